Context: an optimization exercise on an open-source flow, tuned for small area. The choices shown serve that exercise and are no tape-out recipe.
RTL that was checked went through simulation tests only; none was proved equivalent to the original.
Order is by start time. A run may have started before the one above it ended, and the first run may already hold edits.
Some runs may be left out. An edit can pass the tests and still lose a function that they never use.
The RTL of run 2 was laid out without a check of its function.
Power and IR drop assume default switching activity.

[design.v]
module i2c_Slave (
    input scl,
    input clk,
    input rst,
    input sda_i,
    output sda_oe,
    output reg busy,
    output reg ack_err,
    output reg done
);
    reg [7:0] mem [0:127];
    reg [7:0] r_addr;
    reg [6:0] addr;
    reg [7:0] dout, din;
    reg r_mem, w_mem;
    reg sda_t;
    reg sda_en;
    reg [3:0] bitcnt;
    reg [3:0] state;
    localparam IDLE = 0, READ_ADDR = 1, SEND_ACK1 = 2, SEND_DATA = 3,
               MASTER_ACK = 4, READ_DATA = 5, SEND_ACK2 = 6,
               WAIT_P = 7, DETECT_STOP = 8;
    integer i;
    always @(posedge clk) begin
        if (rst) begin
            for (i = 0; i < 128; i = i + 1)
                mem[i] <= i;
            dout <= 0;
        end else begin
            if (r_mem)
                dout <= mem[addr];
            if (w_mem)
                mem[addr] <= din;
        end
    end
    reg sda_prev;
    reg scl_prev;
    always @(posedge clk) begin
        if (rst) begin
            sda_prev <= 1;
            scl_prev <= 1;
        end else begin
            sda_prev <= sda_i;
            scl_prev <= scl;
        end
    end
    wire start_condition = (sda_prev == 1 && sda_i == 0 && scl_prev && scl);
    wire stop_condition  = (sda_prev == 0 && sda_i == 1 && scl_prev && scl);
    wire scl_rise = !scl_prev && scl;
    wire scl_fall = scl_prev && !scl;
    always @(posedge clk) begin
        if (rst) begin
            bitcnt <= 0;
            state <= IDLE;
            r_addr <= 0;
            sda_en <= 0;
            sda_t <= 0;
            addr <= 0;
            r_mem <= 0;
            w_mem <= 0;
            din <= 0;
            ack_err <= 0;
            done <= 0;
            busy <= 0;
        end else begin
            r_mem <= 0;
            w_mem <= 0;
            done <= 0;
            if (start_condition) begin
                busy <= 1;
                state <= READ_ADDR;
                bitcnt <= 0;
                sda_en <= 0;
            end else if (stop_condition && state != IDLE) begin
                busy <= 0;
                done <= (state == DETECT_STOP);
                sda_en <= 0;
                state <= IDLE;
            end else begin
                case (state)
                    IDLE: begin
                        sda_en <= 0;
                    end
                    READ_ADDR: begin
                        if (bitcnt < 8) begin
                            if (scl_rise) begin
                                r_addr <= {r_addr[6:0], sda_i};
                                bitcnt <= bitcnt + 1;
                            end
                        end else if (scl_fall) begin
                            addr <= r_addr[7:1];
                            r_mem <= r_addr[0];
                            state <= SEND_ACK1;
                            sda_en <= 1;
                            sda_t <= 0;
                            bitcnt <= 0;
                        end
                    end
                    SEND_ACK1: begin
                        if (scl_fall) begin
                            if (r_addr[0]) begin
                                sda_en <= 1;
                                sda_t <= dout[7];
                                state <= SEND_DATA;
                            end else begin
                                sda_en <= 0;
                                state <= READ_DATA;
                            end
                        end
                    end
                    READ_DATA: begin
                        if (bitcnt < 8) begin
                            if (scl_rise) begin
                                din <= {din[6:0], sda_i};
                                bitcnt <= bitcnt + 1;
                            end
                        end else if (scl_fall) begin
                            w_mem <= 1;
                            state <= SEND_ACK2;
                            bitcnt <= 0;
                            sda_en <= 1;
                            sda_t <= 0;
                        end
                    end
                    SEND_ACK2: begin
                        if (scl_fall) begin
                            sda_en <= 0;
                            state <= DETECT_STOP;
                        end
                    end
                    SEND_DATA: begin
                        if (scl_fall) begin
                            if (bitcnt == 7) begin
                                bitcnt <= 0;
                                sda_en <= 0;
                                state <= MASTER_ACK;
                            end else begin
                                sda_t <= dout[6 - bitcnt];
                                bitcnt <= bitcnt + 1;
                            end
                        end
                    end
                    MASTER_ACK: begin
                        if (scl_rise) begin
                            ack_err <= (sda_i == 0) ? 1 : 0;
                            state <= DETECT_STOP;
                        end
                    end
                    DETECT_STOP: begin
                    end
                    default: state <= IDLE;
                endcase
            end
        end
    end
    assign sda_oe = sda_en && sda_t == 0;
endmodule
[run.sh]
#!/bin/bash
# synth_recipe.tcl (not shown) runs the flow's synth.tcl, then flattens the netlist and writes it again
# the make line also repeats each setting of config.mk as NAME=value (left out here)
make -C /OpenROAD-flow-scripts/flow DESIGN_CONFIG=/design/flow/config.mk WORK_HOME=/design/flow/orfs CLKGATE_MAP_FILE= SYNTH_SCRIPT=/design/flow/synth_recipe.tcl finish
[config.mk]
export PLATFORM = sky130hd
export DESIGN_NAME = i2c_Slave
export DESIGN_NICKNAME = i2c_Slave
export VERILOG_FILES = /design/flow/design.v
export SDC_FILE = /design/flow/constraint.sdc
export NUM_CORES = 4
export LEC_CHECK = 0
export CAP_MARGIN = 20
export CORE_MARGIN = 2
export CORE_UTILIZATION = 40
export SLEW_MARGIN = 20
[constraint.sdc]
create_clock -name core_clock -period 10.0 [get_ports {clk}]
set_input_delay 2.0000 -clock core_clock [delete_from_list [all_inputs] [get_ports {clk}]]
set_output_delay 2.0000 -clock core_clock [all_outputs]
set_load 0.01 [all_outputs]
==> run summary, run 1 <==
status no timing/DRC/antenna violations; setup TNS 0 ns; number of failing setup endpoints in the final timing report 0; via count of the first global-routing pass 30900; Setup crit start kind input port; maximum count of clock buffers along a single path 3; net switching share of the total power 20.8%; final cell count without fillers 5270; HPWL after detailed placement 85400 um; path type of the worst min-delay path reg -> reg; layout cell share with drive strength beyond 1 16.1%; Vias/cell 5.94; leak pwr 17.4 nW; number of storage elements in the synthesis netlist 1072; multi-input logic area 16800 um^2; detailed-router iteration count before antenna repair 6; Max rail drop VDD 0.000140 V; nets 3542; power density of the placed cells 176 nW/um^2; CTS tree yes; area taken by flip-flops and latches 31800 um^2; internal power of the cells 7.66 mW; share of total power in the clock network 43.9%; unrepaired setup endpoints after global routing false; cell with the most instances after synthesis sky130_fd_sc_hd__edfxtp_1; horizontal die dimension 358 um; routed wire length 145000 um; area share of the largest cell type after synthesis 61.4%; number of distinct standard cells referenced by the synthesized netlist 72; I/O pin cnt 8; cts bufs inserted 111; growth of design area from synthesis to finish 9.81%; number of H-tree levels 3; count of cells resized by post-cts repair 0; root buf cell sky130_fd_sc_hd__clkbuf_16; Worst R2R End mem[1][2]$_SDFFCE_PN0P_; Arrival @ worst endpoint 4.86 ns; final routed wire length divided by cell count 27.6 um; Rows 129; CP startpoint rst; CP Capture Point mem[12][6]$_SDFFCE_PN0P_; maxcap violations 0; number of design-rule violations left by the first detailed-router iteration 3642; number of buffers inserted to repair setup after CTS 0; category of the critical setup timing path in -> reg; core box area 124000 um^2; Max Slew Vio Count 0; pin count of the biggest net entering global routing 109; number of antenna violations at the first check in global routing 9; Worst Clk Skew 0.0326 ns; placed instance count 5060; leading post-synthesis cells by instance count sky130_fd_sc_hd__edfxtp_1, sky130_fd_sc_hd__and2_1, sky130_fd_sc_hd__or3_1; clock latency at the later pin of the worst-skew pair 0.72 ns; worst-margin pin slew 1.12 ns; number of enable flip-flop cells after synthesis 1024; Die Outline Area 128000 um^2; number of fill cells 11000; Post-synth ARST share 0%; critical-path maximum fanout 62; largest area contributor in the netlist sky130_fd_sc_hd__edfxtp_1; Synth Area per Inst 13.4 um^2; relative contribution of sequential cells to total power 53.6%; dominant synthesized flop cell sky130_fd_sc_hd__edfxtp_1; Global Route Usage Sum 22.6%; Tmin final 4.47 ns; Post-route DRC 0; clk sinks 1072; worst-case reg-to-reg path depth 6; Post-CTS Hold Fix Bufs 0; routed via count 31300; share of the cycle needed by the critical path after routing 44.7%; final-report hold violation count 0; residual antenna-violating net count after detailed routing 0; Syn Inst Count 3736; required time at the endpoint of the critical path 10.40 ns; Cell Area, Synth 50100 um^2; final weighted congestion of routability-driven global placement 0.834; achievable frequency 224 MHz; global-route wire length before repair 213000 um; warnings from Yosys 1; Worst Setup End Kind flip-flop; reg2reg start addr[2]$_SDFFE_PP0P_; sequential share of the synthesized area 63.3%; global-route congestion overflow total 0; Area contributors post-synth sky130_fd_sc_hd__edfxtp_1, sky130_fd_sc_hd__and2_1, sky130_fd_sc_hd__mux4_2, sky130_fd_sc_hd__or3_1, sky130_fd_sc_hd__a221oi_1; Die Height 358 um; Initial Utilization 40.4%; Sw Pwr 2.01 mW; register clock-pin slew on the reported worst setup and hold paths 0.06 ns; net count after synthesis 3742; portion of total power attributed to combinational logic 2.4%; startpoint of the worst hold path r_addr[7]$_SDFFE_PP0P_; count of input and output buffers 7; reg-to-reg slack, setup 5.77 ns; relative slew slack 25.4%
## through the flow
stage	worst slack, ns	total power [mW]	cell area [um^2]	utilization [%]	hold slack (ns)
after global routing	5.41	9.92	55000	44.3	0.490
final	5.53	9.68	55000	44.3	0.459
after CTS	5.58	9.71	54900	44.3	0.460
after global placement	4.96	5.51	51200	41.3	0.444
after detailed placement	4.87	5.52	51200	41.3	0.451
after floorplan	6.39	5.41	50100	-	0.432
## cells by family after synthesis
| family | Yosys count | share of synthesized area, % |
|---|---|---|
| buffers and inverters | 394 | 3.32 |
| flip-flops | 1072 | 63.3 |
| AO/OA/AOI/OAI | 427 | 6.47 |
| AND/OR/NAND/NOR | 1614 | 18.5 |
| adder cells (fa/ha/maj) | 2 | 0.0500 |
| multiplexers | 227 | 8.30 |
## per-layer routing
layer / up-vias / global-route usage, % / routed length (um)
met4: 12 / 8.27 / 5050
met5: - / 0 / 74
met2: 1414 / 35.7 / 67500
met3: 270 / 3.89 / 12100
met1: 16000 / 31.5 / 60600
li1: 13700 / - / -
## critical path, stage by stage
cell and delay, ns:
sky130_fd_sc_hd__buf_6 0.23, sky130_fd_sc_hd__nor2b_2 0.70, sky130_fd_sc_hd__nand2_2 0.70, sky130_fd_sc_hd__buf_4 0.52, sky130_fd_sc_hd__nor2_1 0.33, sky130_fd_sc_hd__or2_2 0.30
## cell usage in the layout (no fill, tap or decap), types with 11 or more instances in the layout
cell type,netlist,layout
sky130_fd_sc_hd__or2_2,128,128
sky130_fd_sc_hd__dfxtp_1,48,36
sky130_fd_sc_hd__a21oi_1,60,60
sky130_fd_sc_hd__o21ai_0,46,46
sky130_fd_sc_hd__a221oi_1,129,129
sky130_fd_sc_hd__nor3_1,13,12
sky130_fd_sc_hd__clkinv_2,0,25
sky130_fd_sc_hd__a22oi_1,30,30
sky130_fd_sc_hd__mux4_2,146,146
sky130_fd_sc_hd__nor2_1,210,208
sky130_fd_sc_hd__dfxtp_4,0,11
sky130_fd_sc_hd__buf_4,18,60
sky130_fd_sc_hd__mux2_2,40,40
sky130_fd_sc_hd__a221o_1,21,21
sky130_fd_sc_hd__or3_1,430,430
sky130_fd_sc_hd__a22o_1,21,21
sky130_fd_sc_hd__mux2i_1,35,35
sky130_fd_sc_hd__bufinv_16,0,15
sky130_fd_sc_hd__a31oi_1,16,16
sky130_fd_sc_hd__clkbuf_16,0,112
sky130_fd_sc_hd__clkinv_1,1,23
sky130_fd_sc_hd__edfxtp_1,1024,1024
sky130_fd_sc_hd__and3_1,35,35
sky130_fd_sc_hd__nand2b_1,35,35
sky130_fd_sc_hd__and2_1,566,565
sky130_fd_sc_hd__nand2_1,129,123
sky130_fd_sc_hd__clkbuf_1,277,17
sky130_fd_sc_hd__nand3_1,20,17
## sequential cells by signal, summed over array words and instances, names as in the netlist, 4 cells and up
name,cells
mem,1024
din,8
r_addr,8
bitcnt,4
dout,8
state,4
addr,7
## power groups by stage
stage | combinational [mW] | sequential (mW) | clock, mW
2_1_floorplan | 0.169 | 5.24 | 0
3_3_place_gp | 0.234 | 5.28 | 0
3_5_place_dp | 0.237 | 5.28 | 0
4_1_cts | 0.238 | 5.19 | 4.28
5_1_grt | 0.253 | 5.21 | 4.46
6_report | 0.237 | 5.19 | 4.25
## worst min-delay path by stage
stage                                   endpoint  depth (start not counted)  slack (ns)
final                     r_addr[7]$_SDFFE_PP0P_                          2        0.46
after global routing      r_addr[7]$_SDFFE_PP0P_                          2        0.49
after CTS                 r_addr[7]$_SDFFE_PP0P_                          2        0.46
after detailed placement  r_addr[7]$_SDFFE_PP0P_                          2        0.45
after global placement    r_addr[7]$_SDFFE_PP0P_                          2        0.44
after floorplan           r_addr[7]$_SDFFE_PP0P_                          2        0.43
## cell type report
class | count | share of cell area, %
Clock buffer | 132 | 5.29
Antenna cell | 3 | 0.0137
Timing Repair Buffer | 71 | 1.09
Sequential cell | 1072 | 57.8
Clock inverter | 75 | 1.45
Tap cell | 1637 | 3.73
Inverter | 10 | 0.0683
Multi-Input combinational cell | 2270 | 30.6
==> inputs of run 2 (changes only) <==
--- a/design.v
+++ b/design.v
@@ -9,9 +9,11 @@
     output reg done
 );
-    reg [7:0] mem [0:127];
+    reg [1023:0] m;       
+    reg [3:0] c;          
+    reg fl;               
+    reg pw;               
     reg [7:0] r_addr;
     reg [6:0] addr;
-    reg [7:0] dout, din;
-    reg r_mem, w_mem;
+    reg [7:0] din;
     reg sda_t;
     reg sda_en;
@@ -21,17 +23,30 @@
                MASTER_ACK = 4, READ_DATA = 5, SEND_ACK2 = 6,
                WAIT_P = 7, DETECT_STOP = 8;
-    integer i;
+    wire hit = pw && (addr[3:0] == ~c);
+    integer r, p;
+    always @(posedge clk) begin
+        for (r = 0; r < 8; r = r + 1) begin
+            for (p = 15; p > 0; p = p - 1)
+                m[(r*16+p)*8 +: 8] <= m[(r*16+p-1)*8 +: 8];
+            if (fl)
+                m[(r*16)*8 +: 8] <= {1'b0, r[2:0], ~c};
+            else if (hit && addr[6:4] == r)
+                m[(r*16)*8 +: 8] <= din;
+            else
+                m[(r*16)*8 +: 8] <= m[(r*16+15)*8 +: 8];
+        end
+    end
     always @(posedge clk) begin
         if (rst) begin
-            for (i = 0; i < 128; i = i + 1)
-                mem[i] <= i;
-            dout <= 0;
+            c <= 0;
+            fl <= 1;
         end else begin
-            if (r_mem)
-                dout <= mem[addr];
-            if (w_mem)
-                mem[addr] <= din;
+            c <= c + 1;
+            if (c == 15)
+                fl <= 0;
         end
     end
+    wire [3:0] rpos = addr[3:0] + c;
+    wire [7:0] rbyte = m[{addr[6:4], rpos} * 8 +: 8];
     reg sda_prev;
     reg scl_prev;
@@ -57,6 +72,5 @@
             sda_t <= 0;
             addr <= 0;
-            r_mem <= 0;
-            w_mem <= 0;
+            pw <= 0;
             din <= 0;
             ack_err <= 0;
@@ -64,7 +78,7 @@
             busy <= 0;
         end else begin
-            r_mem <= 0;
-            w_mem <= 0;
             done <= 0;
+            if (hit)
+                pw <= 0;
             if (start_condition) begin
                 busy <= 1;
@@ -90,5 +104,4 @@
                         end else if (scl_fall) begin
                             addr <= r_addr[7:1];
-                            r_mem <= r_addr[0];
                             state <= SEND_ACK1;
                             sda_en <= 1;
@@ -101,5 +114,5 @@
                             if (r_addr[0]) begin
                                 sda_en <= 1;
-                                sda_t <= dout[7];
+                                sda_t <= rbyte[7];
                                 state <= SEND_DATA;
                             end else begin
@@ -116,5 +129,5 @@
                             end
                         end else if (scl_fall) begin
-                            w_mem <= 1;
+                            pw <= 1;
                             state <= SEND_ACK2;
                             bitcnt <= 0;
@@ -136,5 +149,5 @@
                                 state <= MASTER_ACK;
                             end else begin
-                                sda_t <= dout[6 - bitcnt];
+                                sda_t <= rbyte[6 - bitcnt];
                                 bitcnt <= bitcnt + 1;
                             end
==> run 2 against run 1 <==
Against the previous run:
- clock-buffer cell count is 21 higher
- final area is 33% lower
- synthesized cell count is 43% lower
- core utilization is 1.4 points higher
- clock skew is 0.014 ns lower
- flip-flop and latch count is 4 lower
- hold slack worse by 0.12 ns
- non-clock buffer count is 33 lower
- still clean
- area after synthesis is 35% lower
==> run summary, run 2 <==
count of input and output buffers 7 (unchanged); largest area contributor in the netlist sky130_fd_sc_hd__dfxtp_1 (was sky130_fd_sc_hd__edfxtp_1); nets 2171 (was 3542); path type of the worst min-delay path reg -> reg (unchanged); most common cell after layout, fill and taps aside sky130_fd_sc_hd__dfxtp_1 (was sky130_fd_sc_hd__edfxtp_1); dominant combinational cell family by area after synthesis multiplexers (was simple AND/OR/NAND/NOR gates); horizontal die dimension 288 um (was 358 um); sequential share of the synthesized area 66.1% (was 63.3%); area taken by flip-flops and latches 21400 um^2 (was 31800 um^2); I/O pin cnt 8 (unchanged); Synth Area per Inst 15.1 um^2 (was 13.4 um^2); Adder-Cell Fraction of Synth Area 0.294% (was 0.0500%); WHS 0.339 ns (was 0.459 ns); critical path's largest stage delay 0.81 ns (was 0.70 ns); compound-gate portion of the synthesized area 3.19% (was 6.47%); Setup crit start kind flip-flop (was input port); flip-flop count of the largest register after layout 1024 (unchanged); final weighted congestion of routability-driven global placement 0.790 (was 0.834); simple logic cell fraction of the synthesized area 5.27% (was 18.5%); Tmin final 4.89 ns (was 4.47 ns); Initial Utilization 40.3% (was 40.4%); Die Height 288 um (was 358 um); cts bufs inserted 101 (was 111); number of fill cells 6888 (was 11000); number of distinct standard cells referenced by the synthesized netlist 67 (was 72); Arrival @ worst endpoint 5.42 ns (was 4.86 ns); global-route wire length before repair 110000 um (was 213000 um); root buf cell sky130_fd_sc_hd__clkbuf_16 (unchanged); power density of the placed cells 234 nW/um^2 (was 176 nW/um^2); warnings from Yosys 1 (unchanged); routed wire length 70600 um (was 145000 um); slack of the critical path 5.11 ns (was 5.53 ns); via count of the first global-routing pass 18200 (was 30900); fraction of synthesized area in multiplexers 22.5% (was 8.30%); cell breakdown of the critical path ha_4, buf_4, buf_12, mux4_2, mux4_2, o2111a_1, nand3_1, o311ai_0, o311ai_0, o21ai_1 (was buf_6, nor2b_2, nand2_2, buf_4, nor2_1, or2_2); clock latency at the later pin of the worst-skew pair 0.67 ns (was 0.72 ns); number of buffers inserted to repair setup after CTS 0 (unchanged); relative slew slack 25.5% (was 25.4%); growth of design area from synthesis to finish 13.5% (was 9.81%); Post-CTS Hold Fix Bufs 0 (unchanged); setup TNS 0 ns (unchanged); global-route congestion overflow total 0 (unchanged); HPWL after detailed placement 41700 um (was 85400 um); final-report hold violation count 0 (unchanged); area share of the largest cell type after synthesis 66.1% (was 61.4%); Max rail drop VDD 0.000155 V (was 0.000140 V); clk sinks 1068 (was 1072); setup slack at placement 5.01 ns (was 4.87 ns); worst-margin pin slew 1.11 ns (was 1.12 ns); net count after synthesis 2153 (was 3742); top register by number of flip-flops m (was mem); number of antenna violations at the first check in global routing 1 (was 9); Rows 104 (was 129); unrepaired setup endpoints after global routing false (unchanged); number of H-tree levels 3 (unchanged); registers with the highest flip-flop counts m: 1024 flops, din: 8 flops, r_addr: 8 flops; status no timing/DRC/antenna violations (unchanged); antenna diode instance count 0 (was 3); dominant synthesized flop cell sky130_fd_sc_hd__dfxtp_1 (was sky130_fd_sc_hd__edfxtp_1); post-route total power 8.58 mW (was 9.68 mW); Post-synth ARST share 0% (unchanged); routed via count 17100 (was 31300); leading post-synthesis cells by instance count sky130_fd_sc_hd__dfxtp_1, sky130_fd_sc_hd__mux4_2, sky130_fd_sc_hd__nand2_1 (was sky130_fd_sc_hd__edfxtp_1, sky130_fd_sc_hd__and2_1, sky130_fd_sc_hd__or3_1); leak pwr 13.7 nW (was 17.4 nW); count of cells resized by post-cts repair 0 (unchanged); core box area 80300 um^2 (was 124000 um^2); Vias/cell 5.18 (was 5.94); Post-route DRC 0 (unchanged); Die Outline Area 83100 um^2 (was 128000 um^2); Worst Clk Skew 0.0185 ns (was 0.0326 ns); critical-path maximum fanout 114 (was 62); pin count of the biggest net entering global routing 128 (was 109); register clock-pin slew on the reported worst setup and hold paths 0.07 ns (was 0.06 ns); category of the critical setup timing path reg -> reg (was in -> reg); required time at the endpoint of the critical path 10.54 ns (was 10.40 ns); maxcap violations 0 (unchanged); number of failing setup endpoints in the final timing report 0 (unchanged); CTS tree yes (unchanged); cell with the most instances after synthesis sky130_fd_sc_hd__dfxtp_1 (was sky130_fd_sc_hd__edfxtp_1); number of storage elements in the synthesis netlist 1068 (was 1072); commonest non-fill, non-tap cells in the layout sky130_fd_sc_hd__dfxtp_1, sky130_fd_sc_hd__mux4_2, sky130_fd_sc_hd__nand2_1 (was sky130_fd_sc_hd__edfxtp_1, sky130_fd_sc_hd__and2_1, sky130_fd_sc_hd__or3_1); residual antenna-violating net count after detailed routing 0 (unchanged); Cell Area, Synth 32300 um^2 (was 50100 um^2); Global Route Usage Sum 17.3% (was 22.6%); Area contributors post-synth sky130_fd_sc_hd__dfxtp_1, sky130_fd_sc_hd__mux4_2, sky130_fd_sc_hd__mux2i_1, sky130_fd_sc_hd__nand2_1, sky130_fd_sc_hd__a21oi_1 (was sky130_fd_sc_hd__edfxtp_1, sky130_fd_sc_hd__and2_1, sky130_fd_sc_hd__mux4_2, sky130_fd_sc_hd__or3_1, sky130_fd_sc_hd__a221oi_1); Syn Inst Count 2142 (was 3736); layout cell share with drive strength beyond 1 21.2% (was 16.1%); final routed wire length divided by cell count 21.4 um (was 27.6 um); multi-input logic area 10300 um^2 (was 16800 um^2); Max Slew Vio Count 0 (unchanged); share of the cycle needed by the critical path after routing 48.9% (was 44.7%); detailed-router iteration count before antenna repair 7 (was 6); Post-Synth XOR/XNOR Area 0.186% (was 0%); number of enable flip-flop cells after synthesis 0 (was 1024); library cell contributing the largest single delay on the critical path sky130_fd_sc_hd__buf_4 (was sky130_fd_sc_hd__nor2b_2); number of design-rule violations left by the first detailed-router iteration 942 (was 3642); achievable frequency 205 MHz (was 224 MHz); maximum count of clock buffers along a single path 3 (unchanged); Worst Setup End Kind flip-flop (unchanged)
## run 2: critical path, delay by kind of cell (launching register included)
family / cells / cell delay (ns)
flops: 1 / 0.37
compound gates: 4 / 0.79
mux: 2 / 1.06
simple gates: 1 / 0.15
buf+inv: 2 / 1.46
fa+ha+maj: 1 / 0.64
## run 2: metrics by stage
step	utilization [%]	instances	instance area [um^2]
CTS	45.7	3302	36700
finish	45.7	3302	36700
detailed placement	41.6	3117	33400
global placement	41.6	3117	33400
floorplan	-	2142	32300
global route	45.7	3302	36700
## run 2: power by group
part           leakage (nW)  switching [mW]  internal, mW  total [mW]
logic                  3.38           0.177         0.171       0.348
clock network          1.64            1.62          2.16        3.77
registers              8.71          0.0653          4.39        4.46
total                  13.7            1.86          6.72        8.58
## run 2: metal layers
metal | share of wire (%) | global-route usage [%] | routed length [um] | up-vias
met3 | 5.6 | 4.08 | 3970 | 123
li1 | - | - | - | 7847
met5 | 0.018 | 0 | 13 | -
met2 | 46 | 27.4 | 32800 | 372
met4 | 3.0 | 6.00 | 2130 | 2
met1 | 45 | 23.4 | 31700 | 8746
## run 2: kinds of logic (layout without fill, tap and decap cells)
kind of cell | after synthesis | count (layout)
compound gates | 155 | 155
buf+inv | 135 | 235
xor+xnor | 6 | 6
mux | 396 | 396
flops | 1068 | 1068
fa+ha+maj | 7 | 7
simple gates | 375 | 375
## run 2: final timing paths
path,start,to,slack (ns),cells past startpoint
setup / recovery,c[0]$_SDFF_PP0_,sda_t$_SDFFE_PP0P_,5.11,10
hold / removal,m[202]$_DFF_P_,m[210]$_DFF_P_,0.34,0
setup reg to reg,c[0]$_SDFF_PP0_,sda_t$_SDFFE_PP0P_,5.11,10
hold reg to reg,m[202]$_DFF_P_,m[210]$_DFF_P_,0.34,0
## run 2: layout make-up
class	instances	share of cell area, %
clock inverters	32	1.08
flip-flops and latches	1068	58.2
well taps	1060	3.61
clock buffers	153	8.02
repair buffers	38	0.961
multi-input cells	939	28.0
inverters	12	0.123
==> inputs of run 3 (changes only) <==
--- a/design.v
+++ b/design.v
@@ -13,5 +13,7 @@
     reg fl;               
     reg pw;               
-    reg [7:0] r_addr;
+    reg [6:0] a7;         
+    reg rw;               
+    reg [7:0] cap;        
     reg [6:0] addr;
     reg [7:0] din;
@@ -47,6 +49,24 @@
         end
     end
-    wire [3:0] rpos = addr[3:0] + c;
-    wire [7:0] rbyte = m[{addr[6:4], rpos} * 8 +: 8];
+    wire [3:0] rpos = a7[3:0] + c;
+    wire [2:0] rr = a7[6:4];
+    reg [7:0] nxt;
+    always @(*) begin
+        nxt = cap;
+        if (rpos[1:0] == 0) nxt[7] = m[({rr, rpos[3:2], 2'b00}) * 8 + 7];
+        if (rpos == 0 || rpos == 6 || rpos == 11) nxt[6] = m[({rr, rpos}) * 8 + 6];
+        if (rpos[2:0] == 0) begin
+            nxt[5] = m[({rr, rpos[3], 3'b000}) * 8 + 5];
+            nxt[4] = m[({rr, rpos[3], 3'b000}) * 8 + 4];
+            nxt[3] = m[({rr, rpos[3], 3'b000}) * 8 + 3];
+            nxt[2] = m[({rr, rpos[3], 3'b000}) * 8 + 2];
+        end
+        if (rpos == 0) begin
+            nxt[1] = m[({rr, 4'b0000}) * 8 + 1];
+            nxt[0] = m[({rr, 4'b0000}) * 8 + 0];
+        end
+    end
+    always @(posedge clk)
+        cap <= nxt;
     reg sda_prev;
     reg scl_prev;
@@ -68,5 +88,6 @@
             bitcnt <= 0;
             state <= IDLE;
-            r_addr <= 0;
+            a7 <= 0;
+            rw <= 0;
             sda_en <= 0;
             sda_t <= 0;
@@ -99,9 +120,12 @@
                         if (bitcnt < 8) begin
                             if (scl_rise) begin
-                                r_addr <= {r_addr[6:0], sda_i};
+                                if (bitcnt[2:0] == 7)
+                                    rw <= sda_i;
+                                else
+                                    a7 <= {a7[5:0], sda_i};
                                 bitcnt <= bitcnt + 1;
                             end
                         end else if (scl_fall) begin
-                            addr <= r_addr[7:1];
+                            addr <= a7;
                             state <= SEND_ACK1;
                             sda_en <= 1;
@@ -112,7 +136,7 @@
                     SEND_ACK1: begin
                         if (scl_fall) begin
-                            if (r_addr[0]) begin
+                            if (rw) begin
                                 sda_en <= 1;
-                                sda_t <= rbyte[7];
+                                sda_t <= nxt[7];
                                 state <= SEND_DATA;
                             end else begin
@@ -149,5 +173,5 @@
                                 state <= MASTER_ACK;
                             end else begin
-                                sda_t <= rbyte[6 - bitcnt];
+                                sda_t <= nxt[6 - bitcnt];
                                 bitcnt <= bitcnt + 1;
                             end
==> run 3 against run 2 <==
Against the previous run:
- fmax is 25% higher
- non-clock buffer count down 19
- critical path depth increased by 2
- synthesized cell count decreased by 22%
- first-iteration DRC count shrank 27%
- largest power group unchanged
- clock power barely moved
- sequential share of layout area increased by 12 points
- clock skew rose by 0.0061 ns
- setup slack better by 0.98 ns
- largest cell class unchanged
==> run summary, run 3 <==
status no timing/DRC/antenna violations (unchanged); power density of the placed cells 273 nW/um^2 (was 234 nW/um^2); cts bufs inserted 95 (was 101); largest area contributor in the netlist sky130_fd_sc_hd__dfxtp_1 (unchanged); detailed-router iteration count before antenna repair 5 (was 7); number of failing setup endpoints in the final timing report 0 (unchanged); Placed Instance Area 27200 um^2 (was 33400 um^2); Global Route Usage Sum 13.6% (was 17.3%); CTS tree yes (unchanged); I/O pin cnt 8 (unchanged); final-report hold violation count 0 (unchanged); cell count of the worst hold path 0 (unchanged); number of buffers inserted to repair setup after CTS 0 (unchanged); clock latency at the later pin of the worst-skew pair 0.65 ns (was 0.67 ns); routed wire length 44800 um (was 70600 um); Synth Area per Inst 15.6 um^2 (was 15.1 um^2); reg-to-reg slack, setup 6.10 ns (was 5.11 ns); register clock-pin slew on the reported worst setup and hold paths 0.06 ns (was 0.07 ns); relative slew slack 31.4% (was 25.5%); number of distinct standard cells referenced by the synthesized netlist 67 (unchanged); pin count of the biggest net entering global routing 45 (was 128); layout cell share with drive strength beyond 1 13.8% (was 21.2%); Rows 93 (was 104); required time at the endpoint of the critical path 10.57 ns (was 10.54 ns); Syn Inst Count 1679 (was 2142); Initial Utilization 40.6% (was 40.3%); global-route wire length before repair 70800 um (was 110000 um); Tmin final 3.90 ns (was 4.89 ns); Post-route DRC 0 (unchanged); top register by number of flip-flops m (unchanged); critical-path maximum fanout 32 (was 114); Post-CTS Hold Fix Bufs 0 (unchanged); Die Outline Area 67700 um^2 (was 83100 um^2); cell with the most instances after synthesis sky130_fd_sc_hd__dfxtp_1 (unchanged); via count of the first global-routing pass 12200 (was 18200); clk sinks 1076 (was 1068); Max rail drop VDD 0.000120 V (was 0.000155 V); maxcap violations 0 (unchanged); unrepaired setup endpoints after global routing false (unchanged); final weighted congestion of routability-driven global placement 0.830 (was 0.790); setup slack at placement 5.92 ns (was 5.01 ns); Die Height 260 um (was 288 um); Setup crit start kind flip-flop (unchanged); core box area 64700 um^2 (was 80300 um^2); Max Slew Vio Count 0 (unchanged); global-route congestion overflow total 0 (unchanged); most common cell after layout, fill and taps aside sky130_fd_sc_hd__dfxtp_1 (unchanged); leading post-synthesis cells by instance count sky130_fd_sc_hd__dfxtp_1, sky130_fd_sc_hd__mux2i_1, sky130_fd_sc_hd__nor2_1 (was sky130_fd_sc_hd__dfxtp_1, sky130_fd_sc_hd__mux4_2, sky130_fd_sc_hd__nand2_1); Worst Setup End Kind flip-flop (unchanged); Cell Area, Synth 26200 um^2 (was 32300 um^2); Vias/cell 4.48 (was 5.18); sequential share of the synthesized area 82.1% (was 66.1%); HPWL after detailed placement 26400 um (was 41700 um); number of H-tree levels 3 (unchanged); worst-margin pin slew 1.03 ns (was 1.11 ns); slack of the critical path 6.10 ns (was 5.11 ns); antenna diode instance count 0 (unchanged); flip-flop count of the largest register after layout 1024 (unchanged); number of storage elements in the synthesis netlist 1076 (was 1068); maximum count of clock buffers along a single path 3 (unchanged); number of design-rule violations left by the first detailed-router iteration 684 (was 942); final routed wire length divided by cell count 16.8 um (was 21.4 um); count of cells resized by post-cts repair 0 (unchanged); net count after synthesis 1691 (was 2153); root buf cell sky130_fd_sc_hd__clkbuf_16 (unchanged); registers with the highest flip-flop counts m: 1024 flops, cap: 8 flops, din: 8 flops (was m: 1024 flops, din: 8 flops, r_addr: 8 flops); worst-case reg-to-reg path depth 12 (was 10); routed via count 11900 (was 17100); achievable frequency 256 MHz (was 205 MHz); leak pwr 12.3 nW (was 13.7 nW); residual antenna-violating net count after detailed routing 0 (unchanged); Post-synth ARST share 0% (unchanged); category of the critical setup timing path reg -> reg (unchanged); share of the cycle needed by the critical path after routing 39.0% (was 48.9%); number of enable flip-flop cells after synthesis 0 (unchanged); number of antenna violations at the first check in global routing 0 (was 1); Area contributors post-synth sky130_fd_sc_hd__dfxtp_1, sky130_fd_sc_hd__mux4_2, sky130_fd_sc_hd__mux2i_1, sky130_fd_sc_hd__nor2_1, sky130_fd_sc_hd__a21oi_1 (was sky130_fd_sc_hd__dfxtp_1, sky130_fd_sc_hd__mux4_2, sky130_fd_sc_hd__mux2i_1, sky130_fd_sc_hd__nand2_1, sky130_fd_sc_hd__a21oi_1); final design instance area without fill 30600 um^2 (was 36700 um^2); path type of the worst min-delay path reg -> reg (unchanged); Worst Clk Skew 0.0246 ns (was 0.0185 ns); growth of design area from synthesis to finish 16.4% (was 13.5%); horizontal die dimension 260 um (was 288 um); area share of the largest cell type after synthesis 82.1% (was 66.1%); nets 1745 (was 2171); Arrival @ worst endpoint 4.47 ns (was 5.42 ns); dominant synthesized flop cell sky130_fd_sc_hd__dfxtp_1 (unchanged); count of input and output buffers 7 (unchanged); commonest non-fill, non-tap cells in the layout sky130_fd_sc_hd__dfxtp_1, sky130_fd_sc_hd__mux2i_1, sky130_fd_sc_hd__clkbuf_16 (was sky130_fd_sc_hd__dfxtp_1, sky130_fd_sc_hd__mux4_2, sky130_fd_sc_hd__nand2_1); WHS 0.314 ns (was 0.339 ns); warnings from Yosys 1 (unchanged); setup TNS 0 ns (unchanged)
## run 3: cells by family (layout without fill, tap and decap cells)
kind of cell | Yosys count | count (layout) | share of synthesized area [%]
AOI/OAI and AO/OA | 133 | 133 | 3.30
adders and majority gates | 8 | 8 | 0.410
and+or+nand+nor | 230 | 230 | 4.35
muxes | 154 | 154 | 8.24
DFF | 1076 | 1076 | 82.1
buffers and inverters | 68 | 199 | 1.21
xor gates and xnor gates | 10 | 10 | 0.391
## run 3: metrics by stage
| step | util (%) | power (mW) | instances |
|---|---|---|---|
| after floorplan | - | 4.60 | 1679 |
| after global placement | 42.0 | 4.63 | 2491 |
| after detailed placement | 42.0 | 4.64 | 2491 |
| after CTS | 47.2 | 8.43 | 2665 |
| after global routing | 47.2 | 8.62 | 2665 |
| final | 47.2 | 8.35 | 2665 |
## run 3: power breakdown
part	total, mW	leakage [nW]	switching, mW	internal [mW]
sequential	4.47	8.78	0.0423	4.43
combinational	0.0779	1.84	0.0463	0.0316
clock	3.80	1.67	1.55	2.26
## run 3: layer usage
metal  vias up  share of wire (%)  GRT usage [%]
met2       257                 43           20.4
met1      5827                 49           19.1
met3        85                4.7           3.24
li1       5764                  -              -
met4         0                2.7           5.06
met5         -                  0              0
## run 3: final timing paths
check                  start                  to
min reg2reg   m[116]$_DFF_P_      m[124]$_DFF_P_
min           m[116]$_DFF_P_      m[124]$_DFF_P_
max reg2reg  c[0]$_SDFF_PP0_  sda_t$_SDFFE_PP0P_
max          c[0]$_SDFF_PP0_  sda_t$_SDFFE_PP0P_
## run 3: critical path: stages (launching register included)
cell and delay (ns):
sky130_fd_sc_hd__dfxtp_1 0.49, sky130_fd_sc_hd__ha_2 0.26, sky130_fd_sc_hd__fa_1 0.44, sky130_fd_sc_hd__buf_4 0.30, sky130_fd_sc_hd__nor2_2 0.28, sky130_fd_sc_hd__nand2_1 0.37, sky130_fd_sc_hd__or2_1 0.36, sky130_fd_sc_hd__a31oi_1 0.26
sky130_fd_sc_hd__a22oi_1 0.15, sky130_fd_sc_hd__o211ai_2 0.25, sky130_fd_sc_hd__nor3b_1 0.08, sky130_fd_sc_hd__o31a_1 0.34, sky130_fd_sc_hd__o31ai_1 0.22
## run 3: final cells by class
type / instances / area [um^2]
flip-flops and latches: 1076 / 21500
repair buffers: 19 / 160
multi-input cells: 535 / 4380
inverters: 6 / 22.5
fillers: 5518 / 34100
clock buffers: 126 / 2750
well taps: 855 / 1070
clock inverters: 48 / 627
==> inputs of run 4 (changes only) <==
--- a/config.mk
+++ b/config.mk
@@ -9,3 +9,6 @@
 export CORE_MARGIN = 2
 export CORE_UTILIZATION = 40
+export CTS_BUF_LIST = sky130_fd_sc_hd__clkbuf_8
+export CTS_CLUSTER_DIAMETER = 50
+export CTS_CLUSTER_SIZE = 18
 export SLEW_MARGIN = 20
==> run 4 against run 3 <==
Against the previous run:
- register-to-register slack worse by 0.03 ns
- critical path type unchanged
- sequential power about the same
- first-iteration DRC count up 2.8%
- still clean
- sequential share of layout area up 5.0 points
- flip-flop and latch count unchanged
- clock-buffer cell count down 46
- die area unchanged
- final area down 6.6%
- synthesized cell count unchanged
- highest routed layer unchanged
- cell count down 2.4%
==> run summary, run 4 <==
path type of the worst min-delay path reg -> reg (unchanged); area share of the largest cell type after synthesis 82.1% (unchanged); Vias/cell 4.48 (about the same); layout cell share with drive strength beyond 1 10.6% (was 13.8%); number of failing setup endpoints in the final timing report 0 (unchanged); routed wire length 43200 um (was 44800 um); detailed-router iteration count before antenna repair 7 (was 5); count of cells resized by post-cts repair 0 (unchanged); flip-flop count of the largest register after layout 1024 (unchanged); growth of design area from synthesis to finish 8.73% (was 16.4%); I/O pin cnt 8 (unchanged); final-report hold violation count 0 (unchanged); status no timing/DRC/antenna violations (unchanged); power density of the placed cells 232 nW/um^2 (was 273 nW/um^2); number of storage elements in the synthesis netlist 1076 (unchanged); met1 GRT Util 18.8% (was 19.1%); Post-route DRC 0 (unchanged); setup TNS 0 ns (unchanged); dominant synthesized flop cell sky130_fd_sc_hd__dfxtp_1 (unchanged); Die Outline Area 67700 um^2 (unchanged); Global Route Usage Sum 13.2% (was 13.6%); top register by number of flip-flops m (unchanged); count of input and output buffers 7 (unchanged); required time at the endpoint of the critical path 10.60 ns (was 10.57 ns); maxcap violations 0 (unchanged); nets 1725 (was 1745); Cell Area, Synth 26200 um^2 (unchanged); Syn Inst Count 1679 (unchanged); unrepaired setup endpoints after global routing false (unchanged); cell with the most instances after synthesis sky130_fd_sc_hd__dfxtp_1 (unchanged); Util after Layout 44.1% (was 47.2%); via count of the first global-routing pass 11800 (was 12200); busiest layer in global routing met2 (unchanged); Placed Instance Area 27200 um^2 (unchanged); core box area 64700 um^2 (unchanged); relative slew slack 32.2% (was 31.4%); leading post-synthesis cells by instance count sky130_fd_sc_hd__dfxtp_1, sky130_fd_sc_hd__mux2i_1, sky130_fd_sc_hd__nor2_1 (unchanged); number of design-rule violations left by the first detailed-router iteration 703 (was 684); met3 track demand over resource 3.07% (was 3.24%); Rows 93 (unchanged); cell breakdown of the critical path ha_2, fa_1, buf_4, nor2_2, nand2_1, or2_1, a31oi_1, a22oi_1, o211ai_2, nor3b_1, o31a_1, o31ai_1 (unchanged); library cell contributing the largest single delay on the critical path sky130_fd_sc_hd__dfxtp_1 (unchanged); Post-synth ARST share 0% (unchanged); share of the cycle needed by the critical path after routing 39.3% (was 39.0%); Setup crit start kind flip-flop (unchanged); sequential share of the synthesized area 82.1% (unchanged); clk sinks 1076 (unchanged); maximum count of clock buffers along a single path 3 (unchanged); Die Height 260 um (unchanged); Synth Area per Inst 15.6 um^2 (unchanged); global-route congestion overflow total 0 (unchanged); cts bufs inserted 75 (was 95); largest area contributor in the netlist sky130_fd_sc_hd__dfxtp_1 (unchanged); global-route wire length before repair 68600 um (was 70800 um); Initial Utilization 40.6% (unchanged); routed via count 11700 (was 11900); post-route total power 6.62 mW (was 8.35 mW); most common cell after layout, fill and taps aside sky130_fd_sc_hd__dfxtp_1 (unchanged); pin count of the biggest net entering global routing 45 (unchanged); Post-CTS Hold Fix Bufs 0 (unchanged); category of the critical setup timing path reg -> reg (unchanged); number of buffers inserted to repair setup after CTS 0 (unchanged); placed instance count 2491 (unchanged); grt met2 use 19.5% (was 20.4%); worst-margin pin slew 1.01 ns (was 1.03 ns); HPWL after detailed placement 26400 um (unchanged); root buf cell sky130_fd_sc_hd__clkbuf_8 (was sky130_fd_sc_hd__clkbuf_16); final cell count without fillers 2600 (was 2665); critical-path maximum fanout 32 (unchanged); horizontal die dimension 260 um (unchanged); number of H-tree levels 3 (unchanged); final weighted congestion of routability-driven global placement 0.830 (unchanged); number of distinct standard cells referenced by the synthesized netlist 67 (unchanged); Max Slew Vio Count 0 (unchanged); Area contributors post-synth sky130_fd_sc_hd__dfxtp_1, sky130_fd_sc_hd__mux4_2, sky130_fd_sc_hd__mux2i_1, sky130_fd_sc_hd__nor2_1, sky130_fd_sc_hd__a21oi_1 (unchanged); clock latency at the later pin of the worst-skew pair 0.68 ns (was 0.65 ns); final design instance area without fill 28500 um^2 (was 30600 um^2); leak pwr 11.3 nW (was 12.3 nW); register clock-pin slew on the reported worst setup and hold paths 0.10 ns (was 0.06 ns); Worst Clk Skew 0.0228 ns (was 0.0246 ns); commonest non-fill, non-tap cells in the layout sky130_fd_sc_hd__dfxtp_1, sky130_fd_sc_hd__mux2i_1, sky130_fd_sc_hd__clkbuf_8 (was sky130_fd_sc_hd__dfxtp_1, sky130_fd_sc_hd__mux2i_1, sky130_fd_sc_hd__clkbuf_16); number of antenna violations at the first check in global routing 1 (was 0); critical path's largest stage delay 0.51 ns (was 0.49 ns); final routed wire length divided by cell count 16.6 um (was 16.8 um); residual antenna-violating net count after detailed routing 0 (unchanged); achievable frequency 254 MHz (was 256 MHz); registers with the highest flip-flop counts m: 1024 flops, cap: 8 flops, din: 8 flops (unchanged); warnings from Yosys 1 (unchanged); net count after synthesis 1691 (unchanged); Max rail drop VDD 0.0000955 V (was 0.000120 V); CTS tree yes (unchanged); Tmin final 3.93 ns (was 3.90 ns); number of enable flip-flop cells after synthesis 0 (unchanged); Worst Setup End Kind flip-flop (unchanged); Arrival @ worst endpoint 4.53 ns (was 4.47 ns)
[run 4: cell types whose count changed in the layout (fill, tap and decap cells not counted), sizes merged]
| cell | delta |
|---|---|
| bufinv | -10 |
| clkbuf | -46 |
| clkinv | -22 |
| diode | +1 |
| inv | +12 |
[run 4: critical path: cells and delay by family (launching register included)]
family                     cells  cell delay, ns
and+or+nand+nor                4            1.11
DFF                            1            0.51
buffers and inverters          1            0.30
AOI/OAI and AO/OA              5            1.20
adders and majority gates      2            0.72
[run 4: report_power, final]
group / leakage, nW / total, mW / internal, mW / switching, mW
Combinational: 1.84 / 0.0780 / 0.0316 / 0.0464
Clock: 0.709 / 2.08 / 0.809 / 1.27
Sequential: 8.78 / 4.46 / 4.42 / 0.0399
Total: 11.3 / 6.62 / 5.26 / 1.36
[run 4: worst paths after layout]
check                                startpoint                 end  slack (ns)  depth (start not counted)
worst max register to register  c[0]$_SDFF_PP0_  sda_t$_SDFFE_PP0P_        6.07                         12
worst min register to register   m[693]$_DFF_P_      m[701]$_DFF_P_        0.32                          0
worst max-delay path            c[0]$_SDFF_PP0_  sda_t$_SDFFE_PP0P_        6.07                         12
worst min-delay path             m[693]$_DFF_P_      m[701]$_DFF_P_        0.32                          0
[run 4: layout make-up]
cell class                      count  area, um^2
Fill cell                        5749       36200
Sequential cell                  1076       21500
Multi-Input combinational cell    535        4380
Clock buffer                       80        1100
Tap cell                          855        1070
Clock inverter                     28         246
Timing Repair Buffer               19         160
Inverter                            6        22.5
Antenna cell                        1        2.50
[run 4: logic make-up (layout without fill, tap and decap cells)]
| family | Yosys count | in the layout | share of synthesized area, % |
|---|---|---|---|
| flip-flops | 1076 | 1076 | 82.1 |
| AND/OR/NAND/NOR | 230 | 230 | 4.35 |
| multiplexers | 154 | 154 | 8.24 |
| AO/OA/AOI/OAI | 133 | 133 | 3.30 |
| buffers and inverters | 68 | 133 | 1.21 |
| XOR/XNOR | 10 | 10 | 0.391 |
| adder cells (fa/ha/maj) | 8 | 8 | 0.410 |
| other | 0 | 1 | 0 |
[run 4: stage by stage]
stage	hold WS, ns	worst slack [ns]
6_report	0.316	6.07
5_1_grt	0.320	5.89
4_1_cts	0.319	6.06
3_5_place_dp	0.312	5.92
3_3_place_gp	0.310	5.89
2_1_floorplan	0.310	6.68
[run 4: routing by layer]
metal	vias to the layer above	share of wire, %
li1	5677	-
met1	5647	50
met2	240	42
met3	88	4.7
met4	0	2.8
met5	-	0
==> inputs of run 5 (changes only) <==
==> design.v (replaced) <==
module i2c_Slave (
    input scl,
    input clk,
    input rst,
    input sda_i,
    output sda_oe,
    output busy,
    output reg ack_err,
    output reg done
);
    reg [1023:0] m;       
    reg [4:0] c;          
    reg fl;               
    reg pw;               
    reg [6:0] a7;         
    reg rw;               
    reg [6:0] addr;       
    reg [7:0] din;        
    reg oe;               
    reg [3:0] bitcnt;
    reg [2:0] state;
    localparam IDLE = 0, READ_ADDR = 1, SEND_ACK1 = 2, SEND_DATA = 3,
               MASTER_ACK = 4, READ_DATA = 5, SEND_ACK2 = 6,
               DETECT_STOP = 7;
    assign busy = (state != IDLE);
    assign sda_oe = oe;
    wire hit = pw && (addr[3:0] == ~c[3:0]);
    reg [7:0] sel;
    reg [7:0] wdn [0:7];   
    integer r, p;
    always @(*) begin
        for (r = 0; r < 8; r = r + 1) begin
            sel[r] = fl || (hit && addr[6:4] == r);
            wdn[r] = (fl ? {1'b0, r[2:0], ~c[3:0]} : din) ^ {8{c[4]}};
        end
    end
    always @(posedge clk) begin
        for (r = 0; r < 8; r = r + 1) begin
            for (p = 15; p > 0; p = p - 1)
                m[(r*16+p)*8 +: 8] <= m[(r*16+p-1)*8 +: 8];
            m[(r*16)*8 +: 8] <= ~((m[(r*16+15)*8 +: 8] | {8{sel[r]}}) &
                                  (wdn[r] | {8{!sel[r]}}));
        end
    end
    always @(posedge clk) begin
        if (rst) begin
            c <= 0;
            fl <= 1;
        end else begin
            c <= c + 1;
            if (c[3:0] == 15)
                fl <= 0;
        end
    end
    wire [4:0] rsum = a7[3:0] + c;
    wire [3:0] rpos = rsum[3:0];
    wire rinv = rsum[4];
    wire [2:0] rr = a7[6:4];
    reg [7:0] tap, at;
    reg [7:0] nxt;
    always @(*) begin
        tap = 0;
        at = 0;
        at[7] = (rpos[1:0] == 0);
        tap[7] = m[({rr, rpos[3:2], 2'b00}) * 8 + 7];
        at[6] = (rpos == 0 || rpos == 6 || rpos == 11);
        tap[6] = m[({rr, rpos == 6 ? 4'd6 : rpos == 11 ? 4'd11 : 4'd0}) * 8 + 6];
        at[5:2] = {4{rpos[2:0] == 0}};
        tap[5] = m[({rr, rpos[3], 3'b000}) * 8 + 5];
        tap[4] = m[({rr, rpos[3], 3'b000}) * 8 + 4];
        tap[3] = m[({rr, rpos[3], 3'b000}) * 8 + 3];
        tap[2] = m[({rr, rpos[3], 3'b000}) * 8 + 2];
        at[1:0] = {2{rpos == 0}};
        tap[1] = m[({rr, 4'b0000}) * 8 + 1];
        tap[0] = m[({rr, 4'b0000}) * 8 + 0];
        for (p = 0; p < 8; p = p + 1)
            nxt[p] = at[p] ? tap[p] ^ rinv : din[p];
    end
    reg sda_prev;
    reg scl_prev;
    always @(posedge clk) begin
        if (rst) begin
            sda_prev <= 1;
            scl_prev <= 1;
        end else begin
            sda_prev <= sda_i;
            scl_prev <= scl;
        end
    end
    wire start_condition = (sda_prev == 1 && sda_i == 0 && scl_prev && scl);
    wire stop_condition  = (sda_prev == 0 && sda_i == 1 && scl_prev && scl);
    wire scl_rise = !scl_prev && scl;
    wire scl_fall = scl_prev && !scl;
    wire shift_din = !start_condition && !(stop_condition && state != IDLE) &&
                     state == READ_DATA && !bitcnt[3] && scl_rise;
    always @(posedge clk) begin
        if (shift_din)
            din <= {din[6:0], sda_i};
        else if (state != READ_DATA && !pw)
            din <= nxt;
    end
    always @(posedge clk) begin
        if (rst) begin
            bitcnt <= 0;
            state <= IDLE;
            oe <= 0;
            pw <= 0;
            ack_err <= 0;
            done <= 0;
        end else begin
            done <= 0;
            if (hit)
                pw <= 0;
            if (start_condition) begin
                state <= READ_ADDR;
                bitcnt <= 0;
                oe <= 0;
            end else if (stop_condition && state != IDLE) begin
                done <= (state == DETECT_STOP);
                oe <= 0;
                state <= IDLE;
            end else begin
                case (state)
                    READ_ADDR: begin
                        if (!bitcnt[3]) begin
                            if (scl_rise) begin
                                if (bitcnt[2:0] == 7)
                                    rw <= sda_i;
                                else
                                    a7 <= {a7[5:0], sda_i};
                                bitcnt <= bitcnt + 1;
                            end
                        end else if (scl_fall) begin
                            addr <= a7;
                            state <= SEND_ACK1;
                            oe <= 1;
                            bitcnt <= 0;
                        end
                    end
                    SEND_ACK1: begin
                        if (scl_fall) begin
                            if (rw) begin
                                oe <= !nxt[7];
                                state <= SEND_DATA;
                            end else begin
                                oe <= 0;
                                state <= READ_DATA;
                            end
                        end
                    end
                    READ_DATA: begin
                        if (!bitcnt[3]) begin
                            if (scl_rise)
                                bitcnt <= bitcnt + 1;
                        end else if (scl_fall) begin
                            pw <= 1;
                            state <= SEND_ACK2;
                            bitcnt <= 0;
                            oe <= 1;
                        end
                    end
                    SEND_ACK2: begin
                        if (scl_fall) begin
                            oe <= 0;
                            state <= DETECT_STOP;
                        end
                    end
                    SEND_DATA: begin
                        if (scl_fall) begin
                            if (bitcnt == 7) begin
                                bitcnt <= 0;
                                oe <= 0;
                                state <= MASTER_ACK;
                            end else begin
                                oe <= !nxt[6 - bitcnt];
                                bitcnt <= bitcnt + 1;
                            end
                        end
                    end
                    MASTER_ACK: begin
                        if (scl_rise) begin
                            ack_err <= (sda_i == 0) ? 1 : 0;
                            state <= DETECT_STOP;
                        end
                    end
                    default: begin
                    end
                endcase
            end
        end
    end
endmodule
--- a/config.mk
+++ b/config.mk
@@ -8,7 +8,7 @@
 export CAP_MARGIN = 20
 export CORE_MARGIN = 2
-export CORE_UTILIZATION = 40
-export CTS_BUF_LIST = sky130_fd_sc_hd__clkbuf_8
-export CTS_CLUSTER_DIAMETER = 50
-export CTS_CLUSTER_SIZE = 18
+export CORE_UTILIZATION = 70
+export CTS_BUF_LIST = sky130_fd_sc_hd__clkbuf_4
+export CTS_CLUSTER_DIAMETER = 40
+export CTS_CLUSTER_SIZE = 12
 export SLEW_MARGIN = 20
==> run 5 against run 4 <==
Against the previous run:
- still clean on timing, DRC and antenna
- register-to-register slack worse by 0.42 ns
- sequential share of layout area is 4.6 points higher
- die area fell by 44%
- clock-buffer cell count is 32 higher
- clock skew rose by 0.036 ns
- clock power decreased by 15%
- fmax decreased by 14%
- critical path type is now reg -> out
- largest cell class unchanged
- largest power group unchanged
- highest routed layer unchanged
==> run summary, run 5 <==
count of cells resized by post-cts repair 0 (unchanged); number of distinct standard cells referenced by the synthesized netlist 79 (was 67); layout cell share with drive strength beyond 1 11.2% (was 10.6%); sequential share of the synthesized area 85.2% (was 82.1%); number of antenna violations at the first check in global routing 2 (was 1); Buffers & Inverters on Critical Path 1 (unchanged); root buf cell sky130_fd_sc_hd__clkbuf_4 (was sky130_fd_sc_hd__clkbuf_8); Post-CTS Hold Fix Bufs 0 (unchanged); Arrival @ worst endpoint 2.58 ns (was 4.53 ns); cell count of the worst hold path 0 (unchanged); maximum count of clock buffers along a single path 3 (unchanged); category of the critical setup timing path reg -> out (was reg -> reg); largest area contributor in the netlist sky130_fd_sc_hd__dfxtp_1 (unchanged); horizontal die dimension 194 um (was 260 um); growth of design area from synthesis to finish 6.38% (was 8.73%); path type of the worst min-delay path reg -> reg (unchanged); critical path's largest stage delay 0.80 ns (was 0.51 ns); reg-to-reg slack, setup 5.65 ns (was 6.07 ns); final routed wire length divided by cell count 18.2 um (was 16.6 um); pin count of the biggest net entering global routing 34 (was 45); flip-flop count of the largest register after layout 1024 (unchanged); setup slack at placement 5.62 ns (was 5.92 ns); power density of the placed cells 240 nW/um^2 (was 232 nW/um^2); Max rail drop VDD 0.000181 V (was 0.0000955 V); critical-path maximum fanout 22 (was 32); Die Outline Area 37700 um^2 (was 67700 um^2); relative slew slack 24.5% (was 32.2%); clock latency at the later pin of the worst-skew pair 0.84 ns (was 0.68 ns); nets 1685 (was 1725); Worst R2R End din[6]$_DFFE_PP_ (was sda_t$_SDFFE_PP0P_); worst-case reg-to-reg path depth 12 (unchanged); Worst Clk Skew 0.0584 ns (was 0.0228 ns); Syn Inst Count 1573 (was 1679); number of enable flip-flop cells after synthesis 23 (was 0); worst-margin pin slew 1.12 ns (was 1.01 ns); leak pwr 10.6 nW (was 11.3 nW); core box area 35600 um^2 (was 64700 um^2); count of input and output buffers 7 (unchanged); cell with the most instances after synthesis sky130_fd_sc_hd__dfxtp_1 (unchanged); reg2reg start a7[0]$_DFFE_PP_ (was c[0]$_SDFF_PP0_); registers with the highest flip-flop counts m: 1024 flops, din: 8 flops (was m: 1024 flops, cap: 8 flops, din: 8 flops); I/O pin cnt 8 (unchanged); maxcap violations 0 (unchanged); cell class contributing the biggest share of worst-path delay flip-flops (was compound AO/OA/AOI/OAI gates); unrepaired setup endpoints after global routing false (unchanged); dominant synthesized flop cell sky130_fd_sc_hd__dfxtp_1 (unchanged); CP startpoint state[1]$_SDFFE_PP0P_ (was c[0]$_SDFF_PP0_); global-route congestion overflow total 0 (unchanged); Rows 69 (was 93); slack of the critical path 5.42 ns (was 6.07 ns); terminating pin of the worst hold path m[582]$_DFF_P_ (was m[701]$_DFF_P_); warnings from Yosys 2 (was 1); residual antenna-violating net count after detailed routing 0 (unchanged); via count of the first global-routing pass 11200 (was 11800); number of design-rule violations left by the first detailed-router iteration 447 (was 703); cts bufs inserted 103 (was 75); Worst Setup End Kind output pin (was flip-flop); final-report hold violation count 0 (unchanged); Synth Area per Inst 16.1 um^2 (was 15.6 um^2); net count after synthesis 1585 (was 1691); routed via count 11000 (was 11700); required time at the endpoint of the critical path 8.00 ns (was 10.60 ns); library cell contributing the largest single delay on the critical path sky130_fd_sc_hd__dfxtp_1 (unchanged); global-route wire length before repair 61200 um (was 68600 um); cell breakdown of the critical path nor2_1, nand2_1, clkdlybuf4s50_1 (was ha_2, fa_1, buf_4, nor2_2, nand2_1, or2_1, a31oi_1, a22oi_1, o211ai_2, nor3b_1, o31a_1, o31ai_1); number of failing setup endpoints in the final timing report 0 (unchanged); Setup crit start kind flip-flop (unchanged); most common cell after layout, fill and taps aside sky130_fd_sc_hd__dfxtp_1 (unchanged); area share of the largest cell type after synthesis 82.4% (was 82.1%); share of the cycle needed by the critical path after routing 45.8% (was 39.3%); final weighted congestion of routability-driven global placement 0.842 (was 0.830); Cell Area, Synth 25300 um^2 (was 26200 um^2); leading post-synthesis cells by instance count sky130_fd_sc_hd__dfxtp_1, sky130_fd_sc_hd__mux2i_1, sky130_fd_sc_hd__nand2_1 (was sky130_fd_sc_hd__dfxtp_1, sky130_fd_sc_hd__mux2i_1, sky130_fd_sc_hd__nor2_1); startpoint of the worst hold path m[574]$_DFF_P_ (was m[693]$_DFF_P_); status no timing/DRC/antenna violations (unchanged); Area contributors post-synth sky130_fd_sc_hd__dfxtp_1, sky130_fd_sc_hd__mux2i_1, sky130_fd_sc_hd__edfxtp_1, sky130_fd_sc_hd__mux4_2, sky130_fd_sc_hd__xnor2_1 (was sky130_fd_sc_hd__dfxtp_1, sky130_fd_sc_hd__mux4_2, sky130_fd_sc_hd__mux2i_1, sky130_fd_sc_hd__nor2_1, sky130_fd_sc_hd__a21oi_1); Die Height 194 um (was 260 um); Vias/cell 5.12 (was 4.48); number of buffers inserted to repair setup after CTS 0 (unchanged); commonest non-fill, non-tap cells in the layout sky130_fd_sc_hd__dfxtp_1, sky130_fd_sc_hd__clkbuf_4, sky130_fd_sc_hd__mux2i_1 (was sky130_fd_sc_hd__dfxtp_1, sky130_fd_sc_hd__mux2i_1, sky130_fd_sc_hd__clkbuf_8); CTS tree yes (unchanged); top register by number of flip-flops m (unchanged); achievable frequency 219 MHz (was 254 MHz); register clock-pin slew on the reported worst setup and hold paths 0.12 ns (was 0.10 ns); setup TNS 0 ns (unchanged); Initial Utilization 71.2% (was 40.6%); Post-route DRC 0 (unchanged); Tmin final 4.58 ns (was 3.93 ns); routed wire length 39200 um (was 43200 um); clk sinks 1066 (was 1076); HPWL after detailed placement 25000 um (was 26400 um); Post-synth ARST share 0% (unchanged); number of storage elements in the synthesis netlist 1066 (was 1076); number of H-tree levels 3 (unchanged); detailed-router iteration count before antenna repair 4 (was 7); Max Slew Vio Count 0 (unchanged); Global Route Usage Sum 21.4% (was 13.2%)
==> run 5: cell type report <==
class                      instances  area (um^2)
tap                              461          577
sequential                      1066        21600
timing repair buffer              24          198
inverter                          10         37.5
multi-input combinational        468         3570
clock inverter                    12          135
clock buffer                     112          841
antenna                            3         7.51
fill                            2183         8630
==> run 5: metal layers <==
metal | part of all wire [%] | track usage, %
met5 | 0 | 0
met4 | 2.3 | 7.63
met3 | 4.2 | 4.82
met2 | 44 | 32.1
met1 | 50 | 31.1
==> run 5: cells by family after synthesis <==
| logic type | count (synthesis) | share of synthesized area (%) |
|---|---|---|
| compound gates | 124 | 3.48 |
| xor+xnor | 30 | 1.07 |
| fa+ha+maj | 8 | 0.425 |
| buf+inv | 39 | 0.731 |
| flops | 1066 | 85.2 |
| mux | 113 | 5.27 |
| simple gates | 193 | 3.85 |
==> run 5: worst reg2reg max path, stage by stage (launching register included) <==
cell,delay (ns)
sky130_fd_sc_hd__edfxtp_1,0.43
sky130_fd_sc_hd__ha_1,0.25
sky130_fd_sc_hd__fa_1,0.47
sky130_fd_sc_hd__xor2_2,0.17
sky130_fd_sc_hd__buf_4,0.23
sky130_fd_sc_hd__a2111oi_2,0.63
sky130_fd_sc_hd__or2_1,0.38
sky130_fd_sc_hd__mux4_2,0.55
sky130_fd_sc_hd__a31o_1,0.26
sky130_fd_sc_hd__a31oi_1,0.21
sky130_fd_sc_hd__xnor2_1,0.15
sky130_fd_sc_hd__a21oi_1,0.11
sky130_fd_sc_hd__a31o_2,0.25
==> run 5: metrics by stage <==
stage / instances / utilization [%] / cell area, um^2 / hold WS (ns) / total power [mW]
floorplan: 1573 / - / 25300 / 0.310 / 4.71
global placement: 2029 / 73.0 / 26000 / 0.310 / 4.79
detailed placement: 2029 / 73.0 / 26000 / 0.312 / 4.79
CTS: 2153 / 75.7 / 26900 / 0.291 / 6.52
global route: 2156 / 75.7 / 26900 / 0.292 / 6.71
finish: 2156 / 75.7 / 26900 / 0.278 / 6.46
==> run 5: worst max-delay path by stage <==
stage	cells past startpoint	endpoint	slack, ns
global route	3	busy	5.29
detailed placement	4	a7[4]$_DFFE_PP_	5.62
CTS	3	busy	5.39
finish	3	busy	5.42
global placement	4	a7[4]$_DFFE_PP_	5.71
floorplan	12	din[6]$_DFFE_PP_	6.37
==> run 5: report_power, final <==
part	internal, mW	switching (mW)	total (mW)
Sequential	4.42	0.0767	4.50
Clock	0.582	1.17	1.76
Combinational	0.0883	0.115	0.204
Total	5.09	1.37	6.46
==> inputs of run 6 (changes only) <==
--- a/design.v
+++ b/design.v
@@ -25,5 +25,6 @@
     assign busy = (state != IDLE);
     assign sda_oe = oe;
-    wire hit = pw && (addr[3:0] == ~c[3:0]);
+    wire [4:0] cn = c + 1;
+    wire hit = pw && (addr[3:0] == cn[3:0]);
     reg [7:0] sel;
     reg [7:0] wdn [0:7];   
@@ -32,5 +33,5 @@
         for (r = 0; r < 8; r = r + 1) begin
             sel[r] = fl || (hit && addr[6:4] == r);
-            wdn[r] = (fl ? {1'b0, r[2:0], ~c[3:0]} : din) ^ {8{c[4]}};
+            wdn[r] = (fl ? {1'b0, r[2:0], cn[3:0]} : din) ^ {8{!cn[4]}};
         end
     end
@@ -48,32 +49,33 @@
             fl <= 1;
         end else begin
-            c <= c + 1;
+            c <= cn;
             if (c[3:0] == 15)
                 fl <= 0;
         end
     end
-    wire [4:0] rsum = a7[3:0] + c;
-    wire [3:0] rpos = rsum[3:0];
-    wire rinv = rsum[4];
     wire [2:0] rr = a7[6:4];
-    reg [7:0] tap, at;
+    wire [3:0] x = a7[3:0];
+    wire [3:0] cl = c[3:0];
+    wire [1:0] q4 = cl[3:2] - x[3:2];       
+    wire at4 = (cl[1:0] == x[1:0]);
+    wire inv4 = c[4] ^ (cl < {q4, 2'b00});
+    wire q8 = cl[3] ^ x[3];                 
+    wire at8 = (cl[2:0] == x[2:0]);
+    wire inv8 = c[4] ^ (q8 && !cl[3]);
+    wire at16 = (cl == x);
+    wire inv16 = c[4];
     reg [7:0] nxt;
     always @(*) begin
-        tap = 0;
-        at = 0;
-        at[7] = (rpos[1:0] == 0);
-        tap[7] = m[({rr, rpos[3:2], 2'b00}) * 8 + 7];
-        at[6] = (rpos == 0 || rpos == 6 || rpos == 11);
-        tap[6] = m[({rr, rpos == 6 ? 4'd6 : rpos == 11 ? 4'd11 : 4'd0}) * 8 + 6];
-        at[5:2] = {4{rpos[2:0] == 0}};
-        tap[5] = m[({rr, rpos[3], 3'b000}) * 8 + 5];
-        tap[4] = m[({rr, rpos[3], 3'b000}) * 8 + 4];
-        tap[3] = m[({rr, rpos[3], 3'b000}) * 8 + 3];
-        tap[2] = m[({rr, rpos[3], 3'b000}) * 8 + 2];
-        at[1:0] = {2{rpos == 0}};
-        tap[1] = m[({rr, 4'b0000}) * 8 + 1];
-        tap[0] = m[({rr, 4'b0000}) * 8 + 0];
-        for (p = 0; p < 8; p = p + 1)
-            nxt[p] = at[p] ? tap[p] ^ rinv : din[p];
+        nxt = din;
+        if (at4) begin
+            nxt[7] = m[({rr, q4, 2'b00}) * 8 + 7] ^ inv4;
+            nxt[6] = m[({rr, q4, 2'b00}) * 8 + 6] ^ inv4;
+        end
+        if (at8)
+            for (p = 2; p < 6; p = p + 1)
+                nxt[p] = m[({rr, q8, 3'b000}) * 8 + p] ^ inv8;
+        if (at16)
+            for (p = 0; p < 2; p = p + 1)
+                nxt[p] = m[({rr, 4'b0000}) * 8 + p] ^ inv16;
     end
     reg sda_prev;
@@ -141,5 +143,5 @@
                         if (scl_fall) begin
                             if (rw) begin
-                                oe <= !nxt[7];
+                                oe <= !din[7];
                                 state <= SEND_DATA;
                             end else begin
@@ -173,5 +175,5 @@
                                 state <= MASTER_ACK;
                             end else begin
-                                oe <= !nxt[6 - bitcnt];
+                                oe <= !din[6 - bitcnt];
                                 bitcnt <= bitcnt + 1;
                             end
==> run 6 against run 5 <==
Against the previous run:
- combinational power fell by 63%
- via count fell by 9.1%
- fmax rose by 4.0%
- clock power up 4%
- critical endpoint unchanged
- setup slack better by 0.18 ns
- sequential power barely moved
- still clean
- largest cell class unchanged
- non-clock buffer count down 4
- global-route usage decreased by 1.7 points
==> run summary, run 6 <==
Setup crit start kind flip-flop (unchanged); CTS tree yes (unchanged); dominant synthesized flop cell sky130_fd_sc_hd__dfxtp_1 (unchanged); growth of design area from synthesis to finish 6.84% (was 6.38%); share of the cycle needed by the critical path after routing 44.0% (was 45.8%); number of design-rule violations left by the first detailed-router iteration 345 (was 447); cell count of the worst hold path 0 (unchanged); clk sinks 1066 (unchanged); CP startpoint state[1]$_SDFFE_PP0P_ (unchanged); count of cells resized by post-cts repair 0 (unchanged); I/O pin cnt 8 (unchanged); terminating pin of the worst hold path m[625]$_DFF_P_ (was m[582]$_DFF_P_); number of failing setup endpoints in the final timing report 0 (unchanged); sequential share of the synthesized area 86.7% (was 85.2%); global-route wire length before repair 54400 um (was 61200 um); top register by number of flip-flops m (unchanged); number of enable flip-flop cells after synthesis 23 (unchanged); portion of total power attributed to combinational logic 1.2% (was 3.2%); Buffers & Inverters on Critical Path 2 (was 1); status no timing/DRC/antenna violations (unchanged); reg2reg start c[3]$_SDFF_PP0_ (was a7[0]$_DFFE_PP_); core box area 35300 um^2 (was 35600 um^2); cell with the most instances after synthesis sky130_fd_sc_hd__dfxtp_1 (unchanged); startpoint of the worst hold path m[617]$_DFF_P_ (was m[574]$_DFF_P_); area taken by flip-flops and latches 21600 um^2 (unchanged); count of input and output buffers 7 (unchanged); Arrival @ worst endpoint 2.40 ns (was 2.58 ns); Max Slew Vio Count 0 (unchanged); number of antenna violations at the first check in global routing 2 (unchanged); Syn Inst Count 1473 (was 1573); number of buffers inserted to repair setup after CTS 0 (unchanged); root buf cell sky130_fd_sc_hd__clkbuf_4 (unchanged); Global Route Usage Sum 19.8% (was 21.4%); Max rail drop VDD 0.000186 V (was 0.000181 V); Post-synth ARST share 0% (unchanged); number of H-tree levels 3 (unchanged); Worst Setup End Kind output pin (unchanged); registers with the highest flip-flop counts m: 1024 flops, din: 8 flops (unchanged); warnings from Yosys 2 (unchanged); Sw Pwr 1.29 mW (was 1.37 mW); global-route congestion overflow total 0 (unchanged); residual antenna-violating net count after detailed routing 0 (unchanged); Area contributors post-synth sky130_fd_sc_hd__dfxtp_1, sky130_fd_sc_hd__mux2i_1, sky130_fd_sc_hd__edfxtp_1, sky130_fd_sc_hd__mux4_2, sky130_fd_sc_hd__xnor2_1 (unchanged); detailed-router iteration count before antenna repair 4 (unchanged); Tmin final 4.40 ns (was 4.58 ns); power density of the placed cells 242 nW/um^2 (was 240 nW/um^2); achievable frequency 227 MHz (was 219 MHz); relative contribution of sequential cells to total power 70.4% (was 69.6%); Die Height 193 um (was 194 um); cell breakdown of the critical path nor3_1, inv_1, clkdlybuf4s50_1 (was nor2_1, nand2_1, clkdlybuf4s50_1); clock latency at the later pin of the worst-skew pair 0.83 ns (was 0.84 ns); maximum count of clock buffers along a single path 3 (unchanged); category of the critical setup timing path reg -> out (unchanged); internal power of the cells 5.15 mW (was 5.09 mW); final routed wire length divided by cell count 17.1 um (was 18.2 um); routed via count 10000 (was 11000); critical-path maximum fanout 22 (unchanged); path type of the worst min-delay path reg -> reg (unchanged); area share of the largest cell type after synthesis 83.9% (was 82.4%); reg-to-reg slack, setup 6.85 ns (was 5.65 ns); Rows 69 (unchanged); Initial Utilization 70.4% (was 71.2%); maxcap violations 0 (unchanged); final-report hold violation count 0 (unchanged); Cell Area, Synth 24900 um^2 (was 25300 um^2); routed wire length 35100 um (was 39200 um); HPWL after detailed placement 21100 um (was 25000 um); required time at the endpoint of the critical path 8.00 ns (about the same); most common cell after layout, fill and taps aside sky130_fd_sc_hd__dfxtp_1 (unchanged); worst-case reg-to-reg path depth 6 (was 12); flip-flop count of the largest register after layout 1024 (unchanged); layout cell share with drive strength beyond 1 11.2% (about the same); nets 1579 (was 1685); cts bufs inserted 102 (was 103); Worst R2R End din[3]$_DFFE_PP_ (was din[6]$_DFFE_PP_); net switching share of the total power 20.1% (was 21.2%); number of storage elements in the synthesis netlist 1066 (unchanged); Util after Layout 75.3% (was 75.7%); number of fill cells 2129 (was 2183); final weighted congestion of routability-driven global placement 0.817 (was 0.842); critical path's largest stage delay 0.82 ns (was 0.80 ns); largest area contributor in the netlist sky130_fd_sc_hd__dfxtp_1 (unchanged); Post-CTS Hold Fix Bufs 0 (unchanged); Synth Area per Inst 16.9 um^2 (was 16.1 um^2); setup TNS 0 ns (unchanged); net count after synthesis 1484 (was 1585); share of total power in the clock network 28.5% (was 27.2%); cell class contributing the biggest share of worst-path delay flip-flops (unchanged); commonest non-fill, non-tap cells in the layout sky130_fd_sc_hd__dfxtp_1, sky130_fd_sc_hd__clkbuf_4, sky130_fd_sc_hd__mux2i_1 (unchanged); register clock-pin slew on the reported worst setup and hold paths 0.12 ns (about the same); Vias/cell 4.88 (was 5.12); unrepaired setup endpoints after global routing false (unchanged); horizontal die dimension 193 um (was 194 um); pin count of the biggest net entering global routing 24 (was 34); number of distinct standard cells referenced by the synthesized netlist 44 (was 79); setup slack at placement 5.49 ns (was 5.62 ns); slack of the critical path 5.60 ns (was 5.42 ns); Post-route DRC 0 (unchanged); leak pwr 10.5 nW (was 10.6 nW); worst-margin pin slew 1.15 ns (was 1.12 ns); Die Outline Area 37100 um^2 (was 37700 um^2); relative slew slack 23.3% (was 24.5%); Worst Clk Skew 0.0311 ns (was 0.0584 ns); leading post-synthesis cells by instance count sky130_fd_sc_hd__dfxtp_1, sky130_fd_sc_hd__mux2i_1, sky130_fd_sc_hd__nand2_1 (unchanged); library cell contributing the largest single delay on the critical path sky130_fd_sc_hd__dfxtp_1 (unchanged); multi-input logic area 3180 um^2 (was 3570 um^2); via count of the first global-routing pass 10100 (was 11200)
-- run 6: cells by family after synthesis --
logic type	Yosys count	share of synthesized area, %
multiplexers	129	6.50
AND/OR/NAND/NOR	131	2.70
adder cells (fa/ha/maj)	7	0.382
AO/OA/AOI/OAI	72	1.99
buffers and inverters	37	0.583
flip-flops	1066	86.7
XOR/XNOR	31	1.12
-- run 6: layout make-up --
type,instances,share of cell area [%]
clock buffer,110,3.11
inverter,8,0.113
antenna,2,0.0188
tap,461,2.17
multi-input combinational,370,11.9
timing repair buffer,20,0.631
sequential,1066,81.2
clock inverter,18,0.847
-- run 6: worst register-to-register path: stages, from the launching register on --
cell and delay (ns):
sky130_fd_sc_hd__dfxtp_1 0.41, sky130_fd_sc_hd__inv_1 0.11, sky130_fd_sc_hd__ha_1 1.07, sky130_fd_sc_hd__mux4_2 0.49, sky130_fd_sc_hd__mux4_2 0.57, sky130_fd_sc_hd__xor2_1 0.17, sky130_fd_sc_hd__o21ai_0 0.08
-- run 6: metrics by stage --
step | total power [mW] | std cells | hold WS (ns) | cell area, um^2
after floorplan | 4.65 | 1473 | 0.310 | 24900
after global placement | 4.70 | 1925 | 0.310 | 25500
after detailed placement | 4.71 | 1925 | 0.312 | 25500
after CTS | 6.51 | 2053 | 0.321 | 26600
after global routing | 6.69 | 2055 | 0.329 | 26600
final | 6.44 | 2055 | 0.309 | 26600
-- run 6: power by group through the flow --
stage / clock network, mW / logic, mW / registers, mW
5_1_grt: 2.05 / 0.0832 / 4.56
3_3_place_gp: 0 / 0.0734 / 4.62
2_1_floorplan: 0 / 0.0593 / 4.60
6_report: 1.83 / 0.0756 / 4.53
4_1_cts: 1.90 / 0.0758 / 4.54
3_5_place_dp: 0 / 0.0751 / 4.63
-- run 6: how the worst max path moves through the flow --
stage,depth (start not counted),endpoint,slack (ns)
2_1_floorplan,3,a7[0]$_DFFE_PP_,6.61
3_3_place_gp,5,a7[2]$_DFFE_PP_,5.65
3_5_place_dp,5,a7[3]$_DFFE_PP_,5.49
4_1_cts,3,busy,5.52
5_1_grt,3,busy,5.41
6_report,3,busy,5.60
-- run 6: routing by layer --
layer	share of wire [%]	global-route usage, %	wire, um
met5	0	0	0
met4	2.7	8.13	959
met3	3.3	4.27	1170
met2	43	29.0	15100
met1	51	28.9	17900
==> inputs of run 7 (changes only) <==
--- a/config.mk
+++ b/config.mk
@@ -6,5 +6,5 @@
 export NUM_CORES = 4
 export LEC_CHECK = 0
-export CAP_MARGIN = 20
+export CAP_MARGIN = 0
 export CORE_MARGIN = 2
 export CORE_UTILIZATION = 70
@@ -12,3 +12,3 @@
 export CTS_CLUSTER_DIAMETER = 40
 export CTS_CLUSTER_SIZE = 12
-export SLEW_MARGIN = 20
+export SLEW_MARGIN = 0
==> run 7 against run 6 <==
Against the previous run:
- setup slack gained 0.0067 ns
- combinational power is essentially flat
- flip-flop and latch count is the same
==> run summary, run 7 <==
Worst Setup End Kind output pin (unchanged); Vias/cell 4.90 (was 4.88); power density of the placed cells 242 nW/um^2 (about the same); Arrival @ worst endpoint 2.39 ns (was 2.40 ns); achievable frequency 228 MHz (was 227 MHz); HPWL after detailed placement 21100 um (unchanged); share of the cycle needed by the critical path after routing 43.9% (was 44.0%); Syn Inst Count 1473 (unchanged); growth of design area from synthesis to finish 6.80% (was 6.84%); leak pwr 10.5 nW (about the same); commonest non-fill, non-tap cells in the layout sky130_fd_sc_hd__dfxtp_1, sky130_fd_sc_hd__clkbuf_4, sky130_fd_sc_hd__mux2i_1 (unchanged); I/O pin cnt 8 (unchanged); flip-flop count of the largest register after layout 1024 (unchanged); top register by number of flip-flops m (unchanged); number of storage elements in the synthesis netlist 1066 (unchanged); Cell Area, Synth 24900 um^2 (unchanged); horizontal die dimension 193 um (unchanged); startpoint of the worst hold path m[617]$_DFF_P_ (unchanged); routed via count 10100 (was 10000); Area contributors post-synth sky130_fd_sc_hd__dfxtp_1, sky130_fd_sc_hd__mux2i_1, sky130_fd_sc_hd__edfxtp_1, sky130_fd_sc_hd__mux4_2, sky130_fd_sc_hd__xnor2_1 (unchanged); cell breakdown of the critical path nor3_1, inv_1, clkdlybuf4s50_1 (unchanged); cts bufs inserted 102 (unchanged); area share of the largest cell type after synthesis 83.9% (unchanged); WHS 0.307 ns (was 0.309 ns); root buf cell sky130_fd_sc_hd__clkbuf_4 (unchanged); Initial Utilization 70.4% (unchanged); critical path's largest stage delay 0.82 ns (about the same); most common cell after layout, fill and taps aside sky130_fd_sc_hd__dfxtp_1 (unchanged); Worst Clk Skew 0.0325 ns (was 0.0311 ns); leading post-synthesis cells by instance count sky130_fd_sc_hd__dfxtp_1, sky130_fd_sc_hd__mux2i_1, sky130_fd_sc_hd__nand2_1 (unchanged); number of distinct standard cells referenced by the synthesized netlist 44 (unchanged); unrepaired setup endpoints after global routing false (unchanged); category of the critical setup timing path reg -> out (unchanged); critical-path maximum fanout 22 (unchanged); Post-route DRC 0 (unchanged); worst-margin pin slew 1.16 ns (was 1.15 ns); number of enable flip-flop cells after synthesis 23 (unchanged); Die Outline Area 37100 um^2 (unchanged); Post-CTS Hold Fix Bufs 0 (unchanged); number of antenna violations at the first check in global routing 2 (unchanged); core box area 35300 um^2 (unchanged); final routed wire length divided by cell count 17.0 um (was 17.1 um); count of cells resized by post-cts repair 0 (unchanged); Util after Layout 75.2% (was 75.3%); final cell count without fillers 2055 (unchanged); dominant synthesized flop cell sky130_fd_sc_hd__dfxtp_1 (unchanged); layout cell share with drive strength beyond 1 11.1% (was 11.2%); reg2reg start a7[2]$_DFFE_PP_ (was c[3]$_SDFF_PP0_); library cell contributing the largest single delay on the critical path sky130_fd_sc_hd__dfxtp_1 (unchanged); cell with the most instances after synthesis sky130_fd_sc_hd__dfxtp_1 (unchanged); warnings from Yosys 2 (unchanged); Tmin final 4.39 ns (was 4.40 ns); Max Slew Vio Count 0 (unchanged); number of design-rule violations left by the first detailed-router iteration 376 (was 345); Buffers & Inverters on Critical Path 2 (unchanged); routed wire length 35000 um (was 35100 um); registers with the highest flip-flop counts m: 1024 flops, din: 8 flops (unchanged); required time at the endpoint of the critical path 8.00 ns (about the same); via count of the first global-routing pass 10100 (unchanged); placed instance count 1925 (unchanged); status no timing/DRC/antenna violations (unchanged); clock latency at the later pin of the worst-skew pair 0.83 ns (about the same); sequential share of the synthesized area 86.7% (unchanged); number of fill cells 2131 (was 2129); Global Route Usage Sum 19.8% (unchanged); setup TNS 0 ns (unchanged); maxcap violations 0 (unchanged); number of H-tree levels 3 (unchanged); net count after synthesis 1484 (unchanged); final weighted congestion of routability-driven global placement 0.817 (unchanged); pin count of the biggest net entering global routing 24 (unchanged); CTS tree yes (unchanged); CP startpoint state[1]$_SDFFE_PP0P_ (unchanged); count of input and output buffers 7 (unchanged); global-route wire length before repair 54400 um (unchanged); Die Height 193 um (unchanged); Synth Area per Inst 16.9 um^2 (unchanged); final-report hold violation count 0 (unchanged); nets 1579 (unchanged); number of buffers inserted to repair setup after CTS 0 (unchanged); largest area contributor in the netlist sky130_fd_sc_hd__dfxtp_1 (unchanged); residual antenna-violating net count after detailed routing 0 (unchanged); Rows 69 (unchanged); relative slew slack 22.4% (was 23.3%); Post-synth ARST share 0% (unchanged); number of failing setup endpoints in the final timing report 0 (unchanged); path type of the worst min-delay path reg -> reg (unchanged); global-route congestion overflow total 0 (unchanged); clk sinks 1066 (unchanged); Setup crit start kind flip-flop (unchanged); detailed-router iteration count before antenna repair 4 (unchanged); register clock-pin slew on the reported worst setup and hold paths 0.12 ns (about the same); maximum count of clock buffers along a single path 3 (unchanged); Max rail drop VDD 0.000186 V (about the same); cell class contributing the biggest share of worst-path delay flip-flops (unchanged)
[run 7: cell counts after synthesis]
Identical to the previous run, type by type.
[run 7: layout make-up]
type / instances / area (um^2) / share of cell area [%]
sequential: 1066 / 21600 / 81.2
clock inverter: 18 / 225 / 0.848
tap: 461 / 577 / 2.17
inverter: 8 / 30.0 / 0.113
timing repair buffer: 20 / 168 / 0.631
multi-input combinational: 370 / 3170 / 11.9
antenna: 2 / 5.00 / 0.0188
clock buffer: 110 / 826 / 3.11
[run 7: final timing paths]
path                                         end  slack (ns)  cells past startpoint
worst max-delay path                        busy        5.61                      3
worst min-delay path              m[625]$_DFF_P_        0.31                      0
worst max register to register  din[6]$_DFFE_PP_        6.61                      9
worst min register to register    m[625]$_DFF_P_        0.31                      0
[run 7: cell families after synthesis]
logic type	share of synthesized area [%]
XOR/XNOR	1.12
multiplexers	6.50
buffers and inverters	0.583
AND/OR/NAND/NOR	2.70
flip-flops	86.7
AO/OA/AOI/OAI	1.99
adder cells (fa/ha/maj)	0.382
[run 7: worst register-to-register path, delay by kind of cell, from the launching register on]
kind	cells	cell delay [ns]
fa+ha+maj	2	1.43
flops	1	0.43
buf+inv	1	0.05
compound gates	3	0.44
simple gates	3	0.80
[run 7: where the power goes]
group	leakage, nW	switching (mW)	internal (mW)
Combinational	1.15	0.0410	0.0343
Clock	0.607	1.18	0.649
Sequential	8.73	0.0673	4.47
Total	10.5	1.29	5.15
[run 7: metrics by stage]
stage / cell area, um^2 / total power, mW / setup slack (ns)
finish: 26600 / 6.44 / 5.61
CTS: 26600 / 6.51 / 5.52
detailed placement: 25500 / 4.71 / 5.49
floorplan: 24900 / 4.65 / 6.61
global placement: 25500 / 4.70 / 5.65
global route: 26600 / 6.69 / 5.41
[run 7: routing by layer]
metal / track usage [%] / vias to the layer above / part of all wire, %
li1: - / 5042 / -
met1: 28.9 / 4786 / 51
met2: 29.0 / 164 / 43
met3: 4.27 / 73 / 3.3
met4: 8.13 / 0 / 2.8
met5: 0 / - / 0
==> inputs of run 8 (changes only) <==
==> flow/run.sh (new file) <==
#!/bin/bash
# Standard layout (standard.sh, unchanged synthesis and steps), with
# clock tree synthesis told not to add dummy load cells for skew balancing.
set -euo pipefail
export CTS_ARGS="-sink_clustering_enable -repair_clock_nets -sink_clustering_size 12 -sink_clustering_max_diameter 40 -buf_list sky130_fd_sc_hd__clkbuf_4 -dont_use_dummy_load"
bash standard.sh finish > standard.log 2>&1
==> standard.sh (new file) <==
#!/bin/bash
# synth_recipe.tcl (not shown) runs the flow's synth.tcl, then flattens the netlist and writes it again
# the make line also repeats each setting of config.mk as NAME=value (left out here)
make -C /OpenROAD-flow-scripts/flow DESIGN_CONFIG=/design/flow/config.mk WORK_HOME=/design/flow/orfs CLKGATE_MAP_FILE= SYNTH_SCRIPT=/design/flow/synth_recipe.tcl "${@:-finish}"
--- a/config.mk
+++ b/config.mk
@@ -6,5 +6,5 @@
 export NUM_CORES = 4
 export LEC_CHECK = 0
-export CAP_MARGIN = 0
+export CAP_MARGIN = 20
 export CORE_MARGIN = 2
 export CORE_UTILIZATION = 70
@@ -12,3 +12,3 @@
 export CTS_CLUSTER_DIAMETER = 40
 export CTS_CLUSTER_SIZE = 12
-export SLEW_MARGIN = 0
+export SLEW_MARGIN = 20
removed: run.sh
==> run 8 against run 7 <==
Against the previous run:
- still clean
- area after synthesis did not move
- register-to-register slack improved by 0.25 ns
- power decreased by 3.6%
==> run summary, run 8 <==
pin count of the biggest net entering global routing 24 (unchanged); compound-gate portion of the synthesized area 1.99% (unchanged); Tmin final 4.38 ns (was 4.39 ns); post-route total power 6.21 mW (was 6.44 mW); largest area contributor in the netlist sky130_fd_sc_hd__dfxtp_1 (unchanged); Util after Layout 74.5% (was 75.2%); Post-Synth XOR/XNOR Area 1.12% (unchanged); Buffers & Inverters on Critical Path 2 (unchanged); cell breakdown of the critical path nor3_1, inv_1, clkdlybuf4s50_1 (unchanged); Max Slew Vio Count 0 (unchanged); number of failing setup endpoints in the final timing report 0 (unchanged); Die Outline Area 37100 um^2 (unchanged); Synth Area per Inst 16.9 um^2 (unchanged); count of input and output buffers 7 (unchanged); Post-synth ARST share 0% (unchanged); number of enable flip-flop cells after synthesis 23 (unchanged); library cell contributing the largest single delay on the critical path sky130_fd_sc_hd__dfxtp_1 (unchanged); setup TNS 0 ns (unchanged); Vias/cell 4.92 (was 4.90); Die Height 193 um (unchanged); WHS 0.295 ns (was 0.307 ns); fraction of synthesized area in multiplexers 6.50% (unchanged); leak pwr 10.4 nW (was 10.5 nW); Placed Instance Area 25500 um^2 (unchanged); layout cell share with drive strength beyond 1 10.1% (was 11.1%); relative slew slack 21.5% (was 22.4%); Initial Utilization 70.4% (unchanged); sequential share of the synthesized area 86.7% (unchanged); Area contributors post-synth sky130_fd_sc_hd__dfxtp_1, sky130_fd_sc_hd__mux2i_1, sky130_fd_sc_hd__edfxtp_1, sky130_fd_sc_hd__mux4_2, sky130_fd_sc_hd__xnor2_1 (unchanged); number of H-tree levels 3 (unchanged); simple logic cell fraction of the synthesized area 2.70% (unchanged); Max rail drop VDD 0.000173 V (was 0.000186 V); nets 1579 (unchanged); Rows 69 (unchanged); cell class contributing the biggest share of worst-path delay flip-flops (unchanged); placed instance count 1925 (unchanged); final-report hold violation count 0 (unchanged); Worst Clk Skew 0.0788 ns (was 0.0325 ns); registers with the highest flip-flop counts m: 1024 flops, din: 8 flops (unchanged); number of buffers inserted to repair setup after CTS 0 (unchanged); HPWL after detailed placement 21100 um (unchanged); slack of the critical path 5.62 ns (was 5.61 ns); number of storage elements in the synthesis netlist 1066 (unchanged); Adder-Cell Fraction of Synth Area 0.382% (unchanged); final weighted congestion of routability-driven global placement 0.817 (unchanged); required time at the endpoint of the critical path 8.00 ns (about the same); core box area 35300 um^2 (unchanged); horizontal die dimension 193 um (unchanged); status no timing/DRC/antenna violations (unchanged); top register by number of flip-flops m (unchanged); global-route congestion overflow total 0 (unchanged); final design instance area without fill 26300 um^2 (was 26600 um^2); Post-CTS Hold Fix Bufs 0 (unchanged); terminating pin of the worst hold path m[157]$_DFF_P_ (was m[625]$_DFF_P_); number of design-rule violations left by the first detailed-router iteration 374 (was 376); root buf cell sky130_fd_sc_hd__clkbuf_4 (unchanged); maxcap violations 0 (unchanged); number of distinct standard cells referenced by the synthesized netlist 44 (unchanged); cts bufs inserted 102 (unchanged); net count after synthesis 1484 (unchanged); number of antenna violations at the first check in global routing 2 (unchanged); cell count of the worst hold path 0 (unchanged); routed via count 9980 (was 10100); dominant combinational cell family by area after synthesis multiplexers (unchanged); worst-margin pin slew 1.18 ns (was 1.16 ns); worst-case reg-to-reg path depth 6 (was 9); Global Route Usage Sum 19.5% (was 19.8%); I/O pin cnt 8 (unchanged); share of the cycle needed by the critical path after routing 43.8% (was 43.9%); setup slack at placement 5.49 ns (unchanged); critical path's largest stage delay 0.83 ns (was 0.82 ns); startpoint of the worst hold path m[149]$_DFF_P_ (was m[617]$_DFF_P_); count of cells resized by post-cts repair 0 (unchanged); CTS tree yes (unchanged); leading post-synthesis cells by instance count sky130_fd_sc_hd__dfxtp_1, sky130_fd_sc_hd__mux2i_1, sky130_fd_sc_hd__nand2_1 (unchanged); Setup crit start kind flip-flop (unchanged); cell with the most instances after synthesis sky130_fd_sc_hd__dfxtp_1 (unchanged); via count of the first global-routing pass 9993 (was 10100); growth of design area from synthesis to finish 5.69% (was 6.80%); power density of the placed cells 236 nW/um^2 (was 242 nW/um^2); Post-route DRC 0 (unchanged); Syn Inst Count 1473 (unchanged); routed wire length 34500 um (was 35000 um); commonest non-fill, non-tap cells in the layout sky130_fd_sc_hd__dfxtp_1, sky130_fd_sc_hd__mux2i_1, sky130_fd_sc_hd__clkbuf_4 (was sky130_fd_sc_hd__dfxtp_1, sky130_fd_sc_hd__clkbuf_4, sky130_fd_sc_hd__mux2i_1); achievable frequency 228 MHz (about the same); global-route wire length before repair 53900 um (was 54400 um); path type of the worst min-delay path reg -> reg (unchanged); Worst Setup End Kind output pin (unchanged); flip-flop count of the largest register after layout 1024 (unchanged); area share of the largest cell type after synthesis 83.9% (unchanged); critical-path maximum fanout 22 (unchanged); final routed wire length divided by cell count 17.0 um (about the same); clock latency at the later pin of the worst-skew pair 0.79 ns (was 0.83 ns); detailed-router iteration count before antenna repair 5 (was 4); unrepaired setup endpoints after global routing false (unchanged); category of the critical setup timing path reg -> out (unchanged); maximum count of clock buffers along a single path 3 (unchanged); final cell count without fillers 2029 (was 2055); most common cell after layout, fill and taps aside sky130_fd_sc_hd__dfxtp_1 (unchanged); warnings from Yosys 2 (unchanged); Cell Area, Synth 24900 um^2 (unchanged); Worst R2R End din[3]$_DFFE_PP_ (was din[6]$_DFFE_PP_); register clock-pin slew on the reported worst setup and hold paths 0.11 ns (was 0.12 ns); reg2reg start c[3]$_SDFF_PP0_ (was a7[2]$_DFFE_PP_); clk sinks 1066 (unchanged); dominant synthesized flop cell sky130_fd_sc_hd__dfxtp_1 (unchanged); Arrival @ worst endpoint 2.38 ns (was 2.39 ns); reg-to-reg slack, setup 6.86 ns (was 6.61 ns); residual antenna-violating net count after detailed routing 0 (unchanged)
## run 8: changes by cell type in the layout (fill, tap and decap cells not counted)
cell                         before  now
sky130_fd_sc_hd__inv_8            1    0
sky130_fd_sc_hd__clkinvlp_4       3    0
sky130_fd_sc_hd__inv_2            1    0
sky130_fd_sc_hd__fa_1             1    0
sky130_fd_sc_hd__clkinv_4         1    0
sky130_fd_sc_hd__xnor2_2          1    2
sky130_fd_sc_hd__bufinv_16        5    0
sky130_fd_sc_hd__xnor2_1         15   14
sky130_fd_sc_hd__clkinv_1         5    0
sky130_fd_sc_hd__clkinv_2         2    0
sky130_fd_sc_hd__fa_2             0    1
sky130_fd_sc_hd__clkbuf_4       110  102
## run 8: per-layer routing
layer	wire [um]	vias to the layer above	GRT usage, %	share of wire, %
met5	0	-	0	0
met4	720	0	7.11	2.1
met2	14800	152	28.6	43
met3	1150	56	4.31	3.3
met1	17800	4761	28.9	52
li1	-	5011	-	-
## run 8: worst max path at each step
stage                                      from         endpoint  slack, ns  cells past startpoint
final                     state[1]$_SDFFE_PP0P_             busy       5.62                      3
after global placement                      scl  a7[2]$_DFFE_PP_       5.65                      5
after floorplan                           sda_i  a7[0]$_DFFE_PP_       6.61                      3
after CTS                 state[1]$_SDFFE_PP0P_             busy       5.57                      3
after detailed placement                    scl  a7[3]$_DFFE_PP_       5.49                      5
after global routing      state[1]$_SDFFE_PP0P_             busy       5.45                      3
## run 8: kinds of logic after synthesis
group / after synthesis
buf+inv: 37
mux: 129
xor+xnor: 31
simple gates: 131
fa+ha+maj: 7
flops: 1066
compound gates: 72
## run 8: where the power goes
group          switching, mW  total, mW  internal, mW
combinational         0.0412     0.0756        0.0344
sequential            0.0667       4.53          4.47
clock                   1.13       1.60         0.471
## run 8: final cells by class
cell class	instances	area, um^2
multi-input combinational	370	3180
antenna	2	5.00
sequential	1066	21600
fill	2165	9020
clock buffer	102	766
timing repair buffer	20	168
inverter	8	30.0
tap	461	577
==> inputs of run 9 (changes only) <==
--- a/config.mk
+++ b/config.mk
@@ -12,3 +12,4 @@
 export CTS_CLUSTER_DIAMETER = 40
 export CTS_CLUSTER_SIZE = 12
+export GPL_TIMING_DRIVEN = 0
 export SLEW_MARGIN = 20
==> run 9 against run 8 <==
Against the previous run:
- highest routed layer unchanged
- routed wire length is 1.1% higher
- cell count up 0.99%
- flip-flop and latch count unchanged
- power is 0.11% lower
- largest cell class unchanged
- non-clock buffer count is 16 higher
==> run summary, run 9 <==
Initial Utilization 70.4% (unchanged); relative slew slack 23.0% (was 21.5%); power density of the placed cells 235 nW/um^2 (was 236 nW/um^2); routed via count 10200 (was 9980); count of cells resized by post-cts repair 0 (unchanged); cts bufs inserted 101 (was 102); share of the cycle needed by the critical path after routing 46.4% (was 43.8%); unrepaired setup endpoints after global routing false (unchanged); maxcap violations 0 (unchanged); required time at the endpoint of the critical path 8.00 ns (about the same); commonest non-fill, non-tap cells in the layout sky130_fd_sc_hd__dfxtp_1, sky130_fd_sc_hd__mux2i_1, sky130_fd_sc_hd__clkbuf_4 (unchanged); number of storage elements in the synthesis netlist 1066 (unchanged); final-report hold violation count 0 (unchanged); number of antenna violations at the first check in global routing 2 (unchanged); registers with the highest flip-flop counts m: 1024 flops, din: 8 flops (unchanged); cell count of the worst hold path 0 (unchanged); largest area contributor in the netlist sky130_fd_sc_hd__dfxtp_1 (unchanged); global-route wire length before repair 54400 um (was 53900 um); Syn Inst Count 1473 (unchanged); critical-path maximum fanout 10 (was 22); growth of design area from synthesis to finish 5.95% (was 5.69%); I/O pin cnt 8 (unchanged); routed wire length 34900 um (was 34500 um); residual antenna-violating net count after detailed routing 0 (unchanged); number of distinct standard cells referenced by the synthesized netlist 44 (unchanged); CP startpoint state[1]$_SDFFE_PP0P_ (unchanged); core box area 35300 um^2 (unchanged); achievable frequency 215 MHz (was 228 MHz); Util after Layout 74.6% (was 74.5%); dominant synthesized flop cell sky130_fd_sc_hd__dfxtp_1 (unchanged); Worst Setup End Kind output pin (unchanged); terminating pin of the worst hold path m[328]$_DFF_P_ (was m[157]$_DFF_P_); HPWL after detailed placement 21600 um (was 21100 um); final routed wire length divided by cell count 17.0 um (about the same); final weighted congestion of routability-driven global placement 0.870 (was 0.817); CTS tree yes (unchanged); Arrival @ worst endpoint 2.64 ns (was 2.38 ns); worst-case reg-to-reg path depth 8 (was 6); flip-flop count of the largest register after layout 1024 (unchanged); final design instance area without fill 26400 um^2 (was 26300 um^2); number of design-rule violations left by the first detailed-router iteration 438 (was 374); Placed Instance Area 25600 um^2 (was 25500 um^2); net count after synthesis 1484 (unchanged); register clock-pin slew on the reported worst setup and hold paths 0.12 ns (was 0.11 ns); leading post-synthesis cells by instance count sky130_fd_sc_hd__dfxtp_1, sky130_fd_sc_hd__mux2i_1, sky130_fd_sc_hd__nand2_1 (unchanged); horizontal die dimension 193 um (unchanged); Die Outline Area 37100 um^2 (unchanged); category of the critical setup timing path reg -> out (unchanged); final cell count without fillers 2049 (was 2029); status no timing/DRC/antenna violations (unchanged); Worst Clk Skew 0.0590 ns (was 0.0788 ns); Max rail drop VDD 0.000199 V (was 0.000173 V); top register by number of flip-flops m (unchanged); Synth Area per Inst 16.9 um^2 (unchanged); number of buffers inserted to repair setup after CTS 0 (unchanged); number of H-tree levels 3 (unchanged); number of failing setup endpoints in the final timing report 0 (unchanged); leak pwr 10.3 nW (was 10.4 nW); clock latency at the later pin of the worst-skew pair 0.82 ns (was 0.79 ns); nets 1594 (was 1579); clk sinks 1066 (unchanged); number of enable flip-flop cells after synthesis 23 (unchanged); placed instance count 1941 (was 1925); Post-CTS Hold Fix Bufs 0 (unchanged); Worst R2R End din[3]$_DFFE_PP_ (unchanged); Die Height 193 um (unchanged); setup TNS 0 ns (unchanged); Post-route DRC 0 (unchanged); root buf cell sky130_fd_sc_hd__clkbuf_4 (unchanged); slack of the critical path 5.36 ns (was 5.62 ns); maximum count of clock buffers along a single path 3 (unchanged); Post-synth ARST share 0% (unchanged); path type of the worst min-delay path reg -> reg (unchanged); pin count of the biggest net entering global routing 16 (was 24); Vias/cell 4.96 (was 4.92); setup slack at placement 5.46 ns (was 5.49 ns); Setup crit start kind flip-flop (unchanged); Area contributors post-synth sky130_fd_sc_hd__dfxtp_1, sky130_fd_sc_hd__mux2i_1, sky130_fd_sc_hd__edfxtp_1, sky130_fd_sc_hd__mux4_2, sky130_fd_sc_hd__xnor2_1 (unchanged); warnings from Yosys 2 (unchanged); area share of the largest cell type after synthesis 83.9% (unchanged); global-route congestion overflow total 0 (unchanged); Max Slew Vio Count 0 (unchanged); layout cell share with drive strength beyond 1 9.36% (was 10.1%); via count of the first global-routing pass 10000 (was 9993); detailed-router iteration count before antenna repair 4 (was 5); worst-margin pin slew 1.15 ns (was 1.18 ns); Rows 69 (unchanged); sequential share of the synthesized area 86.7% (unchanged); reg2reg start c[3]$_SDFF_PP0_ (unchanged); WHS 0.299 ns (was 0.295 ns); count of input and output buffers 7 (unchanged); post-route total power 6.20 mW (was 6.21 mW); reg-to-reg slack, setup 6.37 ns (was 6.86 ns); Global Route Usage Sum 19.8% (was 19.5%); startpoint of the worst hold path m[320]$_DFF_P_ (was m[149]$_DFF_P_); Tmin final 4.64 ns (was 4.38 ns); Cell Area, Synth 24900 um^2 (unchanged); most common cell after layout, fill and taps aside sky130_fd_sc_hd__dfxtp_1 (unchanged); cell with the most instances after synthesis sky130_fd_sc_hd__dfxtp_1 (unchanged)
run 9: cell counts after synthesis:
No cell type changed its count.
run 9: worst max-delay path by stage:
| stage | slack (ns) | to |
|---|---|---|
| 6_report | 5.36 | busy |
| 3_5_place_dp | 5.46 | a7[6]$_DFFE_PP_ |
| 5_1_grt | 5.11 | busy |
| 3_3_place_gp | 5.43 | din[6]$_DFFE_PP_ |
| 4_1_cts | 5.29 | busy |
| 2_1_floorplan | 6.61 | a7[0]$_DFFE_PP_ |
run 9: final cells by class:
type	instances	area, um^2
antenna	7	17.5
timing repair buffer	7	70.1
clock buffer	101	758
fill	2205	8950
buffer	29	115
inverter	8	30.0
tap	461	577
multi-input combinational	370	3220
sequential	1066	21600
run 9: cells by family (layout without fill, tap and decap cells):
kind of cell,after synthesis,count (layout),synth area share [%]
AOI/OAI and AO/OA,72,72,1.99
xor gates and xnor gates,31,31,1.12
adders and majority gates,7,7,0.382
buffers and inverters,37,145,0.583
DFF,1066,1066,86.7
muxes,129,129,6.50
other,0,7,0
and+or+nand+nor,131,131,2.70
run 9: where the power goes:
| group | leakage, nW | internal [mW] | switching (mW) |
|---|---|---|---|
| registers | 8.73 | 4.47 | 0.0623 |
| clock network | 0.465 | 0.466 | 1.12 |
| logic | 1.13 | 0.0353 | 0.0474 |
run 9: critical path: stages, from the launching register on:
cell,delay (ns)
sky130_fd_sc_hd__dfxtp_1,0.38
sky130_fd_sc_hd__buf_1,0.39
sky130_fd_sc_hd__clkbuf_1,0.37
sky130_fd_sc_hd__nor3_1,0.12
sky130_fd_sc_hd__inv_1,0.07
sky130_fd_sc_hd__clkdlybuf4s50_1,0.52
run 9: layer usage:
layer | part of all wire (%) | vias to the layer above | wire length [um] | track usage (%)
met5 | 0 | - | 0 | 0
met4 | 2.8 | 0 | 964 | 7.57
met3 | 4.2 | 76 | 1450 | 4.69
met2 | 42 | 170 | 14500 | 28.3
met1 | 51 | 4877 | 17900 | 29.7
li1 | - | 5033 | - | -
==> inputs of run 10 (changes only) <==
--- a/design.v
+++ b/design.v
@@ -104,5 +104,4 @@
     always @(posedge clk) begin
         if (rst) begin
-            bitcnt <= 0;
             state <= IDLE;
             oe <= 0;
==> flow/run.sh (replaced) <==
#!/bin/bash
# Standard layout (standard.sh, unchanged synthesis and steps), with
# clock tree synthesis told not to add dummy load cells for skew balancing.
set -euo pipefail
export CTS_ARGS="-sink_clustering_enable -repair_clock_nets -sink_clustering_size 13 -sink_clustering_max_diameter 32 -buf_list sky130_fd_sc_hd__clkbuf_4 -dont_use_dummy_load"
bash standard.sh finish > standard.log 2>&1
--- a/config.mk
+++ b/config.mk
@@ -10,6 +10,5 @@
 export CORE_UTILIZATION = 70
 export CTS_BUF_LIST = sky130_fd_sc_hd__clkbuf_4
-export CTS_CLUSTER_DIAMETER = 40
-export CTS_CLUSTER_SIZE = 12
-export GPL_TIMING_DRIVEN = 0
+export CTS_CLUSTER_DIAMETER = 32
+export CTS_CLUSTER_SIZE = 13
 export SLEW_MARGIN = 20
==> run 10 against run 9 <==
Against the previous run:
- sequential share of layout area is 0.074 points higher
- clock power is 6% higher
- largest power group unchanged
- die area hardly changed
- core utilization is 0.071 points higher
- final area hardly changed
- hold slack worse by 0.037 ns
- still clean
- area after synthesis hardly changed
- routed wire length is 1.1% lower
- global-route usage is 0.39 points lower
- combinational power is 64% higher
- via count is 1.3% lower
==> run summary, run 10 <==
number of storage elements in the synthesis netlist 1066 (unchanged); Max rail drop VDD 0.000181 V (was 0.000199 V); Worst Setup End Kind output pin (unchanged); number of distinct standard cells referenced by the synthesized netlist 52 (was 44); maximum count of clock buffers along a single path 3 (unchanged); area share of the largest cell type after synthesis 83.7% (was 83.9%); I/O pin cnt 8 (unchanged); warnings from Yosys 2 (unchanged); worst-margin pin slew 1.09 ns (was 1.15 ns); Worst R2R End m[384]$_DFF_P_ (was din[3]$_DFFE_PP_); number of antenna violations at the first check in global routing 1 (was 2); most common cell after layout, fill and taps aside sky130_fd_sc_hd__dfxtp_1 (unchanged); sequential share of the synthesized area 86.9% (was 86.7%); category of the critical setup timing path reg -> out (unchanged); status no timing/DRC/antenna violations (unchanged); horizontal die dimension 192 um (was 193 um); WHS 0.262 ns (was 0.299 ns); cts bufs inserted 120 (was 101); count of cells resized by post-cts repair 0 (unchanged); top register by number of flip-flops m (unchanged); clock latency at the later pin of the worst-skew pair 0.83 ns (was 0.82 ns); Post-route DRC 0 (unchanged); final routed wire length divided by cell count 17.0 um (about the same); Tmin final 4.36 ns (was 4.64 ns); worst-case reg-to-reg path depth 6 (was 8); count of input and output buffers 7 (unchanged); Max Slew Vio Count 0 (unchanged); CTS tree yes (unchanged); Arrival @ worst endpoint 2.36 ns (was 2.64 ns); growth of design area from synthesis to finish 6.13% (was 5.95%); HPWL after detailed placement 20700 um (was 21600 um); final-report hold violation count 0 (unchanged); Post-CTS Hold Fix Bufs 0 (unchanged); share of the cycle needed by the critical path after routing 43.6% (was 46.4%); residual antenna-violating net count after detailed routing 0 (unchanged); layout cell share with drive strength beyond 1 11.3% (was 9.36%); power density of the placed cells 242 nW/um^2 (was 235 nW/um^2); register clock-pin slew on the reported worst setup and hold paths 0.10 ns (was 0.12 ns); via count of the first global-routing pass 10100 (was 10000); global-route congestion overflow total 0 (unchanged); pin count of the biggest net entering global routing 41 (was 16); Cell Area, Synth 24900 um^2 (about the same); registers with the highest flip-flop counts m: 1024 flops, din: 8 flops (unchanged); Initial Utilization 70.4% (about the same); required time at the endpoint of the critical path 8.00 ns (about the same); Vias/cell 4.94 (was 4.96); Worst Clk Skew 0.0786 ns (was 0.0590 ns); setup TNS 0 ns (unchanged); flip-flop count of the largest register after layout 1024 (unchanged); commonest non-fill, non-tap cells in the layout sky130_fd_sc_hd__dfxtp_1, sky130_fd_sc_hd__clkbuf_4, sky130_fd_sc_hd__mux2i_1 (was sky130_fd_sc_hd__dfxtp_1, sky130_fd_sc_hd__mux2i_1, sky130_fd_sc_hd__clkbuf_4); final cell count without fillers 2028 (was 2049); number of buffers inserted to repair setup after CTS 0 (unchanged); routed via count 10000 (was 10200); Die Height 192 um (was 193 um); reg2reg start c[0]$_SDFF_PP0_ (was c[3]$_SDFF_PP0_); Setup crit start kind flip-flop (unchanged); root buf cell sky130_fd_sc_hd__clkbuf_4 (unchanged); clk sinks 1066 (unchanged); startpoint of the worst hold path m[353]$_DFF_P_ (was m[320]$_DFF_P_); Die Outline Area 37000 um^2 (was 37100 um^2); number of H-tree levels 3 (unchanged); largest area contributor in the netlist sky130_fd_sc_hd__dfxtp_1 (unchanged); nets 1579 (was 1594); unrepaired setup endpoints after global routing false (unchanged); leak pwr 10.4 nW (was 10.3 nW); Post-synth ARST share 0% (unchanged); cell count of the worst hold path 0 (unchanged); global-route wire length before repair 53600 um (was 54400 um); final weighted congestion of routability-driven global placement 0.818 (was 0.870); Util after Layout 74.7% (was 74.6%); number of enable flip-flop cells after synthesis 27 (was 23); Area contributors post-synth sky130_fd_sc_hd__dfxtp_1, sky130_fd_sc_hd__mux2i_1, sky130_fd_sc_hd__edfxtp_1, sky130_fd_sc_hd__mux4_2, sky130_fd_sc_hd__xnor2_1 (unchanged); number of failing setup endpoints in the final timing report 0 (unchanged); Syn Inst Count 1457 (was 1473); net count after synthesis 1468 (was 1484); reg-to-reg slack, setup 6.84 ns (was 6.37 ns); maxcap violations 0 (unchanged); critical-path maximum fanout 18 (was 10); leading post-synthesis cells by instance count sky130_fd_sc_hd__dfxtp_1, sky130_fd_sc_hd__mux2i_1, sky130_fd_sc_hd__mux4_2 (was sky130_fd_sc_hd__dfxtp_1, sky130_fd_sc_hd__mux2i_1, sky130_fd_sc_hd__nand2_1); relative slew slack 27.2% (was 23.0%); Global Route Usage Sum 19.4% (was 19.8%); path type of the worst min-delay path reg -> reg (unchanged); Synth Area per Inst 17.1 um^2 (was 16.9 um^2); core box area 35300 um^2 (unchanged); dominant synthesized flop cell sky130_fd_sc_hd__dfxtp_1 (unchanged); number of design-rule violations left by the first detailed-router iteration 364 (was 438); achievable frequency 229 MHz (was 215 MHz); routed wire length 34500 um (was 34900 um); cell with the most instances after synthesis sky130_fd_sc_hd__dfxtp_1 (unchanged); terminating pin of the worst hold path m[361]$_DFF_P_ (was m[328]$_DFF_P_); placed instance count 1907 (was 1941); detailed-router iteration count before antenna repair 5 (was 4); Rows 69 (unchanged)
## run 10: logic make-up (layout without fill, tap and decap cells)
group,count (synthesis),count (layout),share of synthesized area (%)
AND/OR/NAND/NOR,132,132,2.71
adder cells (fa/ha/maj),7,7,0.383
XOR/XNOR,30,30,1.09
buffers and inverters,37,146,0.584
other,0,1,0
AO/OA/AOI/OAI,68,68,2.02
flip-flops,1066,1066,86.9
multiplexers,117,117,6.28
## run 10: power by group
group	internal, mW	leakage [nW]	switching [mW]	total [mW]
combinational	0.0625	1.10	0.0733	0.136
sequential	4.48	8.74	0.0828	4.56
clock	0.549	0.552	1.15	1.69
total	5.09	10.4	1.30	6.39
## run 10: worst max path at each step
stage                                startpoint         endpoint  slack (ns)  depth (start not counted)
after floorplan                             scl  a7[0]$_DFFE_PP_        6.17                          7
final                     state[1]$_SDFFE_PP0P_             busy        5.64                          3
after CTS                 state[1]$_SDFFE_PP0P_             busy        5.63                          3
after detailed placement                  sda_i  a7[4]$_DFFE_PP_        5.33                          7
after global routing      state[1]$_SDFFE_PP0P_             busy        5.45                          3
after global placement                    sda_i  a7[5]$_DFFE_PP_        5.39                          7
## run 10: metal layers
metal  vias up  wire [um]  track usage (%)  part of all wire (%)
met5         -          0                0                     0
met4         0        882             8.72                   2.6
met3        63       1500             4.60                   4.3
met2       191      14700             28.1                    43
met1      4761      17400             28.2                    50
li1       5010          -                -                     -
## run 10: critical path: stages, from the launching register on
cell,delay (ns)
sky130_fd_sc_hd__dfxtp_1,0.71
sky130_fd_sc_hd__nor2_1,0.23
sky130_fd_sc_hd__nand2_1,0.12
sky130_fd_sc_hd__clkdlybuf4s50_1,0.53
## run 10: final cells by class
class	count	area (um^2)
Fill cell	2195	8930
Inverter	9	33.8
Sequential cell	1066	21600
Tap cell	461	577
Antenna cell	1	2.50
Timing Repair Buffer	17	145
Clock buffer	120	901
Multi-Input combinational cell	354	3110
## run 10: through the flow
step / power (mW) / worst slack (ns) / area (um^2)
after global routing: 6.66 / 5.45 / 26400
after CTS: 6.46 / 5.63 / 26400
after global placement: 4.78 / 5.39 / 25500
after floorplan: 4.72 / 6.17 / 24900
after detailed placement: 4.79 / 5.33 / 25500
final: 6.39 / 5.64 / 26400
==> inputs of run 11 (changes only) <==
==> flow/run.sh (replaced) <==
#!/bin/bash
# Standard layout (standard.sh, unchanged synthesis and steps), with
# clock tree synthesis told not to add dummy load cells for skew balancing.
set -euo pipefail
export CTS_ARGS="-sink_clustering_enable -repair_clock_nets -sink_clustering_size 12 -sink_clustering_max_diameter 40 -buf_list sky130_fd_sc_hd__clkbuf_4 -dont_use_dummy_load"
bash standard.sh finish > standard.log 2>&1
--- a/config.mk
+++ b/config.mk
@@ -10,5 +10,5 @@
 export CORE_UTILIZATION = 70
 export CTS_BUF_LIST = sky130_fd_sc_hd__clkbuf_4
-export CTS_CLUSTER_DIAMETER = 32
-export CTS_CLUSTER_SIZE = 13
+export CTS_CLUSTER_DIAMETER = 40
+export CTS_CLUSTER_SIZE = 12
 export SLEW_MARGIN = 20
==> run 11 against run 10 <==
Against the previous run:
- sequential share of layout area increased by 0.40 points
- still clean
- area after synthesis unchanged
- setup slack improved by 0.046 ns
- critical endpoint unchanged
- critical path type unchanged
==> run summary, run 11 <==
Initial Utilization 70.4% (unchanged); final-report hold violation count 0 (unchanged); most common cell after layout, fill and taps aside sky130_fd_sc_hd__dfxtp_1 (unchanged); largest area contributor in the netlist sky130_fd_sc_hd__dfxtp_1 (unchanged); final cell count without fillers 2011 (was 2028); CTS tree yes (unchanged); Setup crit start kind flip-flop (unchanged); setup TNS 0 ns (unchanged); flip-flop count of the largest register after layout 1024 (unchanged); number of antenna violations at the first check in global routing 1 (unchanged); Post-synth ARST share 0% (unchanged); number of storage elements in the synthesis netlist 1066 (unchanged); leak pwr 10.3 nW (was 10.4 nW); layout cell share with drive strength beyond 1 10.3% (was 11.3%); number of enable flip-flop cells after synthesis 27 (unchanged); nets 1562 (was 1579); core box area 35300 um^2 (unchanged); routed wire length 34200 um (was 34500 um); placed instance count 1907 (unchanged); top register by number of flip-flops m (unchanged); residual antenna-violating net count after detailed routing 0 (unchanged); Die Outline Area 37000 um^2 (unchanged); power density of the placed cells 240 nW/um^2 (was 242 nW/um^2); warnings from Yosys 2 (unchanged); via count of the first global-routing pass 9963 (was 10100); cell count of the worst hold path 0 (unchanged); horizontal die dimension 192 um (unchanged); net count after synthesis 1468 (unchanged); required time at the endpoint of the critical path 8.00 ns (about the same); clock latency at the later pin of the worst-skew pair 0.80 ns (was 0.83 ns); Max rail drop VDD 0.000169 V (was 0.000181 V); reg2reg start c[0]$_SDFF_PP0_ (unchanged); count of input and output buffers 7 (unchanged); Tmin final 4.31 ns (was 4.36 ns); category of the critical setup timing path reg -> out (unchanged); Post-route DRC 0 (unchanged); share of the cycle needed by the critical path after routing 43.1% (was 43.6%); Global Route Usage Sum 19.3% (was 19.4%); cts bufs inserted 103 (was 120); registers with the highest flip-flop counts m: 1024 flops, din: 8 flops (unchanged); sequential share of the synthesized area 86.9% (unchanged); cell with the most instances after synthesis sky130_fd_sc_hd__dfxtp_1 (unchanged); area share of the largest cell type after synthesis 83.7% (unchanged); number of failing setup endpoints in the final timing report 0 (unchanged); worst-margin pin slew 1.10 ns (was 1.09 ns); worst-case reg-to-reg path depth 7 (was 6); Worst R2R End m[519]$_DFF_P_ (was m[384]$_DFF_P_); detailed-router iteration count before antenna repair 4 (was 5); Syn Inst Count 1457 (unchanged); reg-to-reg slack, setup 6.90 ns (was 6.84 ns); startpoint of the worst hold path m[238]$_DFF_P_ (was m[353]$_DFF_P_); Die Height 192 um (unchanged); HPWL after detailed placement 20700 um (unchanged); critical-path maximum fanout 18 (unchanged); number of distinct standard cells referenced by the synthesized netlist 52 (unchanged); achievable frequency 232 MHz (was 229 MHz); global-route wire length before repair 53200 um (was 53600 um); status no timing/DRC/antenna violations (unchanged); Worst Setup End Kind output pin (unchanged); unrepaired setup endpoints after global routing false (unchanged); final weighted congestion of routability-driven global placement 0.818 (unchanged); commonest non-fill, non-tap cells in the layout sky130_fd_sc_hd__dfxtp_1, sky130_fd_sc_hd__clkbuf_4, sky130_fd_sc_hd__mux2i_1 (unchanged); maximum count of clock buffers along a single path 3 (unchanged); register clock-pin slew on the reported worst setup and hold paths 0.12 ns (was 0.10 ns); clk sinks 1066 (unchanged); Post-CTS Hold Fix Bufs 0 (unchanged); Vias/cell 4.95 (was 4.94); Rows 69 (unchanged); CP startpoint state[1]$_SDFFE_PP0P_ (unchanged); maxcap violations 0 (unchanged); number of H-tree levels 3 (unchanged); Worst Clk Skew 0.0839 ns (was 0.0786 ns); Max Slew Vio Count 0 (unchanged); count of cells resized by post-cts repair 0 (unchanged); number of buffers inserted to repair setup after CTS 0 (unchanged); dominant synthesized flop cell sky130_fd_sc_hd__dfxtp_1 (unchanged); leading post-synthesis cells by instance count sky130_fd_sc_hd__dfxtp_1, sky130_fd_sc_hd__mux2i_1, sky130_fd_sc_hd__mux4_2 (unchanged); I/O pin cnt 8 (unchanged); number of design-rule violations left by the first detailed-router iteration 415 (was 364); routed via count 9953 (was 10000); WHS 0.289 ns (was 0.262 ns); Cell Area, Synth 24900 um^2 (unchanged); global-route congestion overflow total 0 (unchanged); Synth Area per Inst 17.1 um^2 (unchanged); root buf cell sky130_fd_sc_hd__clkbuf_4 (unchanged); growth of design area from synthesis to finish 5.61% (was 6.13%); final routed wire length divided by cell count 17.0 um (about the same); path type of the worst min-delay path reg -> reg (unchanged); Arrival @ worst endpoint 2.31 ns (was 2.36 ns); terminating pin of the worst hold path m[246]$_DFF_P_ (was m[361]$_DFF_P_); Area contributors post-synth sky130_fd_sc_hd__dfxtp_1, sky130_fd_sc_hd__mux2i_1, sky130_fd_sc_hd__edfxtp_1, sky130_fd_sc_hd__mux4_2, sky130_fd_sc_hd__xnor2_1 (unchanged); relative slew slack 26.7% (was 27.2%); pin count of the biggest net entering global routing 41 (unchanged)
==> run 11: cell counts after synthesis <==
No cell type changed its count.
==> run 11: final cells by class <==
cell class,count,area (um^2)
Sequential cell,1066,21600
Fill cell,2209,9060
Multi-Input combinational cell,354,3110
Clock buffer,103,773
Tap cell,461,577
Timing Repair Buffer,17,145
Inverter,9,33.8
Antenna cell,1,2.50
==> run 11: layer usage <==
| metal | share of wire (%) | up-vias | global-route usage, % |
|---|---|---|---|
| li1 | - | 4967 | - |
| met1 | 51 | 4721 | 28.3 |
| met2 | 42 | 199 | 27.9 |
| met3 | 3.9 | 66 | 4.56 |
| met4 | 2.8 | 0 | 8.10 |
| met5 | 0 | - | 0 |
==> run 11: where the power goes <==
part	leakage, nW	switching [mW]	internal (mW)
Combinational	1.10	0.0730	0.0624
Sequential	8.74	0.0830	4.48
Clock	0.474	1.12	0.476
==> run 11: worst max-delay path, cell delays in order, from the launching register on <==
cell and delay [ns]:
sky130_fd_sc_hd__dfxtp_1 0.71, sky130_fd_sc_hd__nor2_1 0.23, sky130_fd_sc_hd__nand2_1 0.12, sky130_fd_sc_hd__clkdlybuf4s50_1 0.53
==> run 11: worst max path at each step <==
stage / end / slack [ns] / depth (start not counted)
2_1_floorplan: a7[0]$_DFFE_PP_ / 6.17 / 7
3_3_place_gp: a7[5]$_DFFE_PP_ / 5.39 / 7
3_5_place_dp: a7[4]$_DFFE_PP_ / 5.33 / 7
4_1_cts: busy / 5.66 / 3
5_1_grt: busy / 5.47 / 3
6_report: busy / 5.69 / 3
==> run 11: logic make-up (layout without fill, tap and decap cells) <==
| group | after synthesis | after routing | share of synthesized area, % |
|---|---|---|---|
| AO/OA/AOI/OAI | 68 | 68 | 2.02 |
| other | 0 | 1 | 0 |
| XOR/XNOR | 30 | 30 | 1.09 |
| adder cells (fa/ha/maj) | 7 | 7 | 0.383 |
| AND/OR/NAND/NOR | 132 | 132 | 2.71 |
| flip-flops | 1066 | 1066 | 86.9 |
| multiplexers | 117 | 117 | 6.28 |
| buffers and inverters | 37 | 129 | 0.584 |
==> run 11: metrics by stage <==
| step | cell area (um^2) | setup slack, ns | power, mW | utilization [%] |
|---|---|---|---|---|
| floorplan | 24900 | 6.17 | 4.72 | - |
| global placement | 25500 | 5.39 | 4.78 | 72.1 |
| detailed placement | 25500 | 5.33 | 4.79 | 72.2 |
| CTS | 26300 | 5.66 | 6.36 | 74.3 |
| global route | 26300 | 5.47 | 6.56 | 74.3 |
| finish | 26300 | 5.69 | 6.30 | 74.3 |
==> inputs of run 12 (changes only) <==
==> flow/run.sh (replaced) <==
#!/bin/bash
# Standard layout (standard.sh, unchanged synthesis and steps), with
# clock tree synthesis told not to add dummy load cells for skew balancing.
set -euo pipefail
export CTS_ARGS="-sink_clustering_enable -repair_clock_nets -sink_clustering_size 22 -sink_clustering_max_diameter 35 -buf_list sky130_fd_sc_hd__clkbuf_8 -dont_use_dummy_load"
bash standard.sh finish > standard.log 2>&1
--- a/config.mk
+++ b/config.mk
@@ -9,6 +9,6 @@
 export CORE_MARGIN = 2
 export CORE_UTILIZATION = 70
-export CTS_BUF_LIST = sky130_fd_sc_hd__clkbuf_4
-export CTS_CLUSTER_DIAMETER = 40
-export CTS_CLUSTER_SIZE = 12
+export CTS_BUF_LIST = sky130_fd_sc_hd__clkbuf_8
+export CTS_CLUSTER_DIAMETER = 35
+export CTS_CLUSTER_SIZE = 22
 export SLEW_MARGIN = 20
==> run 12 against run 11 <==
Against the previous run:
- still clean
- setup slack improved by 0.13 ns
- clock power increased by 31%
- global-route usage increased by 0.18 points
- routed wire length increased by 1.2%
- register-to-register slack about the same
- sequential power about the same
- power increased by 8.0%
- critical path type unchanged
- largest cell class unchanged
- highest routed layer unchanged
==> run summary, run 12 <==
status no timing/DRC/antenna violations (unchanged); cts bufs inserted 102 (was 103); worst-case reg-to-reg path depth 6 (was 7); top register by number of flip-flops m (unchanged); most common cell after layout, fill and taps aside sky130_fd_sc_hd__dfxtp_1 (unchanged); count of input and output buffers 7 (unchanged); reg2reg start c[0]$_SDFF_PP0_ (unchanged); setup TNS 0 ns (unchanged); root buf cell sky130_fd_sc_hd__clkbuf_8 (was sky130_fd_sc_hd__clkbuf_4); Post-CTS Hold Fix Bufs 0 (unchanged); horizontal die dimension 192 um (unchanged); Max Slew Vio Count 0 (unchanged); multi-input logic area 3110 um^2 (unchanged); Max rail drop VDD 0.000201 V (was 0.000169 V); Synth Area per Inst 17.1 um^2 (unchanged); clock latency at the later pin of the worst-skew pair 0.67 ns (was 0.80 ns); number of design-rule violations left by the first detailed-router iteration 414 (was 415); registers with the highest flip-flop counts m: 1024 flops, din: 8 flops (unchanged); routed via count 9936 (was 9953); required time at the endpoint of the critical path 8.00 ns (about the same); CTS tree yes (unchanged); Area contributors post-synth sky130_fd_sc_hd__dfxtp_1, sky130_fd_sc_hd__mux2i_1, sky130_fd_sc_hd__edfxtp_1, sky130_fd_sc_hd__mux4_2, sky130_fd_sc_hd__xnor2_1 (unchanged); leak pwr 10.6 nW (was 10.3 nW); residual antenna-violating net count after detailed routing 0 (unchanged); Worst R2R End m[384]$_DFF_P_ (was m[519]$_DFF_P_); largest area contributor in the netlist sky130_fd_sc_hd__dfxtp_1 (unchanged); Post-route DRC 0 (unchanged); Post-synth ARST share 0% (unchanged); I/O pin cnt 8 (unchanged); area taken by flip-flops and latches 21600 um^2 (unchanged); share of the cycle needed by the critical path after routing 41.8% (was 43.1%); achievable frequency 239 MHz (was 232 MHz); power density of the placed cells 253 nW/um^2 (was 240 nW/um^2); Initial Utilization 70.4% (unchanged); maximum count of clock buffers along a single path 3 (unchanged); maxcap violations 0 (unchanged); cell with the most instances after synthesis sky130_fd_sc_hd__dfxtp_1 (unchanged); register clock-pin slew on the reported worst setup and hold paths 0.11 ns (was 0.12 ns); final-report hold violation count 0 (unchanged); Cell Area, Synth 24900 um^2 (unchanged); warnings from Yosys 2 (unchanged); net count after synthesis 1468 (unchanged); number of failing setup endpoints in the final timing report 0 (unchanged); number of buffers inserted to repair setup after CTS 0 (unchanged); flip-flop count of the largest register after layout 1024 (unchanged); Syn Inst Count 1457 (unchanged); final routed wire length divided by cell count 17.2 um (was 17.0 um); Die Outline Area 37000 um^2 (unchanged); final weighted congestion of routability-driven global placement 0.818 (unchanged); worst-margin pin slew 1.11 ns (was 1.10 ns); reg-to-reg slack, setup 6.91 ns (was 6.90 ns); startpoint of the worst hold path m[8]$_DFF_P_ (was m[238]$_DFF_P_); number of antenna violations at the first check in global routing 0 (was 1); sequential share of the synthesized area 86.9% (unchanged); Setup crit start kind flip-flop (unchanged); category of the critical setup timing path reg -> out (unchanged); number of distinct standard cells referenced by the synthesized netlist 52 (unchanged); dominant synthesized flop cell sky130_fd_sc_hd__dfxtp_1 (unchanged); routed wire length 34600 um (was 34200 um); path type of the worst min-delay path reg -> reg (unchanged); Tmin final 4.18 ns (was 4.31 ns); core box area 35300 um^2 (unchanged); number of H-tree levels 3 (unchanged); Global Route Usage Sum 19.5% (was 19.3%); layout cell share with drive strength beyond 1 10.3% (about the same); antenna diode instance count 0 (was 1); WHS 0.285 ns (was 0.289 ns); pin count of the biggest net entering global routing 41 (unchanged); commonest non-fill, non-tap cells in the layout sky130_fd_sc_hd__dfxtp_1, sky130_fd_sc_hd__clkbuf_8, sky130_fd_sc_hd__mux2i_1 (was sky130_fd_sc_hd__dfxtp_1, sky130_fd_sc_hd__clkbuf_4, sky130_fd_sc_hd__mux2i_1); Vias/cell 4.95 (about the same); number of fill cells 2112 (was 2209); HPWL after detailed placement 20700 um (unchanged); via count of the first global-routing pass 9956 (was 9963); Worst Clk Skew 0.0746 ns (was 0.0839 ns); unrepaired setup endpoints after global routing false (unchanged); number of storage elements in the synthesis netlist 1066 (unchanged); global-route congestion overflow total 0 (unchanged); clk sinks 1066 (unchanged); Arrival @ worst endpoint 2.18 ns (was 2.31 ns); count of cells resized by post-cts repair 0 (unchanged); growth of design area from synthesis to finish 8.14% (was 5.61%); nets 1561 (was 1562); detailed-router iteration count before antenna repair 4 (unchanged); Worst Setup End Kind output pin (unchanged); number of enable flip-flop cells after synthesis 27 (unchanged); global-route wire length before repair 53600 um (was 53200 um); relative slew slack 26.1% (was 26.7%); area share of the largest cell type after synthesis 83.7% (unchanged); critical-path maximum fanout 18 (unchanged); Rows 69 (unchanged); terminating pin of the worst hold path m[16]$_DFF_P_ (was m[246]$_DFF_P_); cell count of the worst hold path 0 (unchanged); Die Height 192 um (unchanged); leading post-synthesis cells by instance count sky130_fd_sc_hd__dfxtp_1, sky130_fd_sc_hd__mux2i_1, sky130_fd_sc_hd__mux4_2 (unchanged)
-- run 12: cell counts after synthesis --
No cell type changed its count.
-- run 12: logic make-up after synthesis --
logic type | after synthesis | share of synthesized area, %
xor+xnor | 30 | 1.09
compound gates | 68 | 2.02
flops | 1066 | 86.9
fa+ha+maj | 7 | 0.383
buf+inv | 37 | 0.584
simple gates | 132 | 2.71
mux | 117 | 6.28
-- run 12: per-layer routing --
layer / track usage [%] / routed length, um
met1: 28.5 / 17700
met3: 4.66 / 1300
met5: 0 / 0
met4: 8.43 / 1090
met2: 28.0 / 14500
-- run 12: cell type report --
cell class                      count  area share, %
Sequential cell                  1066           80.4
Tap cell                          461           2.15
Clock buffer                      102           5.22
Timing Repair Buffer               17          0.540
Multi-Input combinational cell    354           11.6
Inverter                            9          0.126
-- run 12: power by group --
part           switching (mW)  internal (mW)  leakage, nW
clock network            1.20          0.905        0.733
logic                  0.0730         0.0624         1.10
registers              0.0830           4.48         8.74
total                    1.35           5.45         10.6
-- run 12: worst max path at each step --
stage	start	end	slack, ns	depth (start not counted)
2_1_floorplan	scl	a7[0]$_DFFE_PP_	6.17	7
3_3_place_gp	sda_i	a7[5]$_DFFE_PP_	5.39	7
3_5_place_dp	sda_i	a7[4]$_DFFE_PP_	5.33	7
4_1_cts	state[1]$_SDFFE_PP0P_	busy	5.82	3
5_1_grt	state[1]$_SDFFE_PP0P_	busy	5.63	3
6_report	state[1]$_SDFFE_PP0P_	busy	5.82	3
-- run 12: stage by stage --
step	std cells	total power, mW	instance area, um^2	setup WS [ns]	utilization (%)
finish	2009	6.80	26900	5.82	76.1
global route	2009	7.06	26900	5.63	76.1
CTS	2009	6.87	26900	5.82	76.1
detailed placement	1907	4.79	25500	5.33	72.2
global placement	1907	4.78	25500	5.39	72.1
floorplan	1457	4.72	24900	6.17	-
-- run 12: critical path, stage by stage, from the launching register on --
cell                              delay [ns]
sky130_fd_sc_hd__dfxtp_1                0.70
sky130_fd_sc_hd__nor2_1                 0.23
sky130_fd_sc_hd__nand2_1                0.12
sky130_fd_sc_hd__clkdlybuf4s50_1        0.53
==> inputs of run 13 (changes only) <==
==> flow/run.sh (replaced) <==
#!/bin/bash
# Standard layout (standard.sh, unchanged synthesis and steps), with
# clock tree synthesis told not to add dummy load cells for skew balancing.
set -euo pipefail
export CTS_ARGS="-sink_clustering_enable -repair_clock_nets -sink_clustering_size 30 -sink_clustering_max_diameter 35 -buf_list sky130_fd_sc_hd__clkbuf_16 -dont_use_dummy_load"
bash standard.sh finish > standard.log 2>&1
--- a/config.mk
+++ b/config.mk
@@ -9,6 +9,6 @@
 export CORE_MARGIN = 2
 export CORE_UTILIZATION = 70
-export CTS_BUF_LIST = sky130_fd_sc_hd__clkbuf_8
+export CTS_BUF_LIST = sky130_fd_sc_hd__clkbuf_16
 export CTS_CLUSTER_DIAMETER = 35
-export CTS_CLUSTER_SIZE = 22
+export CTS_CLUSTER_SIZE = 30
 export SLEW_MARGIN = 20
==> run 13 against run 12 <==
Against the previous run:
- still clean
- global-route usage up 2.8 points
- synthesized cell count stayed put
- setup slack improved by 0.034 ns
- flip-flop and latch count unchanged
- area after synthesis unchanged
- final area is 4.3% higher
- clock skew is 0.018 ns lower
- critical endpoint unchanged
==> run summary, run 13 <==
status no timing/DRC/antenna violations (unchanged); final weighted congestion of routability-driven global placement 0.818 (unchanged); placed instance count 1907 (unchanged); setup TNS 0 ns (unchanged); detailed-router iteration count before antenna repair 5 (was 4); top register by number of flip-flops m (unchanged); Worst Clk Skew 0.0564 ns (was 0.0746 ns); startpoint of the worst hold path m[1004]$_DFF_P_ (was m[8]$_DFF_P_); leading post-synthesis cells by instance count sky130_fd_sc_hd__dfxtp_1, sky130_fd_sc_hd__mux2i_1, sky130_fd_sc_hd__mux4_2 (unchanged); Rows 69 (unchanged); critical-path maximum fanout 18 (unchanged); registers with the highest flip-flop counts m: 1024 flops, din: 8 flops (unchanged); Max rail drop VDD 0.000231 V (was 0.000201 V); Global Route Usage Sum 22.3% (was 19.5%); via count of the first global-routing pass 10800 (was 9956); Worst Setup End Kind output pin (unchanged); category of the critical setup timing path reg -> out (unchanged); Post-synth ARST share 0% (unchanged); HPWL after detailed placement 20700 um (unchanged); clk sinks 1066 (unchanged); nets 1561 (unchanged); cts bufs inserted 102 (unchanged); area share of the largest cell type after synthesis 83.7% (unchanged); Vias/cell 5.07 (was 4.95); Arrival @ worst endpoint 2.15 ns (was 2.18 ns); setup slack at placement 5.33 ns (unchanged); net count after synthesis 1468 (unchanged); number of storage elements in the synthesis netlist 1066 (unchanged); post-route total power 7.87 mW (was 6.80 mW); count of input and output buffers 7 (unchanged); core box area 35300 um^2 (unchanged); largest area contributor in the netlist sky130_fd_sc_hd__dfxtp_1 (unchanged); final cell count without fillers 2009 (unchanged); Util after Layout 79.4% (was 76.1%); residual antenna-violating net count after detailed routing 0 (unchanged); terminating pin of the worst hold path m[1012]$_DFF_P_ (was m[16]$_DFF_P_); number of design-rule violations left by the first detailed-router iteration 448 (was 414); share of the cycle needed by the critical path after routing 41.5% (was 41.8%); worst-margin pin slew 1.11 ns (about the same); Setup crit start kind flip-flop (unchanged); final-report hold violation count 0 (unchanged); clock latency at the later pin of the worst-skew pair 0.63 ns (was 0.67 ns); number of H-tree levels 3 (unchanged); maxcap violations 0 (unchanged); most common cell after layout, fill and taps aside sky130_fd_sc_hd__dfxtp_1 (unchanged); global-route wire length before repair 60900 um (was 53600 um); power density of the placed cells 281 nW/um^2 (was 253 nW/um^2); dominant synthesized flop cell sky130_fd_sc_hd__dfxtp_1 (unchanged); Post-CTS Hold Fix Bufs 0 (unchanged); I/O pin cnt 8 (unchanged); pin count of the biggest net entering global routing 41 (unchanged); reg2reg start c[0]$_SDFF_PP0_ (unchanged); growth of design area from synthesis to finish 12.8% (was 8.14%); routed wire length 39800 um (was 34600 um); path type of the worst min-delay path reg -> reg (unchanged); Tmin final 4.15 ns (was 4.18 ns); Max Slew Vio Count 0 (unchanged); layout cell share with drive strength beyond 1 10.3% (unchanged); root buf cell sky130_fd_sc_hd__clkbuf_16 (was sky130_fd_sc_hd__clkbuf_8); Placed Instance Area 25500 um^2 (unchanged); Die Height 192 um (unchanged); CTS tree yes (unchanged); leak pwr 11.1 nW (was 10.6 nW); horizontal die dimension 192 um (unchanged); achievable frequency 241 MHz (was 239 MHz); maximum count of clock buffers along a single path 3 (unchanged); cell count of the worst hold path 0 (unchanged); slack of the critical path 5.85 ns (was 5.82 ns); warnings from Yosys 2 (unchanged); Syn Inst Count 1457 (unchanged); Synth Area per Inst 17.1 um^2 (unchanged); number of enable flip-flop cells after synthesis 27 (unchanged); global-route congestion overflow total 0 (unchanged); number of antenna violations at the first check in global routing 0 (unchanged); final routed wire length divided by cell count 19.8 um (was 17.2 um); register clock-pin slew on the reported worst setup and hold paths 0.05 ns (was 0.11 ns); reg-to-reg slack, setup 6.88 ns (was 6.91 ns); flip-flop count of the largest register after layout 1024 (unchanged); Initial Utilization 70.4% (unchanged); routed via count 10200 (was 9936); unrepaired setup endpoints after global routing false (unchanged); Die Outline Area 37000 um^2 (unchanged); cell with the most instances after synthesis sky130_fd_sc_hd__dfxtp_1 (unchanged); WHS 0.288 ns (was 0.285 ns); count of cells resized by post-cts repair 0 (unchanged); sequential share of the synthesized area 86.9% (unchanged); relative slew slack 25.6% (was 26.1%); commonest non-fill, non-tap cells in the layout sky130_fd_sc_hd__dfxtp_1, sky130_fd_sc_hd__clkbuf_16, sky130_fd_sc_hd__mux2i_1 (was sky130_fd_sc_hd__dfxtp_1, sky130_fd_sc_hd__clkbuf_8, sky130_fd_sc_hd__mux2i_1); Area contributors post-synth sky130_fd_sc_hd__dfxtp_1, sky130_fd_sc_hd__mux2i_1, sky130_fd_sc_hd__edfxtp_1, sky130_fd_sc_hd__mux4_2, sky130_fd_sc_hd__xnor2_1 (unchanged); Post-route DRC 0 (unchanged); antenna diode instance count 0 (unchanged); required time at the endpoint of the critical path 8.00 ns (about the same); number of distinct standard cells referenced by the synthesized netlist 52 (unchanged); worst-case reg-to-reg path depth 7 (was 6); Worst R2R End m[512]$_DFF_P_ (was m[384]$_DFF_P_); final design instance area without fill 28000 um^2 (was 26900 um^2); number of buffers inserted to repair setup after CTS 0 (unchanged); Cell Area, Synth 24900 um^2 (unchanged); number of failing setup endpoints in the final timing report 0 (unchanged)
==> run 13: changes by cell type in the layout (fill, tap and decap cells not counted) <==
cell                        before  now
sky130_fd_sc_hd__a41oi_4         0    1
sky130_fd_sc_hd__a41oi_2         2    1
sky130_fd_sc_hd__clkbuf_16       0  102
sky130_fd_sc_hd__clkbuf_8      102    0
==> run 13: power breakdown <==
part           total [mW]  leakage [nW]  internal (mW)  switching (mW)
logic               0.138          1.10         0.0626          0.0758
clock network        3.15          1.26           1.78            1.37
registers            4.58          8.74           4.49          0.0967
total                7.87          11.1           6.33            1.54
==> run 13: worst max path at each step <==
stage                               start         endpoint  slack, ns  depth (start not counted)
global placement                    sda_i  a7[5]$_DFFE_PP_       5.39                          7
floorplan                             scl  a7[0]$_DFFE_PP_       6.17                          7
detailed placement                  sda_i  a7[4]$_DFFE_PP_       5.33                          7
global route        state[1]$_SDFFE_PP0P_             busy       5.68                          3
CTS                 state[1]$_SDFFE_PP0P_             busy       5.87                          3
finish              state[1]$_SDFFE_PP0P_             busy       5.85                          3
==> run 13: layout make-up <==
type	instances	area, um^2
Clock buffer	102	2550
Sequential cell	1066	21600
Tap cell	461	577
Multi-Input combinational cell	354	3120
Inverter	9	33.8
Fill cell	1838	7270
Timing Repair Buffer	17	145
==> run 13: kinds of logic (layout without fill, tap and decap cells) <==
| family | Yosys count | in the layout | synth area share (%) |
|---|---|---|---|
| muxes | 117 | 117 | 6.28 |
| adders and majority gates | 7 | 7 | 0.383 |
| xor gates and xnor gates | 30 | 30 | 1.09 |
| AOI/OAI and AO/OA | 68 | 68 | 2.02 |
| buffers and inverters | 37 | 128 | 0.584 |
| and+or+nand+nor | 132 | 132 | 2.71 |
| DFF | 1066 | 1066 | 86.9 |
==> run 13: critical path, stage by stage, from the launching register on <==
cell and delay (ns):
sky130_fd_sc_hd__dfxtp_1 0.69, sky130_fd_sc_hd__nor2_1 0.23, sky130_fd_sc_hd__nand2_1 0.12, sky130_fd_sc_hd__clkdlybuf4s50_1 0.53
==> run 13: metal layers <==
metal / share of wire [%] / routed length [um] / global-route usage (%) / up-vias
met2: 47 / 18500 / 35.0 / 188
met3: 3.4 / 1370 / 4.56 / 72
li1: - / - / - / 4939
met4: 2.6 / 1030 / 8.54 / 0
met1: 47 / 18900 / 31.0 / 4977
met5: 0 / 0 / 0 / -
==> inputs of run 14 (changes only) <==
==> flow/run.sh (replaced) <==
#!/bin/bash
# Standard layout (standard.sh, unchanged synthesis and steps), with
# clock tree synthesis told not to add dummy load cells for skew balancing,
# and the port buffers made with the smallest buffer cell.
set -euo pipefail
export CTS_ARGS="-sink_clustering_enable -repair_clock_nets -sink_clustering_size 12 -sink_clustering_max_diameter 40 -buf_list sky130_fd_sc_hd__clkbuf_4 -dont_use_dummy_load"
export BUFFER_PORTS_ARGS="-buffer_cell sky130_fd_sc_hd__buf_1"
bash standard.sh finish > standard.log 2>&1
--- a/config.mk
+++ b/config.mk
@@ -9,6 +9,6 @@
 export CORE_MARGIN = 2
 export CORE_UTILIZATION = 70
-export CTS_BUF_LIST = sky130_fd_sc_hd__clkbuf_16
-export CTS_CLUSTER_DIAMETER = 35
-export CTS_CLUSTER_SIZE = 30
+export CTS_BUF_LIST = sky130_fd_sc_hd__clkbuf_4
+export CTS_CLUSTER_DIAMETER = 40
+export CTS_CLUSTER_SIZE = 12
 export SLEW_MARGIN = 20
==> run 14 against run 13 <==
Against the previous run:
- still clean on timing, DRC and antenna
- sequential share of layout area increased by 5.4 points
- flip-flop and latch count is the same
- sequential power hardly changed
- final area fell by 6.5%
- global-route usage fell by 3.2 points
- critical path type unchanged
- largest cell class unchanged
==> run summary, run 14 <==
number of antenna violations at the first check in global routing 2 (was 0); cts bufs inserted 102 (unchanged); Global Route Usage Sum 19.2% (was 22.3%); unrepaired setup endpoints after global routing false (unchanged); number of storage elements in the synthesis netlist 1066 (unchanged); sequential share of the synthesized area 86.9% (unchanged); Tmin final 3.94 ns (was 4.15 ns); count of input and output buffers 7 (unchanged); Worst Setup End Kind output pin (unchanged); dominant synthesized flop cell sky130_fd_sc_hd__dfxtp_1 (unchanged); Worst Clk Skew 0.0658 ns (was 0.0564 ns); HPWL after detailed placement 20700 um (about the same); registers with the highest flip-flop counts m: 1024 flops, din: 8 flops (unchanged); Area contributors post-synth sky130_fd_sc_hd__dfxtp_1, sky130_fd_sc_hd__mux2i_1, sky130_fd_sc_hd__edfxtp_1, sky130_fd_sc_hd__mux4_2, sky130_fd_sc_hd__xnor2_1 (unchanged); number of enable flip-flop cells after synthesis 27 (unchanged); routed wire length 34100 um (was 39800 um); global-route congestion overflow total 0 (unchanged); clock latency at the later pin of the worst-skew pair 0.78 ns (was 0.63 ns); leading post-synthesis cells by instance count sky130_fd_sc_hd__dfxtp_1, sky130_fd_sc_hd__mux2i_1, sky130_fd_sc_hd__mux4_2 (unchanged); maxcap violations 0 (unchanged); Die Outline Area 37000 um^2 (unchanged); number of distinct standard cells referenced by the synthesized netlist 52 (unchanged); worst-margin pin slew 1.19 ns (was 1.11 ns); core box area 35300 um^2 (unchanged); commonest non-fill, non-tap cells in the layout sky130_fd_sc_hd__dfxtp_1, sky130_fd_sc_hd__clkbuf_4, sky130_fd_sc_hd__mux2i_1 (was sky130_fd_sc_hd__dfxtp_1, sky130_fd_sc_hd__clkbuf_16, sky130_fd_sc_hd__mux2i_1); cell with the most instances after synthesis sky130_fd_sc_hd__dfxtp_1 (unchanged); achievable frequency 254 MHz (was 241 MHz); leak pwr 10.3 nW (was 11.1 nW); Initial Utilization 70.4% (unchanged); final routed wire length divided by cell count 16.9 um (was 19.8 um); final cell count without fillers 2011 (was 2009); power density of the placed cells 240 nW/um^2 (was 281 nW/um^2); required time at the endpoint of the critical path 8.00 ns (about the same); top register by number of flip-flops m (unchanged); path type of the worst min-delay path reg -> reg (unchanged); net count after synthesis 1468 (unchanged); maximum count of clock buffers along a single path 3 (unchanged); layout cell share with drive strength beyond 1 10.3% (about the same); residual antenna-violating net count after detailed routing 0 (unchanged); Post-CTS Hold Fix Bufs 0 (unchanged); Placed Instance Area 25400 um^2 (was 25500 um^2); worst-case reg-to-reg path depth 6 (was 7); Max Slew Vio Count 0 (unchanged); Cell Area, Synth 24900 um^2 (unchanged); relative slew slack 20.3% (was 25.6%); area taken by flip-flops and latches 21600 um^2 (unchanged); share of the cycle needed by the critical path after routing 39.4% (was 41.5%); final weighted congestion of routability-driven global placement 0.835 (was 0.818); clk sinks 1066 (unchanged); Rows 69 (unchanged); CTS tree yes (unchanged); Post-route DRC 0 (unchanged); root buf cell sky130_fd_sc_hd__clkbuf_4 (was sky130_fd_sc_hd__clkbuf_16); detailed-router iteration count before antenna repair 5 (unchanged); placed instance count 1907 (unchanged); Post-synth ARST share 0% (unchanged); horizontal die dimension 192 um (unchanged); global-route wire length before repair 52800 um (was 60900 um); setup TNS 0 ns (unchanged); largest area contributor in the netlist sky130_fd_sc_hd__dfxtp_1 (unchanged); most common cell after layout, fill and taps aside sky130_fd_sc_hd__dfxtp_1 (unchanged); count of cells resized by post-cts repair 0 (unchanged); Arrival @ worst endpoint 1.94 ns (was 2.15 ns); WHS 0.290 ns (was 0.288 ns); status no timing/DRC/antenna violations (unchanged); number of H-tree levels 3 (unchanged); register clock-pin slew on the reported worst setup and hold paths 0.12 ns (was 0.05 ns); number of fill cells 2223 (was 1838); critical-path maximum fanout 14 (was 18); category of the critical setup timing path reg -> out (unchanged); growth of design area from synthesis to finish 5.43% (was 12.8%); pin count of the biggest net entering global routing 30 (was 41); multi-input logic area 3110 um^2 (was 3120 um^2); via count of the first global-routing pass 9829 (was 10800); area share of the largest cell type after synthesis 83.7% (unchanged); Syn Inst Count 1457 (unchanged); flip-flop count of the largest register after layout 1024 (unchanged); final-report hold violation count 0 (unchanged); number of buffers inserted to repair setup after CTS 0 (unchanged); cell count of the worst hold path 0 (unchanged); warnings from Yosys 2 (unchanged); Die Height 192 um (unchanged); final design instance area without fill 26200 um^2 (was 28000 um^2); routed via count 10000 (was 10200); number of design-rule violations left by the first detailed-router iteration 430 (was 448); number of failing setup endpoints in the final timing report 0 (unchanged); I/O pin cnt 8 (unchanged); Vias/cell 5.00 (was 5.07); Max rail drop VDD 0.000169 V (was 0.000231 V); Synth Area per Inst 17.1 um^2 (unchanged); Setup crit start kind flip-flop (unchanged); nets 1561 (unchanged)
run 14: worst max-delay path, stage by stage, from the launching register on:
cell and delay, ns:
sky130_fd_sc_hd__dfxtp_1 0.65, sky130_fd_sc_hd__inv_1 0.27, sky130_fd_sc_hd__nand2_1 0.11, sky130_fd_sc_hd__buf_1 0.15
run 14: logic make-up after synthesis:
| family | synth area share, % |
|---|---|
| flops | 86.9 |
| simple gates | 2.71 |
| mux | 6.28 |
| compound gates | 2.02 |
| buf+inv | 0.584 |
| xor+xnor | 1.09 |
| fa+ha+maj | 0.383 |
run 14: metal layers:
| metal | global-route usage (%) | part of all wire [%] | vias to the layer above |
|---|---|---|---|
| li1 | - | - | 4976 |
| met1 | 28.6 | 51 | 4812 |
| met2 | 27.4 | 42 | 185 |
| met3 | 4.31 | 4.1 | 72 |
| met4 | 7.72 | 2.7 | 0 |
| met5 | 0 | 0 | - |
run 14: final timing paths:
path | from | slack, ns | end
worst max-delay path | state[2]$_SDFFE_PP0P_ | 6.06 | busy
worst min-delay path | m[307]$_DFF_P_ | 0.29 | m[315]$_DFF_P_
worst max register to register | c[3]$_SDFF_PP0_ | 6.89 | din[2]$_DFFE_PP_
worst min register to register | m[307]$_DFF_P_ | 0.29 | m[315]$_DFF_P_
run 14: per-stage QoR:
stage | setup slack [ns] | power (mW) | util [%]
floorplan | 6.17 | 4.72 | -
global placement | 5.72 | 4.77 | 72.0
detailed placement | 5.65 | 4.78 | 72.0
CTS | 6.02 | 6.35 | 74.2
global route | 5.85 | 6.55 | 74.2
finish | 6.06 | 6.28 | 74.2
run 14: cell type report:
class	count	share of cell area (%)
inverters	9	0.129
multi-input cells	354	11.9
flip-flops and latches	1066	82.5
well taps	461	2.20
repair buffers	17	0.387
diodes	2	0.0191
clock buffers	102	2.92
run 14: power by group:
group / internal (mW) / switching [mW]
Combinational: 0.0557 / 0.0739
Sequential: 4.48 / 0.0794
Clock: 0.471 / 1.12

## afterwards: timing with drivers on the ports
The results above use ideal ports. As a check the final layouts listed here were re-extracted and re-timed, cells and wires unchanged.
Step 1 sets driving cells, clkbuf_16 on the clock port and buf_2 on the other inputs (assumed; they add their load-dependent delay and slew).
Step 2 adds t to the input delays and takes it off the output delays; t is the mean of the earliest and latest rising clock arrival at the registers after step 1. Input paths then give back, and output paths get back, about the clock's delay inside the block.
Three values: no drivers, after step 1, after step 2; two values: the first two.
run | t, ns | setup WS [ns] | worst data-port slew with drivers (ns)
run 1 | 0.772 | 5.531 / 5.572 / 4.800 | 0.04
run 2 | 0.728 | 5.114 / 5.114 / 5.114 | 0.03
run 3 | 0.692 | 6.096 / 6.096 / 5.836 | 0.05
run 4 | 0.724 | 6.069 / 6.069 / 5.843 | 0.04
run 5 | 0.864 | 5.424 / 5.372 / 5.590 | 0.03
run 6 | 0.855 | 5.599 / 5.549 / 5.467 | 0.03
run 7 | 0.855 | 5.606 / 5.556 / 5.465 | 0.03
run 8 | 0.807 | 5.622 / 5.573 / 5.409 | 0.03
run 9 | 0.830 | 5.357 / 5.311 / 5.473 | 0.03
run 10 | 0.829 | 5.641 / 5.592 / 5.303 | 0.03
run 11 | 0.809 | 5.687 / 5.635 / 5.312 | 0.03
run 12 | 0.684 | 5.816 / 5.766 / 5.276 | 0.03
run 13 | 0.647 | 5.850 / 5.799 / 5.265 | 0.03
run 14 | 0.813 | 6.060 / 6.011 / 5.591 | 0.03
After both steps setup and hold are still met in every run listed. For run 1, which loses most, drivers alone change the setup slack by +0.041 ns; drivers and shift together by -0.731 ns.
